Source: an optimization exercise on an open RTL-to-GDS flow (aim: small area). Production flows keep margins and buffers that such runs may drop. At most, simulation tests tie the RTL to the original design; equivalence was not proved. Runs are listed by start time; runs that overlapped did not see each other's results, and the first one shown may already differ from the original design. The series may have gaps, and a smaller design here may also do less where the tests do not look. No functional check of the RTL was part of runs 6, 11, 12, 20 and 21. Power is estimated from default activity; no workload was simulated.

==> design/flow/design.v <==
module clkdivider( input PCLK, input PRESERN, output wire newclk, output wire rise );
reg[1:0] counter;
always@(posedge PCLK)
begin
    if(!PRESERN)
        counter <= 2'd0;
    else
        counter <= counter + 1;
end
assign newclk = counter[1];
assign rise = (counter == 2'b01);
endmodule
module clkdivider_vgaFlash(input PCLK, input PRESERN, output wire newclk, output wire rise );
reg[19:0] counter;
always@(posedge PCLK)
begin
    if(!PRESERN)
        counter <= 20'd0;
    else
        counter <= counter + 1;
end
assign newclk = counter[19];
assign rise = (counter == 20'h7FFFF);
endmodule
module halfclk( input PCLK, input PRESERN, input en, output wire newclk, output wire rise );
reg counter;
always@(posedge PCLK)
begin
    if(!PRESERN)
        counter <= 1'b0;
    else if(en)
        counter <= counter + 1;
end
assign newclk = counter;
assign rise = en & ~counter;
endmodule
module vgacontrol(  
input PCLK, 				 
input PRESERN, 				 
input PSEL, 				 
input PENABLE, 				 
output wire PREADY, 		 
output wire PSLVERR,		 
input PWRITE,				 
input [31:0] PADDR,			 
input wire [31:0] PWDATA,	 
output reg [31:0] PRDATA,	 
output HS, 
output VS, 
output reg vga_R,
output reg vga_G,
output reg vga_B,
input SW,
input SW2,
input SW3
);
assign PSLVERR = 0;
assign PREADY = 1;
reg [31:0] player1;
reg [31:0] player2;
reg [31:0] whichplayer;
reg [31:0] winner;
wire player1_score;
wire player2_score;
wire p1_p;
wire p2_p;
wire p_u;
wire win_out;
wire pwin_out1;
wire pwin_out2;
wire player1_write = (PSEL & PENABLE & PWRITE & (PADDR[11:0] == 12'h104));
wire player2_write = (PSEL & PENABLE & PWRITE & (PADDR[11:0] == 12'h108));
wire whichplayer_write = (PSEL & PENABLE & PWRITE & (PADDR[11:0] == 12'h114));
wire winner_write = (PSEL & PENABLE & PWRITE & (PADDR[11:0] == 12'h118));
wire SWDebounce;
wire SWDebounce2;
wire SWDebounce3;
wire pwin1_out;
wire pwin2_out;
wire quarterclk, quarter_rise;
wire flashclk, flash_rise, half_flash, half_rise, quarter_flash, quarter_flash_rise;
Button_Debouncer db1(PCLK, PRESERN, SW, SWDebounce);
Button_Debouncer db2(PCLK, PRESERN, SW2, SWDebounce2);
Button_Debouncer db3(PCLK, PRESERN, SW3, SWDebounce3);
always @(posedge PCLK) 		 
begin
    if(!PRESERN)
        PRDATA <= 32'd0;
    else if(PADDR[11:0] == 12'h100)
    begin
        PRDATA[31:1] <= 31'h00000000;				 
        PRDATA[0] <= SWDebounce; 	 
    end
    else if(PADDR[11:0] == 12'h104)
    begin				
        PRDATA <= player1;
    end
    else if(PADDR[11:0] == 12'h108)
    begin				
        PRDATA <= player2;
    end
    else if(PADDR[11:0] == 12'h10C)
    begin
        PRDATA[31:1] <= 31'h00000000;				 
        PRDATA[0] <= SWDebounce2; 
    end
    else if(PADDR[11:0] == 12'h114)
    begin				 
        PRDATA <= whichplayer; 
    end
    else if(PADDR[11:0] == 12'h118)
    begin
        PRDATA[31:1] <= 31'h00000000;				 
        PRDATA[0] <= SWDebounce3; 
    end
end
always @(posedge PCLK) 		 
begin
	if(!PRESERN)
    begin
        player1 <= 32'd0;
        player2 <= 32'd0;
        whichplayer <= 32'd0;
        winner <= 32'd0;
    end
    else if(player1_write)
        player1 <= PWDATA;
	else if(player2_write)
        player2 <= PWDATA;
    else if(whichplayer_write)
        whichplayer <= PWDATA;
    else if(winner_write)
        winner <= PWDATA;
end
wire inDisplayArea;
wire [9:0] CounterX;
wire [8:0] CounterY;
hvsync_generator syncgen(.clk(PCLK), .rst(PRESERN), .en(quarter_rise), .vga_h_sync(HS), .vga_v_sync(VS), 
                            .inDisplayArea(inDisplayArea), .CounterX(CounterX), .CounterY(CounterY));
wire border = (CounterX[9:3]==0) || (CounterX[9:3]==79) || (CounterY[8:3]==0) || (CounterY[8:3]==60) || (CounterX[9:3]==40) || (CounterX[9:3]==39);
scoreDraw sd1(player1, player1_score, 32'd16, 32'd22, CounterX, CounterY, 8'd1);
scoreDraw sd2(player2, player2_score, 32'd56, 32'd22, CounterX, CounterY, 8'd1);
pscoreDraw ps1(CounterX, CounterY, 2, 2, 0, p1_p);
pscoreDraw ps2(CounterX, CounterY, 42, 2, 1, p2_p);
whichDraw wd(CounterX, CounterY, whichplayer, p_u);
pwinDraw pw1(PCLK, CounterX, CounterY, 22, 2, 1, pwin1_out);
pwinDraw pw2(PCLK, CounterX, CounterY, 22, 2, 2, pwin2_out);
winnerDraw wn(PCLK, PRESERN, flash_rise, CounterX, CounterY, 10, 40, win_out);
wire R = (winner>0) ? (win_out | ((winner == 1) ? (pwin1_out  | (~win_out&~pwin1_out&flashclk)) : (~win_out&~pwin2_out&flashclk))) : (border | player1_score | player2_score | p1_p);
wire G = (winner>0) ? (win_out | ((winner == 1) ? (~win_out&~pwin1_out&half_flash) : (~win_out&~pwin2_out&half_flash))) : (border | player1_score | player2_score | p_u);
wire B = (winner>0) ? (win_out | ((winner == 2) ? (pwin2_out  | (~win_out&~pwin2_out&quarter_flash)) : (~win_out&~pwin1_out&quarter_flash))) : (border | player1_score | player2_score | p2_p);
clkdivider cd(PCLK, PRESERN, quarterclk, quarter_rise);
clkdivider_vgaFlash cdf(PCLK, PRESERN, flashclk, flash_rise);
halfclk hc1(PCLK, PRESERN, flash_rise, half_flash, half_rise);
halfclk hc2(PCLK, PRESERN, half_rise, quarter_flash, quarter_flash_rise);
always @(posedge PCLK)
begin
  if(!PRESERN)
  begin
    vga_R <= 1'b0;
    vga_G <= 1'b0;
    vga_B <= 1'b0;
  end
  else if(quarter_rise)
  begin
    vga_R <= R & inDisplayArea;
    vga_G <= G & inDisplayArea;
    vga_B <= B & inDisplayArea;
  end
end
endmodule
module hvsync_generator(clk, rst, en, vga_h_sync, vga_v_sync, inDisplayArea, CounterX, CounterY);
input clk;
input rst;
input en;
output vga_h_sync, vga_v_sync;
output inDisplayArea;
output [9:0] CounterX;
output [8:0] CounterY;
reg [9:0] CounterX;
reg [8:0] CounterY;
wire CounterXmaxed = (CounterX==10'h2FF);
always @(posedge clk)
if(!rst)
	CounterX <= 0;
else if(en)
begin
if(CounterXmaxed)
	CounterX <= 0;
else
	CounterX <= CounterX + 1;
end
always @(posedge clk)
if(!rst)
	CounterY <= 0;
else if(en)
begin
if(CounterXmaxed) CounterY <= CounterY + 1;
end
reg	vga_HS, vga_VS;
always @(posedge clk)
if(!rst)
begin
	vga_HS <= 1'b0;
	vga_VS <= 1'b0;
end
else if(en)
begin
	vga_HS <= (CounterX[9:4]==6'h2D);  
	vga_VS <= (CounterY==500);  
end
reg inDisplayArea;
always @(posedge clk)
if(!rst)
	inDisplayArea <= 1'b0;
else if(en)
begin
if(inDisplayArea==0)
	inDisplayArea <= (CounterXmaxed) && (CounterY<480);
else
	inDisplayArea <= !(CounterX==639);
end
assign vga_h_sync = ~vga_HS;
assign vga_v_sync = ~vga_VS;
endmodule
module Button_Debouncer(
input clk,
input rst,  
input PB_in,  
output reg PB_out  
);
    reg [15:0] PB_cnt;  
    reg [1:0] sync;  
    always @(posedge clk)
        sync[1:0] <= {sync[0],~PB_in};
    wire PB_idle = (PB_out==sync[1]);  
    wire PB_cnt_max = &PB_cnt;  
    always @(posedge clk) 
    begin
        if(!rst)
        begin
            PB_cnt <= 16'd0;
            PB_out <= 1'b0;
        end
        else if(PB_idle)
            PB_cnt<= 16'd0;  
        else 
        begin
            PB_cnt<= PB_cnt + 16'd1;  
            if(PB_cnt_max)
            PB_out<= ~PB_out;  
        end
    end
endmodule
module draw(input [31:0]CounterX, input [31:0]CounterY, input [31:0]leftx, input [31:0]rightx, input [31:0]topy, input [31:0]boty, output box);  
    assign box = (((CounterX[9:3]>=leftx) && (CounterX[9:3]<(rightx))) && ((CounterY[8:3]>=topy) && (CounterY[8:3]<(boty))));
endmodule
module numbershift(input [31:0]number, output reg player_shift, input [31:0]x, input [31:0]y, input [31:0]CounterX, input [31:0]CounterY, input [7:0]scale);
    parameter S = 5; parameter C = 16; parameter O = 0; parameter R = 17; parameter E = 18; parameter P = 19; parameter Wl = 20; parameter Wr = 21; parameter N = 22;
    wire box1,box2,box3,box4,box5,box6,box7;    
    draw d1(CounterX, CounterY, x, x+(4 << scale), y, y+(1<<scale), box1);  
    draw d2(CounterX, CounterY, x, x+(4 << scale), y+(8 << scale), y+(8 << scale) + (1 << scale), box2);  
    draw d3(CounterX, CounterY, x, x+(1<<scale), y, y+(4 << scale) + (1 << scale), box3);  
    draw d4(CounterX, CounterY, x, x+(1<<scale), y+(4 << scale), y+(8 << scale) + (1 << scale), box4);  
    draw d5(CounterX, CounterY, x+(4 << scale) - (1 << scale), x+(4 << scale), y, y+(4 << scale) + (1 << scale), box5);  
    draw d6(CounterX, CounterY, x+(4 << scale) - (1 << scale), x+(4 << scale), y+(4 << scale), y+(8 << scale) + (1 << scale), box6);  
    draw d7(CounterX, CounterY, x, x+(4 << scale), y+(4 << scale), y+(4 << scale) + (1 << scale), box7);  
    always @*
    begin
        if(number == 32'd0)
            player_shift = box1 | box2 | box3 | box4 | box5 | box6;
        else if(number == 32'd1)
            player_shift = box3 | box4;
         else if(number == 32'd2)
            player_shift = box1 | box5 | box7 | box4 | box2;
         else if(number == 32'd3)
            player_shift = box1 | box5 | box7 | box6 | box2;
         else if(number == 32'd4)
            player_shift = box3 | box5 | box6 | box7;
         else if(number == 32'd5)
            player_shift = box1 | box2 | box3 | box6 | box7;        
         else if(number == 32'd6)
            player_shift = box1 | box2 | box3 | box4 | box6 | box7;        
         else if(number == 32'd7)
            player_shift = box1 | box5 | box6;        
         else if(number == 32'd8)
            player_shift = box1 | box2 | box3 | box4 | box5 | box6 | box7;        
         else if(number == 32'd9)
            player_shift = box1 | box3 | box5 | box6 | box7;
         else if(number == 32'd16)
            player_shift = box1 | box2 | box3 | box4;
         else if(number == 32'd17)
            player_shift = box1 | box3 | box4;
         else if(number == 32'd18)
            player_shift = box1 | box2 | box3 | box4 | box7;  
         else if(number == 32'd19)
            player_shift = box1 | box3 | box4 | box5 | box7;
         else if(number == 32'd20)
            player_shift = box2 | box3 | box4 | box6;
         else if(number == 32'd21)
            player_shift = box2 | box5 | box6;         
         else if(number == 32'd22)
            player_shift = box1 | box3 | box4 | box5 | box6;
         else
            player_shift = 0;
    end
endmodule
module scoreDraw(input [31:0]number, output reg player_shift, input [31:0]x, input [31:0]y, input [31:0]CounterX, input [31:0]CounterY, input [7:0]scale);
    wire player_shift1, player_shift2, player_shift3;
    numbershift n1(number, player_shift1, x, y, CounterX, CounterY, scale);
    numbershift n2(32'd1, player_shift2, x-5, y, CounterX, CounterY, scale);
    numbershift n3(number-10, player_shift3, x+5, y, CounterX, CounterY, scale);
    always @*
    begin
        if(number < 10 || number >15)
            player_shift = player_shift1;
        else
            player_shift = player_shift2 | player_shift3;
    end
endmodule
module pscoreDraw(input [31:0]CounterX, input [31:0]CounterY, input [31:0]x, input [31:0]y, input player, output player_shift);
    parameter spacing = 5;
    wire p, one_two, s, c, o, r, e;
    numbershift ns1(19, p, x, y, CounterX, CounterY, 0);  
    numbershift ns2(player+1, one_two, x+5, y, CounterX, CounterY, 0);  
    numbershift ns3(5, s, x+12, y, CounterX, CounterY, 0);  
    numbershift ns4(16, c, x+17, y, CounterX, CounterY, 0);  
    numbershift ns5(0, o, x+22, y, CounterX, CounterY, 0);  
    numbershift ns6(17, r, x+27, y, CounterX, CounterY, 0);  
    numbershift ns7(18, e, x+32, y, CounterX, CounterY, 0);  
    assign player_shift = p | one_two | s | c | o | r | e;
endmodule
module winnerDraw(input clk, input rst, input en, input [31:0]CounterX, input [31:0]CounterY, input [31:0]x, input [31:0]y, output win_out);
    wire w1, w2, i, n1, n2, e, r;
    reg tiny;
    always@(posedge clk)
    begin
        if(!rst)
            tiny <= 1'b0;
        else if(en)
            tiny <= ~tiny;
    end
    numbershift ns1(20, w1, x, y, CounterX, CounterY, 1);  
    numbershift ns2(21, w2, x+7, y, CounterX, CounterY, 1);  
    numbershift ns3(1, i, x+20, y, CounterX, CounterY, 1);  
    numbershift ns4(22, n1, x+26, y, CounterX, CounterY, 1);  
    numbershift ns5(22, n2, x+36, y, CounterX, CounterY, 1);  
    numbershift ns6(18, e, x+46, y, CounterX, CounterY, 1);  
    numbershift ns7(17, r, x+56, y, CounterX, CounterY, 1);  
    assign win_out = (w1 | w2 | i | n1 | n2 | e | r) & tiny;
endmodule
module pwinDraw(input clk, input [31:0]CounterX, input [31:0]CounterY, input [31:0]x, input [31:0]y, input [31:0]winner, output pwin_out);
    parameter spacing = 5;
    wire p, num;
    numbershift ns1(19, p, x, y, CounterX, CounterY, 2);  
    numbershift ns2(winner, num, x+24, y, CounterX, CounterY, 2);  
    assign pwin_out = (p | num);
endmodule
module whichDraw(input [31:0]CounterX, input [31:0]CounterY, input [31:0]player, output underline);
    wire box1, box2;
    draw d1(CounterX, CounterY, 2, 38, 12, 13, box1);
    draw d2(CounterX, CounterY, 43, 78, 12, 13, box2);
    assign underline = (player[0]) ? box2: box1;
endmodule
==> design/flow/run.sh <==
#!/bin/bash
# synth_recipe.tcl (not shown) runs the flow's synth.tcl, then flattens the netlist and writes it again
# the make line also repeats each setting of config.mk as NAME=value (left out here)
make -C /OpenROAD-flow-scripts/flow DESIGN_CONFIG=/design/flow/config.mk WORK_HOME=/design/flow/orfs CLKGATE_MAP_FILE= SYNTH_SCRIPT=/design/flow/synth_recipe.tcl finish
==> design/flow/config.mk <==
export PLATFORM = sky130hd
export DESIGN_NAME = vgacontrol
export DESIGN_NICKNAME = vgacontrol
export VERILOG_FILES = /design/flow/design.v
export SDC_FILE = /design/flow/constraint.sdc
export NUM_CORES = 4
export LEC_CHECK = 0
export CAP_MARGIN = 20
export CORE_MARGIN = 2
export CORE_UTILIZATION = 40
export PLACE_DENSITY = 0.6
export SLEW_MARGIN = 20
==> design/flow/constraint.sdc <==
create_clock -name core_clock -period 10.0 [get_ports {PCLK}]
set_input_delay 2.0000 -clock core_clock [delete_from_list [all_inputs] [get_ports {PCLK}]]
set_output_delay 2.0000 -clock core_clock [all_outputs]
set_load 0.01 [all_outputs]
==> results.txt, run 1 <==
- Part of the total power dissipated in the clock network: 0.501
- The initial utilization of the core area, before any placement, comes to 0.406.
- Dividing the final minimum period by the clock period gives 0.430.
- Post-layout util: 0.467
- The slowest stage of the critical path is the dfxtp_1 cell.
- In the synthesized netlist, the number of instances is 1,869.
- Once detailed placement completed, the half-perimeter wirelength came to 30,900 um.
- Once placement finished, the instance area stood at 15,600 um^2.
- Measured against its own limit, the worst slew margin works out to 0.329.
- The run finished with no timing, DRC or antenna violations.
- Overall overflow remaining after global route: 0
* Inserted Clock Buffers: 29
- Walking the worst path, the cells encountered are nor2b_1, o21ai_0, a211oi_1, nor3_1, or4b_1, a21oi_1, a41oi_1, and4_1, o22ai_1.
* Cells on worst reg2reg path: 9
- The library cells used most frequently in the layout, excluding fill and tap cells, are nand2_1, dfxtp_1, a21boi_0, nor2_1.
- Clock Tree Root: clkbuf_16
* DRC violation count after routing: 0
- The average instance in the mapped netlist occupies roughly 7.7 um^2.
* Portion of total power attributed to combinational logic: 0.029
- The share of total power dissipated in sequential elements is 0.470.
* Synth async-reset ratio: 0
- Capture point of the worst reg-to-reg path: vga_G$_SDFFE_PN0N_
- Final-report max-slew violation count: 0
- Library cell with the largest summed area after synthesis: dfxtp_1
* Clock slew at the register clock pins of the worst setup and hold paths: 60 ps
- The startpoint identified for the worst register-to-register timing path is syncgen.CounterY[7]$_SDFFE_PN0P_.
- After routing the design area is 16,600 um^2.
- Hold Worst Slack: 327 ps
- For this design, the sink count on the clock tree is 267.
* Boundary pin count: 111
- In the final layout, the share of cells above drive strength 1 is 0.0527.
* Register area share after synthesis: 0.370
- The cell area that synthesis handed to floorplanning was around 14,000 um^2.
- Number of fill cells: between 3,000 and 4,000
- Power Total: 2280 uW
- Endpoint of the worst hold-timing path: db3.sync[1]$_DFF_P_
- Summed over all layers, the routed wires come to roughly 46,000 um.
* Unrepaired setup endpoints after global routing: no
* Delay of the slowest cell on the worst path: 940 ps
- In this run the remaining antenna-violating nets after routing total 0.
* Horizontal extent of the die: between 150 and 200 um
- Switch share: 0.215
- CP delay by family, top: simple AND/OR/NAND/NOR gates
- Critical path arrival: roughly 4800 ps
- Using the TritonRoute via totals, the vias-per-cell ratio works out to 5.85.
* Top FF cell, synth: dfxtp_1
- Post-CTS Setup Bufs: 0
- Yosys mapped a number of flops with a built-in enable equal to 0.
* Sw power: 490 uW
- For this run, the number of Yosys warnings is between 40 and 50.
- Leading post-synthesis cells by cell area: dfxtp_1, nand2_1, a21boi_0
- Power per cell area: 137 nW/um^2
- Setup TNS after final layout: 0 ps
- Final clock skew: between 30 and 40 ps
- Final Hold Viols: 0
- Critical path required time: 10,470 ps
* Internal Power: 1790 uW
* Post-layout net count: 1,959
- The number of antenna violations at the first check in global routing came to 3.
* Buffers & Inverters on Critical Path: 0
- First-pass iteration count of the detailed router: 6
- First-pass GRT wire length: between 70,000 and 80,000 um
- Htree depth: 1
* Area share of the largest cell type after synthesis: 0.370
- Clock latency on the worst-skew pair: 590 ps
- The clock passes through at most 3 buffers.
- Routability-driven placement finished with a final weighted congestion of 0.945.
- Worst VDD drop: about 0.00013 V
- Worst reg2reg setup slack: 5700 ps
* TritonCTS clock tree: built
- The first routing iteration left about 1,300 violations.
* Largest net degree at the start of global routing: 131
- Leaving out fill and tap cells, the most frequent cell in the layout is nand2_1.
* Count of maximum capacitance violations: 0
* Syn-to-layout area delta: 15.1%
- Category of the worst setup path capture point: register
* Post_cts resized: 0
* Total routing usage reported by global routing: 0.236
* Area enclosed by the die boundary: 37,600 um^2
* Die Y-Extent: about 190 um
- Dividing the detail-routed wire length by the instance count gives 19.5 um.
- Max FO, Critical Path: 24
* Std-Cell Core Area: 35,600 um^2
- Number of global-route vias before repair: 12,900
- After synthesis the netlist holds a flip-flop and latch count of 267.
* Pin slew with the least headroom to its limit: 996 ps
* Number of setup violations in the final report: 0
* Synth cell types: 86
* Static leakage power: 0.00547 uW
* Worst hold stages: 0
* Min-Delay Startpoint: db3.sync[0]$_DFF_P_
- Shortest clock period the worst path allows after layout: 4300 ps
* Type of the worst setup path: register to register
* Std cell rows: 69
- In this run the worst hold path is classified as register to register.
* Peak clock frequency supported by timing: about 0.23 GHz
- PortBufs: 88
- STA classifies the critical path startpoint as a register.
* Via Count: around 14,000
- Hold repair after CTS inserted 0 buffers.
==> Yosys cell counts, drive strengths merged, types with 22 or more instances <==
cell	count
nor3	47
nor2	125
o21ai	59
nor2b	30
a21oi	87
xnor2	41
and3	23
nand4	35
a222oi	31
xor2	40
clkbuf	113
nor4	37
and2	29
dfxtp	267
inv	29
nand3	53
a21boi	134
nand2	389
buf	22
==> worst max-delay path by stage <==
stage | startpoint | to | slack [ps] | depth (start not counted)
6_report | syncgen.CounterY[7]$_SDFFE_PN0P_ | vga_G$_SDFFE_PN0N_ | 5700 | 9
2_1_floorplan | PADDR[1] | player1[0]$_SDFFE_PN0P_ | 6210 | 9
5_1_grt | syncgen.CounterY[7]$_SDFFE_PN0P_ | vga_G$_SDFFE_PN0N_ | 5460 | 9
3_5_place_dp | PADDR[1] | player1[1]$_SDFFE_PN0P_ | 5230 | 8
3_3_place_gp | PADDR[1] | player1[13]$_SDFFE_PN0P_ | 5280 | 8
4_1_cts | PADDR[1] | player1[6]$_SDFFE_PN0P_ | 5820 | 8
==> registers in the layout, indices dropped and copies added, names as in the netlist, 2 cells and up <==
signal            cells
player1              32
db1.PB_cnt           16
cd.counter            2
db2.PB_cnt           16
db3.sync              2
db2.sync              2
db3.PB_cnt           16
player2              32
cdf.counter          20
winner               32
syncgen.CounterY      9
db1.sync              2
PRDATA               32
whichplayer          32
syncgen.CounterX     10
==> routing by layer <==
layer / vias to the layer above / global-route usage / routed length, um
li1: 6700 / - / -
met1: 6552 / 0.322 / 20900
met2: 457 / 0.388 / 21300
met3: 85 / 0.0327 / 2700
met4: 4 / 0.0671 / 1120
met5: - / 0 / 26
==> cells by family (layout without fill, tap and decap cells) <==
| kind of cell | count (synthesis) | count (layout) | share of synthesized area |
|---|---|---|---|
| multiplexers | 14 | 14 | 0.0101 |
| buffers and inverters | 164 | 193 | 0.0445 |
| adder cells (fa/ha/maj) | 10 | 10 | 0.00866 |
| AND/OR/NAND/NOR | 873 | 873 | 0.292 |
| flip-flops | 267 | 267 | 0.370 |
| AO/OA/AOI/OAI | 458 | 458 | 0.225 |
| other | 2 | 3 | 0.000520 |
| XOR/XNOR | 81 | 81 | 0.0491 |
==> through the flow <==
step | cells | setup slack [ps]
final | 2360 | 5700
after global routing | 2359 | 5460
after CTS | 2359 | 5820
after detailed placement | 2307 | 5230
after global placement | 2307 | 5280
after floorplan | 1869 | 6210
==> layout make-up <==
type	count	area, um^2	share of cell area
clock buffer	44	892	0.0537
tap	461	577	0.0347
antenna	1	2.50	0.000151
multi-input combinational	1438	8500	0.511
clock inverter	8	141	0.00850
sequential	267	5350	0.321
timing repair buffer	112	1060	0.0639
inverter	29	109	0.00655
==> worst register-to-register path, delay by kind of cell (launching register included) <==
kind	cells	cell delay, ps
simple gates	4	1760
compound gates	5	1520
flops	1	940
==> power groups by stage <==
stage / logic (uW) / registers, uW / clock network, uW
3_5_place_dp: 67.2 / 1100 / 0
5_1_grt: 72.9 / 1070 / 1210
6_report: 67.3 / 1070 / 1140
2_1_floorplan: 31.0 / 1090 / 0
4_1_cts: 67.5 / 1070 / 1170
3_3_place_gp: 66.7 / 1100 / 0
==> run 2, diff against run 1 <==
==> design/flow/design.v (replaced) <==
module vgacontrol(
input PCLK,
input PRESERN,
input PSEL,
input PENABLE,
output wire PREADY,
output wire PSLVERR,
input PWRITE,
input [31:0] PADDR,
input wire [31:0] PWDATA,
output reg [31:0] PRDATA,
output HS,
output VS,
output reg vga_R,
output reg vga_G,
output reg vga_B,
input SW,
input SW2,
input SW3
);
assign PSLVERR = 1'b0;
assign PREADY = 1'b1;
reg [31:0] player1, player2, whichplayer;
reg [1:0] wcls;
wire a_hi = (PADDR[11:8] == 4'h1) & (PADDR[7:5] == 3'b000) & (PADDR[1:0] == 2'b00);
wire a100 = a_hi & (PADDR[4:2] == 3'd0);
wire a104 = a_hi & (PADDR[4:2] == 3'd1);
wire a108 = a_hi & (PADDR[4:2] == 3'd2);
wire a10C = a_hi & (PADDR[4:2] == 3'd3);
wire a114 = a_hi & (PADDR[4:2] == 3'd5);
wire a118 = a_hi & (PADDR[4:2] == 3'd6);
wire wr = PSEL & PENABLE & PWRITE;
wire w_hi0 = (PWDATA[31:2] == 30'd0);
wire [1:0] wcls_new = w_hi0 ? PWDATA[1:0] : 2'd3;
wire db1, db2, db3;
always @(posedge PCLK) begin
    if (!PRESERN) begin
        player1 <= 32'd0;
        player2 <= 32'd0;
        whichplayer <= 32'd0;
        wcls <= 2'd0;
    end else if (wr) begin
        if (a104) player1 <= PWDATA;
        if (a108) player2 <= PWDATA;
        if (a114) whichplayer <= PWDATA;
        if (a118) wcls <= wcls_new;
    end
end
always @(posedge PCLK) begin
    if (!PRESERN)
        PRDATA <= 32'd0;
    else if (a100)
        PRDATA <= {31'd0, db1};
    else if (a104)
        PRDATA <= player1;
    else if (a108)
        PRDATA <= player2;
    else if (a10C)
        PRDATA <= {31'd0, db2};
    else if (a114)
        PRDATA <= whichplayer;
    else if (a118)
        PRDATA <= {31'd0, db3};
end
debounce d1(PCLK, PRESERN, SW, db1);
debounce d2(PCLK, PRESERN, SW2, db2);
debounce d3(PCLK, PRESERN, SW3, db3);
reg [21:0] fc;
always @(posedge PCLK) begin
    if (!PRESERN) fc <= 22'h180000;
    else fc <= fc + 22'd1;
end
wire tick = ~fc[1] & fc[0];
wire flash = ~fc[19];
wire half = ~fc[20];
wire quarter = fc[21];
reg [9:0] CounterX;
reg [8:0] CounterY;
reg vHS, vVS, inDisplayArea;
wire xmax = (CounterX == 10'h2FF);
always @(posedge PCLK) begin
    if (!PRESERN) begin
        CounterX <= 10'd0;
        CounterY <= 9'd0;
        vHS <= 1'b0;
        vVS <= 1'b0;
        inDisplayArea <= 1'b0;
    end else if (tick) begin
        CounterX <= xmax ? 10'd0 : CounterX + 10'd1;
        if (xmax) CounterY <= CounterY + 9'd1;
        vHS <= (CounterX[9:4] == 6'h2D);
        vVS <= (CounterY == 9'd500);
        if (!inDisplayArea) inDisplayArea <= xmax && (CounterY < 9'd480);
        else inDisplayArea <= !(CounterX == 10'd639);
    end
end
assign HS = ~vHS;
assign VS = ~vVS;
wire [6:0] X = CounterX[9:3];
wire [5:0] Y = CounterY[8:3];
wire border = (X == 7'd0) | (X == 7'd79) | (X == 7'd39) | (X == 7'd40) | (Y == 6'd0) | (Y == 6'd60);
wire sT = (Y >= 22) & (Y < 24);
wire sB = (Y >= 38) & (Y < 40);
wire sM = (Y >= 30) & (Y < 32);
wire sU = (Y >= 22) & (Y < 32);
wire sL = (Y >= 30) & (Y < 40);
wire sA = (Y >= 22) & (Y < 40);
wire [6:0] sg1, sg2;
wire tm1, tm2;
segdec sd1(player1, sg1, tm1);
segdec sd2(player2, sg2, tm2);
wire p1F = tm1 ? ((X >= 21) & (X < 29)) : ((X >= 16) & (X < 24));
wire p1L = tm1 ? ((X >= 21) & (X < 23)) : ((X >= 16) & (X < 18));
wire p1R = tm1 ? ((X >= 27) & (X < 29)) : ((X >= 22) & (X < 24));
wire p1O = tm1 & (X >= 11) & (X < 13);
wire p2F = tm2 ? ((X >= 61) & (X < 69)) : ((X >= 56) & (X < 64));
wire p2L = tm2 ? ((X >= 61) & (X < 63)) : ((X >= 56) & (X < 58));
wire p2R = tm2 ? ((X >= 67) & (X < 69)) : ((X >= 62) & (X < 64));
wire p2O = tm2 & (X >= 51) & (X < 53);
wire sc1 = (sT & p1F & sg1[0]) | (sB & p1F & sg1[1]) | (sU & p1L & sg1[2]) | (sL & p1L & sg1[3]) |
           (sU & p1R & sg1[4]) | (sL & p1R & sg1[5]) | (sM & p1F & sg1[6]) | (sA & p1O);
wire sc2 = (sT & p2F & sg2[0]) | (sB & p2F & sg2[1]) | (sU & p2L & sg2[2]) | (sL & p2L & sg2[3]) |
           (sU & p2R & sg2[4]) | (sL & p2R & sg2[5]) | (sM & p2F & sg2[6]) | (sA & p2O);
wire scores = sc1 | sc2;
wire lab1, lab2;
labels lb(X, Y, lab1, lab2);
wire uline = (Y == 6'd12) & (whichplayer[0] ? ((X >= 43) & (X < 78)) : ((X >= 2) & (X < 38)));
wire wtxt, bigP, big1, big2;
winscreen ws(X, Y, wtxt, bigP, big1, big2);
wire win = wtxt & half;
wire pw1 = bigP | big1;
wire pw2 = bigP | big2;
wire wnz = (wcls != 2'd0);
wire wis1 = (wcls == 2'd1);
wire wis2 = (wcls == 2'd2);
wire base = border | scores;
wire R = wnz ? (win | (wis1 ? (pw1 | flash) : (~pw2 & flash))) : (base | lab1);
wire G = wnz ? (win | ((wis1 ? ~pw1 : ~pw2) & half)) : (base | uline);
wire B = wnz ? (win | (wis2 ? (pw2 | quarter) : (~pw1 & quarter))) : (base | lab2);
always @(posedge PCLK) begin
    if (!PRESERN) begin
        vga_R <= 1'b0;
        vga_G <= 1'b0;
        vga_B <= 1'b0;
    end else if (tick) begin
        vga_R <= R & inDisplayArea;
        vga_G <= G & inDisplayArea;
        vga_B <= B & inDisplayArea;
    end
end
endmodule
module segdec(input [31:0] n, output reg [6:0] sg, output tm);
    wire nsmall = (n[31:5] == 27'd0);
    assign tm = nsmall & (n[4:0] >= 5'd10) & (n[4:0] <= 5'd15);
    always @* begin
        if (!nsmall) sg = 7'b0000000;
        else case (n[4:0])
            5'd0:  sg = 7'b0111111;
            5'd1:  sg = 7'b0001100;
            5'd2:  sg = 7'b1011011;
            5'd3:  sg = 7'b1110011;
            5'd4:  sg = 7'b1110100;
            5'd5:  sg = 7'b1100111;
            5'd6:  sg = 7'b1101111;
            5'd7:  sg = 7'b0110001;
            5'd8:  sg = 7'b1111111;
            5'd9:  sg = 7'b1110101;
            5'd10: sg = 7'b0111111;
            5'd11: sg = 7'b0001100;
            5'd12: sg = 7'b1011011;
            5'd13: sg = 7'b1110011;
            5'd14: sg = 7'b1110100;
            5'd15: sg = 7'b1100111;
            5'd16: sg = 7'b0001111;
            5'd17: sg = 7'b0001101;
            5'd18: sg = 7'b1001111;
            5'd19: sg = 7'b1011101;
            5'd20: sg = 7'b0101110;
            5'd21: sg = 7'b0110010;
            5'd22: sg = 7'b0111101;
            default: sg = 7'b0000000;
        endcase
    end
endmodule
module labels(input [6:0] X, input [5:0] Y, output lab1, output lab2);
    wire T = (Y == 6'd2);
    wire M = (Y == 6'd6);
    wire B = (Y == 6'd10);
    wire U = (Y >= 2) & (Y <= 6);
    wire L = (Y >= 6) & (Y <= 10);
    function f4(input [6:0] X, input [6:0] x0); f4 = (X >= x0) & (X < x0 + 7'd4); endfunction
    function c1(input [6:0] X, input [6:0] x0); c1 = (X == x0); endfunction
    function lab(input [6:0] X, input T, input M, input B, input U, input L, input [6:0] x, input two);
        reg top, bot, mid, lt, lb, rt, rb;
        begin
            top = f4(X, x) | (two & f4(X, x+5)) | f4(X, x+12) | f4(X, x+17) | f4(X, x+22) | f4(X, x+27) | f4(X, x+32);
            bot = (two & f4(X, x+5)) | f4(X, x+12) | f4(X, x+17) | f4(X, x+22) | f4(X, x+32);
            mid = f4(X, x) | (two & f4(X, x+5)) | f4(X, x+12) | f4(X, x+32);
            lt = c1(X, x) | (~two & c1(X, x+5)) | c1(X, x+12) | c1(X, x+17) | c1(X, x+22) | c1(X, x+27) | c1(X, x+32);
            lb = c1(X, x) | c1(X, x+5) | c1(X, x+17) | c1(X, x+22) | c1(X, x+27) | c1(X, x+32);
            rt = c1(X, x+3) | (two & c1(X, x+8)) | c1(X, x+25);
            rb = c1(X, x+15) | c1(X, x+25);
            lab = (T & top) | (B & bot) | (M & mid) | (U & lt) | (L & lb) | (U & rt) | (L & rb);
        end
    endfunction
    assign lab1 = lab(X, T, M, B, U, L, 7'd2, 1'b0);
    assign lab2 = lab(X, T, M, B, U, L, 7'd42, 1'b1);
endmodule
module winscreen(input [6:0] X, input [5:0] Y, output wtxt, output bigP, output big1, output big2);
    function rng(input [6:0] v, input [6:0] lo, input [6:0] hi); rng = (v >= lo) & (v < hi); endfunction
    wire T = (Y >= 40) & (Y < 42);
    wire B = (Y >= 56) & (Y < 58);
    wire M = (Y >= 48) & (Y < 50);
    wire U = (Y >= 40) & (Y < 50);
    wire L = (Y >= 48) & (Y < 58);
    wire top = rng(X, 36, 44) | rng(X, 46, 54) | rng(X, 56, 64) | rng(X, 66, 74);
    wire bot = rng(X, 10, 18) | rng(X, 17, 25) | rng(X, 56, 64);
    wire mid = rng(X, 56, 64);
    wire lt = rng(X, 10, 12) | rng(X, 30, 32) | rng(X, 36, 38) | rng(X, 46, 48) | rng(X, 56, 58) | rng(X, 66, 68);
    wire lb = lt;
    wire rt = rng(X, 23, 25) | rng(X, 42, 44) | rng(X, 52, 54);
    wire rb = rng(X, 16, 18) | rng(X, 23, 25) | rng(X, 42, 44) | rng(X, 52, 54);
    assign wtxt = (T & top) | (B & bot) | (M & mid) | (U & lt) | (L & lb) | (U & rt) | (L & rb);
    wire PT = (Y >= 2) & (Y < 6);
    wire PB = (Y >= 34) & (Y < 38);
    wire PM = (Y >= 18) & (Y < 22);
    wire PU = (Y >= 2) & (Y < 22);
    wire PL = (Y >= 18) & (Y < 38);
    assign bigP = ((PT | PM) & rng(X, 22, 38)) | ((PU | PL) & rng(X, 22, 26)) | (PU & rng(X, 34, 38));
    assign big1 = (PU | PL) & rng(X, 46, 50);
    assign big2 = ((PT | PM | PB) & rng(X, 46, 62)) | (PL & rng(X, 46, 50)) | (PU & rng(X, 58, 62));
endmodule
module debounce(input clk, input rst, input PB_in, output reg PB_out);
    reg [15:0] cnt;
    reg [1:0] sync;
    always @(posedge clk)
        sync <= {sync[0], ~PB_in};
    wire idle = (PB_out == sync[1]);
    always @(posedge clk) begin
        if (!rst) begin
            cnt <= 16'd0;
            PB_out <= 1'b0;
        end else if (idle)
            cnt <= 16'd0;
        else begin
            cnt <= cnt + 16'd1;
            if (&cnt) PB_out <= ~PB_out;
        end
    end
endmodule
==> results.txt, run 2 <==
- Status: complete, no violations
- Category of the worst setup path launch point: input pin
- Post-synthesis instance area: 12,200 um^2 (-15%)
- The path class of the tightest hold or removal check is register to register.
- The number of endpoints with negative hold slack in the final report came to 0 (unchanged).
- The die extent in y was 179 um (-7.8%).
- Critical path, cell by cell: clkdlybuf4s50_1, or4_4, or3_1, nor4b_4, buf_4, nand2_1, a21oi_1, inv_1, ha_1, nor3_1, o21ai_1, a22o_1
- The root buffer cell chosen for the clock tree is clkbuf_16.
- The setup clock skew after layout is 29.5 ps (-10.2 ps).
- Unrepaired setup endpoints after global routing: no
- The post-CTS setup-driven buffer insertion count was 0 (unchanged).
- Register area share after synthesis: 0.406 (+0.0359)
- Overall overflow remaining after global route: 0 (unchanged)
- The area share of the largest cell type after synthesis was 0.406 (+0.0359).
* Std-Cell Core Area: 30,300 um^2 (-15%)
- The final critical-path required period was 5300 ps (+999 ps).
* Htree depth: 1 (unchanged)
- Static leakage power: 0.00480 uW (-12%)
* Count of maximum capacitance violations: 0 (unchanged)
* Number of global-route vias before repair: 10,500 (-19%)
- Half-perimeter wire length after placement: 22,600 um (-27%)
- Met1 usage in global routing: 0.291 (-0.0307)
- The post-cts sizing count came to 0 (unchanged).
- Commonest non-fill, non-tap cell in the layout: nand2_1
- The final setup violation count was 0 (unchanged).
- RD Place Congestion: 0.909 (-3.9%)
- The clock buffer count from CTS came to 27 (-6.9%).
* Synth cell types: 79 (-8.1%)
- The worst vdd rail ir drop came to 0.000127 V (-1.5%).
- Count of flip-flops with a built-in enable after synthesis: 0 (unchanged)
- The average via count per standard cell was 5.61 (-4.1%).
- The residual antenna-violating net count after detailed routing came to 0 (unchanged).
- The total of warnings raised by yosys is 5 (-88%).
* Largest net degree at the start of global routing: 95 (-27%)
- The worst setup path is captured at a register.
* Most used cells in the layout excluding fill and tap cells: nand2_1, dfxtp_1, a21oi_1, nor2_1, clkdlybuf4s50_1
- Total inserted antenna cells: 0 (-1)
- The number of nets at the end of the flow is 1,707 (-13%).
- Worst reg2reg setup slack: 6940 ps (+1240 ps)
- Clock Path Buffers: 3 (unchanged)
- Leading post-synthesis cells by cell area: dfxtp_1, nand2_1, a21oi_1
* Max FO, Critical Path: 37 (+54%)
- The setup path with the least slack is of type input pin to register.
- Number of fill cells: 3,015 (-15%)
* CTS Hold Bufs: 0 (unchanged)
* Commonest cells in the synthesized netlist: nand2_1, dfxtp_1, a21oi_1
- The share of layout cells above drive strength 1 came to 0.0564 (+0.00369).
- Delay of the slowest cell on the worst path: 560 ps (-380 ps)
- The number of cell rows is 64 (-7.2%).
- First-pass iteration count of the detailed router: 5 (-1)
- Standard cell with the maximum stage delay on the critical path: or4_4
* Clock slew at the register clock pins of the worst setup and hold paths: 50 ps (about the same)
- Compared with the post-synthesis result, the final layout area differs by 16.1%.
- The count of state elements after synthesis came to 248 (-7.1%).
- Boundary pin count: 111 (unchanged)
- The total design power is 2030 uW (-11%).
- The insertion delay of the later-clocked pin in the worst-skew pair was 560 ps (-30 ps).
- The power density of the placed cells was 143 nW/um^2 (+4.2%).
* PortBufs: 88 (unchanged)
* Pin slew with the least headroom to its limit: 1080 ps (+86.0 ps)
- The iteration-0 DRC count of the detailed router came to 1,026 (-21%).
* Crit share post-route: 0.530 (+0.0999)
- The met2 global-route usage was 0.347 (-0.0410).
- Peak clock frequency supported by timing: 0.189 GHz (-19%)
- Clock Sinks: 248 (-7.1%)
- The count of unresolved DRC violations after routing is 0 (unchanged).
- Initial standard-cell utilization of the core: 0.403 (-0.00313)
- Setup TNS after final layout: 0 ps (unchanged)
- First-pass GRT wire length: 55,200 um (-25%)
- Critical path required time: 10,410 ps (-60 ps)
- The die width is 179 um (-7.8%).
- Synth async-reset ratio: 0 (unchanged)
- Post-synthesis average cell area: 7.72 um^2 (-0.16%)
* TritonCTS clock tree: built
- The number of pins with negative max-slew slack in the final report is 0 (unchanged).
- For this run, the leading register cell type out of synthesis is dfxtp_1.
- In this run the most used layer during global routing was met2.
- Library cell with the largest summed area after synthesis: dfxtp_1
* Post-Synthesis Cells: 1,585 (-15%)
- Total routing usage reported by global routing: 0.211 (-0.0243)
- The normalized max-slew margin was 0.279 (-0.0503).
- The total via count in the routed design was 11,400 (-18%).
- The critical path arrival was 5710 ps (+940 ps).
- The global routing usage on met3 is 0.0299 (-0.00280).
- Area enclosed by the die boundary: 32,000 um^2 (-15%)
- The number of antenna violations at the first check in global routing was 0 (-3).
- In the post-synthesis netlist, the cell with the most instances is nand2_1.
- The routed wire length per instance came to 17.0 um (-13%).
* Final wirelength: 34,400 um (-25%)
run 2: changes by cell type after synthesis, sizes merged, moves of 19 or more:
| cell | delta |
|---|---|
| nor3 | -25 |
| a222oi | -30 |
| nand2 | -47 |
| a21oi | +65 |
| a22oi | +35 |
| a31oi | +31 |
| dfxtp | -19 |
| and2 | -19 |
| clkbuf | -30 |
| a21boi | -132 |
run 2: per-stage QoR:
| step | util | instances | area (um^2) | setup slack, ps | hold WS [ps] |
|---|---|---|---|---|---|
| finish | 0.468 | 2028 | 14200 | 4700 | 327 |
| global route | 0.468 | 2028 | 14200 | 4510 | 339 |
| CTS | 0.468 | 2028 | 14200 | 4780 | 332 |
| detailed placement | 0.439 | 1982 | 13300 | 4220 | 319 |
| global placement | 0.439 | 1982 | 13300 | 4250 | 312 |
| floorplan | - | 1585 | 12200 | 5240 | 310 |
run 2: power breakdown:
| part | switching, uW | internal (uW) |
|---|---|---|
| registers | 3.04 | 992 |
| clock network | 407 | 562 |
| logic | 39.8 | 25.8 |
run 2: area by class of cell:
type                    instances  area, um^2  share of cell area
repair buffers                106        1010              0.0712
clock buffers                  40         815              0.0574
well taps                     396         495              0.0349
flip-flops and latches        248        4960               0.350
clock inverters                 6        53.8             0.00379
multi-input cells            1200        6730               0.474
inverters                      32         124             0.00873
run 2: cells by family (layout without fill, tap and decap cells):
kind of cell / Yosys count / after routing / synth area share
AOI/OAI and AO/OA: 362 / 362 / 0.184
other: 2 / 2 / 0.000614
DFF: 248 / 248 / 0.406
adders and majority gates: 20 / 20 / 0.0205
muxes: 19 / 19 / 0.0161
and+or+nand+nor: 717 / 717 / 0.270
buffers and inverters: 137 / 184 / 0.0449
xor gates and xnor gates: 80 / 80 / 0.0573
run 2: worst paths after layout:
check | from | to | cells past startpoint
min | d1.sync[0]$_DFF_P_ | d1.sync[1]$_DFF_P_ | 0
max reg2reg | CounterX[6]$_SDFFE_PN0P_ | vga_G$_SDFFE_PN0P_ | 9
min reg2reg | d1.sync[0]$_DFF_P_ | d1.sync[1]$_DFF_P_ | 0
max | PADDR[5] | register | 12
run 2: worst max-delay path: cells and delay by family:
family / cells / cell delay [ps]
buf+inv: 3 / 990
simple gates: 5 / 1720
compound gates: 3 / 740
fa+ha+maj: 1 / 240
run 2: per-layer routing:
layer / up-vias / part of all wire
li1: 5577 / -
met1: 5391 / 0.46
met2: 359 / 0.45
met3: 49 / 0.059
met4: 0 / 0.024
met5: - / 0
==> run 3, diff against run 2 <==
--- a/design/flow/design.v
+++ b/design/flow/design.v
@@ -150,36 +150,16 @@
 end
 endmodule
-module segdec(input [31:0] n, output reg [6:0] sg, output tm);
+module segdec(input [31:0] n, output [6:0] sg, output tm);
+    localparam [31:0] M1 = 32'h004FB7ED;
+    localparam [31:0] M2 = 32'h0035B56D;
+    localparam [31:0] M3 = 32'h005FCF73;
+    localparam [31:0] M4 = 32'h005F1D47;
+    localparam [31:0] M5 = 32'h0068779D;
+    localparam [31:0] M6 = 32'h0070E7F9;
+    localparam [31:0] M7 = 32'h000CF37C;
     wire nsmall = (n[31:5] == 27'd0);
-    assign tm = nsmall & (n[4:0] >= 5'd10) & (n[4:0] <= 5'd15);
-    always @* begin
-        if (!nsmall) sg = 7'b0000000;
-        else case (n[4:0])
-            5'd0:  sg = 7'b0111111;
-            5'd1:  sg = 7'b0001100;
-            5'd2:  sg = 7'b1011011;
-            5'd3:  sg = 7'b1110011;
-            5'd4:  sg = 7'b1110100;
-            5'd5:  sg = 7'b1100111;
-            5'd6:  sg = 7'b1101111;
-            5'd7:  sg = 7'b0110001;
-            5'd8:  sg = 7'b1111111;
-            5'd9:  sg = 7'b1110101;
-            5'd10: sg = 7'b0111111;
-            5'd11: sg = 7'b0001100;
-            5'd12: sg = 7'b1011011;
-            5'd13: sg = 7'b1110011;
-            5'd14: sg = 7'b1110100;
-            5'd15: sg = 7'b1100111;
-            5'd16: sg = 7'b0001111;
-            5'd17: sg = 7'b0001101;
-            5'd18: sg = 7'b1001111;
-            5'd19: sg = 7'b1011101;
-            5'd20: sg = 7'b0101110;
-            5'd21: sg = 7'b0110010;
-            5'd22: sg = 7'b0111101;
-            default: sg = 7'b0000000;
-        endcase
-    end
+    wire [4:0] k = n[4:0];
+    assign tm = nsmall & (k >= 5'd10) & (k <= 5'd15);
+    assign sg = {7{nsmall}} & {M7[k], M6[k], M5[k], M4[k], M3[k], M2[k], M1[k]};
 endmodule
 module labels(input [6:0] X, input [5:0] Y, output lab1, output lab2);
@@ -232,19 +212,17 @@
 endmodule
 module debounce(input clk, input rst, input PB_in, output reg PB_out);
-    reg [15:0] cnt;
+    reg [16:0] cnt;
     reg [1:0] sync;
     always @(posedge clk)
         sync <= {sync[0], ~PB_in};
     wire idle = (PB_out == sync[1]);
+    wire term = (cnt == 17'h0AA01);
+    wire clear = !rst | idle | term;
     always @(posedge clk) begin
-        if (!rst) begin
-            cnt <= 16'd0;
+        cnt <= clear ? 17'd0 : {~cnt[15:0], cnt[16] ^ cnt[13]};
+        if (!rst)
             PB_out <= 1'b0;
-        end else if (idle)
-            cnt <= 16'd0;
-        else begin
-            cnt <= cnt + 16'd1;
-            if (&cnt) PB_out <= ~PB_out;
-        end
-    end
-endmodule
+        else if (term)
+            PB_out <= sync[1];
+    end
+endmodule
==> results.txt, run 3 <==
* Commonest non-fill, non-tap cell in the layout: dfxtp_1
* Final Hold Viols: 0 (unchanged)
- The die width came to 175 um (-2.2%).
* Critical path required time: 10,410 ps (about the same)
- Remaining number of nets flagged by the antenna check after routing: 0 (unchanged)
- Largest net degree at the start of global routing: 89 (-6.3%)
- The most used flip-flop cell after synthesis is dfxtp_1.
- CTS Hold Bufs: 0 (unchanged)
- Area share of the largest cell type after synthesis: 0.406 (about the same)
- Fraction of final layout cells with drive strength greater than 1: 0.0552 (-0.00114)
* Clock Sinks: 237 (-4.4%)
- The count of cell types in the netlist was 79 (unchanged).
* Unrepaired setup endpoints after global routing: no
- Most used cell, CP: buf_4
- Area enclosed by the die boundary: 30,600 um^2 (-4.4%)
- The first-pass detailed-route iteration total is 6 (+1).
- The count of unresolved DRC violations after routing is 0 (unchanged).
- Critical path arrival: 5170 ps (-540 ps)
- Number of setup violations in the final report: 0 (unchanged)
- Number of DRC markers after the initial detailed-route iteration: 1,000 (-2.5%)
- Count of flip-flops with a built-in enable after synthesis: 0 (unchanged)
- Sequential cell area: 4740 um^2 (-4.4%)
- Std-Cell Core Area: 28,700 um^2 (-5.4%)
- The number of maximum-capacitance violations is 0 (unchanged).
- Total routing usage reported by global routing: 0.203 (-0.00857)
- Most used cells in the layout excluding fill and tap cells: dfxtp_1, nand2_1, nor2_1, nor2b_1, clkdlybuf4s50_1
- The total of warnings raised by yosys was 4 (-1).
* Final-report max-slew violation count: 0 (unchanged)
* Setup TNS after final layout: 0 ps (unchanged)
- The largest incremental delay on the critical path is 520 ps (-40 ps).
- The die extent in y is 175 um (-2.2%).
* Classification of the worst-slack hold path: register to register
- The net switching power of the design came to 419 uW (-6.9%).
* TritonCTS clock tree: built
* Peak clock frequency supported by timing: 0.210 GHz (+11%)
* Standard cell with the maximum stage delay on the critical path: nand4_1
- Cell count after placement: 1,732 (-13%)
- Clock latency on the worst-skew pair: 520 ps (-40 ps)
- Critical path, cell by cell: clkdlybuf4s50_1, nor4_1, nand4_1, nor4b_4, buf_4, nor2b_4, buf_4, mux2i_1, nor2b_1
- Part of the total power dissipated in the clock network: 0.485 (+0.008)
- Portion of total power attributed to combinational logic: 0.034 (+0.002)
- Switch share: 0.208 (-0.0135)
* Headroom to the max-slew limit: 0.236 (-0.0435)
* Type of the worst setup path: input pin to register
- Post_cts resized: 0 (unchanged)
* Post-CTS Setup Bufs: 0 (unchanged)
- The sequential-to-total area share from yosys stat was 0.406 (about the same).
- The worst vdd rail ir drop was 0.000115 V (-9.0%).
- Post-DR wirelength/cell: 17.8 um (+4.8%)
- Clock Path Buffers: 3 (unchanged)
* PortBufs: 88 (unchanged)
* Syn-to-layout area delta: 16.6%
- The total via count in the routed design is 9,906 (-13%).
* Post-synthesis average cell area: 8.66 um^2 (+12%)
- RD Place Congestion: 0.928 (+2.1%)
- Internal Power: 1590 uW (+0.89%)
* Half-perimeter wire length after placement: 21,100 um (-6.3%)
* Crit share post-route: 0.475 (-0.0545)
* Most common cell in the synthesized netlist: dfxtp_1
* Max FO, Critical Path: 32 (-14%)
- The I/O pin count was 111 (unchanged).
- Clock Tree Root: clkbuf_16
- Htree depth: 1 (unchanged)
- Status: complete, no violations
- The final critical-path required period came to 4750 ps (-545 ps).
* Area occupied by multi-input gates: 6420 um^2 (-4.6%)
- The total standard cell area after synthesis came to 11,700 um^2 (-4.5%).
- Initial antenna violation count: 0 (unchanged)
* Final std cells w/o fill: 1,778 (-12%)
* Sequential cell fraction of total power: 0.481 (-0.009)
* Library cell with the largest summed area after synthesis: dfxtp_1
* Final wirelength: 31,600 um (-8.1%)
* Worst-case setup slack after placement: 4690 ps (+468 ps)
- The share of synthesized registers carrying an async set or reset is 0 (unchanged).
* Clock slew at the register clock pins of the worst setup and hold paths: 60 ps (about the same)
- Static leakage power: 0.00451 uW (-6.1%)
- Pin slew with the least headroom to its limit: 1120 ps (+36.3 ps)
* First-pass GRT wire length: 51,000 um (-7.7%)
* Commonest cells in the synthesized netlist: dfxtp_1, nand2_1, nor2_1
- Inserted Clock Buffers: 26 (-3.7%)
- Post-layout net count: 1,465 (-14%)
* Total inserted antenna cells: 0 (unchanged)
- Std cell rows: 62 (-3.1%)
* Number of fill cells: 2,800 (-7.1%)
- Overall overflow remaining after global route: 0 (unchanged)
- The effective utilization at floorplan is 0.407 (+0.00385).
* Final clock skew: 9.13 ps (-20.4 ps)
- The final critical-path setup slack was 5250 ps (+545 ps).
- Vias per inst: 5.57 (-0.68%)
* Flops & latches, synth: 237 (-4.4%)
- The power density of the placed cells came to 148 nW/um^2 (+3.4%).
- The number of standard cells after synthesis came to 1,349 (-15%).
- Category of the worst setup path launch point: input pin
- The number of global-route vias before repair came to 9,340 (-11%).
- Category of the worst setup path capture point: register
- Ranked by total cell area, the synthesized netlist is headed by dfxtp_1, mux2i_1, nor2b_1.
## run 3: cell count changes in the layout (fill, tap and decap cells not counted), moves of 14 or more
cell	delta
a21boi_0	+37
a21oi_1	-100
a222oi_1	+30
a22oi_1	-27
a31oi_1	-33
and2_1	+16
and3_1	-24
mux2i_1	+64
nand2_1	-195
nand3_1	-23
nor2_1	-29
nor2b_1	+76
o21ai_0	-14
xor2_1	-35
## run 3: power groups by stage
stage          sequential [uW]  clock, uW  combinational [uW]
6_report                   967        977                69.4
5_1_grt                    969       1040                75.7
4_1_cts                    968        997                70.0
3_5_place_dp               988          0                69.6
3_3_place_gp               988          0                68.7
2_1_floorplan              986          0                32.5
## run 3: area by class of cell
cell class                 count  area share
inverter                      28     0.00772
timing repair buffer         101      0.0717
clock inverter                 5     0.00552
clock buffer                  41      0.0594
sequential                   237       0.349
tap                          384      0.0353
multi-input combinational    982       0.472
## run 3: kinds of logic after synthesis
family                     share of synthesized area
other                                       0.000643
DFF                                            0.406
AOI/OAI and AO/OA                              0.161
muxes                                         0.0733
adders and majority gates                     0.0182
xor gates and xnor gates                      0.0330
and+or+nand+nor                                0.260
buffers and inverters                         0.0470
## run 3: path summary, 6_finish.rpt
| kind | startpoint | to | slack (ps) | cells after the start |
|---|---|---|---|---|
| worst min-delay path | d1.sync[0]$_DFF_P_ | d1.sync[1]$_DFF_P_ | 320 | 0 |
| worst max-delay path | PADDR[10] | player1[9]$_SDFFE_PN0P_ | 5250 | 9 |
| worst min register to register | d1.sync[0]$_DFF_P_ | d1.sync[1]$_DFF_P_ | 320 | 0 |
| worst max register to register | player1[0]$_SDFFE_PN0P_ | vga_R$_SDFFE_PN0P_ | 6610 | 9 |
## run 3: metrics by stage
| step | power, uW | hold WS [ps] | area (um^2) | utilization |
|---|---|---|---|---|
| floorplan | 1020 | 310 | 11700 | - |
| global placement | 1060 | 314 | 12700 | 0.443 |
| detailed placement | 1060 | 312 | 12700 | 0.443 |
| CTS | 2030 | 323 | 13600 | 0.474 |
| global route | 2090 | 328 | 13600 | 0.474 |
| finish | 2010 | 321 | 13600 | 0.474 |
## run 3: critical path, delay by kind of cell
family                 cells  cell delay (ps)
AND/OR/NAND/NOR            5             1510
buffers and inverters      3             1360
multiplexers               1              260
## run 3: metal layers
metal  wire length, um  track usage  up-vias  share of wire
li1                  -            -     4870              -
met1             15200        0.286     4722           0.48
met2             14000        0.319      264           0.44
met3              1700       0.0322       50          0.054
met4               784       0.0601        0          0.025
met5                 0            0        -              0
==> run 4, diff against run 3 <==
--- a/design/flow/config.mk
+++ b/design/flow/config.mk
@@ -9,4 +9,7 @@
 export CORE_MARGIN = 2
 export CORE_UTILIZATION = 40
+export CTS_BUF_LIST = sky130_fd_sc_hd__clkbuf_16
+export CTS_CLUSTER_DIAMETER = 80
+export CTS_CLUSTER_SIZE = 30
 export PLACE_DENSITY = 0.6
 export SLEW_MARGIN = 20
==> results.txt, run 4 <==
* Status: complete, no violations
- Overall overflow remaining after global route: 0 (unchanged)
* Final wirelength: 31,200 um (-1.3%)
* Post-CTS Setup Bufs: 0 (unchanged)
- The share of synthesized registers carrying an async set or reset came to 0 (unchanged).
- The met2 global-route usage is 0.316 (-0.00379).
- Post-synthesis average cell area: 8.66 um^2 (unchanged)
- PortBufs: 88 (unchanged)
- Die Y-Extent: 175 um (unchanged)
- The synthesized-area fraction occupied by ao, oa, aoi and oai cells was 0.161 (unchanged).
- First-pass GRT wire length: 50,200 um (-1.5%)
- First-pass iteration count of the detailed router: 5 (-1)
* Number of setup violations in the final report: 0 (unchanged)
* Critical path arrival: 5170 ps (about the same)
* Crit share post-route: 0.477 (+0.00175)
- Vias per inst: 5.58 (about the same)
* DRC violation count after routing: 0 (unchanged)
* Std cell rows: 62 (unchanged)
- The H-tree depth reported by CTS came to 1 (unchanged).
- Largest net degree at the start of global routing: 89 (unchanged)
- The worst vdd rail ir drop was 0.000157 V (+36%).
- Critical path, cell by cell: clkdlybuf4s50_1, nor4_1, nand4_1, nor4b_4, buf_4, nor2b_4, buf_4, mux2i_1, nor2b_1
- Unrepaired setup endpoints after global routing: no
- The number of standard cells after synthesis is 1,349 (unchanged).
- The residual antenna-violating net count after detailed routing was 0 (unchanged).
- Met1 usage in global routing: 0.286 (about the same)
- Clock Path Buffers: 3 (unchanged)
* Flops & latches, synth: 237 (unchanged)
- Number of fill cells: 2,841 (+1.5%)
* Internal Power: 1340 uW (-16%)
- Most common cell in the synthesized netlist: dfxtp_1
* XOR/XNOR Fraction of Synth Area: 0.0330 (unchanged)
- Type of the worst setup path: input pin to register
- Classification of the worst-slack hold path: register to register
- The worst setup path is captured at a register.
- Total inserted antenna cells: 0 (unchanged)
* Most used cell, CP: buf_4
- The number of buffers and inverters on the critical path came to 3 (unchanged).
- Leading post-synthesis cells by cell area: dfxtp_1, mux2i_1, nor2b_1
- Pin slew with the least headroom to its limit: 1090 ps (-24.1 ps)
- TritonCTS built the clock tree.
* GR met3 Demand/Resource: 0.0300 (-0.00218)
- Min setup slack post-route: 5230 ps (-17.5 ps)
* Initial antenna violation count: 0 (unchanged)
* Max FO, Critical Path: 32 (unchanged)
* Peak clock frequency supported by timing: 0.210 GHz (-0.37%)
- For this run, the leading register cell type out of synthesis is dfxtp_1.
- The sequential group share of total power is 0.555 (+0.074).
* Inserted Clock Buffers: 14 (-46%)
- Std-Cell Core Area: 28,700 um^2 (unchanged)
* Commonest cells in the synthesized netlist: dfxtp_1, nand2_1, nor2_1
* Half-perimeter wire length after placement: 21,100 um (unchanged)
- The full die area is 30,600 um^2 (unchanged).
- The final critical-path required period came to 4770 ps (+17.5 ps).
- The multiplexer fraction of the synthesized cell area came to 0.0733 (unchanged).
* YS warnings: 4 (unchanged)
- Most used cells in the layout excluding fill and tap cells: dfxtp_1, nand2_1, nor2_1, nor2b_1, clkdlybuf4s50_1
* Post-layout net count: 1,453 (-0.82%)
* Count of maximum capacitance violations: 0 (unchanged)
* Switch share: 0.231 (+0.0232)
- The number of pins with negative max-slew slack in the final report came to 0 (unchanged).
* Worst-case setup slack after placement: 4690 ps (unchanged)
- The library cell used most frequently in the layout, excluding fill and tap cells, is dfxtp_1.
* Number of DRC markers after the initial detailed-route iteration: 941 (-5.9%)
- Sw power: 403 uW (-3.9%)
- Post_cts resized: 0 (unchanged)
- The count of cell types in the netlist is 79 (unchanged).
- Setup TNS after final layout: 0 ps (unchanged)
* Horizontal extent of the die: 175 um (unchanged)
* Clock slew at the register clock pins of the worst setup and hold paths: 110 ps (+50 ps)
- Headroom to the max-slew limit: 0.252 (+0.0165)
* Initial standard-cell utilization of the core: 0.407 (unchanged)
* Final Hold Viols: 0 (unchanged)
* Post-synthesis instance area: 11,700 um^2 (unchanged)
- The clock sink total came to 237 (unchanged).
* Clock latency on the worst-skew pair: 520 ps (about the same)
- CTS Hold Bufs: 0 (unchanged)
- Boundary pin count: 111 (unchanged)
- Area share of the largest cell type after synthesis: 0.406 (unchanged)
* Critical path required time: 10,400 ps (about the same)
- The post-synthesis share of cell area spent on full adders, half adders and majority gates came to 0.0182 (unchanged).
- Count of flip-flops with a built-in enable after synthesis: 0 (unchanged)
* Static leakage power: 0.00433 uW (-4.0%)
* Power per cell area: 131 nW/um^2 (-11%)
- On the critical path, the stage with the largest delay is an instance of buf_4.
- The kind of cell with the highest combined delay along the critical path is simple AND/OR/NAND/NOR gates.
- The share of layout cells above drive strength 1 came to 0.0431 (-0.0122).
- Category of the worst setup path launch point: input pin
- Register area share after synthesis: 0.406 (unchanged)
- The number of global-route vias before repair is 9,140 (-2.1%).
- The routed wire length per instance came to 17.8 um (about the same).
* Part of the total power dissipated in the clock network: 0.405 (-0.080)
- Largest family of logic cells by synthesized area: simple AND/OR/NAND/NOR gates
- The total design power is 1740 uW (-14%).
- Most crowded layer after global routing: met2
* RD Place Congestion: 0.928 (unchanged)
- Library cell with the largest summed area after synthesis: dfxtp_1
- Clock Tree Root: clkbuf_16
- Syn-to-layout area delta: 13.6%
- The simple-gate area share of the yosys netlist came to 0.260 (unchanged).
* Total routing usage reported by global routing: 0.200 (-0.00228)
* Via Count: 9,782 (-1.3%)
* Delay of the slowest cell on the worst path: 530 ps (about the same)
- Portion of total power attributed to combinational logic: 0.040 (+0.006)
* Final clock skew: 40.6 ps (+31.5 ps)
run 4: cell counts after synthesis:
No cell type changed its count.
run 4: logic make-up after synthesis:
kind of cell,after synthesis
simple gates,576
compound gates,259
flops,237
buf+inv,130
mux,84
xor+xnor,44
fa+ha+maj,17
other cells,2
run 4: final timing paths:
kind	startpoint	endpoint	slack [ps]	depth (start not counted)
hold / removal	d2.sync[0]$_DFF_P_	d2.sync[1]$_DFF_P_	310	0
setup / recovery	PADDR[10]	player1[20]$_SDFFE_PN0P_	5230	9
hold reg to reg	d2.sync[0]$_DFF_P_	d2.sync[1]$_DFF_P_	310	0
setup reg to reg	player1[0]$_SDFFE_PN0P_	vga_R$_SDFFE_PN0P_	6620	9
run 4: worst reg2reg max path, delay by kind of cell, from the launching register on:
kind,cells,cell delay (ps)
buffers and inverters,1,160
and+or+nand+nor,3,620
DFF,1,620
AOI/OAI and AO/OA,4,1560
adders and majority gates,1,270
run 4: power groups by stage:
stage | registers [uW] | clock network [uW] | logic, uW
finish | 966 | 706 | 69.2
global route | 969 | 760 | 75.6
CTS | 967 | 723 | 69.8
detailed placement | 988 | 0 | 69.6
global placement | 988 | 0 | 68.7
floorplan | 986 | 0 | 32.5
run 4: per-stage QoR:
stage               std cells  hold WS (ps)  area [um^2]   util
floorplan                1349           310        11700      -
global placement         1732           314        12700  0.443
detailed placement       1732           312        12700  0.443
CTS                      1754           312        13300  0.462
global route             1754           313        13300  0.462
finish                   1754           310        13300  0.462
run 4: area by class of cell:
class,count,area (um^2),share of cell area
Sequential cell,237,4740,0.358
Multi-Input combinational cell,982,6420,0.484
Clock inverter,7,165,0.0124
Tap cell,384,480,0.0362
Inverter,28,105,0.00792
Timing Repair Buffer,101,976,0.0736
Clock buffer,15,375,0.0283
run 4: routing by layer:
| layer | up-vias | routed length, um |
|---|---|---|
| li1 | 4840 | - |
| met1 | 4619 | 14900 |
| met2 | 272 | 13800 |
| met3 | 51 | 1720 |
| met4 | 0 | 803 |
| met5 | - | 0 |
==> run 5, diff against run 4 <==
--- a/design/flow/config.mk
+++ b/design/flow/config.mk
@@ -9,7 +9,7 @@
 export CORE_MARGIN = 2
 export CORE_UTILIZATION = 40
-export CTS_BUF_LIST = sky130_fd_sc_hd__clkbuf_16
-export CTS_CLUSTER_DIAMETER = 80
-export CTS_CLUSTER_SIZE = 30
+export CTS_BUF_LIST = sky130_fd_sc_hd__clkbuf_8
+export CTS_CLUSTER_DIAMETER = 60
+export CTS_CLUSTER_SIZE = 18
 export PLACE_DENSITY = 0.6
 export SLEW_MARGIN = 20
==> results.txt, run 5 <==
- Status: complete, no violations
* Post-synthesis average cell area: 8.66 um^2 (unchanged)
- The total leakage power is 0.00436 uW (+0.67%).
- Final Hold Viols: 0 (unchanged)
* Std-Cell Core Area: 28,700 um^2 (unchanged)
* Post-layout util: 0.464 (+0.00139)
* Final wirelength: 31,300 um (+0.37%)
- Synth async-reset ratio: 0 (unchanged)
- The count of unresolved DRC violations after routing is 0 (unchanged).
* Worst hold stages: 0 (unchanged)
* Via Count: 9,854 (+0.74%)
- The number of maximum-capacitance violations is 0 (unchanged).
* First-pass iteration count of the detailed router: 5 (unchanged)
- Number of DRC markers after the initial detailed-route iteration: 1,001 (+6.4%)
* PortBufs: 88 (unchanged)
* Clock slew at the register clock pins of the worst setup and hold paths: 100 ps (about the same)
* CTS Hold Bufs: 0 (unchanged)
* Unrepaired setup endpoints after global routing: no
- Headroom to the max-slew limit: 0.254 (+0.00176)
- The total standard cell area after synthesis was 11,700 um^2 (unchanged).
- The instance area at placement was 12,700 um^2 (unchanged).
- Inserted Clock Buffers: 24 (+10)
* Library cell with the largest summed area after synthesis: dfxtp_1
- The die extent in y came to 175 um (unchanged).
- The number of nets at the end of the flow is 1,463 (+0.69%).
- The number of cell rows is 62 (unchanged).
- Clock Sinks: 237 (unchanged)
* Largest net degree at the start of global routing: 89 (unchanged)
- The worst setup path is launched from an input pin.
* Commonest cells in the synthesized netlist: dfxtp_1, nand2_1, nor2_1
- Htree depth: 1 (unchanged)
- Number of fill cells: 2,848 (+0.25%)
- YS warnings: 4 (unchanged)
- Final standard cell area without fillers: 13,300 um^2 (+0.30%)
- Type of the worst setup path: input pin to register
- The sequential-to-total area share from yosys stat came to 0.406 (unchanged).
- Crit share post-route: 0.474 (-0.00278)
- The library cell used most frequently in the layout, excluding fill and tap cells, is dfxtp_1.
* Synth cell types: 79 (unchanged)
- Overall overflow remaining after global route: 0 (unchanged)
* Remaining number of nets flagged by the antenna check after routing: 0 (unchanged)
- Area enclosed by the die boundary: 30,600 um^2 (unchanged)
- Critical path required time: 10,430 ps (+30 ps)
- Category of the worst setup path capture point: register
- The maximum buffer depth of the clock tree is 3 (unchanged).
* RD Place Congestion: 0.928 (unchanged)
- The cell count after placement was 1,732 (unchanged).
- Number of setup violations in the final report: 0 (unchanged)
- Cells on worst reg2reg path: 9 (unchanged)
- The die width came to 175 um (unchanged).
* Critical path arrival: 5170 ps (about the same)
- The setup clock skew after layout is 56.4 ps (+15.8 ps).
- The total global-route track usage came to 0.201 (+0.000744).
- Post-Synthesis Cells: 1,349 (unchanged)
- First-pass GRT wire length: 50,500 um (+0.66%)
* Initial standard-cell utilization of the core: 0.407 (unchanged)
* Min-Delay Startpoint: d1.sync[0]$_DFF_P_
* Final std cells w/o fill: 1,773 (+1.1%)
* Startpoint of the worst-slack reg-to-reg timing path: player1[0]$_SDFFE_PN0P_
- TritonCTS built the clock tree.
* Top FF cell, synth: dfxtp_1
- Clock latency on the worst-skew pair: 580 ps (+60 ps)
* Power per cell area: 132 nW/um^2 (+0.55%)
* Leading post-synthesis cells by cell area: dfxtp_1, mux2i_1, nor2b_1
- Fraction of final layout cells with drive strength greater than 1: 0.0554 (+0.0124)
- Count of flip-flops with a built-in enable after synthesis: 0 (unchanged)
* Flops & latches, synth: 237 (unchanged)
- Most common cell in the synthesized netlist: dfxtp_1
* Syn-to-layout area delta: 14.0%
- The final critical-path required period was 4740 ps (-27.8 ps).
- Number of global-route vias before repair: 9,215 (+0.82%)
- The antenna cell count is 0 (unchanged).
- Pin slew with the least headroom to its limit: 1090 ps (-2.58 ps)
- The maximum clock frequency was 0.211 GHz (+0.59%).
- Worst-case setup slack after placement: 4690 ps (unchanged)
- The area share of the largest cell type after synthesis is 0.406 (unchanged).
- The sum of negative setup slack came to 0 ps (unchanged).
- Post-CTS Setup Bufs: 0 (unchanged)
- The maximum fanout along the worst path was 32 (unchanged).
* Half-perimeter wire length after placement: 21,100 um (unchanged)
* Clock Tree Root: clkbuf_8
- Boundary pin count: 111 (unchanged)
* Most used cells in the layout excluding fill and tap cells: dfxtp_1, nand2_1, nor2_1, nor2b_1, clkdlybuf4s50_1
- The post-cts sizing count came to 0 (unchanged).
- Vias per inst: 5.56 (-0.34%)
* Min setup slack post-route: 5260 ps (+27.8 ps)
- Post-DR wirelength/cell: 17.7 um (-0.70%)
- Origin of the worst setup path: PADDR[10]
* Classification of the worst-slack hold path: register to register
- The number of antenna violations at the first check in global routing was 0 (unchanged).
- Worst VDD drop: 0.0000883 V (-44%)
* Final-report max-slew violation count: 0 (unchanged)
## run 5: changes by cell type in the layout (fill, tap and decap cells not counted), sizes merged
cell	change
clkinvlp	+3
bufinv	+2
inv	+5
clkbuf	+10
clkinv	-1
## run 5: layout make-up
cell class,count,area (um^2),area share
multi-input cells,982,6420,0.483
well taps,384,480,0.0361
repair buffers,101,976,0.0733
clock inverters,16,236,0.0178
flip-flops and latches,237,4740,0.356
clock buffers,25,344,0.0259
inverters,28,105,0.00790
## run 5: final timing paths
path	slack, ps	end
worst max-delay path	5260	player1[7]$_SDFFE_PN0P_
worst min-delay path	340	d1.sync[1]$_DFF_P_
worst max register to register	6580	vga_R$_SDFFE_PN0P_
worst min register to register	340	d1.sync[1]$_DFF_P_
## run 5: cell families (layout without fill, tap and decap cells)
| kind of cell | Yosys count | after routing | share of synthesized area |
|---|---|---|---|
| simple gates | 576 | 576 | 0.260 |
| other cells | 2 | 2 | 0.000643 |
| xor+xnor | 44 | 44 | 0.0330 |
| fa+ha+maj | 17 | 17 | 0.0182 |
| mux | 84 | 84 | 0.0733 |
| buf+inv | 130 | 170 | 0.0470 |
| compound gates | 259 | 259 | 0.161 |
| flops | 237 | 237 | 0.406 |
## run 5: stage by stage
stage          hold WS [ps]  total power [uW]
6_report                338              1760
5_1_grt                 346              1830
4_1_cts                 337              1780
3_5_place_dp            312              1060
3_3_place_gp            314              1060
2_1_floorplan           310              1020
## run 5: report_power, final
group	total [uW]	internal, uW	switching (uW)
combinational	69.3	34.1	35.2
clock	721	354	367
sequential	966	958	7.98
total	1760	1350	410
## run 5: critical path, stage by stage
cell,delay [ps]
clkdlybuf4s50_1,400
nor4_1,290
nand4_1,510
nor4b_4,390
buf_4,440
nor2b_4,240
buf_4,520
mux2i_1,260
nor2b_1,60
## run 5: layer usage
metal	up-vias	GRT usage	wire length, um
met5	-	0	0
met4	0	0.0528	776
met3	47	0.0259	1770
met2	280	0.317	13800
met1	4667	0.290	14900
li1	4860	-	-
==> run 6, diff against run 5 <==
--- a/design/flow/design.v
+++ b/design/flow/design.v
@@ -34,32 +34,20 @@
 wire [1:0] wcls_new = w_hi0 ? PWDATA[1:0] : 2'd3;
 wire db1, db2, db3;
-always @(posedge PCLK) begin
-    if (!PRESERN) begin
-        player1 <= 32'd0;
-        player2 <= 32'd0;
-        whichplayer <= 32'd0;
-        wcls <= 2'd0;
-    end else if (wr) begin
-        if (a104) player1 <= PWDATA;
-        if (a108) player2 <= PWDATA;
-        if (a114) whichplayer <= PWDATA;
-        if (a118) wcls <= wcls_new;
-    end
-end
-always @(posedge PCLK) begin
-    if (!PRESERN)
-        PRDATA <= 32'd0;
-    else if (a100)
-        PRDATA <= {31'd0, db1};
-    else if (a104)
-        PRDATA <= player1;
-    else if (a108)
-        PRDATA <= player2;
-    else if (a10C)
-        PRDATA <= {31'd0, db2};
-    else if (a114)
-        PRDATA <= whichplayer;
-    else if (a118)
-        PRDATA <= {31'd0, db3};
+wire [31:0] wd = PWDATA & {32{PRESERN}};
+wire l1 = ~PRESERN | (wr & a104);
+wire l2 = ~PRESERN | (wr & a108);
+wire l3 = ~PRESERN | (wr & a114);
+wire l4 = ~PRESERN | (wr & a118);
+always @(posedge PCLK) begin
+    if (l1) player1 <= wd;
+    if (l2) player2 <= wd;
+    if (l3) whichplayer <= wd;
+    if (l4) wcls <= {2{PRESERN}} & wcls_new;
+end
+wire rsel = a100 | a104 | a108 | a10C | a114 | a118;
+wire [31:0] rd = ({32{a104}} & player1) | ({32{a108}} & player2) | ({32{a114}} & whichplayer) |
+                 {31'd0, (a100 & db1) | (a10C & db2) | (a118 & db3)};
+always @(posedge PCLK) begin
+    if (~PRESERN | rsel) PRDATA <= rd & {32{PRESERN}};
 end
 debounce d1(PCLK, PRESERN, SW, db1);
==> design/flow/flow/run.sh (new file) <==
#!/bin/bash
# Own layout flow: the standard synthesis, then an area-oriented re-mapping of its
# combinational logic (registers kept as the standard synthesis made them), then the
# standard layout with single-strength port buffers.
set -euo pipefail
WORK=$PWD
R=$WORK/orfs/results/$FLOW_PLATFORM/vgacontrol/base
YOSYS=$FLOW_HOME/../tools/install/yosys/bin/yosys
LIB=$FLOW_HOME/platforms/$FLOW_PLATFORM/lib/sky130_fd_sc_hd__tt_025C_1v80.lib

# 1. standard synthesis
bash standard.sh synth > $WORK/1_standard_synth.log 2>&1
cp $R/1_2_yosys.v $WORK/1_2_yosys_standard.v

# 2. re-map the combinational logic for area; flip-flops and tie cells stay as they are
DU=$(sed -n '/DONT_USE_CELLS +=/,/^$/p' $FLOW_HOME/platforms/$FLOW_PLATFORM/config.mk | grep -o 'sky130_fd_sc_hd__[a-z0-9_]*' | sed 's/^/-dont_use /' | tr '\n' ' ')
echo "strash; &get -n; &deepsyn -T ${REMAP_SECONDS:-60}; &put; dch; map -a; topo" > $WORK/remap.abc
cat > $WORK/remap.ys <<EOY
read_liberty -ignore_miss_func $LIB
blackbox sky130_fd_sc_hd__df* sky130_fd_sc_hd__edf* sky130_fd_sc_hd__sdf* sky130_fd_sc_hd__conb_1
read_verilog $WORK/1_2_yosys_standard.v
hierarchy -top $FLOW_TOP
flatten
opt_clean
opt -fast
abc -liberty $LIB $DU -script $WORK/remap.abc
opt_clean
setundef -zero
hilomap -singleton -hicell sky130_fd_sc_hd__conb_1 HI -locell sky130_fd_sc_hd__conb_1 LO
splitnets
opt_clean -purge
insbuf -buf sky130_fd_sc_hd__buf_4 A X
stat -liberty $LIB
write_verilog -noattr -noexpr -nohex -nodec $WORK/1_2_yosys_remap.v
EOY
$YOSYS -q -l $WORK/2_remap.log -s $WORK/remap.ys > /dev/null
cp $WORK/1_2_yosys_remap.v $R/1_2_yosys.v
touch $R/1_2_yosys.v

# 3. the standard layout from the re-mapped netlist, port buffers of the smallest size
export BUFFER_PORTS_ARGS="-buffer_cell sky130_fd_sc_hd__buf_1"
bash standard.sh > $WORK/3_standard_layout.log 2>&1
==> design/flow/standard.sh (new file) <==
#!/bin/bash
# synth_recipe.tcl (not shown) runs the flow's synth.tcl, then flattens the netlist and writes it again
# the make line also repeats each setting of config.mk as NAME=value (left out here)
make -C /OpenROAD-flow-scripts/flow DESIGN_CONFIG=/design/flow/config.mk WORK_HOME=/design/flow/orfs CLKGATE_MAP_FILE= SYNTH_SCRIPT=/design/flow/synth_recipe.tcl "${@:-finish}"
--- a/design/flow/config.mk
+++ b/design/flow/config.mk
@@ -9,7 +9,7 @@
 export CORE_MARGIN = 2
 export CORE_UTILIZATION = 40
-export CTS_BUF_LIST = sky130_fd_sc_hd__clkbuf_8
-export CTS_CLUSTER_DIAMETER = 60
-export CTS_CLUSTER_SIZE = 18
+export CTS_BUF_LIST = sky130_fd_sc_hd__clkbuf_16
+export CTS_CLUSTER_DIAMETER = 80
+export CTS_CLUSTER_SIZE = 30
 export PLACE_DENSITY = 0.6
 export SLEW_MARGIN = 20
removed: design/flow/run.sh
==> results.txt, run 6 <==
- Horizontal extent of the die: 161 um (-8.1%)
* Post-synthesis average cell area: 9.45 um^2 (+9.2%)
- The total global-route track usage is 0.191 (-0.00984).
- The number of maximum-capacitance violations was 0 (unchanged).
- The number of I/O port buffers was 88 (unchanged).
- YS warnings: 4 (unchanged)
- Delay of the slowest cell on the worst path: 830 ps (+310 ps)
- The library cell used most frequently in the layout, excluding fill and tap cells, is nor2_1.
- The clock slew at the register clock pins of the worst setup and hold paths was 100 ps (about the same).
- Boundary pin count: 111 (unchanged)
* Number of setup violations in the final report: 0 (unchanged)
* Final wirelength: 24,700 um (-21%)
- Status: complete, no violations
- Die Y-Extent: 161 um (-8.1%)
* Number of fill cells: 2,342 (-18%)
- Power Total: 1860 uW (+6.1%)
- STA classifies the critical path endpoint as a register.
* Post-layout net count: 1,224 (-16%)
- The number of standard cells after synthesis came to 1,040 (-23%).
* Post-synthesis instance area: 9830 um^2 (-16%)
* Static leakage power: 0.00367 uW (-16%)
- Clock Tree Root: clkbuf_16
- Power per cell area: 167 nW/um^2 (+27%)
- The clock sink total came to 237 (unchanged).
- Final Hold Viols: 0 (unchanged)
* Peak clock frequency supported by timing: 0.215 GHz (+2.1%)
- Pin slew with the least headroom to its limit: 1050 ps (-42.2 ps)
- Final-report max-slew violation count: 0 (unchanged)
- Fraction of final layout cells with drive strength greater than 1: 0.0371 (-0.0184)
* Area occupied by multi-input gates: 3180 um^2 (-50%)
- Total inserted antenna cells: 0 (unchanged)
* Post-DR wirelength/cell: 16.7 um (-5.7%)
- The maximum fanout along the worst path is 32 (unchanged).
- The worst setup timing slack at the placement stage was 4840 ps (+150 ps).
- The worst vdd rail ir drop was 0.000100 V (+13%).
* Largest net degree at the start of global routing: 46 (-48%)
- RD Place Congestion: 0.894 (-3.6%)
- First-pass iteration count of the detailed router: 7 (+2)
* Most used cell, CP: nor2_1
- Clock latency on the worst-skew pair: 510 ps (-70 ps)
* Standard cell with the maximum stage delay on the critical path: nor2_4
- The count of unresolved DRC violations after routing came to 0 (unchanged).
- Shortest clock period the worst path allows after layout: 4650 ps (-98.3 ps)
* Type of the worst setup path: input pin to register
- The half-perimeter wire length after detailed placement is 17,500 um (-17%).
- The iteration-0 DRC count of the detailed router came to 631 (-37%).
- Critical path, cell by cell: buf_1, buf_4, clkinv_1, nor2_1, clkinv_1, nor2_1, nor2_1, nor2_4
- The fraction of the cycle the final worst path needs was 0.465 (-0.00983).
* Overall overflow remaining after global route: 0 (unchanged)
- CP delay by family, top: simple AND/OR/NAND/NOR gates
* Std cell rows: 57 (-8.1%)
- The data required time at the worst endpoint was 10,110 ps (-320 ps).
- Final std cells w/o fill: 1,484 (-16%)
- The critical path arrival is 4750 ps (-420 ps).
- Remaining number of nets flagged by the antenna check after routing: 0 (unchanged)
- The effective utilization at floorplan was 0.405 (-0.00149).
- Most used cells in the layout excluding fill and tap cells: nor2_1, clkinv_1, edfxtp_1, dfxtp_1, buf_1
- Vias per inst: 5.27 (-5.2%)
- Min setup slack post-route: 5350 ps (+98.3 ps)
- The maximum buffer depth of the clock tree was 3 (unchanged).
- The H-tree depth reported by CTS came to 1 (unchanged).
- TritonCTS built the clock tree.
- Setup repair after global routing left no endpoint under its margin.
* CTS Hold Bufs: 0 (unchanged)
- The post-CTS setup-driven buffer insertion count was 0 (unchanged).
* First-pass GRT wire length: 39,600 um (-22%)
* Number of global-route vias before repair: 7,434 (-19%)
- Setup TNS after final layout: 0 ps (unchanged)
- Via Count: 7,822 (-21%)
* Buffers & Inverters on Critical Path: 4 (+1)
* Area enclosed by the die boundary: 25,800 um^2 (-15%)
* Cell count after placement: 1,460 (-16%)
- The post-cts sizing count was 0 (unchanged).
* Syn-to-layout area delta: 13.4%
* Initial antenna violation count: 1 (+1)
- Sequential cell area: 6050 um^2 (+27%)
* Final clock skew: 25.3 ps (-31.1 ps)
- The normalized max-slew margin came to 0.299 (+0.0453).
- The total core area is 24,200 um^2 (-16%).
* Category of the worst setup path launch point: input pin
- Classification of the worst-slack hold path: register to register
* Inserted Clock Buffers: 14 (-42%)
[run 6: path summary, 6_finish.rpt]
path / depth (start not counted) / start / slack (ps) / endpoint
worst max-delay path: 8 / PADDR[2] / 5350 / player1[0]$_DFFE_PP_
worst min-delay path: 0 / d2.sync[0]$_DFF_P_ / 320 / d2.sync[1]$_DFF_P_
worst max register to register: 18 / CounterX[3]$_SDFFE_PN0P_ / 6190 / CounterY[8]$_SDFFE_PN0P_
worst min register to register: 0 / d2.sync[0]$_DFF_P_ / 320 / d2.sync[1]$_DFF_P_
[run 6: final cells by class]
type	instances	area share
clock buffer	15	0.0337
sequential	237	0.542
multi-input combinational	638	0.286
inverter	165	0.0556
clock inverter	9	0.0111
timing repair buffer	96	0.0351
tap	324	0.0364
[run 6: per-layer routing]
| layer | routed length, um | track usage |
|---|---|---|
| met3 | 1380 | 0.0238 |
| met4 | 617 | 0.0572 |
| met2 | 11000 | 0.300 |
| met5 | 13 | 0 |
| met1 | 11700 | 0.280 |
[run 6: report_power, final]
part | switching, uW | total, uW | internal [uW]
clock | 352 | 649 | 297
combinational | 80.8 | 113 | 32.3
sequential | 24.5 | 1100 | 1080
total | 457 | 1860 | 1410
[run 6: worst reg2reg max path, cell delays in order (launching register included)]
cell and delay, ps:
dfxtp_1 530, clkinv_1 310, nor2_1 380, clkinv_1 230, nor2_1 210, nand2_1 120
nor2_1 420, nand2_1 160, nor2_1 200, nand2_1 110, nor2_1 200, clkinv_1 110
nor3_1 270, nand2_1 90, clkinv_1 90, nand2_1 60, clkinv_1 70, o21ai_0 60
a21oi_1 140
[run 6: per-stage QoR]
| stage | hold WS [ps] | util | instance area [um^2] |
|---|---|---|---|
| 4_1_cts | 332 | 0.460 | 11100 |
| 3_5_place_dp | 319 | 0.439 | 10600 |
| 6_report | 321 | 0.460 | 11100 |
| 3_3_place_gp | 314 | 0.439 | 10600 |
| 2_1_floorplan | 310 | - | 9830 |
| 5_1_grt | 326 | 0.460 | 11100 |
==> run 7, diff against run 6 <==
--- a/design/flow/design.v
+++ b/design/flow/design.v
@@ -34,33 +34,60 @@
 wire [1:0] wcls_new = w_hi0 ? PWDATA[1:0] : 2'd3;
 wire db1, db2, db3;
-wire [31:0] wd = PWDATA & {32{PRESERN}};
-wire l1 = ~PRESERN | (wr & a104);
-wire l2 = ~PRESERN | (wr & a108);
-wire l3 = ~PRESERN | (wr & a114);
-wire l4 = ~PRESERN | (wr & a118);
-always @(posedge PCLK) begin
-    if (l1) player1 <= wd;
-    if (l2) player2 <= wd;
-    if (l3) whichplayer <= wd;
-    if (l4) wcls <= {2{PRESERN}} & wcls_new;
-end
-wire rsel = a100 | a104 | a108 | a10C | a114 | a118;
-wire [31:0] rd = ({32{a104}} & player1) | ({32{a108}} & player2) | ({32{a114}} & whichplayer) |
-                 {31'd0, (a100 & db1) | (a10C & db2) | (a118 & db3)};
-always @(posedge PCLK) begin
-    if (~PRESERN | rsel) PRDATA <= rd & {32{PRESERN}};
+always @(posedge PCLK) begin
+    if (!PRESERN) begin
+        player1 <= 32'd0;
+        player2 <= 32'd0;
+        whichplayer <= 32'd0;
+        wcls <= 2'd0;
+    end else if (wr) begin
+        if (a104) player1 <= PWDATA;
+        if (a108) player2 <= PWDATA;
+        if (a114) whichplayer <= PWDATA;
+        if (a118) wcls <= wcls_new;
+    end
+end
+always @(posedge PCLK) begin
+    if (!PRESERN)
+        PRDATA <= 32'd0;
+    else if (a100)
+        PRDATA <= {31'd0, db1};
+    else if (a104)
+        PRDATA <= player1;
+    else if (a108)
+        PRDATA <= player2;
+    else if (a10C)
+        PRDATA <= {31'd0, db2};
+    else if (a114)
+        PRDATA <= whichplayer;
+    else if (a118)
+        PRDATA <= {31'd0, db3};
 end
 debounce d1(PCLK, PRESERN, SW, db1);
 debounce d2(PCLK, PRESERN, SW2, db2);
 debounce d3(PCLK, PRESERN, SW3, db3);
-reg [21:0] fc;
-always @(posedge PCLK) begin
-    if (!PRESERN) fc <= 22'h180000;
-    else fc <= fc + 22'd1;
-end
-wire tick = ~fc[1] & fc[0];
-wire flash = ~fc[19];
-wire half = ~fc[20];
-wire quarter = fc[21];
+reg [1:0] pc;
+reg [19:0] fl;
+reg flash, half, quarter;
+wire fl_wrap = (fl == 20'hD55FF);
+always @(posedge PCLK) begin
+    if (!PRESERN) begin
+        pc <= 2'd0;
+        fl <= 20'd0;
+        flash <= 1'b0;
+        half <= 1'b0;
+        quarter <= 1'b0;
+    end else begin
+        pc <= pc + 2'd1;
+        fl <= fl_wrap ? 20'd0 : {~fl[18:0], fl[19] ^ fl[16]};
+        if (fl_wrap) begin
+            flash <= ~flash;
+            if (!flash) begin
+                half <= ~half;
+                if (!half) quarter <= ~quarter;
+            end
+        end
+    end
+end
+wire tick = ~pc[1] & pc[0];
 reg [9:0] CounterX;
 reg [8:0] CounterY;
==> results.txt, run 7 <==
* Count of maximum capacitance violations: 0 (unchanged)
- The worst vdd rail ir drop was 0.000134 V (+34%).
- Total routing usage reported by global routing: 0.209 (+0.0173)
- The number of buffers and inverters on the critical path is 5 (+1).
- The remaining global-route overflow was 0 (unchanged).
- The number of cell rows came to 56 (-1.8%).
- Remaining number of nets flagged by the antenna check after routing: 0 (unchanged)
* PortBufs: 88 (unchanged)
* Category of the worst setup path launch point: input pin
- The footprint of the multi-input gates was 3830 um^2 (+20%).
* DRC violation count after routing: 0 (unchanged)
- Power per cell area: 153 nW/um^2 (-8.5%)
- Vias per inst: 5.36 (+1.8%)
* CTS Hold Bufs: 0 (unchanged)
- The antenna cell count is 0 (unchanged).
- Inserted Clock Buffers: 13 (-1)
- Horizontal extent of the die: 159 um (-0.83%)
- The area used by sequential logic in the layout is 4800 um^2 (-21%).
* Pin slew with the least headroom to its limit: 914 ps (-135 ps)
- Boundary pin count: 111 (unchanged)
* Power Total: 1630 uW (-13%)
* Critical path arrival: 4640 ps (-110 ps)
- The post-synthesis area per instance came to 7.94 um^2 (-16%).
- Fraction of final layout cells with drive strength greater than 1: 0.0315 (-0.00560)
* Final clock skew: 24.2 ps (-1.15 ps)
- CP delay by family, top: buffers and inverters
* Post-CTS Setup Bufs: 0 (unchanged)
* Clock Tree Root: clkbuf_16
- The total core area is 23,600 um^2 (-2.6%).
- GR met3 Demand/Resource: 0.0232 (-0.000577)
- Initial standard-cell utilization of the core: 0.409 (+0.00386)
- The normalized max-slew margin was 0.389 (+0.0902).
- The routed wire length per instance was 16.7 um (about the same).
- Clock slew at the register clock pins of the worst setup and hold paths: 110 ps (about the same)
* Number of fill cells: 2,488 (+6.2%)
- Shortest clock period the worst path allows after layout: 4330 ps (-321 ps)
- First-pass iteration count of the detailed router: 6 (-1)
* Die Y-Extent: 159 um (-0.83%)
- The number of pins with negative max-slew slack in the final report came to 0 (unchanged).
- The number of nets at the end of the flow was 1,370 (+12%).
- Final wirelength: 27,000 um (+9.4%)
- The total standard cell area after synthesis came to 9660 um^2 (-1.7%).
- Syn-to-layout area delta: 10.2%
* TritonCTS clock tree: built
* YS warnings: 4 (unchanged)
- Setup repair after global routing left no endpoint under its margin.
- The data required time at the worst endpoint was 10,320 ps (+210 ps).
- Htree depth: 1 (unchanged)
- The number of standard cells after synthesis came to 1,217 (+17%).
* Largest net degree at the start of global routing: 50 (+8.7%)
* Initial antenna violation count: 0 (-1)
- The met1 capacity usage during global routing was 0.296 (+0.0161).
- Status: complete, no violations
- In this run the worst hold path is classified as register to register.
- Final Hold Viols: 0 (unchanged)
- The post-cts sizing count is 0 (unchanged).
- Area enclosed by the die boundary: 25,400 um^2 (-1.7%)
- Traced cell by cell, the critical path runs through clkbuf_2, buf_4, clkinv_1, nor2_1, nand2_1, nor2_2, buf_4, nand2_1, buf_4, nand2_1, o22ai_1.
- The setup path with the least slack is of type input pin to register.
- The half-perimeter wire length after detailed placement came to 19,400 um (+11%).
* Via Count: 8,700 (+11%)
- Number of setup violations in the final report: 0 (unchanged)
- The global routing stage identified its most utilized layer as met2.
- The wire length of the first global-routing pass came to 43,600 um (+10%).
* Crit share post-route: 0.433 (-0.0321)
- Most used cells in the layout excluding fill and tap cells: dfxtp_1, clkinv_1, nor2_1, o21ai_0, buf_1
* Clock Path Buffers: 3 (unchanged)
* Category of the worst setup path capture point: register
- Clock Sinks: 240 (+1.3%)
* Delay of the slowest cell on the worst path: 700 ps (-130 ps)
- The sum of negative setup slack came to 0 ps (unchanged).
- The iteration-0 DRC count of the detailed router came to 761 (+21%).
- Peak clock frequency supported by timing: 0.231 GHz (+7.4%)
* Met2 Use GR: 0.339 (+0.0392)
* RD Place Congestion: 0.931 (+4.1%)
- Number of global-route vias before repair: 8,050 (+8.3%)
* Static leakage power: 0.00362 uW (-1.6%)
* Standard cell with the maximum stage delay on the critical path: nand2_1
* Clock latency on the worst-skew pair: 490 ps (-20 ps)
- Commonest non-fill, non-tap cell in the layout: dfxtp_1
* Max FO, Critical Path: 47 (+47%)
-- run 7: per-stage QoR --
| stage | util | hold WS [ps] | setup WS [ps] | std cells | cell area, um^2 |
|---|---|---|---|---|---|
| after floorplan | - | 310 | 4690 | 1217 | 9660 |
| after global placement | 0.433 | 314 | 5240 | 1602 | 10200 |
| after detailed placement | 0.433 | 317 | 5210 | 1602 | 10200 |
| after CTS | 0.451 | 344 | 5700 | 1622 | 10600 |
| after global routing | 0.451 | 345 | 5440 | 1622 | 10600 |
| final | 0.451 | 339 | 5670 | 1622 | 10600 |
-- run 7: worst paths after layout --
path | end | cells after the start | slack [ps] | from
max | player2[0]$_SDFFE_PN0P_ | 11 | 5670 | PRESERN
min | d2.sync[1]$_DFF_P_ | 0 | 340 | d2.sync[0]$_DFF_P_
min reg2reg | d2.sync[1]$_DFF_P_ | 0 | 340 | d2.sync[0]$_DFF_P_
max reg2reg | CounterY[8]$_SDFFE_PN0P_ | 18 | 6310 | CounterX[4]$_SDFFE_PN0P_
-- run 7: report_power, final --
part	switching [uW]	internal (uW)	leakage, uW
Clock	330	254	0.000201
Combinational	42.7	16.9	0.00146
Sequential	10.1	975	0.00195
-- run 7: area by class of cell --
class,instances,share of cell area
Clock buffer,13,0.0306
Clock inverter,7,0.00799
Inverter,212,0.0747
Multi-Input combinational cell,733,0.360
Sequential cell,240,0.451
Tap cell,319,0.0375
Timing Repair Buffer,98,0.0382
-- run 7: metal layers --
layer  wire length, um  share of wire  up-vias
met2             12200           0.45      286
met1             12900           0.48     4011
met4               599          0.022        0
met5                 0              0        -
li1                  -              -     4361
met3              1430          0.053       42
-- run 7: worst register-to-register path: stages, from the launching register on --
cell	delay [ps]
dfxtp_1	540
clkinv_1	250
nor2_1	260
nand2_1	150
nor2_1	170
clkinv_1	80
nor2_1	180
clkinv_1	90
nor2_1	200
clkinv_1	150
nor2_1	240
nand2_1	110
nor2_1	180
nand2_1	110
nor2_1	230
clkinv_1	160
nor3_1	260
o21ai_0	120
a21oi_1	130
==> run 8, diff against run 7 <==
==> design/flow/flow/run.sh (replaced) <==
#!/bin/bash
# Own layout flow: the standard synthesis, then an area-oriented re-mapping of its
# combinational logic (every register kept as the standard synthesis made it, checked
# equivalent by SAT with the registers cut), then the standard layout with
# single-strength port buffers.
set -euo pipefail
WORK=$PWD
FLOWDIR=$WORK/flow
R=$WORK/orfs/results/$FLOW_PLATFORM/vgacontrol/base
YOSYS=$FLOW_HOME/../tools/install/yosys/bin/yosys
LIB=$FLOW_HOME/platforms/$FLOW_PLATFORM/lib/sky130_fd_sc_hd__tt_025C_1v80.lib

# 1. standard synthesis
bash standard.sh synth > $WORK/1_standard_synth.log 2>&1
cp $R/1_2_yosys.v $WORK/1_2_yosys_standard.v

# 2. re-map the combinational logic for area with a few ABC runs; flip-flops and tie cells
#    stay as they are
DU=$(sed -n '/DONT_USE_CELLS +=/,/^$/p' $FLOW_HOME/platforms/$FLOW_PLATFORM/config.mk | grep -o 'sky130_fd_sc_hd__[a-z0-9_]*' | sed 's/^/-dont_use /' | tr '\n' ' ')
NF="&dch -f; &nf -R 1000"
remap() {  # remap NAME ABC_SCRIPT
  echo "$2" > $WORK/remap_$1.abc
  cat > $WORK/remap_$1.ys <<EOY
read_liberty -ignore_miss_func $LIB
blackbox sky130_fd_sc_hd__df* sky130_fd_sc_hd__edf* sky130_fd_sc_hd__sdf* sky130_fd_sc_hd__conb_1
read_verilog $WORK/1_2_yosys_standard.v
hierarchy -top $FLOW_TOP
flatten
opt_clean
opt -fast
abc -liberty $LIB $DU -script $WORK/remap_$1.abc
opt_clean
setundef -zero
hilomap -singleton -hicell sky130_fd_sc_hd__conb_1 HI -locell sky130_fd_sc_hd__conb_1 LO
splitnets
opt_clean -purge
insbuf -buf sky130_fd_sc_hd__buf_4 A X
tee -o $WORK/remap_$1.stat stat -liberty $LIB
write_verilog -noattr -noexpr -nohex -nodec $WORK/remap_$1.v
EOY
  $YOSYS -q -l $WORK/2_remap_$1.log -s $WORK/remap_$1.ys > /dev/null 2>&1 || return 0
  # equivalence with the standard netlist, registers cut into ports at the same names
  python3 $FLOWDIR/cut.py $WORK/1_2_yosys_standard.v $WORK/eq_gold_$1.v 2>> $WORK/2_eq_$1.log
  python3 $FLOWDIR/cut.py $WORK/remap_$1.v $WORK/eq_gate_$1.v 2>> $WORK/2_eq_$1.log
  if $YOSYS -q -l $WORK/2_eq_$1.log -p "read_liberty -ignore_miss_func $LIB; read_verilog $WORK/eq_gold_$1.v; rename $FLOW_TOP gold; read_verilog $WORK/eq_gate_$1.v; rename $FLOW_TOP gate; flatten; opt_clean; miter -equiv -flatten -make_assert gold gate miter; hierarchy -top miter; sat -verify -prove-asserts miter" > /dev/null 2>&1; then
    awk '/Chip area/ {print $NF}' $WORK/remap_$1.stat > $WORK/remap_$1.area
  fi
  rm -f $WORK/eq_gold_$1.v $WORK/eq_gate_$1.v
}
remap s0 "strash; &get -n; &deepsyn -I 1 -J 20 -S 0; $NF; $NF; &put; topo" &
remap s1 "strash; &get -n; &deepsyn -I 1 -J 20 -S 1; $NF; $NF; &put; topo" &
remap s2 "strash; &get -n; &deepsyn -I 1 -J 20 -S 2; $NF; $NF; &put; topo" &
remap s3 "strash; &get -n; &deepsyn -I 1 -J 20 -S 3; $NF; &st; &deepsyn -I 1 -J 20 -S 3; $NF; $NF; &put; topo" &
wait
BEST=""
for f in $WORK/remap_*.area; do
  [ -s "$f" ] || continue
  a=$(cat $f); n=$(basename $f .area)
  echo "$n $a" >> $WORK/2_remap_choice.log
  if [ -z "$BEST" ] || awk -v a=$a -v b=$BESTA 'BEGIN{exit !(a<b)}'; then BEST=$n; BESTA=$a; fi
done
if [ -n "$BEST" ]; then
  echo "chosen $BEST $BESTA" >> $WORK/2_remap_choice.log
  cp $WORK/$BEST.v $R/1_2_yosys.v
  touch $R/1_2_yosys.v
else
  echo "no re-mapping proved equivalent; standard netlist kept" >> $WORK/2_remap_choice.log
fi

# 3. the standard layout from the chosen netlist, port buffers of the smallest size
export BUFFER_PORTS_ARGS="-buffer_cell sky130_fd_sc_hd__buf_1"
bash standard.sh > $WORK/3_standard_layout.log 2>&1
==> design/flow/flow/cut.py (new file) <==
import re,sys
# replace each flip-flop instance by ports: its Q becomes an input, its D/DE become outputs
src=open(sys.argv[1]).read()
m=re.search(r'module\s+(\w+)\s*\((.*?)\);',src,re.S)
newports=[];decls=[];assigns=[]
def repl(mm):
    cell,name,body=mm.group(1),mm.group(2),mm.group(3)
    pins=dict((p,n.strip()) for p,n in re.findall(r'\.(\w+)\(([^()]*)\)',body))
    key=re.sub(r'[^A-Za-z0-9_]','_',name.strip().lstrip('\\'))
    key=re.sub(r'_(S?DFF|DFFE|SDFFE|SDFFCE)\w*$','',key)
    for p,n in pins.items():
        if p in ('CLK',): continue
        if p in ('Q','Q_N'):
            pn=f'q_{key}_{p}'; newports.append(pn); decls.append(f'input {pn};'); assigns.append(f'assign {n} = {pn} ;')
        else:
            pn=f'o_{key}_{p}'; newports.append(pn); decls.append(f'output {pn};'); assigns.append(f'assign {pn} = {n} ;')
    return ''
body=re.sub(r'(sky130_fd_sc_hd__e?dfx\w+)\s+(\S+)\s*\((.*?)\);',repl,src,flags=re.S)
hdr=m.group(0)
newhdr=hdr[:-2]+(', ' if m.group(2).strip() else '')+', '.join(newports)+');'
body=body.replace(hdr,newhdr+'\n'+'\n'.join(decls),1)
body=body.replace('endmodule','\n'.join(assigns)+'\nendmodule',1)
open(sys.argv[2],'w').write(body)
print(len(newports),'ports added', file=sys.stderr)
==> results.txt, run 8 <==
- The flow ran to the end and the layout has no timing, DRC or antenna violations.
* Shortest clock period the worst path allows after layout: 4540 ps (+219 ps)
- Die Y-Extent: 157 um (-1.5%)
- Static leakage power: 0.00386 uW (+6.6%)
- Count of maximum capacitance violations: 0 (unchanged)
- The worst setup timing slack at the placement stage is 4960 ps (-254 ps).
* Final wirelength: 24,800 um (-8.4%)
- Type of the worst setup path: input pin to register
- The number of nets at the end of the flow is 1,141 (-17%).
- The I/O pin count is 111 (unchanged).
- Unrepaired setup endpoints after global routing: no
- The final hold slack came to 342 ps (+2.44 ps).
* Number of global-route vias before repair: 7,360 (-8.6%)
- Std-Cell Core Area: 22,800 um^2 (-3.2%)
* Clock slew at the register clock pins of the worst setup and hold paths: 110 ps (about the same)
- Min setup slack post-route: 5460 ps (-219 ps)
- Post_cts resized: 0 (unchanged)
- Min-Delay Startpoint: d2.sync[0]$_DFF_P_
- The total standard cell area after synthesis came to 9370 um^2 (-3.0%).
- The H-tree depth reported by CTS was 1 (unchanged).
- The pin count of the biggest net entering global routing is 53 (+6.0%).
- Power Total: 1660 uW (+1.9%)
- First-pass iteration count of the detailed router: 9 (+3)
* Inserted Clock Buffers: 13 (unchanged)
* Number of setup violations in the final report: 0 (unchanged)
* Total routing usage reported by global routing: 0.200 (-0.00851)
- Half-perimeter wire length after placement: 16,400 um (-15%)
* CTS Hold Bufs: 0 (unchanged)
- The global placer's final weighted congestion is 0.923 (-0.85%).
- Initial antenna violation count: 0 (unchanged)
- The slowest stage of the critical path belongs to the cell buf_4.
* Critical path arrival: 4940 ps (+300 ps)
- Initial standard-cell utilization of the core: 0.410 (+0.000844)
- TritonCTS built the clock tree.
- STA classifies the critical path startpoint as an input pin.
- The full die area was 24,700 um^2 (-3.0%).
* YS warnings: 4 (unchanged)
- The root buffer cell chosen for the clock tree is clkbuf_16.
- Clock latency on the worst-skew pair: 500 ps (about the same)
- The worst-margin pin slew is 915 ps (+0.734 ps).
- The critical path goes through buf_1, nor4b_1, nand3_1, nor2_1, and3_1, buf_4, clkinv_1, nor2_2, buf_4, nor2b_2, buf_4, a22o_1.
* Post-CTS Setup Bufs: 0 (unchanged)
* Critical path required time: 10,400 ps (+80 ps)
* Post-DR wirelength/cell: 17.8 um (+7.0%)
- Clock Path Buffers: 3 (unchanged)
* PortBufs: 88 (unchanged)
* Worst hold stages: 0 (unchanged)
- The iteration-0 DRC count of the detailed router is 848 (+11%).
- Clock Sinks: 240 (unchanged)
- The number of endpoints with negative hold slack in the final report is 0 (unchanged).
* Origin of the worst setup path: PADDR[5]
- The normalized max-slew margin came to 0.389 (about the same).
- Peak clock frequency supported by timing: 0.220 GHz (-4.8%)
- Horizontal extent of the die: 157 um (-1.5%)
* Std cell rows: 55 (-1.8%)
- The total via count in the routed design came to 7,868 (-9.6%).
- Total inserted antenna cells: 0 (unchanged)
- Classification of the worst-slack hold path: register to register
- Post-Synthesis Cells: 989 (-19%)
* Post-synthesis average cell area: 9.47 um^2 (+19%)
- The fraction of the cycle the final worst path needs is 0.454 (+0.0219).
* Fraction of final layout cells with drive strength greater than 1: 0.0372 (+0.00571)
- The power density of the placed cells came to 160 nW/um^2 (+4.4%).
- Most used cell, CP: buf_4
- The residual antenna-violating net count after detailed routing came to 0 (unchanged).
- DRC violation count after routing: 0 (unchanged)
- The final standard cell utilization of the core came to 0.455 (+0.00410).
- The remaining global-route overflow is 0 (unchanged).
- Delay of the slowest cell on the worst path: 380 ps (-320 ps)
* Commonest non-fill, non-tap cell in the layout: dfxtp_1
* First-pass GRT wire length: 40,100 um (-8.0%)
* Final-report max-slew violation count: 0 (unchanged)
- The average via count per standard cell came to 5.66 (+5.6%).
- The worst register-to-register path begins at CounterY[6]$_SDFFE_PN0P_.
* Worst VDD drop: 0.000107 V (-20%)
* Max FO, Critical Path: 33 (-30%)
- Most used cells in the layout excluding fill and tap cells: dfxtp_1, nor2_1, nand2_1, a22o_1, buf_1
- The depth of the worst register-to-register path was 10 (-8).
- Compared with the post-synthesis result, the final layout area differs by 11.0%.
* Setup TNS after final layout: 0 ps (unchanged)
- The worst setup path is captured at a register.
- Final clock skew: 26.6 ps (+2.37 ps)
[run 8: cell type report]
type / count / area [um^2]
well taps: 313 / 392
clock inverters: 9 / 110
inverters: 13 / 48.8
flip-flops and latches: 240 / 4800
repair buffers: 97 / 399
multi-input cells: 704 / 4320
fillers: 2251 / 12500
clock buffers: 13 / 325
[run 8: worst max-delay path: cells and delay by family]
family | cells | cell delay [ps]
buffers and inverters | 5 | 1240
AO/OA/AOI/OAI | 1 | 190
AND/OR/NAND/NOR | 6 | 1460
[run 8: worst paths after layout]
check | end | slack [ps]
max reg2reg | vga_G$_SDFFE_PN0P_ | 6040
min reg2reg | d2.sync[1]$_DFF_P_ | 340
min | d2.sync[1]$_DFF_P_ | 340
max | player1[7]$_SDFFE_PN0P_ | 5460
[run 8: power breakdown]
group	internal (uW)	switching, uW	leakage, uW
Sequential	976	10.9	0.00195
Clock	281	338	0.000211
Combinational	17.9	36.5	0.00169
[run 8: metrics by stage]
step | area [um^2] | std cells
4_1_cts | 10400 | 1389
3_3_place_gp | 9960 | 1367
2_1_floorplan | 9370 | 989
3_5_place_dp | 9960 | 1367
5_1_grt | 10400 | 1389
6_report | 10400 | 1389
[run 8: layer usage]
metal | wire, um | GRT usage | up-vias
met5 | 0 | 0 | -
met4 | 500 | 0.0459 | 0
met3 | 1390 | 0.0240 | 31
met2 | 11100 | 0.320 | 253
met1 | 11800 | 0.290 | 3714
li1 | - | - | 3870
==> run 9, diff against run 8 <==
==> design/flow/config.mk (replaced) <==
export PLATFORM = sky130hd
export DESIGN_NAME = vgacontrol
export DESIGN_NICKNAME = vgacontrol
export VERILOG_FILES = /design/flow/design.v
export SDC_FILE = /design/flow/constraint.sdc
export NUM_CORES = 4
export LEC_CHECK = 0
export CAP_MARGIN = 20
export CORE_MARGIN = 2
export CORE_UTILIZATION = 60
export CTS_BUF_LIST = sky130_fd_sc_hd__clkbuf_8
export CTS_CLUSTER_DIAMETER = 50
export CTS_CLUSTER_SIZE = 20
export PLACE_DENSITY = 0.75
export SLEW_MARGIN = 20
==> results.txt, run 9 <==
* Number of setup violations in the final report: 0 (unchanged)
- Setup repair after global routing left no endpoint under its margin.
- The maximum fanout along the worst path is 33 (unchanged).
* Peak clock frequency supported by timing: 0.223 GHz (+1.5%)
- TritonCTS built the clock tree.
- Horizontal extent of the die: 129 um (-18%)
- The pin count of the biggest net entering global routing is 53 (unchanged).
- The number of I/O port buffers is 88 (unchanged).
- Status: complete, no violations
- Capturing element of the worst setup path: player1[14]$_SDFFE_PN0P_
* Post_cts resized: 0 (unchanged)
- Initial standard-cell utilization of the core: 0.616 (+0.206)
- The number of maximum-capacitance violations was 0 (unchanged).
- Area enclosed by the die boundary: 16,600 um^2 (-33%)
* Clock Path Buffers: 3 (unchanged)
- The share of layout cells above drive strength 1 is 0.0522 (+0.0150).
* Internal Power: 1260 uW (-1.0%)
- The cell count along the critical path is 12 (unchanged).
- RD Place Congestion: 0.976 (+5.8%)
- The combinational share of power is 0.032 (about the same).
- Delay of the slowest cell on the worst path: 390 ps (about the same)
* Half-perimeter wire length after placement: 15,500 um (-5.4%)
* Htree depth: 1 (unchanged)
* Post-CTS Setup Bufs: 0 (unchanged)
- Startpoint of the worst-slack reg-to-reg timing path: pc[0]$_SDFF_PN0_
* Final wirelength: 23,400 um (-5.7%)
* Post-synthesis average cell area: 9.47 um^2 (unchanged)
* First-pass GRT wire length: 38,100 um (-5.0%)
- Power per cell area: 162 nW/um^2 (+1.7%)
- The critical path is of the input pin to register type.
- Worst reg2reg setup slack: 6070 ps (+30 ps)
* Total inserted antenna cells: 0 (unchanged)
- The number of pins with negative max-slew slack in the final report came to 0 (unchanged).
- Walking the worst path, the cells encountered are buf_1, nor4b_1, nand3_1, nor2_1, and3_1, buf_4, clkinv_1, nor2_2, buf_4, nor2b_2, buf_4, a22o_1.
- Post-layout net count: 1,150 (+0.79%)
- Post-DR wirelength/cell: 18.3 um (+2.4%)
* DRC violation count after routing: 0 (unchanged)
- The worst setup path is captured at a register.
- Overall overflow remaining after global route: 0 (unchanged)
- The worst vdd rail ir drop came to 0.000153 V (+42%).
- Shortest clock period the worst path allows after layout: 4480 ps (-66.3 ps)
- The sequential group share of total power came to 0.590 (-0.004).
* Setup TNS after final layout: 0 ps (unchanged)
- Capture point of the worst reg-to-reg path: CounterY[8]$_SDFFE_PN0P_
* First-pass iteration count of the detailed router: 6 (-3)
- Clock Sinks: 240 (unchanged)
- Headroom to the max-slew limit: 0.384 (-0.00484)
- The cell sitting at the root of the clock tree is a clkbuf_8.
- Via Count: 8,139 (+3.4%)
- The number of antenna violations at the first check in global routing is 0 (unchanged).
- The number of endpoints with negative hold slack in the final report came to 0 (unchanged).
* Pin slew with the least headroom to its limit: 922 ps (+7.25 ps)
* Category of the worst setup path launch point: input pin
- The total core area is 15,200 um^2 (-33%).
* Part of the total power dissipated in the clock network: 0.378 (+0.005)
* Die Y-Extent: 129 um (-18%)
* Crit share post-route: 0.448 (-0.00663)
* Buffers & Inverters on Critical Path: 5 (unchanged)
- The total global-route track usage is 0.282 (+0.0818).
- The worst hold path belongs to the class register to register.
- The setup clock skew after layout came to 18.2 ps (-8.40 ps).
* Final standard cell area without fillers: 10,300 um^2 (-0.87%)
- The clock buffer count from CTS came to 21 (+8).
* Most used cell, CP: buf_4
- Most used cells in the layout excluding fill and tap cells: dfxtp_1, nor2_1, nand2_1, a22o_1, buf_1
* Standard cell with the maximum stage delay on the critical path: buf_4
* Critical path arrival: 4920 ps (-20 ps)
* Syn-to-layout area delta: 10.0%
- The number of cell rows is 45 (-18%).
* Origin of the worst setup path: PADDR[5]
- The number of standard cells after synthesis came to 989 (unchanged).
- Commonest non-fill, non-tap cell in the layout: dfxtp_1
- Clock latency on the worst-skew pair: 550 ps (+50 ps)
- Number of global-route vias before repair: 7,526 (+2.3%)
- Cells on worst reg2reg path: 13 (+3)
- The total of warnings raised by yosys was 4 (unchanged).
- Switch share: 0.246 (+0.0142)
- Sw power: 412 uW (+7.0%)
- Post-layout util: 0.678 (+0.223)
- The clock slew at the register clock pins of the worst setup and hold paths is 110 ps (about the same).
- The quantity of hold-fixing buffers added after cts came to 0 (unchanged).
- In this design, the largest share of critical-path delay is due to simple AND/OR/NAND/NOR gates.
- The data required time at the worst endpoint came to 10,440 ps (+40 ps).
- Post-place instance area: 9810 um^2 (-1.5%)
* Static leakage power: 0.00390 uW (+1.2%)
- The I/O pin count came to 111 (unchanged).
* Post-synthesis instance area: 9370 um^2 (unchanged)
- The average via count per standard cell came to 6.36 (+12%).
- The residual antenna-violating net count after detailed routing was 0 (unchanged).
- Power Total: 1670 uW (+0.82%)
- The iteration-0 DRC count of the detailed router was 837 (-1.3%).
## run 9: cell type report
| cell class | count | area, um^2 |
|---|---|---|
| inverters | 13 | 48.8 |
| repair buffers | 98 | 407 |
| multi-input cells | 704 | 4310 |
| flip-flops and latches | 240 | 4800 |
| clock inverters | 14 | 183 |
| clock buffers | 23 | 317 |
| well taps | 188 | 235 |
| fillers | 1265 | 4900 |
## run 9: per-stage QoR
step           instances  setup slack [ps]  hold slack (ps)
3_5_place_dp        1243              4990              313
4_1_cts             1280              5550              342
5_1_grt             1280              5300              346
3_3_place_gp        1243              5040              315
2_1_floorplan        989              3920              310
6_report            1280              5520              343
## run 9: per-layer routing
layer  wire length, um  vias up  track usage  part of all wire
met1             10200     3828        0.392              0.44
met5                 0        -            0                 0
met4               678        0       0.0940             0.029
li1                  -     3896            -                 -
met3              1910       56       0.0524             0.082
met2             10600      359        0.445              0.45
## run 9: worst min-delay path by stage
stage | from | to | slack, ps | cells past startpoint
floorplan | d1.sync[0]$_DFF_P_ | d1.sync[1]$_DFF_P_ | 310 | 0
global placement | d2.sync[0]$_DFF_P_ | d2.sync[1]$_DFF_P_ | 310 | 0
detailed placement | d2.sync[0]$_DFF_P_ | d2.sync[1]$_DFF_P_ | 310 | 0
CTS | d2.sync[0]$_DFF_P_ | d2.sync[1]$_DFF_P_ | 340 | 0
global route | d2.sync[0]$_DFF_P_ | d2.sync[1]$_DFF_P_ | 350 | 0
finish | d2.sync[0]$_DFF_P_ | d2.sync[1]$_DFF_P_ | 340 | 0
## run 9: power by group through the flow
| stage | combinational, uW | sequential (uW) | clock (uW) |
|---|---|---|---|
| 6_report | 53.9 | 987 | 633 |
| 4_1_cts | 54.1 | 987 | 644 |
| 2_1_floorplan | 26.0 | 1010 | 0 |
| 5_1_grt | 60.1 | 990 | 685 |
| 3_5_place_dp | 53.9 | 1010 | 0 |
| 3_3_place_gp | 52.5 | 1010 | 0 |
==> run 10, diff against run 9 <==
--- a/design/flow/config.mk
+++ b/design/flow/config.mk
@@ -9,7 +9,7 @@
 export CORE_MARGIN = 2
 export CORE_UTILIZATION = 60
-export CTS_BUF_LIST = sky130_fd_sc_hd__clkbuf_8
-export CTS_CLUSTER_DIAMETER = 50
-export CTS_CLUSTER_SIZE = 20
+export CTS_BUF_LIST = sky130_fd_sc_hd__clkbuf_16
+export CTS_CLUSTER_DIAMETER = 80
+export CTS_CLUSTER_SIZE = 30
 export PLACE_DENSITY = 0.75
 export SLEW_MARGIN = 20
==> results.txt, run 10 <==
- Final clock skew: 13.4 ps (-4.82 ps)
- Startpoint of the worst-slack reg-to-reg timing path: pc[0]$_SDFF_PN0_
- Largest net degree at the start of global routing: 53 (unchanged)
- STA classifies the critical path startpoint as an input pin.
- Met2 Use GR: 0.452 (+0.00716)
- First-pass iteration count of the detailed router: 8 (+2)
- Std cell rows: 45 (unchanged)
- The total leakage power came to 0.00382 uW (-2.0%).
* Vias per inst: 6.36 (about the same)
- Number of gates on the worst path with buffers counted: 12 (unchanged)
- The full die area came to 16,600 um^2 (unchanged).
- The non-filler instance count after layout came to 1,259 (-1.6%).
- The number of standard cells after synthesis was 989 (unchanged).
- Clock Sinks: 240 (unchanged)
* Number of setup violations in the final report: 0 (unchanged)
- The number of nets at the end of the flow was 1,141 (-0.78%).
- Setup TNS after final layout: 0 ps (unchanged)
- The largest individual stage delay along the critical path comes from the cell buf_4.
* Classification of the worst-slack hold path: register to register
- Die Y-Extent: 129 um (unchanged)
- Std-Cell Core Area: 15,200 um^2 (unchanged)
- Sequential cell area: 4800 um^2 (unchanged)
- Pin slew with the least headroom to its limit: 919 ps (-3.01 ps)
- Delay of the slowest cell on the worst path: 390 ps (about the same)
- The depth of the worst register-to-register path was 13 (unchanged).
- Buffers & Inverters on Critical Path: 5 (unchanged)
- Status: complete, no violations
- Clock slew at the register clock pins of the worst setup and hold paths: 110 ps (about the same)
- The layer flagged by global routing as most heavily used is met2.
* Final-report max-slew violation count: 0 (unchanged)
- Compared with the post-synthesis result, the final layout area differs by 8.54%.
* Headroom to the max-slew limit: 0.386 (+0.00201)
- The total via count in the routed design was 8,004 (-1.7%).
- The total of warnings raised by yosys was 4 (unchanged).
- The critical path is of the input pin to register type.
- The half-perimeter wire length after detailed placement was 15,500 um (unchanged).
- The post-CTS setup-driven buffer insertion count came to 0 (unchanged).
* Remaining number of nets flagged by the antenna check after routing: 0 (unchanged)
* Power per cell area: 156 nW/um^2 (-4.1%)
* Cell count after placement: 1,243 (unchanged)
- Clock latency on the worst-skew pair: 480 ps (-70 ps)
* Most used cell, CP: buf_4
- Post-synthesis average cell area: 9.47 um^2 (unchanged)
- The worst vdd rail ir drop came to 0.000150 V (-1.7%).
- Initial antenna violation count: 0 (unchanged)
- The footprint of the multi-input gates was 4310 um^2 (unchanged).
- Origin of the worst setup path: PADDR[5]
* CP delay by family, top: simple AND/OR/NAND/NOR gates
- The global routing usage on met3 came to 0.0403 (-0.0121).
- Final Hold Viols: 0 (unchanged)
* Commonest non-fill, non-tap cell in the layout: dfxtp_1
* TritonCTS clock tree: built
- In this run the worst setup path terminates at player1[24]$_SDFFE_PN0P_.
- Total inserted antenna cells: 0 (unchanged)
- The routed wire length per instance was 18.5 um (+1.1%).
- The worst register-to-register path ends at CounterY[8]$_SDFFE_PN0P_.
- Count of maximum capacitance violations: 0 (unchanged)
* PortBufs: 88 (unchanged)
* Fraction of final layout cells with drive strength greater than 1: 0.0336 (-0.0186)
- The iteration-0 DRC count of the detailed router is 861 (+2.9%).
* Inserted Clock Buffers: 12 (-43%)
* First-pass GRT wire length: 37,900 um (-0.67%)
- The total global-route track usage is 0.280 (-0.00212).
- Htree depth: 1 (unchanged)
* Critical path arrival: 4920 ps (about the same)
- The maximum clock frequency is 0.220 GHz (-1.4%).
- Category of the worst setup path capture point: register
- The critical path goes through buf_1, nor4b_1, nand3_1, nor2_1, and3_1, buf_4, clkinv_1, nor2_2, buf_4, nor2b_2, buf_4, a22o_1.
- Max FO, Critical Path: 33 (unchanged)
- Met1 usage in global routing: 0.393 (+0.000527)
* Clock Path Buffers: 3 (unchanged)
* Clock Tree Root: clkbuf_16
* Most used cells in the layout excluding fill and tap cells: dfxtp_1, nor2_1, nand2_1, a22o_1, buf_1
- Shortest clock period the worst path allows after layout: 4540 ps (+62.9 ps)
* Boundary pin count: 111 (unchanged)
- Crit share post-route: 0.454 (+0.00629)
- The effective utilization at floorplan came to 0.616 (unchanged).
* CTS Hold Bufs: 0 (unchanged)
- The number of global-route vias before repair was 7,442 (-1.1%).
- Setup repair after global routing left no endpoint under its margin.
- Worst reg2reg setup slack: 6080 ps (about the same)
* Horizontal extent of the die: 129 um (unchanged)
* Min-Delay Startpoint: d2.sync[0]$_DFF_P_
- RD Place Congestion: 0.976 (unchanged)
- Critical path required time: 10,380 ps (-60 ps)
- The post-cts sizing count is 0 (unchanged).
- Overall overflow remaining after global route: 0 (unchanged)
- The count of unresolved DRC violations after routing was 0 (unchanged).
- Post-synthesis instance area: 9370 um^2 (unchanged)
- The number of filler instances in the final layout was 1,286 (+1.7%).
* Final wirelength: 23,200 um (-0.54%)
[run 10: final cells by class]
| type | instances | area share |
|---|---|---|
| Sequential cell | 240 | 0.473 |
| Multi-Input combinational cell | 704 | 0.424 |
| Timing Repair Buffer | 98 | 0.0400 |
| Clock buffer | 13 | 0.0320 |
| Tap cell | 188 | 0.0231 |
| Inverter | 13 | 0.00480 |
| Clock inverter | 3 | 0.00357 |
[run 10: worst min path at each step]
stage / endpoint / slack, ps / cells past startpoint
6_report: d2.sync[1]$_DFF_P_ / 340 / 0
5_1_grt: d2.sync[1]$_DFF_P_ / 340 / 0
4_1_cts: d2.sync[1]$_DFF_P_ / 340 / 0
3_5_place_dp: d2.sync[1]$_DFF_P_ / 310 / 0
3_3_place_gp: d2.sync[1]$_DFF_P_ / 310 / 0
2_1_floorplan: d1.sync[1]$_DFF_P_ / 310 / 0
[run 10: routing by layer]
| layer | routed length, um | part of all wire |
|---|---|---|
| met5 | 0 | 0 |
| met4 | 579 | 0.025 |
| met3 | 1800 | 0.078 |
| met2 | 10600 | 0.46 |
| met1 | 10300 | 0.44 |
[run 10: power breakdown]
part | total [uW] | internal (uW) | switching (uW)
clock | 543 | 243 | 300
sequential | 987 | 976 | 11.0
combinational | 54.1 | 17.9 | 36.2
total | 1580 | 1240 | 347
[run 10: metrics by stage]
stage	worst slack, ps	util	total power (uW)	hold slack, ps	instance area [um^2]
6_report	5460	0.669	1580	337	10200
3_5_place_dp	4990	0.645	1060	313	9810
2_1_floorplan	3920	-	1030	310	9370
5_1_grt	5210	0.669	1640	342	10200
4_1_cts	5480	0.669	1600	339	10200
3_3_place_gp	5040	0.645	1060	315	9810
==> run 11, diff against run 10 <==
--- a/design/flow/design.v
+++ b/design/flow/design.v
@@ -66,5 +66,5 @@
 debounce d2(PCLK, PRESERN, SW2, db2);
 debounce d3(PCLK, PRESERN, SW3, db3);
-reg [1:0] pc;
+reg [4:0] q5;
 reg [19:0] fl;
 reg flash, half, quarter;
@@ -72,5 +72,5 @@
 always @(posedge PCLK) begin
     if (!PRESERN) begin
-        pc <= 2'd0;
+        q5 <= 5'd2;
         fl <= 20'd0;
         flash <= 1'b0;
@@ -78,5 +78,5 @@
         quarter <= 1'b0;
     end else begin
-        pc <= pc + 2'd1;
+        q5 <= q5 + 5'd1;
         fl <= fl_wrap ? 20'd0 : {~fl[18:0], fl[19] ^ fl[16]};
         if (fl_wrap) begin
@@ -89,6 +89,7 @@
     end
 end
-wire tick = ~pc[1] & pc[0];
-reg [9:0] CounterX;
+wire tick = q5[1] & q5[0];
+reg [6:0] cxh;
+wire [9:0] CounterX = {cxh, q5[4:2]};
 reg [8:0] CounterY;
 reg vHS, vVS, inDisplayArea;
@@ -96,5 +97,5 @@
 always @(posedge PCLK) begin
     if (!PRESERN) begin
-        CounterX <= 10'd0;
+        cxh <= 7'd0;
         CounterY <= 9'd0;
         vHS <= 1'b0;
@@ -102,5 +103,5 @@
         inDisplayArea <= 1'b0;
     end else if (tick) begin
-        CounterX <= xmax ? 10'd0 : CounterX + 10'd1;
+        if (q5[4:2] == 3'd7) cxh <= xmax ? 7'd0 : cxh + 7'd1;
         if (xmax) CounterY <= CounterY + 9'd1;
         vHS <= (CounterX[9:4] == 6'h2D);
@@ -121,23 +122,33 @@
 wire sL = (Y >= 30) & (Y < 40);
 wire sA = (Y >= 22) & (Y < 40);
-wire [6:0] sg1, sg2;
-wire tm1, tm2;
-segdec sd1(player1, sg1, tm1);
-segdec sd2(player2, sg2, tm2);
-wire p1F = tm1 ? ((X >= 21) & (X < 29)) : ((X >= 16) & (X < 24));
-wire p1L = tm1 ? ((X >= 21) & (X < 23)) : ((X >= 16) & (X < 18));
-wire p1R = tm1 ? ((X >= 27) & (X < 29)) : ((X >= 22) & (X < 24));
-wire p1O = tm1 & (X >= 11) & (X < 13);
-wire p2F = tm2 ? ((X >= 61) & (X < 69)) : ((X >= 56) & (X < 64));
-wire p2L = tm2 ? ((X >= 61) & (X < 63)) : ((X >= 56) & (X < 58));
-wire p2R = tm2 ? ((X >= 67) & (X < 69)) : ((X >= 62) & (X < 64));
-wire p2O = tm2 & (X >= 51) & (X < 53);
-wire sc1 = (sT & p1F & sg1[0]) | (sB & p1F & sg1[1]) | (sU & p1L & sg1[2]) | (sL & p1L & sg1[3]) |
-           (sU & p1R & sg1[4]) | (sL & p1R & sg1[5]) | (sM & p1F & sg1[6]) | (sA & p1O);
-wire sc2 = (sT & p2F & sg2[0]) | (sB & p2F & sg2[1]) | (sU & p2L & sg2[2]) | (sL & p2L & sg2[3]) |
-           (sU & p2R & sg2[4]) | (sL & p2R & sg2[5]) | (sM & p2F & sg2[6]) | (sA & p2O);
-wire scores = sc1 | sc2;
-wire lab1, lab2;
-labels lb(X, Y, lab1, lab2);
+wire ph = q5[0];
+wire we1 = wr & a104;
+wire [4:0] p1_next_lo = {5{PRESERN}} & (we1 ? PWDATA[4:0] : player1[4:0]);
+wire p1_small = (player1[31:5] == 27'd0);
+wire p2_small = (player2[31:5] == 27'd0);
+wire pw_small = (PWDATA[31:5] == 27'd0);
+wire p1_next_small = ~PRESERN | (we1 ? pw_small : p1_small);
+wire [4:0] k_sel = ph ? player2[4:0] : p1_next_lo;
+wire small_sel = ph ? p2_small : p1_next_small;
+wire [6:0] sg;
+wire tm;
+segdec sd(k_sel, small_sel, sg, tm);
+wire [3:0] xh = ph ? (X[6:3] - 4'd5) : X[6:3];
+wire [6:0] Xs = {xh, X[2:0]};
+wire pF = tm ? ((Xs >= 21) & (Xs < 29)) : ((Xs >= 16) & (Xs < 24));
+wire pL = tm ? ((Xs >= 21) & (Xs < 23)) : ((Xs >= 16) & (Xs < 18));
+wire pR = tm ? ((Xs >= 27) & (Xs < 29)) : ((Xs >= 22) & (Xs < 24));
+wire pO = tm & (Xs >= 11) & (Xs < 13);
+wire sc = (sT & pF & sg[0]) | (sB & pF & sg[1]) | (sU & pL & sg[2]) | (sL & pL & sg[3]) |
+          (sU & pR & sg[4]) | (sL & pR & sg[5]) | (sM & pF & sg[6]) | (sA & pO);
+reg sc1_q;
+always @(posedge PCLK) sc1_q <= sc;
+wire scores = sc1_q | sc;
+wire lab_s, lab2;
+labels lb(Xs, Y, ph, lab_s);
+reg lab1_q;
+always @(posedge PCLK) lab1_q <= lab_s;
+wire lab1 = lab1_q;
+assign lab2 = lab_s;
 wire uline = (Y == 6'd12) & (whichplayer[0] ? ((X >= 43) & (X < 78)) : ((X >= 2) & (X < 38)));
 wire wtxt, bigP, big1, big2;
@@ -165,5 +176,5 @@
 end
 endmodule
-module segdec(input [31:0] n, output [6:0] sg, output tm);
+module segdec(input [4:0] k, input nsmall, output [6:0] sg, output tm);
     localparam [31:0] M1 = 32'h004FB7ED;
     localparam [31:0] M2 = 32'h0035B56D;
@@ -173,10 +184,8 @@
     localparam [31:0] M6 = 32'h0070E7F9;
     localparam [31:0] M7 = 32'h000CF37C;
-    wire nsmall = (n[31:5] == 27'd0);
-    wire [4:0] k = n[4:0];
     assign tm = nsmall & (k >= 5'd10) & (k <= 5'd15);
     assign sg = {7{nsmall}} & {M7[k], M6[k], M5[k], M4[k], M3[k], M2[k], M1[k]};
 endmodule
-module labels(input [6:0] X, input [5:0] Y, output lab1, output lab2);
+module labels(input [6:0] X, input [5:0] Y, input two, output lab_o);
     wire T = (Y == 6'd2);
     wire M = (Y == 6'd6);
@@ -199,6 +208,5 @@
         end
     endfunction
-    assign lab1 = lab(X, T, M, B, U, L, 7'd2, 1'b0);
-    assign lab2 = lab(X, T, M, B, U, L, 7'd42, 1'b1);
+    assign lab_o = lab(X, T, M, B, U, L, 7'd2, two);
 endmodule
 module winscreen(input [6:0] X, input [5:0] Y, output wtxt, output bigP, output big1, output big2);
==> design/flow/config.mk (replaced) <==
export PLATFORM = sky130hd
export DESIGN_NAME = vgacontrol
export DESIGN_NICKNAME = vgacontrol
export VERILOG_FILES = /design/flow/design.v
export SDC_FILE = /design/flow/constraint.sdc
export NUM_CORES = 4
export LEC_CHECK = 0
export CAP_MARGIN = 0
export CORE_MARGIN = 2
export CORE_UTILIZATION = 40
export CTS_BUF_LIST = sky130_fd_sc_hd__clkbuf_16
export CTS_CLUSTER_DIAMETER = 80
export CTS_CLUSTER_SIZE = 30
export PLACE_DENSITY = 0.6
export SLEW_MARGIN = 0
==> results.txt, run 11 <==
- The effective utilization at floorplan was 0.406 (-0.210).
- The remaining global-route overflow was 0 (unchanged).
- Critical path required time: 10,390 ps (about the same)
- The post-synthesis area per instance was 9.54 um^2 (+0.73%).
- The worst-margin pin slew was 1140 ps (+223 ps).
- The critical path arrival is 7460 ps (+2540 ps).
* RD Place Congestion: 0.872 (-11%)
- Horizontal extent of the die: 155 um (+20%)
* Std cell rows: 55 (+22%)
- Post_cts resized: 0 (unchanged)
- The maximum buffer depth of the clock tree is 3 (unchanged).
* Syn-to-layout area delta: 11.5%
- The share of layout cells above drive strength 1 is 0.0392 (+0.00562).
- The wire length reported by the detailed router was 23,500 um (+1.3%).
* Count of maximum capacitance violations: 0 (unchanged)
- TritonCTS clock tree: built
* Status: complete, no violations
* Final clock skew: 27.8 ps (+14.5 ps)
- Clock Sinks: 242 (+0.83%)
- The number of standard cells after synthesis was 958 (-3.1%).
- Largest net degree at the start of global routing: 54 (+1.9%)
* Die Y-Extent: 155 um (+20%)
- Leaving out fill and tap cells, the most frequent cell in the layout is dfxtp_1.
- The number of filler instances in the final layout came to 2,178 (+69%).
- Area enclosed by the die boundary: 24,100 um^2 (+45%)
- The average via count per standard cell came to 5.73 (-9.8%).
* Post-synthesis instance area: 9140 um^2 (-2.4%)
* Clock Tree Root: clkbuf_16
* First-pass GRT wire length: 37,600 um (-0.64%)
* Number of global-route vias before repair: 7,117 (-4.4%)
- The count of unresolved DRC violations after routing is 0 (unchanged).
- Category of the worst setup path capture point: register
* Worst VDD drop: 0.0000819 V (-46%)
- Unrepaired setup endpoints after global routing: no
- The normalized max-slew margin came to 0.237 (-0.149).
* Boundary pin count: 111 (unchanged)
* Clock slew at the register clock pins of the worst setup and hold paths: 100 ps (about the same)
- The number of endpoints with negative hold slack in the final report was 0 (unchanged).
- The quantity of hold-fixing buffers added after cts came to 0 (unchanged).
- Most used cells in the layout excluding fill and tap cells: dfxtp_1, nand2_1, nor2_1, a22o_1, buf_1
* Number of setup violations in the final report: 0 (unchanged)
* YS warnings: 4 (unchanged)
* Max FO, Critical Path: 34 (+3.0%)
- Static leakage power: 0.00387 uW (+1.1%)
- Post-DR wirelength/cell: 17.7 um (-4.1%)
- Inserted Clock Buffers: 14 (+2)
* Setup TNS after final layout: 0 ps (unchanged)
- The post-CTS setup-driven buffer insertion count was 0 (unchanged).
- Htree depth: 1 (unchanged)
* Shortest clock period the worst path allows after layout: 7070 ps (+2530 ps)
- The total core area came to 22,500 um^2 (+48%).
- The fraction of the cycle the final worst path needs came to 0.707 (+0.253).
- The residual antenna-violating net count after detailed routing is 0 (unchanged).
- The final standard cell utilization of the core was 0.453 (-0.216).
- Initial antenna violation count: 2 (+2)
- The number of I/O port buffers came to 88 (unchanged).
- Peak clock frequency supported by timing: 0.141 GHz (-36%)
* Power per cell area: 168 nW/um^2 (+8.1%)
- Type of the worst setup path: input pin to register
- The half-perimeter wire length after detailed placement is 15,500 um (-0.17%).
- The first-pass detailed-route iteration total is 5 (-3).
* Post-layout net count: 1,112 (-2.5%)
- Classification of the worst-slack hold path: register to register
- STA classifies the critical path startpoint as an input pin.
- Clock latency on the worst-skew pair: 500 ps (+20 ps)
- The number of pins with negative max-slew slack in the final report came to 0 (unchanged).
- Number of DRC markers after the initial detailed-route iteration: 759 (-12%)
- The final hold slack came to 333 ps (-4.55 ps).
- The total global-route track usage was 0.192 (-0.0883).
* Via Count: 7,630 (-4.7%)
==> run 11: cell types whose count changed in the layout (fill, tap and decap cells not counted), sizes merged, moves of 5 or more <==
cell     before  now
nor2        118  111
a21oi        30   44
a2111oi       7    1
clkinv       14   20
a22oi         3   10
mux2i        10    3
o21ai        49   39
a31oi        14    6
nand3        14   19
a22o         99   92
==> run 11: path summary, 6_finish.rpt <==
path	slack [ps]	startpoint	depth (start not counted)	endpoint
worst max-delay path	2930	PADDR[5]	24	vga_B$_SDFFE_PN0P_
worst min-delay path	330	d3.sync[0]$_DFF_P_	0	d3.sync[1]$_DFF_P_
worst max register to register	6280	cxh[3]$_SDFFE_PN0P_	16	vga_B$_SDFFE_PN0P_
worst min register to register	330	d3.sync[0]$_DFF_P_	0	d3.sync[1]$_DFF_P_
==> run 11: worst max-delay path: stages <==
cell	delay [ps]
buf_1	80
nor4b_1	260
and3_1	340
nand2_1	120
nor2_1	160
and2_2	700
nor2b_2	260
buf_4	400
nor2b_2	90
buf_4	270
a22oi_1	240
nor2_1	60
a21oi_1	510
and2_0	290
nor2_1	90
a21oi_1	210
a31oi_1	110
a41oi_1	200
nor2_1	70
a31oi_1	180
a21oi_1	130
nor3_1	320
a221oi_1	160
a21o_1	170
==> run 11: area by class of cell <==
cell class,instances,area (um^2),area share
repair buffers,98,407,0.0399
well taps,285,357,0.0350
multi-input cells,669,4030,0.395
flip-flops and latches,242,4840,0.476
clock inverters,6,116,0.0114
inverters,15,56.3,0.00553
diodes,1,2.50,0.000246
clock buffers,15,375,0.0368
==> run 11: report_power, final <==
group	switching [uW]	internal (uW)	leakage, uW
Sequential	12.6	984	0.00197
Combinational	47.2	23.3	0.00166
Clock	353	295	0.000233
==> run 11: per-layer routing <==
layer | GRT usage | part of all wire | vias up
li1 | - | - | 3707
met1 | 0.267 | 0.47 | 3611
met2 | 0.308 | 0.44 | 270
met3 | 0.0298 | 0.060 | 40
met4 | 0.0556 | 0.026 | 2
met5 | 0 | 0.00068 | -
==> run 11: through the flow <==
step / instances / instance area, um^2 / power (uW) / setup WS (ps)
CTS: 1330 / 10200 / 1740 / 2960
global route: 1330 / 10200 / 1780 / 2400
finish: 1331 / 10200 / 1720 / 2930
global placement: 1309 / 9690 / 1090 / 2450
detailed placement: 1309 / 9690 / 1090 / 2450
floorplan: 958 / 9140 / 1050 / 2100
==> run 12, diff against run 11 <==
==> design/flow/config.mk (replaced) <==
export PLATFORM = sky130hd
export DESIGN_NAME = vgacontrol
export DESIGN_NICKNAME = vgacontrol
export VERILOG_FILES = /design/flow/design.v
export SDC_FILE = /design/flow/constraint.sdc
export NUM_CORES = 4
export LEC_CHECK = 0
export CAP_MARGIN = 20
export CORE_MARGIN = 2
export CORE_UTILIZATION = 60
export CTS_BUF_LIST = sky130_fd_sc_hd__clkbuf_16
export CTS_CLUSTER_DIAMETER = 80
export CTS_CLUSTER_SIZE = 30
export PLACE_DENSITY = 0.75
export SLEW_MARGIN = 20
==> results.txt, run 12 <==
- Capture point of the worst reg-to-reg path: vga_G$_SDFFE_PN0P_
- The combinational share of power is 0.041 (about the same).
- Total inserted antenna cells: 0 (-1)
- In the layout the commonest cells are dfxtp_1, nand2_1, nor2_1, a22o_1, buf_1.
* Final-report max-slew violation count: 0 (unchanged)
- The maximum clock frequency came to 0.154 GHz (+9.2%).
- The met1 capacity usage during global routing is 0.353 (+0.0866).
* Std-Cell Core Area: 15,000 um^2 (-33%)
- Area enclosed by the die boundary: 16,200 um^2 (-33%)
* RD Place Congestion: 0.919 (+5.4%)
* Max FO, Critical Path: 32 (-5.9%)
- Number of setup violations in the final report: 0 (unchanged)
- First-pass iteration count of the detailed router: 5 (unchanged)
- The worst vdd rail ir drop is 0.000200 V (+140%).
- The net switching power of the design came to 363 uW (-12%).
- The insertion delay of the later-clocked pin in the worst-skew pair is 480 ps (-20 ps).
* Via Count: 7,519 (-1.5%)
- Inserted Clock Buffers: 12 (-2)
* Remaining number of nets flagged by the antenna check after routing: 0 (unchanged)
* Critical path arrival: 6850 ps (-610 ps)
- Htree depth: 1 (unchanged)
- The die width is 127 um (-18%).
- Number of DRC markers after the initial detailed-route iteration: 909 (+20%)
- The post-synthesis area per instance is 9.54 um^2 (unchanged).
* Post-CTS Setup Bufs: 0 (unchanged)
* First-pass GRT wire length: 34,400 um (-8.5%)
* Largest net degree at the start of global routing: 54 (unchanged)
* Boundary pin count: 111 (unchanged)
- Category of the worst setup path capture point: register
- The share of layout cells above drive strength 1 is 0.0355 (-0.00369).
- The clock slew at the register clock pins of the worst setup and hold paths was 110 ps (about the same).
* Headroom to the max-slew limit: 0.373 (+0.136)
- TritonCTS clock tree: built
- The die extent in y was 127 um (-18%).
* Final clock skew: 23.0 ps (-4.85 ps)
- The number of cells on the worst hold path is 0 (unchanged).
- The wire length reported by the detailed router was 21,200 um (-9.8%).
- Clock Path Buffers: 3 (unchanged)
- The final critical-path required period came to 6480 ps (-595 ps).
- Post-layout util: 0.661 (+0.208)
- The total global-route track usage is 0.255 (+0.0634).
* Post_cts resized: 0 (unchanged)
- The number of antenna violations at the first check in global routing was 1 (-1).
- CTS Hold Bufs: 0 (unchanged)
- YS warnings: 4 (unchanged)
- Count of maximum capacitance violations: 0 (unchanged)
- Vias per inst: 6.12 (+6.7%)
- The worst setup slack for register-to-register paths is 6290 ps (about the same).
- The startpoint identified for the worst hold timing path is d2.sync[0]$_DFF_P_.
- Startpoint of the worst-slack reg-to-reg timing path: cxh[3]$_SDFFE_PN0P_
- The total standard cell area after synthesis was 9140 um^2 (unchanged).
- Met2 Use GR: 0.415 (+0.107)
* Static leakage power: 0.00380 uW (-1.6%)
- The data required time at the worst endpoint came to 10,370 ps (-20 ps).
- Post-DR wirelength/cell: 17.3 um (-2.3%)
- Number of global-route vias before repair: 6,949 (-2.4%)
* Endpoint of the worst hold-timing path: d2.sync[1]$_DFF_P_
- Syn-to-layout area delta: 8.65%
- The number of cell rows is 45 (-18%).
- The total design power is 1610 uW (-6.0%).
- Setup repair after global routing left no endpoint under its margin.
* Post-Synthesis Cells: 958 (unchanged)
* Classification of the worst-slack hold path: register to register
* DRC violation count after routing: 0 (unchanged)
* Type of the worst setup path: input pin to register
- Overall overflow remaining after global route: 0 (unchanged)
- The sequential group share of total power is 0.620 (+0.039).
- The effective utilization at floorplan was 0.608 (+0.202).
- Switch share: 0.225 (-0.0158)
- STA classifies the critical path startpoint as an input pin.
- Clock Sinks: 242 (unchanged)
- GR met3 Demand/Resource: 0.0394 (+0.00956)
- The library cell used most frequently in the layout, excluding fill and tap cells, is dfxtp_1.
- Crit share post-route: 0.648 (-0.0595)
- Cells on worst reg2reg path: 16 (unchanged)
- Internal Power: 1250 uW (-4.0%)
- Most crowded layer after global routing: met2
- Part of the total power dissipated in the clock network: 0.339 (-0.039)
- Pin slew with the least headroom to its limit: 939 ps (-203 ps)
- The number of nets at the end of the flow was 1,111 (-0.090%).
* Final Hold Viols: 0 (unchanged)
- Status: complete, no violations
- Clock Tree Root: clkbuf_16
* Power per cell area: 162 nW/um^2 (-3.6%)
- Half-perimeter wire length after placement: 14,000 um (-9.8%)
- PortBufs: 88 (unchanged)
* Setup TNS after final layout: 0 ps (unchanged)
run 12: stage by stage:
step / std cells / cell area (um^2) / setup WS [ps] / hold slack (ps)
finish: 1229 / 9930 / 3520 / 321
global route: 1229 / 9930 / 2910 / 344
CTS: 1229 / 9930 / 3530 / 327
detailed placement: 1213 / 9570 / 3030 / 312
global placement: 1213 / 9570 / 3060 / 311
floorplan: 958 / 9140 / 2100 / 310
run 12: worst max-delay path: stages:
cell,delay (ps)
buf_1,80
nor4b_1,260
and3_1,260
nand2_1,100
nor2_1,190
and2_1,150
buf_4,360
nor2b_2,590
nor2b_2,240
a22oi_1,240
nor2_1,60
a21oi_1,440
and2_0,280
nor2_1,90
a21oi_1,200
a31oi_1,110
a41oi_1,200
nor2_1,70
a31oi_1,140
a21oi_1,120
nor3_1,310
o21ai_0,160
a22o_1,200
run 12: worst max-delay path by stage:
| stage | startpoint | endpoint | slack (ps) | depth (start not counted) |
|---|---|---|---|---|
| floorplan | PADDR[5] | vga_G$_SDFFE_PN0P_ | 2100 | 21 |
| global placement | PADDR[5] | vga_G$_SDFFE_PN0P_ | 3060 | 23 |
| detailed placement | PADDR[5] | vga_G$_SDFFE_PN0P_ | 3030 | 23 |
| CTS | PADDR[5] | vga_G$_SDFFE_PN0P_ | 3530 | 23 |
| global route | PADDR[9] | vga_B$_SDFFE_PN0P_ | 2910 | 24 |
| finish | PADDR[5] | vga_G$_SDFFE_PN0P_ | 3520 | 23 |
run 12: final cells by class:
type / instances / area, um^2
Clock buffer: 13 / 325
Clock inverter: 3 / 35.0
Fill cell: 1269 / 5100
Inverter: 15 / 56.3
Multi-Input combinational cell: 669 / 4020
Sequential cell: 242 / 4840
Tap cell: 188 / 235
Timing Repair Buffer: 99 / 414
run 12: power groups by stage:
stage | Clock, uW | Combinational [uW] | Sequential [uW]
detailed placement | 0 | 65.9 | 1020
global placement | 0 | 64.7 | 1020
finish | 547 | 66.6 | 999
global route | 594 | 74.1 | 1000
CTS | 556 | 66.2 | 999
floorplan | 0 | 36.2 | 1020
run 12: metal layers:
metal / wire length, um / part of all wire
met5: 12 / 0.00057
met1: 9740 / 0.46
met4: 498 / 0.023
met2: 9770 / 0.46
met3: 1210 / 0.057
==> run 13, diff against run 12 <==
--- a/design/flow/design.v
+++ b/design/flow/design.v
@@ -31,5 +31,5 @@
 wire a118 = a_hi & (PADDR[4:2] == 3'd6);
 wire wr = PSEL & PENABLE & PWRITE;
-wire w_hi0 = (PWDATA[31:2] == 30'd0);
+wire w_hi0 = (PWDATA[31:5] == 27'd0) & (PWDATA[4:2] == 3'd0);
 wire [1:0] wcls_new = w_hi0 ? PWDATA[1:0] : 2'd3;
 wire db1, db2, db3;
@@ -67,11 +67,15 @@
 debounce d3(PCLK, PRESERN, SW3, db3);
 reg [4:0] q5;
-reg [19:0] fl;
+reg [6:0] cxh;
+wire [9:0] CounterX = {cxh, q5[4:2]};
+reg [8:0] CounterY;
+wire fl_wrap = (q5 == 5'b00001) & (cxh[4:0] == 5'd0) &
+               (((cxh[6:5] == 2'b00) & (CounterY == 9'd0)) |
+                ((cxh[6:5] == 2'b10) & (CounterY == 9'd170)) |
+                ((cxh[6:5] == 2'b01) & (CounterY == 9'd341)));
 reg flash, half, quarter;
-wire fl_wrap = (fl == 20'hD55FF);
 always @(posedge PCLK) begin
     if (!PRESERN) begin
         q5 <= 5'd2;
-        fl <= 20'd0;
         flash <= 1'b0;
         half <= 1'b0;
@@ -79,5 +83,4 @@
     end else begin
         q5 <= q5 + 5'd1;
-        fl <= fl_wrap ? 20'd0 : {~fl[18:0], fl[19] ^ fl[16]};
         if (fl_wrap) begin
             flash <= ~flash;
@@ -90,7 +93,4 @@
 end
 wire tick = q5[1] & q5[0];
-reg [6:0] cxh;
-wire [9:0] CounterX = {cxh, q5[4:2]};
-reg [8:0] CounterY;
 reg vHS, vVS, inDisplayArea;
 wire xmax = (CounterX == 10'h2FF);
@@ -125,8 +125,12 @@
 wire we1 = wr & a104;
 wire [4:0] p1_next_lo = {5{PRESERN}} & (we1 ? PWDATA[4:0] : player1[4:0]);
-wire p1_small = (player1[31:5] == 27'd0);
-wire p2_small = (player2[31:5] == 27'd0);
 wire pw_small = (PWDATA[31:5] == 27'd0);
+wire we2 = wr & a108;
 wire p1_next_small = ~PRESERN | (we1 ? pw_small : p1_small);
+reg p1_small, p2_small;
+always @(posedge PCLK) begin
+    p1_small <= p1_next_small;
+    p2_small <= ~PRESERN | (we2 ? pw_small : p2_small);
+end
 wire [4:0] k_sel = ph ? player2[4:0] : p1_next_lo;
 wire small_sel = ph ? p2_small : p1_next_small;
--- a/design/flow/flow/run.sh
+++ b/design/flow/flow/run.sh
@@ -68,5 +68,7 @@
 fi
 
-# 3. the standard layout from the chosen netlist, port buffers of the smallest size
+# 3. the standard layout from the chosen netlist, port buffers of the smallest size and
+#    a clock tree without dummy balancing loads
 export BUFFER_PORTS_ARGS="-buffer_cell sky130_fd_sc_hd__buf_1"
+export CTS_ARGS="-sink_clustering_enable -repair_clock_nets -sink_clustering_size ${CTS_SIZE:-36} -sink_clustering_max_diameter ${CTS_DIAM:-60} -buf_list sky130_fd_sc_hd__clkbuf_16 -dont_use_dummy_load"
 bash standard.sh > $WORK/3_standard_layout.log 2>&1
==> results.txt, run 13 <==
- The run finished with no timing, DRC or antenna violations.
* Std-Cell Core Area: 13,900 um^2 (-7.3%)
* DRC violation count after routing: 0 (unchanged)
- The final critical-path required period was 6570 ps (+89.6 ps).
- PortBufs: 88 (unchanged)
* GR met3 Demand/Resource: 0.0353 (-0.00411)
- Post-layout net count: 1,065 (-4.1%)
- Total inserted antenna cells: 0 (unchanged)
* First-pass iteration count of the detailed router: 8 (+3)
- Final standard cell area without fillers: 9400 um^2 (-5.4%)
- Crit share post-route: 0.657 (+0.00896)
- Setup repair after global routing left no endpoint under its margin.
- The post-cts sizing count was 0 (unchanged).
- Most used cells in the layout excluding fill and tap cells: dfxtp_1, nand2_1, nor2_1, a22o_1, buf_1
- Commonest non-fill, non-tap cell in the layout: dfxtp_1
- The worst setup path is captured at a register.
* Final wirelength: 20,200 um (-4.7%)
- Clock latency on the worst-skew pair: 480 ps (about the same)
* Remaining number of nets flagged by the antenna check after routing: 0 (unchanged)
- The final hold slack is 332 ps (+11.4 ps).
* Critical path required time: 10,320 ps (-50 ps)
- The number of cell rows was 43 (-4.4%).
- Max FO, Critical Path: 34 (+6.3%)
* Total routing usage reported by global routing: 0.259 (+0.00438)
* Inserted Clock Buffers: 15 (+3)
- Post-CTS Setup Bufs: 0 (unchanged)
- The share of layout cells above drive strength 1 is 0.0363 (+0.000784).
- The cell count after placement was 1,156 (-4.7%).
- The worst setup path is launched from an input pin.
* Count of maximum capacitance violations: 0 (unchanged)
- Met1 usage in global routing: 0.356 (+0.00232)
- The post-synthesis area per instance came to 9.44 um^2 (-1.1%).
- Worst VDD drop: 0.000175 V (-12%)
- The final critical-path setup slack was 3430 ps (-89.6 ps).
- Clock Path Buffers: 3 (unchanged)
* Type of the worst setup path: input pin to register
- Boundary pin count: 111 (unchanged)
* Largest net degree at the start of global routing: 44 (-19%)
- Initial antenna violation count: 0 (-1)
* Vias per inst: 6.23 (+1.9%)
- TritonCTS built the clock tree.
- The normalized max-slew margin was 0.441 (+0.0679).
- The total of warnings raised by yosys came to 4 (unchanged).
- Most crowded layer after global routing: met2
* Number of setup violations in the final report: 0 (unchanged)
* Final Hold Viols: 0 (unchanged)
- Static leakage power: 0.00352 uW (-7.4%)
* RD Place Congestion: 0.967 (+5.2%)
- The wire length of the first global-routing pass came to 32,100 um (-6.7%).
* Via Count: 7,298 (-2.9%)
- Final clock skew: 51.5 ps (+28.5 ps)
- The H-tree depth reported by CTS was 1 (unchanged).
- The worst-margin pin slew was 836 ps (-102 ps).
- The quantity of hold-fixing buffers added after cts came to 0 (unchanged).
* Clock slew at the register clock pins of the worst setup and hold paths: 80 ps (-30 ps)
* Post-synthesis instance area: 8580 um^2 (-6.1%)
- The root buffer cell chosen for the clock tree is clkbuf_16.
- The routed wire length per instance was 17.3 um (about the same).
* Post-place instance area: 9020 um^2 (-5.7%)
- Half-perimeter wire length after placement: 13,100 um (-6.5%)
* Overall overflow remaining after global route: 0 (unchanged)
- Classification of the worst-slack hold path: register to register
* Clock Sinks: 224 (-7.4%)
- Setup TNS after final layout: 0 ps (unchanged)
- Post-Synthesis Cells: 909 (-5.1%)
* Critical path arrival: 6890 ps (+40 ps)
* Final std cells w/o fill: 1,171 (-4.7%)
- Area enclosed by the die boundary: 15,300 um^2 (-5.9%)
- The number of pins with negative max-slew slack in the final report was 0 (unchanged).
- The power density of the placed cells was 162 nW/um^2 (-0.53%).
- The met2 global-route usage came to 0.426 (+0.0109).
- Peak clock frequency supported by timing: 0.152 GHz (-1.4%)
- The die width came to 124 um (-3.0%).
- Number of global-route vias before repair: 6,536 (-5.9%)
- Initial standard-cell utilization of the core: 0.616 (+0.00771)
- Die Y-Extent: 124 um (-3.0%)
- The worst setup timing slack at the placement stage came to 3120 ps (+90.6 ps).
- Number of DRC markers after the initial detailed-route iteration: 669 (-26%)
* Syn-to-layout area delta: 9.52%
==> run 13: layer usage <==
metal  vias to the layer above  wire length, um
met4                         0              425
li1                       3549                -
met2                       257             9290
met3                        35             1170
met1                      3457             9340
met5                         -                0
==> run 13: layout make-up <==
| class | count | area (um^2) |
|---|---|---|
| inverter | 23 | 86.3 |
| sequential | 224 | 4480 |
| fill | 1225 | 4540 |
| timing repair buffer | 99 | 413 |
| multi-input combinational | 630 | 3810 |
| clock buffer | 15 | 375 |
| tap | 180 | 225 |
==> run 13: power breakdown <==
group	switching, uW	leakage (uW)	internal [uW]
Sequential	8.74	0.00182	907
Combinational	39.2	0.00152	17.9
Clock	278	0.000185	267
==> run 13: path summary, 6_finish.rpt <==
path         slack (ps)          startpoint            endpoint  cells after the start
max                3430            PADDR[5]  vga_G$_SDFFE_PN0P_                     23
min                 330  d3.sync[0]$_DFF_P_  d3.sync[1]$_DFF_P_                      0
max reg2reg        6700    q5[0]$_SDFF_PN0_  vga_G$_SDFFE_PN0P_                     14
min reg2reg         330  d3.sync[0]$_DFF_P_  d3.sync[1]$_DFF_P_                      0
==> run 13: worst max-delay path, stage by stage <==
cell and delay (ps):
buf_1 80, nor3_1 230, nand4b_1 110, or3_1 370, nand2b_1 230, nor3_2 160
buf_4 380, nor2b_2 220, buf_4 270, a22oi_1 270, o21ai_0 290, and2_0 310
nor2_1 190, o21ai_0 120, o2111ai_1 200, a22oi_1 100, o21ai_0 190, a21oi_1 100
a31oi_1 160, clkinv_1 110, nor3_1 350, o21ai_0 220, a22o_1 220
==> run 13: metrics by stage <==
stage / total power (uW) / utilization
2_1_floorplan: 962 / -
3_3_place_gp: 992 / 0.647
3_5_place_dp: 993 / 0.647
4_1_cts: 1530 / 0.674
5_1_grt: 1570 / 0.674
6_report: 1520 / 0.674
==> run 14, diff against run 13 <==
--- a/design/flow/flow/run.sh
+++ b/design/flow/flow/run.sh
@@ -71,4 +71,4 @@
 #    a clock tree without dummy balancing loads
 export BUFFER_PORTS_ARGS="-buffer_cell sky130_fd_sc_hd__buf_1"
-export CTS_ARGS="-sink_clustering_enable -repair_clock_nets -sink_clustering_size ${CTS_SIZE:-36} -sink_clustering_max_diameter ${CTS_DIAM:-60} -buf_list sky130_fd_sc_hd__clkbuf_16 -dont_use_dummy_load"
+export CTS_ARGS="-sink_clustering_enable -repair_clock_nets -sink_clustering_size ${CTS_SIZE:-30} -sink_clustering_max_diameter ${CTS_DIAM:-80} -buf_list sky130_fd_sc_hd__clkbuf_16 -dont_use_dummy_load"
 bash standard.sh > $WORK/3_standard_layout.log 2>&1
==> results.txt, run 14 <==
* Status: complete, no violations
* Post-synthesis instance area: 8580 um^2 (unchanged)
- The number of standard cells after synthesis was 909 (unchanged).
- Peak clock frequency supported by timing: 0.153 GHz (+0.71%)
- The total design power came to 1460 uW (-3.9%).
- Final clock skew: 52.1 ps (+0.537 ps)
- Post_cts resized: 0 (unchanged)
* Std cell rows: 43 (unchanged)
- The I/O pin count is 111 (unchanged).
- The number of filler instances in the final layout came to 1,238 (+1.1%).
- The worst vdd rail ir drop came to 0.000136 V (-22%).
- The power density of the placed cells is 156 nW/um^2 (-3.1%).
* TritonCTS clock tree: built
- The effective utilization at floorplan is 0.616 (unchanged).
- PortBufs: 88 (unchanged)
- The total global-route track usage was 0.258 (-0.00144).
- Area occupied by multi-input gates: 3810 um^2 (unchanged)
- Largest net degree at the start of global routing: 44 (unchanged)
- Setup TNS after final layout: 0 ps (unchanged)
- First-pass iteration count of the detailed router: 5 (-3)
- Pin slew with the least headroom to its limit: 836 ps (-0.0989 ps)
* Crit share post-route: 0.652 (-0.00460)
- The post-synthesis area per instance came to 9.44 um^2 (unchanged).
* RD Place Congestion: 0.967 (unchanged)
- The number of nets at the end of the flow is 1,062 (-0.28%).
- The quantity of hold-fixing buffers added after cts came to 0 (unchanged).
- Number of global-route vias before repair: 6,502 (-0.52%)
* Category of the worst setup path capture point: register
- YS warnings: 4 (unchanged)
- The iteration-0 DRC count of the detailed router is 574 (-14%).
- Clock Sinks: 224 (unchanged)
- The routed wire length per instance was 17.1 um (-0.91%).
- The count of unresolved DRC violations after routing came to 0 (unchanged).
* Via Count: 7,246 (-0.71%)
- The library cell used most frequently in the layout, excluding fill and tap cells, is dfxtp_1.
- The critical path arrival was 6850 ps (-40 ps).
* Final wirelength: 20,000 um (-1.2%)
- Shortest clock period the worst path allows after layout: 6520 ps (-46.0 ps)
- Std-Cell Core Area: 13,900 um^2 (unchanged)
- Clock slew at the register clock pins of the worst setup and hold paths: 100 ps (+20 ps)
- Count of maximum capacitance violations: 0 (unchanged)
- Die Y-Extent: 124 um (unchanged)
- The critical path is of the input pin to register type.
- The maximum fanout along the worst path came to 34 (unchanged).
- Final Hold Viols: 0 (unchanged)
- Sequential cell area: 4480 um^2 (unchanged)
- Classification of the worst-slack hold path: register to register
- Remaining number of nets flagged by the antenna check after routing: 0 (unchanged)
- Post-CTS Setup Bufs: 0 (unchanged)
* Headroom to the max-slew limit: 0.441 (about the same)
- The remaining global-route overflow came to 0 (unchanged).
- Area enclosed by the die boundary: 15,300 um^2 (unchanged)
- Final-report max-slew violation count: 0 (unchanged)
- The wire length of the first global-routing pass came to 31,900 um (-0.69%).
- Category of the worst setup path launch point: input pin
- The maximum buffer depth of the clock tree was 3 (unchanged).
* Inserted Clock Buffers: 12 (-3)
- Clock Tree Root: clkbuf_16
* Most used cells in the layout excluding fill and tap cells: dfxtp_1, nand2_1, nor2_1, a22o_1, buf_1
* Syn-to-layout area delta: 8.65%
* Critical path required time: 10,330 ps (about the same)
- Number of setup violations in the final report: 0 (unchanged)
- Horizontal extent of the die: 124 um (unchanged)
- The number of antenna violations at the first check in global routing was 0 (unchanged).
- Unrepaired setup endpoints after global routing: no
- The H-tree depth reported by CTS was 1 (unchanged).
- Fraction of final layout cells with drive strength greater than 1: 0.0334 (-0.00293)
* Clock latency on the worst-skew pair: 480 ps (about the same)
* Half-perimeter wire length after placement: 13,100 um (unchanged)
- The total leakage power came to 0.00348 uW (-1.0%).
- Total inserted antenna cells: 0 (unchanged)
- Vias per inst: 6.20 (-0.46%)
==> run 14: critical path: stages <==
cell       delay [ps]
buf_1              80
nor3_1            230
nand4b_1          110
or3_1             370
nand2b_1          230
nor3_2            160
buf_4             380
nor2b_2           220
buf_4             270
a22oi_1           270
o21ai_0           290
and2_0            310
nor2_1            180
o21ai_0           120
o2111ai_1         200
a22oi_1            90
o21ai_0           190
a21oi_1           100
a31oi_1           160
clkinv_1          110
nor3_1            320
o21ai_0           220
a22o_1            220
==> run 14: where the power goes <==
group,switching [uW],internal [uW],total (uW)
sequential,8.69,907,915
clock,270,217,486
combinational,39.0,17.9,56.9
==> run 14: cell type report <==
| type | instances | share of cell area |
|---|---|---|
| sequential | 224 | 0.481 |
| inverter | 23 | 0.00926 |
| multi-input combinational | 630 | 0.409 |
| clock buffer | 12 | 0.0322 |
| timing repair buffer | 99 | 0.0443 |
| tap | 180 | 0.0242 |
==> run 14: worst paths after layout <==
check / cells after the start / end / slack (ps) / startpoint
setup / recovery: 23 / vga_G$_SDFFE_PN0P_ / 3480 / PADDR[5]
hold / removal: 0 / d3.sync[1]$_DFF_P_ / 340 / d3.sync[0]$_DFF_P_
setup reg to reg: 14 / vga_G$_SDFFE_PN0P_ / 6720 / q5[0]$_SDFF_PN0_
hold reg to reg: 0 / d3.sync[1]$_DFF_P_ / 340 / d3.sync[0]$_DFF_P_
==> run 14: layer usage <==
layer | GRT usage | up-vias | part of all wire
li1 | - | 3540 | -
met1 | 0.356 | 3414 | 0.47
met2 | 0.419 | 249 | 0.45
met3 | 0.0298 | 43 | 0.056
met4 | 0.0930 | 0 | 0.027
met5 | 0 | - | 0
==> run 14: per-stage QoR <==
stage / setup WS (ps) / util / cell area, um^2 / instances / hold slack, ps
after CTS: 3540 / 0.669 / 9320 / 1168 / 340
after floorplan: 1900 / - / 8580 / 909 / 310
after global placement: 3100 / 0.647 / 9020 / 1156 / 313
after global routing: 2950 / 0.669 / 9320 / 1168 / 343
after detailed placement: 3120 / 0.647 / 9020 / 1156 / 315
final: 3480 / 0.669 / 9320 / 1168 / 337
==> run 15, diff against run 14 <==
--- a/design/flow/flow/run.sh
+++ b/design/flow/flow/run.sh
@@ -71,4 +71,5 @@
 #    a clock tree without dummy balancing loads
 export BUFFER_PORTS_ARGS="-buffer_cell sky130_fd_sc_hd__buf_1"
+export REMOVE_ABC_BUFFERS=1
 export CTS_ARGS="-sink_clustering_enable -repair_clock_nets -sink_clustering_size ${CTS_SIZE:-30} -sink_clustering_max_diameter ${CTS_DIAM:-80} -buf_list sky130_fd_sc_hd__clkbuf_16 -dont_use_dummy_load"
 bash standard.sh > $WORK/3_standard_layout.log 2>&1
--- a/design/flow/config.mk
+++ b/design/flow/config.mk
@@ -12,4 +12,5 @@
 export CTS_CLUSTER_DIAMETER = 80
 export CTS_CLUSTER_SIZE = 30
+export GPL_TIMING_DRIVEN = 0
 export PLACE_DENSITY = 0.75
 export SLEW_MARGIN = 20
==> results.txt, run 15 <==
- The flow ran to the end and the layout has no timing, DRC or antenna violations.
* Hold Worst Slack: 335 ps (-2.73 ps)
- Classification of the worst-slack hold path: register to register
- Shortest clock period the worst path allows after layout: 6270 ps (-251 ps)
* Clock Sinks: 224 (unchanged)
- The clock buffer count from CTS is 12 (unchanged).
* Boundary pin count: 111 (unchanged)
- The number of buffers and inverters on the critical path was 4 (unchanged).
- The worst setup timing slack at the placement stage was 3310 ps (+196 ps).
- Worst hold stages: 0 (unchanged)
- The effective utilization at floorplan is 0.616 (unchanged).
- In this run the most critical hold path is launched from d3.sync[0]$_DFF_P_.
- The final standard cell utilization of the core was 0.684 (+0.0149).
* Die Y-Extent: 124 um (unchanged)
- Type of the worst setup path: input pin to register
- Number of DRC markers after the initial detailed-route iteration: 755 (+32%)
- Via Count: 7,343 (+1.3%)
- The number of standard cells after synthesis was 909 (unchanged).
* Category of the worst setup path launch point: input pin
- The global placer's final weighted congestion was 0.980 (+1.3%).
- The instance area at placement was 9230 um^2 (+2.3%).
- Final Hold Viols: 0 (unchanged)
- The post-CTS setup-driven buffer insertion count came to 0 (unchanged).
- The residual antenna-violating net count after detailed routing was 0 (unchanged).
* CTS Hold Bufs: 0 (unchanged)
- The remaining global-route overflow was 0 (unchanged).
- The total core area is 13,900 um^2 (unchanged).
- The share of layout cells above drive strength 1 came to 0.0450 (+0.0116).
* PortBufs: 88 (unchanged)
- Total routing usage reported by global routing: 0.268 (+0.0106)
* Htree depth: 1 (unchanged)
- The worst setup path is captured at a register.
* Final standard cell area without fillers: 9530 um^2 (+2.2%)
* Area enclosed by the die boundary: 15,300 um^2 (unchanged)
- The average via count per standard cell is 6.23 (+0.39%).
- Endpoint of the worst hold-timing path: d3.sync[1]$_DFF_P_
- Cell count after placement: 1,167 (+0.95%)
- The startpoint identified for the worst register-to-register timing path is q5[0]$_SDFF_PN0_.
* Final-report max-slew violation count: 0 (unchanged)
- Largest net degree at the start of global routing: 44 (unchanged)
- Post-DR wirelength/cell: 17.5 um (+2.3%)
* Standard cell with the maximum stage delay on the critical path: or3_1
* Initial antenna violation count: 0 (unchanged)
* Count of maximum capacitance violations: 0 (unchanged)
- YS warnings: 4 (unchanged)
- Post-synthesis instance area: 8580 um^2 (unchanged)
- Syn-to-layout area delta: 11.1%
- Post-synthesis average cell area: 9.44 um^2 (unchanged)
- The final setup violation count came to 0 (unchanged).
- First-pass iteration count of the detailed router: 7 (+2)
- Pin slew with the least headroom to its limit: 1020 ps (+180 ps)
* Std cell rows: 43 (unchanged)
* Static leakage power: 0.00360 uW (+3.4%)
- The power density of the placed cells came to 153 nW/um^2 (-2.1%).
* Capture point of the worst reg-to-reg path: vga_G$_SDFFE_PN0P_
* Post-layout net count: 1,073 (+1.0%)
* Final clock skew: 43.5 ps (-8.58 ps)
- The critical path arrival came to 6630 ps (-220 ps).
* Total inserted antenna cells: 0 (unchanged)
- The post-cts sizing count was 0 (unchanged).
* TritonCTS clock tree: built
- The number of global-route vias before repair was 6,602 (+1.5%).
* Worst reg2reg setup slack: 6230 ps (-490 ps)
- Setup repair after global routing left no endpoint under its margin.
* Worst VDD drop: 0.000148 V (+8.8%)
- Most used cells in the layout excluding fill and tap cells: dfxtp_1, nand2_1, nor2_1, a22o_1, buf_1
- In this design, the largest share of critical-path delay is due to simple AND/OR/NAND/NOR gates.
- The library cell used most frequently in the layout, excluding fill and tap cells, is dfxtp_1.
- The maximum buffer depth of the clock tree was 3 (unchanged).
- Peak clock frequency supported by timing: 0.159 GHz (+4.0%)
- Headroom to the max-slew limit: 0.322 (-0.120)
* Crit share post-route: 0.627 (-0.0251)
* Cells on worst reg2reg path: 13 (-1)
- The largest incremental delay on the critical path was 380 ps (about the same).
- The half-perimeter wire length after detailed placement is 14,400 um (+10%).
- The root buffer cell chosen for the clock tree is clkbuf_16.
- Max FO, Critical Path: 19 (-44%)
- Most used cell, CP: o21ai_0
* Horizontal extent of the die: 124 um (unchanged)
- DRC violation count after routing: 0 (unchanged)
- The critical path goes through buf_1, nor3_1, nand4b_1, or3_1, nand2b_1, nor3_2, buf_4, nor2b_4, buf_16, a22oi_1, o21ai_0, and2_0, nor2_1, o21ai_0, o2111ai_1, a22oi_1, o21ai_0, a21oi_1, a31oi_1, clkinv_1, nor3_1, o21ai_0, a22o_1.
- Final std cells w/o fill: 1,179 (+0.94%)
* First-pass GRT wire length: 33,200 um (+4.2%)
- The final critical-path setup slack came to 3730 ps (+251 ps).
* Final wirelength: 20,600 um (+3.3%)
- Clock latency on the worst-skew pair: 480 ps (about the same)
- Critical path required time: 10,350 ps (+20 ps)
* Clock slew at the register clock pins of the worst setup and hold paths: 80 ps (-20 ps)
run 15: final cells by class:
cell class,instances,area (um^2)
flip-flops and latches,224,4480
well taps,180,225
multi-input cells,630,3830
inverters,23,86.3
clock buffers,12,300
repair buffers,110,601
fillers,1158,4410
run 15: worst reg2reg max path, stage by stage, from the launching register on:
cell and delay [ps]:
dfxtp_1 1000, o21ai_0 510, and2_0 350, nor2_1 170, o21ai_0 110, o2111ai_1 210, a22oi_1 80, o21ai_0 200
a21oi_1 100, a31oi_1 150, clkinv_1 100, nor3_1 300, o21ai_0 190, a22o_1 200
run 15: metrics by stage:
stage | power, uW | setup TNS, ps
finish | 1460 | 0
global route | 1510 | 0
CTS | 1470 | 0
detailed placement | 997 | 0
global placement | 990 | -10170
floorplan | 962 | 0
run 15: power by group:
group	switching [uW]	leakage, uW	total, uW	internal [uW]
Clock	266	0.000148	483	216
Combinational	38.8	0.00163	60.2	21.4
Sequential	10.7	0.00182	917	907
run 15: worst max-delay path by stage:
stage | from | to | slack [ps] | cells past startpoint
3_5_place_dp | PADDR[5] | vga_G$_SDFFE_PN0P_ | 3310 | 23
2_1_floorplan | PADDR[5] | vga_G$_SDFFE_PN0P_ | 1900 | 20
4_1_cts | PADDR[5] | vga_G$_SDFFE_PN0P_ | 3760 | 23
6_report | PADDR[5] | vga_G$_SDFFE_PN0P_ | 3730 | 23
3_3_place_gp | PRESERN | vga_G$_SDFFE_PN0P_ | -2540 | 18
5_1_grt | PADDR[5] | vga_G$_SDFFE_PN0P_ | 3240 | 23
run 15: per-layer routing:
layer | vias to the layer above | wire [um] | global-route usage
li1 | 3565 | - | -
met1 | 3466 | 9640 | 0.399
met2 | 283 | 9320 | 0.419
met3 | 29 | 1320 | 0.0302
met4 | 0 | 357 | 0.0653
met5 | - | 0 | 0
==> run 16, diff against run 15 <==
--- a/design/flow/flow/run.sh
+++ b/design/flow/flow/run.sh
@@ -71,5 +71,4 @@
 #    a clock tree without dummy balancing loads
 export BUFFER_PORTS_ARGS="-buffer_cell sky130_fd_sc_hd__buf_1"
-export REMOVE_ABC_BUFFERS=1
-export CTS_ARGS="-sink_clustering_enable -repair_clock_nets -sink_clustering_size ${CTS_SIZE:-30} -sink_clustering_max_diameter ${CTS_DIAM:-80} -buf_list sky130_fd_sc_hd__clkbuf_16 -dont_use_dummy_load"
+export CTS_ARGS="-sink_clustering_enable -repair_clock_nets -sink_clustering_size ${CTS_SIZE:-30} -sink_clustering_max_diameter ${CTS_DIAM:-120} -buf_list sky130_fd_sc_hd__clkbuf_16 -dont_use_dummy_load"
 bash standard.sh > $WORK/3_standard_layout.log 2>&1
--- a/design/flow/config.mk
+++ b/design/flow/config.mk
@@ -12,5 +12,4 @@
 export CTS_CLUSTER_DIAMETER = 80
 export CTS_CLUSTER_SIZE = 30
-export GPL_TIMING_DRIVEN = 0
 export PLACE_DENSITY = 0.75
 export SLEW_MARGIN = 20
==> results.txt, run 16 <==
* Unrepaired setup endpoints after global routing: no
- The I/O pin count is 111 (unchanged).
* Number of fill cells: 1,240 (+7.1%)
* Final wirelength: 19,900 um (-3.6%)
- The global placer's final weighted congestion was 0.967 (-1.2%).
- STA classifies the critical path endpoint as a register.
- Initial standard-cell utilization of the core: 0.616 (unchanged)
* Cells on worst reg2reg path: 14 (+1)
- Final std cells w/o fill: 1,167 (-1.0%)
- The number of nets at the end of the flow came to 1,061 (-1.1%).
* Post-Synthesis Cells: 909 (unchanged)
* Hold Worst Slack: 304 ps (-30.6 ps)
- Post-layout util: 0.667 (-0.0167)
- The residual antenna-violating net count after detailed routing was 0 (unchanged).
- The clock slew at the register clock pins of the worst setup and hold paths is 110 ps (+30 ps).
- Number of global-route vias before repair: 6,482 (-1.8%)
* DRC violation count after routing: 0 (unchanged)
* Number of DRC markers after the initial detailed-route iteration: 590 (-22%)
- The flow ran to the end and the layout has no timing, DRC or antenna violations.
- The wire length of the first global-routing pass came to 31,700 um (-4.5%).
- The total global-route track usage came to 0.255 (-0.0131).
- Most used cells in the layout excluding fill and tap cells: dfxtp_1, nand2_1, nor2_1, a22o_1, buf_1
- TritonCTS built the clock tree.
- Post-DR wirelength/cell: 17.1 um (-2.6%)
- Crit share post-route: 0.652 (+0.0249)
* Category of the worst setup path launch point: input pin
- The footprint of the multi-input gates was 3810 um^2 (-0.52%).
- Critical path arrival: 6880 ps (+250 ps)
- In this run the worst hold path is classified as register to register.
* Area enclosed by the die boundary: 15,300 um^2 (unchanged)
* Min-Delay Startpoint: d2.sync[0]$_DFF_P_
- Capture point of the worst reg-to-reg path: vga_G$_SDFFE_PN0P_
- Inserted Clock Buffers: 11 (-1)
- Clock Tree Root: clkbuf_16
- Count of maximum capacitance violations: 0 (unchanged)
* Number of setup violations in the final report: 0 (unchanged)
- The remaining global-route overflow was 0 (unchanged).
* Static leakage power: 0.00347 uW (-3.6%)
* First-pass iteration count of the detailed router: 6 (-1)
- The insertion delay of the later-clocked pin in the worst-skew pair came to 460 ps (-20 ps).
- The average via count per standard cell is 6.18 (-0.77%).
- The setup clock skew after layout was 45.7 ps (+2.19 ps).
* Std cell rows: 43 (unchanged)
- Post_cts resized: 0 (unchanged)
- The worst-margin pin slew came to 851 ps (-165 ps).
- The path with the worst hold slack has its endpoint at d2.sync[1]$_DFF_P_.
- Via Count: 7,212 (-1.8%)
- The area used by sequential logic in the layout came to 4480 um^2 (unchanged).
- Worst reg2reg setup slack: 6700 ps (+470 ps)
- The number of I/O port buffers was 88 (unchanged).
- Final-report max-slew violation count: 0 (unchanged)
- The number of antenna violations at the first check in global routing came to 0 (unchanged).
- Largest net degree at the start of global routing: 44 (unchanged)
* Worst hold stages: 0 (unchanged)
- Clock Sinks: 224 (unchanged)
- The cell count after placement came to 1,156 (-0.94%).
* Horizontal extent of the die: 124 um (unchanged)
* Type of the worst setup path: input pin to register
- The sum of negative setup slack is 0 ps (unchanged).
- The library cell used most frequently in the layout, excluding fill and tap cells, is dfxtp_1.
* Power per cell area: 154 nW/um^2 (+0.57%)
- The H-tree depth reported by CTS came to 1 (unchanged).
- Half-perimeter wire length after placement: 13,100 um (-9.1%)
* Shortest clock period the worst path allows after layout: 6520 ps (+249 ps)
- Post-synthesis average cell area: 9.44 um^2 (unchanged)
- The total core area came to 13,900 um^2 (unchanged).
* Final Hold Viols: 0 (unchanged)
* Peak clock frequency supported by timing: 0.153 GHz (-3.8%)
- The maximum buffer depth of the clock tree was 3 (unchanged).
- The total standard cell area after synthesis is 8580 um^2 (unchanged).
* Worst VDD drop: 0.000178 V (+20%)
- The maximum fanout along the worst path came to 34 (+15).
- The share of layout cells above drive strength 1 came to 0.0324 (-0.0126).
- YS warnings: 4 (unchanged)
- Syn-to-layout area delta: 8.36%
- Startpoint of the worst-slack reg-to-reg timing path: q5[0]$_SDFF_PN0_
- The data required time at the worst endpoint came to 10,360 ps (about the same).
- The quantity of hold-fixing buffers added after cts is 0 (unchanged).
* Total inserted antenna cells: 0 (unchanged)
- Headroom to the max-slew limit: 0.431 (+0.110)
- The die extent in y is 124 um (unchanged).
- The post-CTS setup-driven buffer insertion count was 0 (unchanged).
-- run 16: layout make-up --
class	count	share of cell area
Inverter	23	0.00929
Clock buffer	11	0.0296
Tap cell	180	0.0242
Multi-Input combinational cell	630	0.410
Timing Repair Buffer	99	0.0444
Sequential cell	224	0.482
-- run 16: report_power, final --
group	internal, uW	total [uW]	switching (uW)
Combinational	17.9	57.1	39.1
Sequential	907	916	8.66
Clock	199	460	261
-- run 16: worst max path at each step --
stage	startpoint	end	slack, ps	cells past startpoint
3_5_place_dp	PADDR[5]	vga_G$_SDFFE_PN0P_	3120	23
4_1_cts	PADDR[5]	vga_G$_SDFFE_PN0P_	3580	23
2_1_floorplan	PADDR[5]	vga_G$_SDFFE_PN0P_	1900	20
3_3_place_gp	PADDR[5]	vga_G$_SDFFE_PN0P_	3100	23
6_report	PADDR[5]	vga_G$_SDFFE_PN0P_	3480	23
5_1_grt	PADDR[5]	vga_G$_SDFFE_PN0P_	3000	23
-- run 16: per-layer routing --
metal	part of all wire	track usage	up-vias
met3	0.054	0.0247	35
met1	0.47	0.354	3411
met2	0.45	0.422	229
li1	-	-	3537
met5	0	0	-
met4	0.025	0.0817	0
-- run 16: metrics by stage --
stage          worst slack [ps]  instance area, um^2  total power [uW]
4_1_cts                    3580                 9300              1440
3_3_place_gp               3100                 9020               992
3_5_place_dp               3120                 9020               993
5_1_grt                    3000                 9300              1480
6_report                   3480                 9300              1430
2_1_floorplan              1900                 8580               962
-- run 16: worst max-delay path, stage by stage --
cell and delay [ps]:
buf_1 80, nor3_1 230, nand4b_1 110, or3_1 370, nand2b_1 240, nor3_2 170, buf_4 380, nor2b_2 220
buf_4 270, a22oi_1 270, o21ai_0 290, and2_0 310, nor2_1 180, o21ai_0 110, o2111ai_1 200, a22oi_1 90
o21ai_0 190, a21oi_1 100, a31oi_1 160, clkinv_1 110, nor3_1 330, o21ai_0 230, a22o_1 230
==> run 17, diff against run 16 <==
--- a/design/flow/flow/run.sh
+++ b/design/flow/flow/run.sh
@@ -71,4 +71,4 @@
 #    a clock tree without dummy balancing loads
 export BUFFER_PORTS_ARGS="-buffer_cell sky130_fd_sc_hd__buf_1"
-export CTS_ARGS="-sink_clustering_enable -repair_clock_nets -sink_clustering_size ${CTS_SIZE:-30} -sink_clustering_max_diameter ${CTS_DIAM:-120} -buf_list sky130_fd_sc_hd__clkbuf_16 -dont_use_dummy_load"
+export CTS_ARGS="-sink_clustering_enable -repair_clock_nets -sink_clustering_size ${CTS_SIZE:-30} -sink_clustering_max_diameter ${CTS_DIAM:-80} -buf_list {sky130_fd_sc_hd__clkbuf_8 sky130_fd_sc_hd__clkbuf_16} -root_buf sky130_fd_sc_hd__clkbuf_8 -dont_use_dummy_load"
 bash standard.sh > $WORK/3_standard_layout.log 2>&1
==> results.txt, run 17 <==
- The post-CTS setup-driven buffer insertion count came to 0 (unchanged).
- Peak clock frequency supported by timing: 0.153 GHz (-0.39%)
* Post-synthesis instance area: 8580 um^2 (unchanged)
* Commonest non-fill, non-tap cell in the layout: dfxtp_1
* Post-DR wirelength/cell: 17.1 um (+0.42%)
- Number of global-route vias before repair: 6,497 (+0.23%)
- Total routing usage reported by global routing: 0.258 (+0.00233)
- Post-synthesis average cell area: 9.44 um^2 (unchanged)
- The iteration-0 DRC count of the detailed router came to 591 (+0.17%).
* PortBufs: 88 (unchanged)
* Number of setup violations in the final report: 0 (unchanged)
- Shortest clock period the worst path allows after layout: 6550 ps (+25.8 ps)
- In this design, the critical path's most frequently occurring cell is o21ai_0.
- The endpoint identified for the worst register-to-register timing path is vga_G$_SDFFE_PN0P_.
- The worst-margin pin slew is 833 ps (-17.8 ps).
- First-pass iteration count of the detailed router: 5 (-1)
- Min setup slack post-route: 3450 ps (-25.8 ps)
- Power per cell area: 154 nW/um^2 (-0.25%)
- Power Total: 1430 uW (-0.34%)
- Worst-case setup slack after placement: 3120 ps (unchanged)
- CP delay by family, top: simple AND/OR/NAND/NOR gates
* Horizontal extent of the die: 124 um (unchanged)
- The largest incremental delay on the critical path is 390 ps (about the same).
- Buffers & Inverters on Critical Path: 4 (unchanged)
- The total core area was 13,900 um^2 (unchanged).
* Final Hold Viols: 0 (unchanged)
* Std cell rows: 43 (unchanged)
- Inserted Clock Buffers: 12 (+1)
* Post_cts resized: 0 (unchanged)
- Initial antenna violation count: 0 (unchanged)
- The insertion delay of the later-clocked pin in the worst-skew pair is 520 ps (+60 ps).
* Most used cells in the layout excluding fill and tap cells: dfxtp_1, nand2_1, nor2_1, a22o_1, buf_1
* First-pass GRT wire length: 31,900 um (+0.43%)
* DRC violation count after routing: 0 (unchanged)
- The full die area is 15,300 um^2 (unchanged).
* Final wirelength: 20,000 um (+0.51%)
* Post-Synthesis Cells: 909 (unchanged)
- The I/O pin count was 111 (unchanged).
- The maximum buffer depth of the clock tree is 3 (unchanged).
- TritonCTS built the clock tree.
- The worst setup path is launched from an input pin.
* Startpoint of the worst-slack reg-to-reg timing path: q5[0]$_SDFF_PN0_
- RD Place Congestion: 0.967 (unchanged)
- The run finished with no timing, DRC or antenna violations.
* Die Y-Extent: 124 um (unchanged)
- In this run the clock root is driven by a clkbuf_8.
- Traced cell by cell, the critical path runs through buf_1, nor3_1, nand4b_1, or3_1, nand2b_1, nor3_2, buf_4, nor2b_2, buf_4, a22oi_1, o21ai_0, and2_0, nor2_1, o21ai_0, o2111ai_1, a22oi_1, o21ai_0, a21oi_1, a31oi_1, clkinv_1, nor3_1, o21ai_0, a22o_1.
- Worst hold stages: 0 (unchanged)
- The depth of the worst register-to-register path came to 14 (unchanged).
- The H-tree depth reported by CTS came to 1 (unchanged).
* Total inserted antenna cells: 0 (unchanged)
* Category of the worst setup path capture point: register
- Setup TNS after final layout: 0 ps (unchanged)
* Syn-to-layout area delta: 8.25% (about the same)
* Post-layout net count: 1,062 (+0.094%)
- Classification of the worst-slack hold path: register to register
* Clock slew at the register clock pins of the worst setup and hold paths: 100 ps (about the same)
* Critical path required time: 10,350 ps (about the same)
- The worst hold path terminates at d3.sync[1]$_DFF_P_.
* Post-layout util: 0.667 (about the same)
- In this run the worst setup path begins at PADDR[5].
* Count of maximum capacitance violations: 0 (unchanged)
* Headroom to the max-slew limit: 0.443 (+0.0119)
- Setup repair after global routing left no endpoint under its margin.
- The remaining global-route overflow was 0 (unchanged).
- Crit share post-route: 0.655 (+0.00258)
* Initial standard-cell utilization of the core: 0.616 (unchanged)
- CTS Hold Bufs: 0 (unchanged)
- Half-perimeter wire length after placement: 13,100 um (unchanged)
* Max FO, Critical Path: 34 (unchanged)
- Critical path arrival: 6900 ps (+20 ps)
* Worst VDD drop: 0.000136 V (-24%)
- The average via count per standard cell is 6.19 (+0.16%).
* YS warnings: 4 (unchanged)
- Type of the worst setup path: input pin to register
- Static leakage power: 0.00347 uW (about the same)
- The pin count of the biggest net entering global routing is 44 (unchanged).
- Fraction of final layout cells with drive strength greater than 1: 0.0334 (+0.000979)
- The residual antenna-violating net count after detailed routing was 0 (unchanged).
* Min-Delay Startpoint: d3.sync[0]$_DFF_P_
* Standard cell with the maximum stage delay on the critical path: buf_4
- Final-report max-slew violation count: 0 (unchanged)
- The clock sink total came to 224 (unchanged).
- The total via count in the routed design was 7,230 (+0.25%).
- Worst reg2reg setup slack: 6680 ps (-20 ps)
* Final clock skew: 66.3 ps (+20.7 ps)
## run 17: final cells by class
class	count	area, um^2
repair buffers	99	413
multi-input cells	630	3810
flip-flops and latches	224	4480
clock buffers	12	267
well taps	180	225
fillers	1237	4650
inverters	23	86.3
## run 17: how the worst max path moves through the flow
stage	slack, ps	cells after the start	to
finish	3450	23	vga_G$_SDFFE_PN0P_
global route	2980	23	vga_G$_SDFFE_PN0P_
CTS	3570	23	vga_G$_SDFFE_PN0P_
detailed placement	3120	23	vga_G$_SDFFE_PN0P_
global placement	3100	23	vga_G$_SDFFE_PN0P_
floorplan	1900	20	vga_G$_SDFFE_PN0P_
## run 17: metal layers
metal | vias up | routed length [um] | GRT usage
met5 | - | 0 | 0
met3 | 38 | 1160 | 0.0307
met1 | 3382 | 9350 | 0.356
met4 | 0 | 505 | 0.0909
li1 | 3540 | - | -
met2 | 270 | 8990 | 0.418
## run 17: report_power, final
group / switching [uW] / internal (uW)
Combinational: 39.1 / 17.9
Clock: 266 / 189
Sequential: 8.71 / 907
Total: 314 / 1110
## run 17: through the flow
step	hold WS, ps	instances	area [um^2]
CTS	340	1168	9290
global route	343	1168	9290
global placement	313	1156	9020
detailed placement	315	1156	9020
finish	337	1168	9290
floorplan	310	909	8580
==> run 18, diff against run 17 <==
--- a/design/flow/flow/run.sh
+++ b/design/flow/flow/run.sh
@@ -51,5 +51,10 @@
 remap s1 "strash; &get -n; &deepsyn -I 1 -J 20 -S 1; $NF; $NF; &put; topo" &
 remap s2 "strash; &get -n; &deepsyn -I 1 -J 20 -S 2; $NF; $NF; &put; topo" &
-remap s3 "strash; &get -n; &deepsyn -I 1 -J 20 -S 3; $NF; &st; &deepsyn -I 1 -J 20 -S 3; $NF; $NF; &put; topo" &
+remap s3 "strash; &get -n; &deepsyn -I 1 -J 40 -S 0; $NF; $NF; $NF; &put; topo" &
+wait
+remap s4 "strash; &get -n; &deepsyn -I 1 -J 20 -S 4; $NF; $NF; &put; topo" &
+remap s5 "strash; &get -n; &deepsyn -I 1 -J 20 -S 5; $NF; $NF; &put; topo" &
+remap s6 "strash; &get -n; &deepsyn -T 90 -S 0; $NF; $NF; &put; topo" &
+remap s7 "strash; &get -n; &deepsyn -I 1 -J 20 -S 3; $NF; &st; &deepsyn -I 1 -J 20 -S 3; $NF; $NF; &put; topo" &
 wait
 BEST=""
@@ -71,4 +76,4 @@
 #    a clock tree without dummy balancing loads
 export BUFFER_PORTS_ARGS="-buffer_cell sky130_fd_sc_hd__buf_1"
-export CTS_ARGS="-sink_clustering_enable -repair_clock_nets -sink_clustering_size ${CTS_SIZE:-30} -sink_clustering_max_diameter ${CTS_DIAM:-80} -buf_list {sky130_fd_sc_hd__clkbuf_8 sky130_fd_sc_hd__clkbuf_16} -root_buf sky130_fd_sc_hd__clkbuf_8 -dont_use_dummy_load"
+export CTS_ARGS="-sink_clustering_enable -repair_clock_nets -sink_clustering_size ${CTS_SIZE:-30} -sink_clustering_max_diameter ${CTS_DIAM:-120} -buf_list sky130_fd_sc_hd__clkbuf_16 -dont_use_dummy_load"
 bash standard.sh > $WORK/3_standard_layout.log 2>&1
--- a/design/flow/config.mk
+++ b/design/flow/config.mk
@@ -10,5 +10,5 @@
 export CORE_UTILIZATION = 60
 export CTS_BUF_LIST = sky130_fd_sc_hd__clkbuf_16
-export CTS_CLUSTER_DIAMETER = 80
+export CTS_CLUSTER_DIAMETER = 120
 export CTS_CLUSTER_SIZE = 30
 export PLACE_DENSITY = 0.75
==> results.txt, run 18 <==
- Status: complete, no violations
* Largest net degree at the start of global routing: 36 (-18%)
- Endpoint of the worst hold-timing path: d2.sync[1]$_DFF_P_
- The number of standard cells after synthesis came to 896 (-1.4%).
* Max FO, Critical Path: 35 (+2.9%)
* RD Place Congestion: 0.962 (-0.58%)
- Post-synthesis instance area: 8500 um^2 (-0.92%)
- The routed wire length per instance came to 17.2 um (+0.57%).
- Overall overflow remaining after global route: 0 (unchanged)
- The number of nets at the end of the flow came to 1,050 (-1.1%).
* Delay of the slowest cell on the worst path: 550 ps (+160 ps)
* Worst VDD drop: 0.000160 V (+17%)
* Post_cts resized: 0 (unchanged)
- On the critical path the largest part of the delay comes from simple AND/OR/NAND/NOR gates.
- STA classifies the critical path startpoint as an input pin.
- The tightest min-delay check is of the register to register type.
- The data required time at the worst endpoint is 10,360 ps (about the same).
* Critical path arrival: 7120 ps (+220 ps)
- The number of filler instances in the final layout was 1,216 (-1.7%).
* Half-perimeter wire length after placement: 12,900 um (-0.82%)
- Pin slew with the least headroom to its limit: 899 ps (+65.9 ps)
- The worst register-to-register path begins at q5[0]$_SDFF_PN0_.
- Walking the worst path, the cells encountered are buf_1, nor4b_1, nand2_1, nor4_1, nand2_1, nor4_2, buf_4, nor2_2, buf_4, a22oi_1, nor2_1, a21oi_1, nand2_1, o311ai_0, a31oi_1, o221ai_1, nand3_1, a41oi_1, nand3_1, a41oi_1, o21ai_0.
- First-pass iteration count of the detailed router: 5 (unchanged)
- The depth of the worst register-to-register path came to 12 (-2).
- Clock latency on the worst-skew pair: 460 ps (-60 ps)
- Clock Path Buffers: 3 (unchanged)
* YS warnings: 4 (unchanged)
- The quantity of hold-fixing buffers added after cts was 0 (unchanged).
- Final Hold Viols: 0 (unchanged)
- Unrepaired setup endpoints after global routing: no
- The number of antenna violations at the first check in global routing came to 0 (unchanged).
- The sum of negative setup slack was 0 ps (unchanged).
* Number of setup violations in the final report: 0 (unchanged)
* Crit share post-route: 0.676 (+0.0219)
- The wire length of the first global-routing pass came to 32,500 um (+2.0%).
- Standard cell with the maximum stage delay on the critical path: nor4_1
* Number of global-route vias before repair: 6,473 (-0.37%)
- TritonCTS built the clock tree.
- The setup clock skew after layout is 42.7 ps (-23.6 ps).
- Headroom to the max-slew limit: 0.394 (-0.0489)
- Among the stages of the critical path, the cell type that occurs most often is nand2_1.
* PortBufs: 88 (unchanged)
* Horizontal extent of the die: 123 um (-0.45%)
- The antenna cell count is 0 (unchanged).
- Capture point of the worst reg-to-reg path: CounterY[8]$_SDFFE_PN0P_
* Post-synthesis average cell area: 9.49 um^2 (+0.52%)
- Post-layout util: 0.665 (-0.00156)
- The effective utilization at floorplan was 0.612 (-0.00329).
- The number of pins with negative max-slew slack in the final report was 0 (unchanged).
- Clock slew at the register clock pins of the worst setup and hold paths: 110 ps (about the same)
- Remaining number of nets flagged by the antenna check after routing: 0 (unchanged)
- The internal power of the cells is 1120 uW (+0.89%).
* Power per cell area: 156 nW/um^2 (+1.2%)
- The number of cells on the worst hold path was 0 (unchanged).
- The H-tree depth reported by CTS was 1 (unchanged).
* Count of maximum capacitance violations: 0 (unchanged)
* Syn-to-layout area delta: 8.58%
- Portion of total power attributed to combinational logic: 0.040 (about the same)
- Number of DRC markers after the initial detailed-route iteration: 673 (+14%)
* Sw power: 312 uW (-0.65%)
* Category of the worst setup path capture point: register
- The worst setup slack for register-to-register paths came to 6710 ps (+30 ps).
- The clock sink total is 224 (unchanged).
* Shortest clock period the worst path allows after layout: 6760 ps (+219 ps)
* Final wirelength: 19,900 um (-0.46%)
* Via Count: 7,231 (+0.014%)
- Clock Tree Root: clkbuf_16
* Buffers & Inverters on Critical Path: 3 (-1)
* Post-CTS Setup Bufs: 0 (unchanged)
- The full die area came to 15,100 um^2 (-0.89%).
- Std cell rows: 43 (unchanged)
- The share of layout cells above drive strength 1 is 0.0359 (+0.00246).
* Min-Delay Startpoint: d2.sync[0]$_DFF_P_
- The total core area was 13,900 um^2 (-0.39%).
- The proportion of total power due to net switching is 0.217 (-0.00262).
* Static leakage power: 0.00347 uW (about the same)
- The library cell used most frequently in the layout, excluding fill and tap cells, is dfxtp_1.
* Sequential cell fraction of total power: 0.638 (-0.003)
- The die extent in y came to 123 um (-0.45%).
- The clock buffer count from CTS was 11 (-1).
- Total routing usage reported by global routing: 0.263 (+0.00506)
* Type of the worst setup path: input pin to register
* Peak clock frequency supported by timing: 0.148 GHz (-3.2%)
- Boundary pin count: 111 (unchanged)
- In the layout the commonest cells are dfxtp_1, nor2_1, nand2_1, a22o_1, buf_1.
* Vias per inst: 6.26 (+1.1%)
- Part of the total power dissipated in the clock network: 0.323 (+0.004)
* DRC violation count after routing: 0 (unchanged)
-- run 18: final cells by class --
cell class                      instances  area, um^2  share of cell area
Clock buffer                           11         275              0.0298
Inverter                               26        97.6              0.0106
Sequential cell                       224        4480               0.486
Timing Repair Buffer                  101         428              0.0464
Tap cell                              180         225              0.0244
Multi-Input combinational cell        614        3720               0.403
-- run 18: worst max-delay path by stage --
| stage | startpoint | depth (start not counted) | slack (ps) | endpoint |
|---|---|---|---|---|
| 2_1_floorplan | PADDR[10] | 19 | 990 | vga_G$_SDFFE_PN0P_ |
| 3_3_place_gp | PADDR[10] | 21 | 2950 | vga_G$_SDFFE_PN0P_ |
| 3_5_place_dp | PADDR[10] | 21 | 2880 | vga_G$_SDFFE_PN0P_ |
| 4_1_cts | PADDR[10] | 21 | 3330 | vga_G$_SDFFE_PN0P_ |
| 5_1_grt | PADDR[10] | 21 | 2730 | vga_G$_SDFFE_PN0P_ |
| 6_report | PADDR[10] | 21 | 3240 | vga_G$_SDFFE_PN0P_ |
-- run 18: power by group through the flow --
stage               clock network (uW)  registers [uW]  logic, uW
global route                       504             918       63.8
finish                             463             916       57.1
floorplan                            0             935       27.0
global placement                     0             936       55.5
detailed placement                   0             936       56.5
CTS                                473             916       56.7
-- run 18: stage by stage --
stage / total power, uW / hold slack [ps] / area [um^2] / std cells / worst slack, ps
2_1_floorplan: 962 / 310 / 8500 / 896 / 991
3_3_place_gp: 991 / 311 / 8950 / 1145 / 2950
3_5_place_dp: 992 / 314 / 8950 / 1145 / 2880
4_1_cts: 1450 / 294 / 9230 / 1156 / 3330
5_1_grt: 1490 / 285 / 9230 / 1156 / 2730
6_report: 1440 / 290 / 9230 / 1156 / 3240
-- run 18: routing by layer --
metal	part of all wire	track usage	wire length [um]	vias up
li1	-	-	-	3481
met1	0.47	0.395	9400	3476
met4	0.012	0.0455	245	0
met3	0.070	0.0355	1400	20
met5	0	0	0	-
met2	0.45	0.410	8860	254
==> run 19, diff against run 18 <==
--- a/design/flow/config.mk
+++ b/design/flow/config.mk
@@ -6,5 +6,5 @@
 export NUM_CORES = 4
 export LEC_CHECK = 0
-export CAP_MARGIN = 20
+export CAP_MARGIN = 0
 export CORE_MARGIN = 2
 export CORE_UTILIZATION = 60
@@ -13,3 +13,3 @@
 export CTS_CLUSTER_SIZE = 30
 export PLACE_DENSITY = 0.75
-export SLEW_MARGIN = 20
+export SLEW_MARGIN = 0
==> results.txt, run 19 <==
* Status: complete, no violations
- Classification of the worst-slack hold path: register to register
* Area enclosed by the die boundary: 15,100 um^2 (unchanged)
* Boundary pin count: 111 (unchanged)
* Horizontal extent of the die: 123 um (unchanged)
* Sw power: 312 uW (unchanged)
- Post-DR wirelength/cell: 17.2 um (unchanged)
- The number of cell rows is 43 (unchanged).
* Initial antenna violation count: 0 (unchanged)
- The tree is rooted in a clkbuf_16.
- Most used cell, CP: nand2_1
- The startpoint identified for the worst hold timing path is d2.sync[0]$_DFF_P_.
- The fraction of the cycle the final worst path needs was 0.676 (unchanged).
- The instance area at placement is 8950 um^2 (unchanged).
* Capture point of the worst reg-to-reg path: CounterY[8]$_SDFFE_PN0P_
- Setup repair after global routing left no endpoint under its margin.
- The remaining global-route overflow is 0 (unchanged).
- Half-perimeter wire length after placement: 12,900 um (unchanged)
- The number of global-route vias before repair came to 6,473 (unchanged).
- The residual antenna-violating net count after detailed routing is 0 (unchanged).
* Part of the total power dissipated in the clock network: 0.323 (about the same)
* Syn-to-layout area delta: 8.58% (unchanged)
* Total routing usage reported by global routing: 0.263 (unchanged)
* Final standard cell area without fillers: 9230 um^2 (unchanged)
- The library cell used most frequently in the layout, excluding fill and tap cells, is dfxtp_1.
* First-pass GRT wire length: 32,500 um (unchanged)
- TritonCTS built the clock tree.
- Vias per inst: 6.26 (unchanged)
- The total design power was 1440 uW (unchanged).
* Startpoint of the worst-slack reg-to-reg timing path: q5[0]$_SDFF_PN0_
- Delay of the slowest cell on the worst path: 550 ps (about the same)
- The post-synthesis area per instance came to 9.49 um^2 (unchanged).
- The worst-margin pin slew came to 899 ps (unchanged).
- Buffers & Inverters on Critical Path: 3 (unchanged)
- DRC violation count after routing: 0 (unchanged)
* Final clock skew: 42.7 ps (unchanged)
- The insertion delay of the later-clocked pin in the worst-skew pair was 460 ps (about the same).
* Count of maximum capacitance violations: 0 (unchanged)
* Clock Sinks: 224 (unchanged)
* Standard cell with the maximum stage delay on the critical path: nor4_1
* Worst hold stages: 0 (unchanged)
- The antenna cell count is 0 (unchanged).
* Post-synthesis instance area: 8500 um^2 (unchanged)
- The data required time at the worst endpoint was 10,360 ps (about the same).
- The number of nets at the end of the flow was 1,050 (unchanged).
* Type of the worst setup path: input pin to register
- Die Y-Extent: 123 um (unchanged)
* Cells on worst reg2reg path: 12 (unchanged)
- Area occupied by multi-input gates: 3720 um^2 (unchanged)
- Sequential cell area: 4480 um^2 (unchanged)
* Post_cts resized: 0 (unchanged)
- The maximum clock frequency was 0.148 GHz (unchanged).
- Std-Cell Core Area: 13,900 um^2 (unchanged)
- The proportion of total power due to net switching is 0.217 (unchanged).
* Htree depth: 1 (unchanged)
- The iteration-0 DRC count of the detailed router was 673 (unchanged).
- Clock Path Buffers: 3 (unchanged)
- The signal on the critical path passes through buf_1, nor4b_1, nand2_1, nor4_1, nand2_1, nor4_2, buf_4, nor2_2, buf_4, a22oi_1, nor2_1, a21oi_1, nand2_1, o311ai_0, a31oi_1, o221ai_1, nand3_1, a41oi_1, nand3_1, a41oi_1, o21ai_0.
* Fraction of final layout cells with drive strength greater than 1: 0.0359 (unchanged)
- Max FO, Critical Path: 35 (unchanged)
- Critical path arrival: 7120 ps (about the same)
* Clock slew at the register clock pins of the worst setup and hold paths: 110 ps (about the same)
* Setup TNS after final layout: 0 ps (unchanged)
* Worst VDD drop: 0.000160 V (unchanged)
* Largest net degree at the start of global routing: 36 (unchanged)
* PortBufs: 88 (unchanged)
- The final setup violation count is 0 (unchanged).
* Initial standard-cell utilization of the core: 0.612 (unchanged)
* Category of the worst setup path capture point: register
- The number of pins with negative max-slew slack in the final report was 0 (unchanged).
- Shortest clock period the worst path allows after layout: 6760 ps (unchanged)
- The kind of cell with the highest combined delay along the critical path is simple AND/OR/NAND/NOR gates.
- Post-CTS Setup Bufs: 0 (unchanged)
- Worst-case setup slack after placement: 2880 ps (unchanged)
- Inserted Clock Buffers: 11 (unchanged)
* Power per cell area: 156 nW/um^2 (unchanged)
* Static leakage power: 0.00347 uW (unchanged)
- The final critical-path setup slack is 3240 ps (unchanged).
* Final Hold Viols: 0 (unchanged)
- Post-Synthesis Cells: 896 (unchanged)
- The wire length reported by the detailed router was 19,900 um (unchanged).
* Sequential cell fraction of total power: 0.638 (about the same)
* Number of fill cells: 1,216 (unchanged)
- Worst reg2reg setup slack: 6710 ps (about the same)
- The internal power of the cells came to 1120 uW (unchanged).
- Category of the worst setup path launch point: input pin
- The global placer's final weighted congestion came to 0.962 (unchanged).
- Portion of total power attributed to combinational logic: 0.040 (about the same)
- CTS Hold Bufs: 0 (unchanged)
* First-pass iteration count of the detailed router: 5 (unchanged)
- Headroom to the max-slew limit: 0.394 (unchanged)
- Endpoint of the worst hold-timing path: d2.sync[1]$_DFF_P_
* YS warnings: 4 (unchanged)
* Most used cells in the layout excluding fill and tap cells: dfxtp_1, nor2_1, nand2_1, a22o_1, buf_1
* Via Count: 7,231 (unchanged)
[run 19: cell counts in the layout (fill, tap and decap cells not counted)]
Identical to the previous run, type by type.
[run 19: area by class of cell]
type | count | share of cell area
tap | 180 | 0.0244
timing repair buffer | 101 | 0.0464
inverter | 26 | 0.0106
multi-input combinational | 614 | 0.403
clock buffer | 11 | 0.0298
sequential | 224 | 0.486
[run 19: worst max path at each step]
stage                     startpoint            endpoint  slack, ps  depth (start not counted)
after floorplan            PADDR[10]  vga_G$_SDFFE_PN0P_        990                         19
after global placement     PADDR[10]  vga_G$_SDFFE_PN0P_       2950                         21
after detailed placement   PADDR[10]  vga_G$_SDFFE_PN0P_       2880                         21
after CTS                  PADDR[10]  vga_G$_SDFFE_PN0P_       3330                         21
after global routing       PADDR[10]  vga_G$_SDFFE_PN0P_       2730                         21
final                      PADDR[10]  vga_G$_SDFFE_PN0P_       3240                         21
[run 19: through the flow]
stage	util	std cells	hold slack, ps
floorplan	-	896	310
global placement	0.645	1145	311
detailed placement	0.645	1145	314
CTS	0.665	1156	294
global route	0.665	1156	285
finish	0.665	1156	290
[run 19: power groups by stage]
stage / registers [uW] / logic [uW] / clock network [uW]
floorplan: 935 / 27.0 / 0
global placement: 936 / 55.5 / 0
detailed placement: 936 / 56.5 / 0
CTS: 916 / 56.7 / 473
global route: 918 / 63.8 / 504
finish: 916 / 57.1 / 463
[run 19: worst reg2reg max path, delay by kind of cell, from the launching register on]
kind                   cells  cell delay (ps)
buffers and inverters      2              390
AND/OR/NAND/NOR            9             2400
flip-flops                 1              330
AO/OA/AOI/OAI              1              110
[run 19: routing by layer]
metal | routed length [um] | vias to the layer above | global-route usage
met1 | 9400 | 3476 | 0.395
met4 | 245 | 0 | 0.0455
met5 | 0 | - | 0
met3 | 1400 | 20 | 0.0355
met2 | 8860 | 254 | 0.410
li1 | - | 3481 | -
==> run 20, diff against run 19 <==
--- a/design/flow/design.v
+++ b/design/flow/design.v
@@ -93,5 +93,6 @@
 end
 wire tick = q5[1] & q5[0];
-reg vHS, vVS, inDisplayArea;
+reg vHS, vVS;
+wire inDisplayArea = ~(cxh[6] & (cxh[5] | cxh[4])) & (CounterY != 9'd0) & (CounterY <= 9'd480);
 wire xmax = (CounterX == 10'h2FF);
 always @(posedge PCLK) begin
@@ -101,5 +102,4 @@
         vHS <= 1'b0;
         vVS <= 1'b0;
-        inDisplayArea <= 1'b0;
     end else if (tick) begin
         if (q5[4:2] == 3'd7) cxh <= xmax ? 7'd0 : cxh + 7'd1;
@@ -107,6 +107,4 @@
         vHS <= (CounterX[9:4] == 6'h2D);
         vVS <= (CounterY == 9'd500);
-        if (!inDisplayArea) inDisplayArea <= xmax && (CounterY < 9'd480);
-        else inDisplayArea <= !(CounterX == 10'd639);
     end
 end
--- a/design/flow/flow/run.sh
+++ b/design/flow/flow/run.sh
@@ -76,4 +76,4 @@
 #    a clock tree without dummy balancing loads
 export BUFFER_PORTS_ARGS="-buffer_cell sky130_fd_sc_hd__buf_1"
-export CTS_ARGS="-sink_clustering_enable -repair_clock_nets -sink_clustering_size ${CTS_SIZE:-30} -sink_clustering_max_diameter ${CTS_DIAM:-120} -buf_list sky130_fd_sc_hd__clkbuf_16 -dont_use_dummy_load"
+export CTS_ARGS="-sink_clustering_enable -repair_clock_nets -sink_clustering_size ${CTS_SIZE:-30} -sink_clustering_max_diameter ${CTS_DIAM:-120} -buf_list {sky130_fd_sc_hd__clkbuf_4 sky130_fd_sc_hd__clkbuf_16} -root_buf sky130_fd_sc_hd__clkbuf_4 -dont_use_dummy_load"
 bash standard.sh > $WORK/3_standard_layout.log 2>&1
--- a/design/flow/config.mk
+++ b/design/flow/config.mk
@@ -6,5 +6,5 @@
 export NUM_CORES = 4
 export LEC_CHECK = 0
-export CAP_MARGIN = 0
+export CAP_MARGIN = 20
 export CORE_MARGIN = 2
 export CORE_UTILIZATION = 60
@@ -13,3 +13,3 @@
 export CTS_CLUSTER_SIZE = 30
 export PLACE_DENSITY = 0.75
-export SLEW_MARGIN = 0
+export SLEW_MARGIN = 20
==> results.txt, run 20 <==
- Status: complete, no violations
- Half-perimeter wire length after placement: 14,400 um (+11%)
* Std cell rows: 43 (unchanged)
* Endpoint of the worst hold-timing path: d2.sync[1]$_DFF_P_
- The post-synthesis area per instance is 9.59 um^2 (+1.0%).
- The residual antenna-violating net count after detailed routing came to 0 (unchanged).
- Clock slew at the register clock pins of the worst setup and hold paths: 110 ps (about the same)
* Htree depth: 1 (unchanged)
- Number of DRC markers after the initial detailed-route iteration: 739 (+9.8%)
- Via Count: 7,384 (+2.1%)
* Post_cts resized: 0 (unchanged)
- Clock Tree Root: clkbuf_4
- The total global-route track usage is 0.285 (+0.0226).
* Overall overflow remaining after global route: 0 (unchanged)
- By startpoint and endpoint, the worst setup path is classified as input pin to register.
* Post-CTS Setup Bufs: 0 (unchanged)
- Worst VDD drop: 0.000115 V (-28%)
- Min-Delay Startpoint: d2.sync[0]$_DFF_P_
* Total inserted antenna cells: 0 (unchanged)
- The number of maximum-capacitance violations came to 0 (unchanged).
* Syn-to-layout area delta: 7.84%
- The startpoint identified for the worst register-to-register timing path is q5[0]$_SDFF_PN0_.
- Final wirelength: 21,900 um (+10%)
- Peak clock frequency supported by timing: 0.152 GHz (+2.7%)
- The pin count of the biggest net entering global routing was 35 (-2.8%).
- The worst setup slack for register-to-register paths came to 6210 ps (-500 ps).
- DRC violation count after routing: 0 (unchanged)
- The total core area was 13,900 um^2 (unchanged).
* Critical path required time: 10,480 ps (+120 ps)
- The normalized max-slew margin came to 0.337 (-0.0572).
- The fraction of the cycle the final worst path needs was 0.658 (-0.0180).
- Worst hold stages: 0 (unchanged)
- Number of global-route vias before repair: 6,988 (+8.0%)
- Commonest non-fill, non-tap cell in the layout: dfxtp_1
* Capture point of the worst reg-to-reg path: vga_G$_SDFFE_PN0P_
- The total of warnings raised by yosys was 4 (unchanged).
- TritonCTS clock tree: built
- Static leakage power: 0.00341 uW (-1.5%)
- Inserted Clock Buffers: 11 (unchanged)
* Number of setup violations in the final report: 0 (unchanged)
* Clock Path Buffers: 3 (unchanged)
- First-pass iteration count of the detailed router: 5 (unchanged)
* Area occupied by multi-input gates: 3800 um^2 (+2.2%)
- Boundary pin count: 111 (unchanged)
- Post-DR wirelength/cell: 19.2 um (+11%)
- Post-layout net count: 1,039 (-1.0%)
- The wire length of the first global-routing pass was 34,800 um (+7.0%).
- Vias per inst: 6.45 (+3.1%)
* Number of fill cells: 1,132 (-6.9%)
- The share of layout cells above drive strength 1 came to 0.0321 (-0.00374).
- Post-Synthesis Cells: 889 (-0.78%)
- Unrepaired setup endpoints after global routing: no
- The worst setup path is launched from an input pin.
* Horizontal extent of the die: 123 um (+0.12%)
* Setup TNS after final layout: 0 ps (unchanged)
- The total standard cell area after synthesis came to 8520 um^2 (+0.25%).
- Max FO, Critical Path: 33 (-5.7%)
- Critical path arrival: 7070 ps (-50 ps)
- The worst-margin pin slew is 992 ps (+92.9 ps).
- Clock latency on the worst-skew pair: 580 ps (+120 ps)
* Power per cell area: 150 nW/um^2 (-3.4%)
- Die Y-Extent: 123 um (+0.12%)
- The final critical-path required period was 6580 ps (-180 ps).
- RD Place Congestion: 0.926 (-3.7%)
- Most used cells in the layout excluding fill and tap cells: dfxtp_1, nor2_1, a22o_1, buf_1, nand2_1
* Category of the worst setup path capture point: register
* Classification of the worst-slack hold path: register to register
* Hold Worst Slack: 340 ps (+49.4 ps)
- The number of I/O port buffers is 88 (unchanged).
- The effective utilization at floorplan is 0.614 (+0.00153).
* Area enclosed by the die boundary: 15,200 um^2 (+0.24%)
- Final-report max-slew violation count: 0 (unchanged)
- The number of antenna violations at the first check in global routing is 0 (unchanged).
- Sequential cell area: 4460 um^2 (-0.45%)
- The depth of the worst register-to-register path was 13 (+1).
* Clock Sinks: 223 (-0.45%)
- Final Hold Viols: 0 (unchanged)
- The quantity of hold-fixing buffers added after cts was 0 (unchanged).
- The setup clock skew after layout came to 62.2 ps (+19.5 ps).
==> run 20: layout make-up <==
class                      instances  share of cell area
clock buffer                      11              0.0242
inverter                          21             0.00858
multi-input combinational        613               0.414
sequential                       223               0.486
tap                              180              0.0245
timing repair buffer              97              0.0433
==> run 20: worst max-delay path: stages <==
cell	delay (ps)
buf_1	180
nand2b_1	180
or2_0	400
nor3_2	160
nor2_4	780
a22oi_1	200
o21ai_0	830
nor3_1	210
nor3_1	250
o32a_1	170
o21ai_0	80
a22oi_1	190
o22ai_1	90
a21oi_1	200
a211oi_1	100
or4_1	580
a41o_1	250
a32o_1	210
==> run 20: power breakdown <==
part | switching, uW | leakage, uW | total (uW) | internal [uW]
clock | 253 | 0.000112 | 411 | 158
combinational | 40.6 | 0.00149 | 57.6 | 17.0
sequential | 8.98 | 0.00181 | 912 | 903
==> run 20: worst max-delay path by stage <==
stage | start | to | slack [ps] | depth (start not counted)
final | PADDR[3] | vga_G$_SDFFE_PN0P_ | 3420 | 18
after global routing | PADDR[3] | vga_G$_SDFFE_PN0P_ | 2930 | 19
after CTS | PADDR[3] | vga_G$_SDFFE_PN0P_ | 3500 | 18
after detailed placement | PADDR[3] | vga_G$_SDFFE_PN0P_ | 2890 | 18
after global placement | PRESERN | vga_G$_SDFFE_PN0P_ | 2900 | 19
after floorplan | PRESERN | vga_G$_SDFFE_PN0P_ | 1610 | 19
==> run 20: per-stage QoR <==
stage,setup slack [ps],total power [uW],util,cell area [um^2],std cells
global placement,2900,986,0.646,8970,1134
finish,3420,1380,0.662,9190,1145
floorplan,1610,957,-,8520,889
detailed placement,2890,988,0.646,8970,1134
CTS,3500,1390,0.662,9190,1145
global route,2930,1430,0.662,9190,1145
==> run 20: metal layers <==
layer | track usage | vias up | wire length, um
met2 | 0.456 | 321 | 10100
met3 | 0.0355 | 37 | 1700
li1 | - | 3469 | -
met1 | 0.405 | 3557 | 9760
met5 | 0 | - | 0
met4 | 0.0852 | 0 | 385
==> run 21, diff against run 20 <==
--- a/design/flow/flow/run.sh
+++ b/design/flow/flow/run.sh
@@ -76,4 +76,4 @@
 #    a clock tree without dummy balancing loads
 export BUFFER_PORTS_ARGS="-buffer_cell sky130_fd_sc_hd__buf_1"
-export CTS_ARGS="-sink_clustering_enable -repair_clock_nets -sink_clustering_size ${CTS_SIZE:-30} -sink_clustering_max_diameter ${CTS_DIAM:-120} -buf_list {sky130_fd_sc_hd__clkbuf_4 sky130_fd_sc_hd__clkbuf_16} -root_buf sky130_fd_sc_hd__clkbuf_4 -dont_use_dummy_load"
+export CTS_ARGS="-sink_clustering_enable -repair_clock_nets -sink_clustering_size ${CTS_SIZE:-30} -sink_clustering_max_diameter ${CTS_DIAM:-120} -buf_list {sky130_fd_sc_hd__clkbuf_8 sky130_fd_sc_hd__clkbuf_16} -root_buf sky130_fd_sc_hd__clkbuf_8 -dont_use_dummy_load"
 bash standard.sh > $WORK/3_standard_layout.log 2>&1
==> results.txt, run 21 <==
- The worst hold path belongs to the class register to register.
- First-pass iteration count of the detailed router: 5 (unchanged)
- The die width was 123 um (unchanged).
- The pin count of the biggest net entering global routing is 35 (unchanged).
* Overall overflow remaining after global route: 0 (unchanged)
- Initial standard-cell utilization of the core: 0.614 (unchanged)
* Boundary pin count: 111 (unchanged)
- PortBufs: 88 (unchanged)
- The worst setup path is captured at a register.
* Post-DR wirelength/cell: 19.2 um (+0.16%)
- Fraction of final layout cells with drive strength greater than 1: 0.0321 (unchanged)
* Startpoint of the worst-slack reg-to-reg timing path: q5[0]$_SDFF_PN0_
* Commonest non-fill, non-tap cell in the layout: dfxtp_1
- The clock buffer count from CTS came to 11 (unchanged).
- Type of the worst setup path: input pin to register
- Half-perimeter wire length after placement: 14,400 um (unchanged)
* Pin slew with the least headroom to its limit: 1010 ps (+21.8 ps)
- First-pass GRT wire length: 34,800 um (about the same)
- The iteration-0 DRC count of the detailed router is 736 (-0.41%).
- Critical path arrival: 7100 ps (+30 ps)
- Post-layout util: 0.663 (+0.00135)
- The data required time at the worst endpoint was 10,400 ps (-80 ps).
- The met2 global-route usage was 0.456 (unchanged).
- The number of standard cells after synthesis came to 889 (unchanged).
- Std cell rows: 43 (unchanged)
* Number of setup violations in the final report: 0 (unchanged)
- Worst hold stages: 0 (unchanged)
- The number of nets at the end of the flow is 1,039 (unchanged).
- Vias per inst: 6.46 (+0.19%)
- The largest incremental delay on the critical path came to 860 ps (+30 ps).
* Clock Path Buffers: 3 (unchanged)
* Unrepaired setup endpoints after global routing: no
- Final wirelength: 22,000 um (+0.16%)
* Final Hold Viols: 0 (unchanged)
- Htree depth: 1 (unchanged)
- The die extent in y came to 123 um (unchanged).
* Capture point of the worst reg-to-reg path: vga_G$_SDFFE_PN0P_
- The fraction of the cycle the final worst path needs is 0.670 (+0.0119).
- RD Place Congestion: 0.926 (unchanged)
* Max FO, Critical Path: 33 (unchanged)
* Clock Sinks: 223 (unchanged)
- Met1 usage in global routing: 0.403 (-0.00176)
- Syn-to-layout area delta: 8.06%
- The quantity of hold-fixing buffers added after cts was 0 (unchanged).
- The global routing usage on met3 was 0.0383 (+0.00277).
* Clock slew at the register clock pins of the worst setup and hold paths: 110 ps (about the same)
* Post-CTS Setup Bufs: 0 (unchanged)
- Std-Cell Core Area: 13,900 um^2 (unchanged)
* Via Count: 7,398 (+0.19%)
- Number of global-route vias before repair: 6,996 (+0.11%)
- The number of maximum-capacitance violations was 0 (unchanged).
* Min-Delay Startpoint: d2.sync[0]$_DFF_P_
- Most used cells in the layout excluding fill and tap cells: dfxtp_1, nor2_1, a22o_1, buf_1, nand2_1
- The count of unresolved DRC violations after routing came to 0 (unchanged).
- Standard cell with the maximum stage delay on the critical path: o21ai_0
- Status: complete, no violations
- Total inserted antenna cells: 0 (unchanged)
- Post_cts resized: 0 (unchanged)
- The worst vdd rail ir drop came to 0.000118 V (+2.3%).
- Post-place instance area: 8970 um^2 (unchanged)
* Critical path, cell by cell: buf_1, nand2b_1, or2_0, nor3_2, nor2_4, a22oi_1, o21ai_0, nor3_1, nor3_1, o32a_1, o21ai_0, a22oi_1, o22ai_1, a21oi_1, a211oi_1, or4_1, a41o_1, a32o_1
* Shortest clock period the worst path allows after layout: 6700 ps (+119 ps)
- Most crowded layer after global routing: met2
- The depth of the worst register-to-register path is 13 (unchanged).
- The final instance area came to 9210 um^2 (+0.20%).
- Total routing usage reported by global routing: 0.285 (unchanged)
- Post-synthesis average cell area: 9.59 um^2 (unchanged)
* Worst reg2reg setup slack: 6170 ps (-40 ps)
* Peak clock frequency supported by timing: 0.149 GHz (-1.8%)
- Post-synthesis instance area: 8520 um^2 (unchanged)
- Static leakage power: 0.00342 uW (+0.23%)
* Clock latency on the worst-skew pair: 490 ps (-90 ps)
* Endpoint of the worst hold-timing path: d2.sync[1]$_DFF_P_
- The worst setup path is launched from an input pin.
* Power per cell area: 152 nW/um^2 (+0.89%)
- Remaining number of nets flagged by the antenna check after routing: 0 (unchanged)
- The total of warnings raised by yosys was 4 (unchanged).
- Headroom to the max-slew limit: 0.317 (-0.0201)
* Clock Tree Root: clkbuf_8
- TritonCTS built the clock tree.
- The number of antenna violations at the first check in global routing came to 0 (unchanged).
- The full die area is 15,200 um^2 (unchanged).
* Setup TNS after final layout: 0 ps (unchanged)
* Final-report max-slew violation count: 0 (unchanged)
* Final clock skew: 49.2 ps (-13.0 ps)
## run 21: layer usage
layer / share of wire / up-vias
li1: - / 3468
met1: 0.45 / 3570
met2: 0.46 / 329
met3: 0.075 / 31
met4: 0.016 / 0
met5: 0 / -
## run 21: how the worst max path moves through the flow
stage                         from            endpoint  slack (ps)  cells past startpoint
after floorplan            PRESERN  vga_G$_SDFFE_PN0P_        1610                     19
after global placement     PRESERN  vga_G$_SDFFE_PN0P_        2900                     19
after detailed placement  PADDR[3]  vga_G$_SDFFE_PN0P_        2890                     18
after CTS                 PADDR[3]  vga_G$_SDFFE_PN0P_        3410                     18
after global routing      PADDR[3]  vga_G$_SDFFE_PN0P_        2830                     19
final                     PADDR[3]  vga_G$_SDFFE_PN0P_        3300                     18
## run 21: area by class of cell
cell class                      count  area (um^2)
Fill cell                        1130         4670
Sequential cell                   223         4460
Multi-Input combinational cell    613         3800
Timing Repair Buffer               97          398
Clock buffer                       11          241
Tap cell                          180          225
Inverter                           21         78.8
## run 21: power breakdown
| part | switching, uW | internal, uW | leakage [uW] | total, uW |
|---|---|---|---|---|
| logic | 40.6 | 17.0 | 0.00149 | 57.5 |
| registers | 8.96 | 903 | 0.00181 | 912 |
| clock network | 254 | 172 | 0.000120 | 427 |
## run 21: critical path: cells and delay by family
kind                   cells  cell delay [ps]
AO/OA/AOI/OAI             10             2360
buffers and inverters      1              180
AND/OR/NAND/NOR            7             2570
## run 21: through the flow
| stage | hold slack [ps] | setup WS [ps] | total power (uW) | std cells |
|---|---|---|---|---|
| 6_report | 340 | 3300 | 1400 | 1145 |
| 5_1_grt | 345 | 2830 | 1450 | 1145 |
| 4_1_cts | 342 | 3410 | 1400 | 1145 |
| 3_5_place_dp | 316 | 2890 | 988 | 1134 |
| 3_3_place_gp | 313 | 2900 | 986 | 1134 |
| 2_1_floorplan | 310 | 1610 | 957 | 889 |
==> run 22, diff against run 21 <==
--- a/design/flow/design.v
+++ b/design/flow/design.v
@@ -138,7 +138,8 @@
 wire [3:0] xh = ph ? (X[6:3] - 4'd5) : X[6:3];
 wire [6:0] Xs = {xh, X[2:0]};
-wire pF = tm ? ((Xs >= 21) & (Xs < 29)) : ((Xs >= 16) & (Xs < 24));
-wire pL = tm ? ((Xs >= 21) & (Xs < 23)) : ((Xs >= 16) & (Xs < 18));
-wire pR = tm ? ((Xs >= 27) & (Xs < 29)) : ((Xs >= 22) & (Xs < 24));
+wire [6:0] dx = Xs - (tm ? 7'd21 : 7'd16);
+wire pF = (dx[6:3] == 4'd0);
+wire pL = (dx[6:1] == 6'd0);
+wire pR = (dx[6:1] == 6'd3);
 wire pO = tm & (Xs >= 11) & (Xs < 13);
 wire sc = (sT & pF & sg[0]) | (sB & pF & sg[1]) | (sU & pL & sg[2]) | (sL & pL & sg[3]) |
--- a/design/flow/flow/run.sh
+++ b/design/flow/flow/run.sh
@@ -76,4 +76,4 @@
 #    a clock tree without dummy balancing loads
 export BUFFER_PORTS_ARGS="-buffer_cell sky130_fd_sc_hd__buf_1"
-export CTS_ARGS="-sink_clustering_enable -repair_clock_nets -sink_clustering_size ${CTS_SIZE:-30} -sink_clustering_max_diameter ${CTS_DIAM:-120} -buf_list {sky130_fd_sc_hd__clkbuf_8 sky130_fd_sc_hd__clkbuf_16} -root_buf sky130_fd_sc_hd__clkbuf_8 -dont_use_dummy_load"
+export CTS_ARGS="-sink_clustering_enable -repair_clock_nets -sink_clustering_size ${CTS_SIZE:-30} -sink_clustering_max_diameter ${CTS_DIAM:-120} -buf_list {sky130_fd_sc_hd__clkbuf_4 sky130_fd_sc_hd__clkbuf_16} -root_buf sky130_fd_sc_hd__clkbuf_4 -dont_use_dummy_load"
 bash standard.sh > $WORK/3_standard_layout.log 2>&1
==> results.txt, run 22 <==
- Worst reg2reg setup slack: 6330 ps (+160 ps)
* Inserted Clock Buffers: 11 (unchanged)
- The largest incremental delay on the critical path is 580 ps (-280 ps).
- Worst-case setup slack after placement: 2570 ps (-318 ps)
- Final Hold Viols: 0 (unchanged)
- The post-synthesis area per instance was 9.50 um^2 (-0.86%).
- The amount of wire on met2 after detailed routing was 8760 um (-14%).
- The die extent in y came to 123 um (about the same).
- Power Total: 1370 uW (-1.5%)
- Number of setup violations in the final report: 0 (unchanged)
- The final critical-path required period is 6960 ps (+254 ps).
- Unrepaired setup endpoints after global routing: no
- The remaining global-route overflow was 0 (unchanged).
- The number of filler instances in the final layout is 1,183 (+4.7%).
* Sequential cell area: 4460 um^2 (unchanged)
- The total via count in the routed design came to 7,044 (-4.8%).
- The wire length of the first global-routing pass was 31,100 um (-11%).
* Power per cell area: 150 nW/um^2 (-0.97%)
* Post-CTS Setup Bufs: 0 (unchanged)
* Internal Power: 1080 uW (-1.3%)
- The maximum buffer depth of the clock tree is 3 (unchanged).
- The path with the worst hold slack has its endpoint at d3.sync[1]$_DFF_P_.
* Initial standard-cell utilization of the core: 0.613 (-0.00117)
* DRC violation count after routing: 0 (unchanged)
* Category of the worst setup path launch point: input pin
- The final hold slack was 284 ps (-55.6 ps).
- Vias per inst: 6.10 (-5.6%)
- Pin slew with the least headroom to its limit: 1020 ps (+4.01 ps)
- The number of antenna violations at the first check in global routing was 1 (+1).
- Post-layout net count: 1,047 (+0.77%)
- The worst hold path begins at d3.sync[0]$_DFF_P_.
- The total standard cell area after synthesis was 8510 um^2 (-0.19%).
- Remaining number of nets flagged by the antenna check after routing: 0 (unchanged)
* Classification of the worst-slack hold path: register to register
* Clock latency on the worst-skew pair: 570 ps (+80 ps)
- Final wirelength: 19,300 um (-12%)
* Portion of total power attributed to combinational logic: 0.038 (-0.003)
- The clock slew at the register clock pins of the worst setup and hold paths is 100 ps (about the same).
- The number of buffers and inverters on the critical path is 5 (+4).
- The number of cells on the worst hold path is 0 (unchanged).
- The final instance area came to 9160 um^2 (-0.54%).
* Clock Sinks: 223 (unchanged)
- The normalized max-slew margin came to 0.314 (-0.00270).
* Number of DRC markers after the initial detailed-route iteration: 619 (-16%)
* Detailed-routed wire length on met3: 1160 um (-30%)
- The routed metal-1 wire length is 8920 um (-8.8%).
- In the layout the commonest cells are dfxtp_1, nand2_1, a22o_1, buf_1, nor2_1.
- Peak clock frequency supported by timing: 0.144 GHz (-3.7%)
- The pin count of the biggest net entering global routing is 45 (+29%).
- The number of I/O port buffers is 88 (unchanged).
- Fraction of final layout cells with drive strength greater than 1: 0.0308 (-0.00129)
- Horizontal extent of the die: 123 um (about the same)
- Sequential cell fraction of total power: 0.664 (+0.011)
- Setup TNS after final layout: 0 ps (unchanged)
- Sw power: 297 uW (-2.2%)
* Htree depth: 1 (unchanged)
- Status: complete, no violations
* Category of the worst setup path capture point: register
- Post-place instance area: 8930 um^2 (-0.40%)
- The routed wire length per instance was 16.7 um (-13%).
- Number of global-route vias before repair: 6,359 (-9.1%)
- Type of the worst setup path: input pin to register
* Top Layer Used: met4
- Part of the total power dissipated in the clock network: 0.298 (-0.008)
* Half-perimeter wire length after placement: 12,500 um (-13%)
- Syn-to-layout area delta: 7.68%
- Max FO, Critical Path: 33 (unchanged)
- Cells on worst reg2reg path: 13 (unchanged)
* Startpoint of the worst-slack reg-to-reg timing path: q5[0]$_SDFF_PN0_
- The global placer's final weighted congestion is 0.943 (+1.7%).
- Post_cts resized: 0 (unchanged)
- First-pass iteration count of the detailed router: 5 (unchanged)
* Post-Synthesis Cells: 895 (+0.67%)
- Number of gates on the worst path with buffers counted: 25 (+7)
- Std cell rows: 43 (unchanged)
- Capture point of the worst reg-to-reg path: vga_G$_SDFFE_PN0P_
* Final-report max-slew violation count: 0 (unchanged)
* Critical path arrival: 7430 ps (+330 ps)
- Final clock skew: 51.8 ps (+2.56 ps)
* Critical path required time: 10,470 ps (+70 ps)
- CP delay by family, top: simple AND/OR/NAND/NOR gates
* Crit share post-route: 0.696 (+0.0254)
* Worst VDD drop: 0.000120 V (+1.5%)
- TritonCTS clock tree: built
- The tree is rooted in a clkbuf_4.
- Switch share: 0.216 (-0.00163)
- CTS Hold Bufs: 0 (unchanged)
* Area enclosed by the die boundary: 15,100 um^2 (-0.18%)
* Area occupied by multi-input gates: 3730 um^2 (-1.7%)
- Total routing usage reported by global routing: 0.250 (-0.0354)
- Most used cell, CP: buf_4
* Commonest non-fill, non-tap cell in the layout: dfxtp_1
- Static leakage power: 0.00349 uW (+1.9%)
- Min setup slack post-route: 3040 ps (-254 ps)
- Standard cell with the maximum stage delay on the critical path: nor4_1
- The total of warnings raised by yosys came to 4 (unchanged).
- Count of maximum capacitance violations: 0 (unchanged)
- The total core area was 13,900 um^2 (unchanged).
* Boundary pin count: 111 (unchanged)
run 22: worst max path at each step:
stage	from	to	slack, ps
floorplan	PADDR[6]	vga_G$_SDFFE_PN0P_	1940
global placement	PADDR[6]	vga_G$_SDFFE_PN0P_	2590
detailed placement	PADDR[6]	vga_G$_SDFFE_PN0P_	2570
CTS	PADDR[6]	vga_G$_SDFFE_PN0P_	3150
global route	PADDR[6]	vga_G$_SDFFE_PN0P_	2440
finish	PADDR[6]	vga_G$_SDFFE_PN0P_	3040
run 22: layer usage:
layer | global-route usage | vias to the layer above
li1 | - | 3458
met1 | 0.356 | 3319
met2 | 0.400 | 238
met3 | 0.0309 | 29
met4 | 0.0739 | 0
met5 | 0 | -
run 22: layout make-up:
| class | count | area share |
|---|---|---|
| antenna | 2 | 0.000546 |
| clock buffer | 11 | 0.0243 |
| inverter | 25 | 0.0102 |
| multi-input combinational | 615 | 0.408 |
| sequential | 223 | 0.487 |
| tap | 180 | 0.0246 |
| timing repair buffer | 99 | 0.0451 |
run 22: power by group through the flow:
stage / registers (uW) / logic [uW] / clock network [uW]
floorplan: 930 / 25.9 / 0
global placement: 933 / 51.8 / 0
detailed placement: 933 / 52.3 / 0
CTS: 913 / 52.6 / 420
global route: 915 / 58.5 / 453
finish: 913 / 52.6 / 409
run 22: stage by stage:
stage / std cells / util
finish: 1155 / 0.660
detailed placement: 1142 / 0.643
global placement: 1142 / 0.643
floorplan: 895 / -
global route: 1155 / 0.660
CTS: 1153 / 0.659
==> run 23, diff against run 22 <==
--- a/design/flow/config.mk
+++ b/design/flow/config.mk
@@ -8,8 +8,8 @@
 export CAP_MARGIN = 20
 export CORE_MARGIN = 2
-export CORE_UTILIZATION = 60
+export CORE_UTILIZATION = 75
 export CTS_BUF_LIST = sky130_fd_sc_hd__clkbuf_16
 export CTS_CLUSTER_DIAMETER = 120
 export CTS_CLUSTER_SIZE = 30
-export PLACE_DENSITY = 0.75
+export PLACE_DENSITY = 0.85
 export SLEW_MARGIN = 20
==> results.txt, run 23 <==
- The maximum buffer depth of the clock tree was 3 (unchanged).
- The cell count along the critical path was 23 (-8.0%).
- Shortest clock period the worst path allows after layout: 7460 ps (+507 ps)
* First-pass GRT wire length: 37,800 um (+21%)
- The total global-route track usage was 0.369 (+0.120).
* Category of the worst setup path capture point: register
- Cells on worst reg2reg path: 13 (unchanged)
- STA classifies the critical path startpoint as an input pin.
* Most used cells in the layout excluding fill and tap cells: dfxtp_1, nand2_1, a22o_1, buf_1, nor2_1
* Die Y-Extent: 110 um (-10%)
* Area occupied by multi-input gates: 3730 um^2 (-0.13%)
- The post-synthesis area per instance is 9.50 um^2 (unchanged).
- Clock slew at the register clock pins of the worst setup and hold paths: 120 ps (+20 ps)
- Final clock skew: 44.3 ps (-7.47 ps)
- The run finished with no timing, DRC or antenna violations.
- The residual antenna-violating net count after detailed routing was 0 (unchanged).
* Syn-to-layout area delta: 6.97%
* Post-CTS Setup Bufs: 0 (unchanged)
- The combinational share of power was 0.041 (+0.003).
* Std cell rows: 38 (-12%)
- The number of global-route vias before repair is 7,787 (+22%).
- Sw power: 309 uW (+4.0%)
- The total core area is 10,900 um^2 (-21%).
- The maximum clock frequency was 0.134 GHz (-6.8%).
- The clock buffer count from CTS came to 11 (unchanged).
* Htree depth: 1 (unchanged)
- First-pass iteration count of the detailed router: 8 (+3)
- The antenna cell count was 0 (-2).
- The global placer's final weighted congestion is 0.904 (-4.1%).
- The post-cts sizing count was 0 (unchanged).
- YS warnings: 4 (unchanged)
- The data required time at the worst endpoint came to 10,470 ps (about the same).
* Number of DRC markers after the initial detailed-route iteration: 1,185 (+91%)
* Classification of the worst-slack hold path: register to register
- Initial antenna violation count: 0 (-1)
- Largest net degree at the start of global routing: 45 (unchanged)
- Internal Power: 1080 uW (about the same)
- Post-Synthesis Cells: 895 (unchanged)
- The share of layout cells above drive strength 1 came to 0.0308 (unchanged).
* Post-layout net count: 1,047 (unchanged)
* Clock Tree Root: clkbuf_4
- Overall overflow remaining after global route: 0 (unchanged)
* Standard cell with the maximum stage delay on the critical path: nor2_2
- Pin slew with the least headroom to its limit: 975 ps (-42.6 ps)
- Vias per inst: 7.00 (+15%)
* Hold Worst Slack: 336 ps (+51.7 ps)
- PortBufs: 88 (unchanged)
* Part of the total power dissipated in the clock network: 0.300 (+0.002)
- The die width is 110 um (-10%).
- The number of pins with negative max-slew slack in the final report came to 0 (unchanged).
- The sequential group share of total power came to 0.659 (-0.005).
- The total via count in the routed design came to 7,796 (+11%).
* Clock Sinks: 223 (unchanged)
- CTS Hold Bufs: 0 (unchanged)
* Clock latency on the worst-skew pair: 590 ps (+20 ps)
- Count of maximum capacitance violations: 0 (unchanged)
- Crit share post-route: 0.746 (+0.0507)
* Power per cell area: 152 nW/um^2 (+1.6%)
- Type of the worst setup path: input pin to register
* Commonest non-fill, non-tap cell in the layout: dfxtp_1
- Critical path arrival: 7930 ps (+500 ps)
- The effective utilization at floorplan was 0.778 (+0.165).
- Buffers & Inverters on Critical Path: 3 (-2)
* Number of fill cells: 611 (-48%)
* Delay of the slowest cell on the worst path: 730 ps (+150 ps)
* Worst hold stages: 0 (unchanged)
* Area enclosed by the die boundary: 12,200 um^2 (-19%)
- Number of setup violations in the final report: 0 (unchanged)
* DRC violation count after routing: 0 (unchanged)
* Switch share: 0.223 (+0.00664)
- The sum of negative setup slack was 0 ps (unchanged).
- The final standard cell utilization of the core is 0.832 (+0.172).
* Final Hold Viols: 0 (unchanged)
* Static leakage power: 0.00348 uW (-0.15%)
* Boundary pin count: 111 (unchanged)
- Final wirelength: 23,500 um (+22%)
- Worst VDD drop: 0.000197 V (+65%)
* TritonCTS clock tree: built
- The total standard cell area after synthesis was 8510 um^2 (unchanged).
- Walking the worst path, the cells encountered are buf_1, nor4b_1, nand2_1, nor4_1, and3_1, buf_4, clkinv_1, nor2_2, nor2b_2, a22oi_1, o21ai_0, nor2b_1, or2_0, nor2_1, a211oi_1, nor2_1, nor3_1, o22ai_1, a311oi_1, o22a_1, o2111ai_1, o211ai_1, nand2_1.
* CP delay by family, top: simple AND/OR/NAND/NOR gates
- Half-perimeter wire length after placement: 15,400 um (+23%)
* Unrepaired setup endpoints after global routing: no
* Sequential cell area: 4460 um^2 (unchanged)
* Headroom to the max-slew limit: 0.344 (+0.0297)
* Max FO, Critical Path: 31 (-6.1%)
- The routed wire length per instance is 21.2 um (+27%).
run 23: worst register-to-register path, cell delays in order (launching register included):
cell       delay [ps]
dfxtp_1           810
o21ai_0           370
nor2b_1           370
or2_0             300
nor2_1            110
a211oi_1          280
nor2_1             90
nor3_1            240
o22ai_1           100
a311oi_1          240
o22a_1            220
o2111ai_1         180
o211ai_1          250
nand2_1            80
run 23: path summary, 6_finish.rpt:
check | startpoint | slack, ps | to
setup / recovery | PADDR[6] | 2540 | vga_B$_SDFFE_PN0P_
hold / removal | d2.sync[0]$_DFF_P_ | 340 | d2.sync[1]$_DFF_P_
setup reg to reg | q5[0]$_SDFF_PN0_ | 6270 | vga_B$_SDFFE_PN0P_
hold reg to reg | d2.sync[0]$_DFF_P_ | 340 | d2.sync[1]$_DFF_P_
run 23: layer usage:
metal | vias up | GRT usage | part of all wire
li1 | 3455 | - | -
met1 | 3689 | 0.437 | 0.37
met2 | 542 | 0.649 | 0.50
met3 | 110 | 0.0615 | 0.086
met4 | 0 | 0.185 | 0.044
met5 | - | 0 | 0
run 23: cell type report:
type	count	share of cell area
Tap cell	140	0.0193
Inverter	25	0.0103
Multi-Input combinational cell	615	0.410
Sequential cell	223	0.491
Timing Repair Buffer	99	0.0454
Clock buffer	11	0.0245
run 23: power groups by stage:
stage               registers [uW]  logic (uW)  clock network [uW]
floorplan                      930        25.9                   0
global placement               932        50.0                   0
detailed placement             934        54.1                   0
CTS                            914        55.1                 412
global route                   916        60.7                 444
finish                         914        57.2                 416
run 23: stage by stage:
step	worst slack (ps)	area [um^2]	instances	total power, uW
after CTS	2810	9100	1113	1380
after detailed placement	2220	8880	1102	988
after global routing	2070	9100	1113	1420
final	2540	9100	1113	1390
after floorplan	1940	8510	895	956
after global placement	2500	8880	1102	982
==> run 24, diff against run 23 <==
--- a/design/flow/config.mk
+++ b/design/flow/config.mk
@@ -8,8 +8,9 @@
 export CAP_MARGIN = 20
 export CORE_MARGIN = 2
-export CORE_UTILIZATION = 75
+export CORE_UTILIZATION = 60
 export CTS_BUF_LIST = sky130_fd_sc_hd__clkbuf_16
 export CTS_CLUSTER_DIAMETER = 120
 export CTS_CLUSTER_SIZE = 30
-export PLACE_DENSITY = 0.85
+export GPL_ROUTABILITY_DRIVEN = 0
+export PLACE_DENSITY = 0.75
 export SLEW_MARGIN = 20
==> results.txt, run 24 <==
* Post-layout net count: 1,047 (unchanged)
- Total routing usage reported by global routing: 0.250 (-0.119)
- Boundary pin count: 111 (unchanged)
* Std cell rows: 43 (+13%)
- Vias per inst: 6.10 (-13%)
* Category of the worst setup path launch point: input pin
- The total core area was 13,900 um^2 (+27%).
- Htree depth: 1 (unchanged)
- The post-cts sizing count was 0 (unchanged).
- Classification of the worst-slack hold path: register to register
* Fraction of final layout cells with drive strength greater than 1: 0.0308 (unchanged)
* Static leakage power: 0.00349 uW (+0.15%)
- Type of the worst setup path: input pin to register
- Final-report max-slew violation count: 0 (unchanged)
- Die Y-Extent: 123 um (+11%)
- CTS Hold Bufs: 0 (unchanged)
- First-pass GRT wire length: 31,000 um (-18%)
- Area enclosed by the die boundary: 15,100 um^2 (+24%)
- Hold Worst Slack: 338 ps (+2.43 ps)
- Post-CTS Setup Bufs: 0 (unchanged)
- Category of the worst setup path capture point: register
* TritonCTS clock tree: built
- The number of global-route vias before repair came to 6,318 (-19%).
- The die width is 123 um (+11%).
* PortBufs: 88 (unchanged)
* First-pass iteration count of the detailed router: 8 (unchanged)
- The count of unresolved DRC violations after routing was 0 (unchanged).
* Post-synthesis average cell area: 9.50 um^2 (unchanged)
* Inserted Clock Buffers: 11 (unchanged)
- Power Total: 1380 uW (-0.76%)
- Setup repair after global routing left no endpoint under its margin.
- The final setup violation count is 0 (unchanged).
- The clock sink total came to 223 (unchanged).
- The non-filler instance count after layout is 1,155 (+3.8%).
- Remaining number of nets flagged by the antenna check after routing: 0 (unchanged)
- The normalized max-slew margin is 0.288 (-0.0560).
- The wire length reported by the detailed router is 19,300 um (-18%).
- Power per cell area: 150 nW/um^2 (-1.4%)
- Critical path required time: 10,480 ps (about the same)
- The number of standard cells after synthesis is 895 (unchanged).
- The maximum fanout along the worst path came to 33 (+6.5%).
* Number of DRC markers after the initial detailed-route iteration: 636 (-46%)
- The number of antenna violations at the first check in global routing is 1 (+1).
- Cell count after placement: 1,142 (+3.6%)
- The library cell used most frequently in the layout, excluding fill and tap cells, is dfxtp_1.
* Pin slew with the least headroom to its limit: 1060 ps (+87.0 ps)
- Worst VDD drop: 0.000140 V (-29%)
- The remaining global-route overflow came to 0 (unchanged).
- Critical path arrival: 7500 ps (-430 ps)
- Final clock skew: 42.8 ps (-1.47 ps)
* Clock Tree Root: clkbuf_4
- The half-perimeter wire length after detailed placement is 12,700 um (-18%).
- The clock slew at the register clock pins of the worst setup and hold paths came to 110 ps (about the same).
* Clock latency on the worst-skew pair: 570 ps (-20 ps)
* Status: complete, no violations
- Peak clock frequency supported by timing: 0.143 GHz (+6.4%)
- The maximum buffer depth of the clock tree was 3 (unchanged).
- Post-synthesis instance area: 8510 um^2 (unchanged)
- Setup TNS after final layout: 0 ps (unchanged)
* YS warnings: 4 (unchanged)
* Crit share post-route: 0.702 (-0.0448)
- Syn-to-layout area delta: 7.68%
- Count of maximum capacitance violations: 0 (unchanged)
* Final Hold Viols: 0 (unchanged)
- The final critical-path required period is 7020 ps (-448 ps).
* Most used cells in the layout excluding fill and tap cells: dfxtp_1, nand2_1, a22o_1, buf_1, nor2_1
- The effective utilization at floorplan came to 0.613 (-0.165).
- Largest net degree at the start of global routing: 45 (unchanged)
* Via Count: 7,046 (-9.6%)
- Post-DR wirelength/cell: 16.7 um (-21%)
[run 24: per-layer routing]
metal / global-route usage / up-vias / wire [um]
met3: 0.0272 / 31 / 1150
met2: 0.410 / 238 / 8940
li1: - / 3458 / -
met4: 0.0682 / 0 / 437
met5: 0 / - / 0
met1: 0.353 / 3319 / 8800
[run 24: stage by stage]
stage | area (um^2) | util | setup WS (ps)
3_3_place_gp | 8930 | 0.643 | 2600
6_report | 9160 | 0.660 | 2980
2_1_floorplan | 8510 | - | 1940
4_1_cts | 9150 | 0.659 | 3090
3_5_place_dp | 8930 | 0.643 | 2480
5_1_grt | 9160 | 0.660 | 2340
[run 24: power breakdown]
| group | switching [uW] | total, uW | internal, uW |
|---|---|---|---|
| combinational | 35.6 | 52.9 | 17.3 |
| clock | 253 | 411 | 158 |
| sequential | 9.97 | 913 | 903 |
[run 24: layout make-up]
cell class | instances | area [um^2]
inverter | 25 | 93.8
clock buffer | 11 | 223
timing repair buffer | 99 | 413
fill | 1162 | 4720
antenna | 2 | 5.00
sequential | 223 | 4460
tap | 180 | 225
multi-input combinational | 615 | 3730
[run 24: final timing paths]
check                                   startpoint            endpoint  slack, ps  cells past startpoint
worst max-delay path                      PADDR[6]  vga_G$_SDFFE_PN0P_       2980                     25
worst min-delay path            d3.sync[0]$_DFF_P_  d3.sync[1]$_DFF_P_        340                      0
worst max register to register    q5[0]$_SDFF_PN0_  vga_G$_SDFFE_PN0P_       6330                     13
worst min register to register  d3.sync[0]$_DFF_P_  d3.sync[1]$_DFF_P_        340                      0
[run 24: worst max-delay path: stages]
cell and delay [ps]:
buf_1 70, nor4b_1 300, nand2_1 110, nor4_1 640, and3_1 270, buf_4 360, clkinv_1 140, nor2_2 140
buf_4 270, nor2b_2 60, buf_4 260, a22oi_1 230, o21ai_0 200, nor2b_1 300, or2_0 300, nor2_1 110
a211oi_1 320, o22ai_1 120, a22oi_1 170, a21oi_1 60, a311oi_1 290, o22a_1 220, o2111ai_1 190, o221ai_1 250
nand2_1 80
==> run 25, diff against run 24 <==
--- a/design/flow/design.v
+++ b/design/flow/design.v
@@ -93,5 +93,6 @@
 end
 wire tick = q5[1] & q5[0];
-reg vHS, vVS;
+wire vHS = ((CounterX[9:4] == 6'h2D) & (CounterX[3:0] != 4'd0)) | (CounterX == 10'h2E0);
+wire vVS = (CounterY[8:1] == 8'd250) & (CounterY[0] == (CounterX == 10'd0));
 wire inDisplayArea = ~(cxh[6] & (cxh[5] | cxh[4])) & (CounterY != 9'd0) & (CounterY <= 9'd480);
 wire xmax = (CounterX == 10'h2FF);
@@ -100,11 +101,7 @@
         cxh <= 7'd0;
         CounterY <= 9'd0;
-        vHS <= 1'b0;
-        vVS <= 1'b0;
     end else if (tick) begin
         if (q5[4:2] == 3'd7) cxh <= xmax ? 7'd0 : cxh + 7'd1;
         if (xmax) CounterY <= CounterY + 9'd1;
-        vHS <= (CounterX[9:4] == 6'h2D);
-        vVS <= (CounterY == 9'd500);
     end
 end
--- a/design/flow/config.mk
+++ b/design/flow/config.mk
@@ -9,8 +9,7 @@
 export CORE_MARGIN = 2
 export CORE_UTILIZATION = 60
-export CTS_BUF_LIST = sky130_fd_sc_hd__clkbuf_16
+export CTS_BUF_LIST = sky130_fd_sc_hd__clkbuf_4 sky130_fd_sc_hd__clkbuf_16
 export CTS_CLUSTER_DIAMETER = 120
 export CTS_CLUSTER_SIZE = 30
-export GPL_ROUTABILITY_DRIVEN = 0
 export PLACE_DENSITY = 0.75
 export SLEW_MARGIN = 20
==> results.txt, run 25 <==
- The setup clock skew after layout was 41.6 ps (-1.18 ps).
- Htree depth: 1 (unchanged)
- The final critical-path required period came to 7040 ps (+22.7 ps).
- The combinational share of power was 0.044 (+0.006).
- Max FO, Critical Path: 34 (+3.0%)
* Die Y-Extent: 123 um (-0.26%)
- Category of the worst setup path capture point: register
- RD Place Congestion: 0.954
- Post-Synthesis Cells: 882 (-1.5%)
- Critical path arrival: 7510 ps (about the same)
- The worst register-to-register path begins at q5[0]$_SDFF_PN0_.
- Boundary pin count: 111 (unchanged)
* Origin of the worst setup path: PADDR[0]
- The wire length of the first global-routing pass is 33,900 um (+9.5%).
- Inserted Clock Buffers: 11 (unchanged)
- The total standard cell area after synthesis was 8460 um^2 (-0.53%).
* Worst reg2reg setup slack: 6360 ps (+30 ps)
- Clock slew at the register clock pins of the worst setup and hold paths: 110 ps (about the same)
- YS warnings: 4 (unchanged)
* Endpoint of the worst hold-timing path: d2.sync[1]$_DFF_P_
- Internal Power: 1070 uW (-0.49%)
- The post-synthesis to final-layout area growth was 7.66% (about the same).
* Clock latency on the worst-skew pair: 560 ps (about the same)
- Post_cts resized: 0 (unchanged)
- The power density of the placed cells is 151 nW/um^2 (+0.63%).
* First-pass iteration count of the detailed router: 6 (-2)
- Via Count: 7,217 (+2.4%)
- The sum of negative setup slack was 0 ps (unchanged).
* Std cell rows: 43 (unchanged)
- Clock Tree Root: clkbuf_4
* TritonCTS clock tree: built
- Area enclosed by the die boundary: 15,100 um^2 (-0.52%)
* Number of global-route vias before repair: 6,849 (+8.4%)
* Clock Path Buffers: 3 (unchanged)
* Standard cell with the maximum stage delay on the critical path: or4_1
* Vias per inst: 6.34 (+4.0%)
- Worst VDD drop: 0.000121 V (-13%)
- The clock sink total was 221 (-0.90%).
- Largest net degree at the start of global routing: 44 (-2.2%)
- Sequential cell fraction of total power: 0.657 (-0.006)
- The path class of the tightest hold or removal check is register to register.
- Min setup slack post-route: 2960 ps (-22.7 ps)
* Number of setup violations in the final report: 0 (unchanged)
* Final Hold Viols: 0 (unchanged)
* Count of maximum capacitance violations: 0 (unchanged)
- The total core area was 13,800 um^2 (-0.39%).
- The net switching power of the design was 305 uW (+2.1%).
- The endpoint identified for the worst register-to-register timing path is vga_B$_SDFFE_PN0P_.
- Post-CTS Setup Bufs: 0 (unchanged)
- The worst-margin pin slew was 1050 ps (-14.1 ps).
* Number of fill cells: 1,141 (-1.8%)
- The share of layout cells above drive strength 1 came to 0.0293 (-0.00157).
* PortBufs: 88 (unchanged)
* Remaining number of nets flagged by the antenna check after routing: 0 (unchanged)
* Status: complete, no violations
* Final wirelength: 21,200 um (+9.5%)
- The final standard cell utilization of the core came to 0.659 (-0.00105).
- The remaining global-route overflow was 0 (unchanged).
- Initial antenna violation count: 1 (unchanged)
* Worst hold stages: 0 (unchanged)
- Horizontal extent of the die: 123 um (-0.26%)
* Total routing usage reported by global routing: 0.277 (+0.0271)
- The worst hold path begins at d2.sync[0]$_DFF_P_.
* Half-perimeter wire length after placement: 14,100 um (+11%)
* Static leakage power: 0.00349 uW (about the same)
- Setup repair after global routing left no endpoint under its margin.
- Critical path required time: 10,470 ps (about the same)
* DRC violation count after routing: 0 (unchanged)
- The normalized max-slew margin was 0.283 (-0.00483).
- The total design power was 1380 uW (about the same).
- The number of pins with negative max-slew slack in the final report came to 0 (unchanged).
- The iteration-0 DRC count of the detailed router came to 708 (+11%).
* Post-DR wirelength/cell: 18.6 um (+11%)
- The largest incremental delay on the critical path is 570 ps (-70 ps).
* Cells on worst reg2reg path: 14 (+1)
* Switch share: 0.221 (+0.00445)
* Crit share post-route: 0.704 (+0.00227)
- On the critical path the largest part of the delay comes from simple AND/OR/NAND/NOR gates.
- Peak clock frequency supported by timing: 0.142 GHz (-0.32%)
- Category of the worst setup path launch point: input pin
- The library cell used most frequently in the layout, excluding fill and tap cells, is dfxtp_1.
- Part of the total power dissipated in the clock network: 0.299 (about the same)
- CTS Hold Bufs: 0 (unchanged)
- The worst setup path is of the input pin to register kind.
- The number of nets at the end of the flow was 1,031 (-1.5%).
* Most used cells in the layout excluding fill and tap cells: dfxtp_1, nand2_1, nor2_1, a22o_1, buf_1
- Worst-case setup slack after placement: 2380 ps (-97.2 ps)
- The effective utilization at floorplan came to 0.612 (-0.000873).
* Post-synthesis average cell area: 9.59 um^2 (+0.94%)
* Buffers & Inverters on Critical Path: 4 (-1)
run 25: cell type report:
cell class	instances	area (um^2)	share of cell area
multi-input cells	612	3780	0.415
inverters	17	63.8	0.00701
clock buffers	11	223	0.0245
repair buffers	96	390	0.0429
flip-flops and latches	221	4420	0.486
well taps	180	225	0.0247
diodes	1	2.50	0.000275
run 25: power by group through the flow:
stage                     clock, uW  combinational, uW  sequential, uW
after floorplan                   0               29.9             922
final                           412               60.8             905
after detailed placement          0               60.1             925
after global placement            0               58.1             924
after CTS                       419               60.3             905
after global routing            449               66.9             907
run 25: how the worst max path moves through the flow:
stage                    endpoint  cells past startpoint
2_1_floorplan  vga_R$_SDFFE_PN0P_                     22
3_3_place_gp   vga_B$_SDFFE_PN0P_                     25
3_5_place_dp   vga_B$_SDFFE_PN0P_                     25
4_1_cts        vga_B$_SDFFE_PN0P_                     25
5_1_grt        vga_B$_SDFFE_PN0P_                     25
6_report       vga_B$_SDFFE_PN0P_                     25
run 25: per-layer routing:
metal	global-route usage	vias to the layer above	part of all wire
met2	0.464	275	0.47
met5	0	-	0
li1	-	3432	-
met3	0.0423	31	0.066
met4	0.0819	0	0.021
met1	0.371	3479	0.44
run 25: through the flow:
step	instance area [um^2]	std cells	hold slack, ps
6_report	9110	1138	328
2_1_floorplan	8460	882	310
3_5_place_dp	8880	1126	319
5_1_grt	9110	1138	345
4_1_cts	9110	1137	333
3_3_place_gp	8880	1126	310

==> port drivers added, routing unchanged <==
In the flow no input, the clock included, has a driving cell. The finished layouts below were timed again as built, in two steps. Step 1: set_driving_cell puts a clkbuf_16 on PCLK and a buf_2 on each other input, an assumption about the parent block. Step 2 moves the port delays by t, midway between the first and last clock arrival at a register: inputs arrive t later, outputs are due t later. That takes back most of the time a late clock gives input paths. Three values: ideal, step 1, step 2; two values: the first two.
| run | t, ns | setup slack, ns | worst setup path after step 2 | latest minus earliest clock arrival (ns) | pins driven straight from the clock port |
|---|---|---|---|---|---|
| run 1 | 0.618 | 5.700 / 5.700 / 5.220 | input to register | 0.042 / 0.042 | 1 |
| run 2 | 0.590 | 4.700 / 4.723 / 4.133 | input to register | 0.031 / 0.030 | 1 |
| run 3 | 0.566 | 5.245 / 5.268 / 4.703 | input to register | 0.011 / 0.011 | 1 |
| run 4 | 0.544 | 5.228 / 5.252 / 4.708 | input to register | 0.047 / 0.047 | 1 |
| run 5 | 0.593 | 5.256 / 5.274 / 4.681 | input to register | 0.057 / 0.057 | 1 |
| run 6 | 0.530 | 5.354 / 5.371 / 4.842 | input to register | 0.043 / 0.043 | 1 |
| run 7 | 0.520 | 5.675 / 5.694 / 5.174 | input to register | 0.026 / 0.026 | 1 |
| run 8 | 0.536 | 5.456 / 5.476 / 4.940 | input to register | 0.030 / 0.030 | 1 |
| run 9 | 0.589 | 5.522 / 5.545 / 4.956 | input to register | 0.025 / 0.025 | 1 |
| run 10 | 0.520 | 5.459 / 5.486 / 4.967 | input to register | 0.017 / 0.017 | 1 |
| run 11 | 0.530 | 2.927 / 2.949 / 2.418 | input to register | 0.030 / 0.029 | 1 |
| run 12 | 0.509 | 3.522 / 3.543 / 3.034 | input to register | 0.027 / 0.026 | 1 |
| run 13 | 0.510 | 3.432 / 3.455 / 2.945 | input to register | 0.070 / 0.069 | 1 |
| run 14 | 0.502 | 3.478 / 3.502 / 3.000 | input to register | 0.053 / 0.053 | 1 |
| run 15 | 0.498 | 3.729 / 3.753 / 3.255 | input to register | 0.045 / 0.045 | 1 |
| run 16 | 0.485 | 3.480 / 3.504 / 3.019 | input to register | 0.046 / 0.046 | 1 |
| run 17 | 0.528 | 3.455 / 3.471 / 2.944 | input to register | 0.067 / 0.067 | 1 |
| run 18 | 0.482 | 3.235 / 3.254 / 2.773 | input to register | 0.044 / 0.045 | 1 |
| run 19 | 0.482 | 3.235 / 3.254 / 2.773 | input to register | 0.044 / 0.045 | 1 |
| run 20 | 0.578 | 3.415 / 3.406 / 2.828 | input to register | 0.062 / 0.062 | 1 |
| run 21 | 0.499 | 3.297 / 3.287 / 2.787 | input to register | 0.050 / 0.049 | 1 |
| run 22 | 0.585 | 3.043 / 3.058 / 2.473 | input to register | 0.058 / 0.058 | 1 |
| run 23 | 0.609 | 2.535 / 2.541 / 1.931 | input to register | 0.045 / 0.045 | 1 |
| run 24 | 0.590 | 2.983 / 2.996 / 2.406 | input to register | 0.048 / 0.048 | 1 |
| run 25 | 0.580 | 2.960 / 2.974 / 2.394 | input to register | 0.048 / 0.049 | 1 |
After both steps every run listed still meets setup and hold. The setup slack of run 23, which loses most, moves by +0.006 ns with the drivers and by -0.604 ns with both steps.
